Background: an optimization exercise with open tools, aiming at small area and a short achievable clock period. Do not read the settings as production practice. At most, simulation tests tie the RTL to the original design; equivalence was not proved. Runs are listed by start time; runs that overlapped did not see each other's results, and the first one shown may already differ from the original design. The series may have gaps, and a smaller design here may also do less where the tests do not look. The RTL of runs 3 to 14 was laid out without a check of its function. Power figures rest on the tool's default switching activity, not on a simulated workload.

[flow/run.sh]
#!/bin/bash
# synth_recipe.tcl (not shown) runs the flow's synth.tcl, then flattens the netlist and writes it again
# the make line also repeats each setting of config.mk as NAME=value (left out here)
make -C /OpenROAD-flow-scripts/flow DESIGN_CONFIG=/design/flow/config.mk WORK_HOME=/design/flow/orfs CLKGATE_MAP_FILE= SYNTH_SCRIPT=/design/flow/synth_recipe.tcl finish
[flow/config.mk]
export PLATFORM = sky130hd
export DESIGN_NAME = final_top
export DESIGN_NICKNAME = final_top
export VERILOG_FILES = /design/flow/design.v
export SDC_FILE = /design/flow/constraint.sdc
export NUM_CORES = 4
export LEC_CHECK = 0
export CAP_MARGIN = 20
export CORE_MARGIN = 2
export CORE_UTILIZATION = 40
export SLEW_MARGIN = 20
[flow/design.v]
module instruction_decoder (
    input [31:0] instruction,
    output reg [3:0] opcode,
    output reg [3:0] reg1,
    output reg [3:0] reg2,
    output reg [3:0] destReg,
    output reg [15:0] immediate
);
    always @(*) begin
        opcode = instruction[31:28];
        reg1 = instruction[27:24];
        reg2 = instruction[23:20];
        destReg = instruction[19:16];
        immediate = instruction[15:0];
    end
endmodule
module reg_file (
    input clk,
    input rst,  
    input [3:0] read_reg1,
    input [3:0] read_reg2,
    input [3:0] write_reg,
    input [15:0] write_data,
    input write_enable,
    output reg [15:0] read_data1,
    output reg [15:0] read_data2
);
    reg [255:0] registers;
    wire [15:0] regs_w [0:15];
    integer i;
    genvar g;
    generate
        for (g = 0; g < 16; g = g + 1) begin : rd
            assign regs_w[g] = registers[g*16 +: 16];
        end
    endgenerate
    always @(posedge clk or posedge rst) begin
        if (rst) begin
            registers <= 256'b0;
        end else begin
            for (i = 0; i < 16; i = i + 1) begin
                if (write_enable && write_reg == i)
                    registers[i*16 +: 16] <= write_data;
            end
        end
    end
    always @(*) begin
        read_data1 = (write_enable && write_reg == read_reg1) ? write_data : regs_w[read_reg1];
        read_data2 = (write_enable && write_reg == read_reg2) ? write_data : regs_w[read_reg2];
    end
endmodule
module alu (
    input [15:0] operand1,
    input [15:0] operand2,
    input carry_in,
    input [3:0] opcode,
    output reg [15:0] result,
    output reg zero,
    output reg carry_out
);
    always @(*) begin
        case (opcode)
            4'b0011: {carry_out, result} = operand1 + operand2 + carry_in;
            4'b0100: {carry_out, result} = operand1 - (operand2 + carry_in);
            4'b0101, 4'b1101: {carry_out, result} = {1'b0, operand1 & operand2};
            4'b0110, 4'b1110: {carry_out, result} = {1'b0, operand1 | operand2};
            4'b0111, 4'b1111: {carry_out, result} = {1'b0, operand1 ^ operand2};
            4'b1000: {carry_out, result} = {1'b0, operand1 << operand2};
            4'b1001: {carry_out, result} = {1'b0, operand1 >> operand2};
            4'b1010: {carry_out, result} = {1'b0, $signed(operand1) >>> operand2};
            4'b1011: {carry_out, result} = {1'b0, operand1 + operand2};  
            4'b1100: {carry_out, result} = {1'b0, operand1 - operand2};  
            default: {carry_out, result} = 17'b0;
        endcase
        zero = ({carry_out, result} == 17'b0) ? 1'b1 : 1'b0;
    end
endmodule
module final_top (
    input clk,
    input rst,  
    input [31:0] instruction,
    input [15:0] data_in,  
    output [15:0] data_out,  
    output [15:0] addr,  
    output we,  
    output [15:0] out_reg,  
    output zero,
    output carry
);
    wire [3:0] opcode, reg1, reg2, destReg;
    wire [15:0] alu_result, alu_operand1, alu_operand2, immediate, write_data, reg_data1, reg_data2;
    wire write_enable_rf, zero_d2, carry_d2;
    reg [31:0] instruction_d1;
    reg [15:0] alu_operand1_d2, alu_operand2_d2, addr_d2, data_out_d2, write_data_d3, alu_result_d3;
    reg [3:0] opcode_d2, destReg_d2, destReg_d3;
    reg we_d2, zero_d3, carry_d3, write_enable_rf_d3;
    instruction_decoder id (
        .instruction (instruction_d1),
        .opcode (opcode),
        .reg1 (reg1),
        .reg2 (reg2),
        .destReg (destReg),
        .immediate (immediate)
    );
    reg_file rf (
        .clk(clk),
        .rst(rst),
        .read_reg1(reg1),
        .read_reg2(reg2),
        .write_reg(destReg_d3),
        .write_data(write_data),
        .write_enable(write_enable_rf),
        .read_data1(reg_data1),
        .read_data2(reg_data2)
    );
    alu alu_unit (
        .operand1(alu_operand1),
        .operand2(alu_operand2),
        .carry_in(carry_d3),
        .opcode(opcode_d2),
        .result(alu_result),
        .zero(zero_d2),
        .carry_out(carry_d2)
    );
    always @(posedge clk or posedge rst) begin
        if (rst) begin
            instruction_d1 <= 32'b0;
        end else begin
            instruction_d1 <= instruction;
        end
    end
    always @(posedge clk or posedge rst) begin
        if (rst) begin
            opcode_d2 <= 4'b0;
            alu_operand1_d2 <= 16'b0;
            alu_operand2_d2 <= 16'b0;
            addr_d2 <= 16'b0;
            data_out_d2 <= 16'b0;
            we_d2 <= 1'b0;
            destReg_d2 <= 4'b0;
        end else begin
            opcode_d2 <= opcode;
            alu_operand1_d2 <= reg_data1;
            alu_operand2_d2 <= (opcode == 4'b1011 || opcode == 4'b1100 || opcode == 4'b1101 || opcode == 4'b1110 || opcode == 4'b1111) ? immediate : reg_data2;
            addr_d2 <= immediate;
            data_out_d2 <= (opcode == 4'b0001) ? reg_data1 : 16'b0;
            destReg_d2 <= destReg;
            we_d2 <= (opcode == 4'b0001);
        end
    end
    always @(posedge clk or posedge rst) begin
        if (rst) begin
            write_enable_rf_d3 <= 1'b0;
            write_data_d3 <= 16'b0;
            alu_result_d3 <= 16'b0;
            zero_d3 <= 1'b0;
            carry_d3 <= 1'b0;
            destReg_d3 <= 4'b0;
        end else begin
            carry_d3 <= carry_d2;  
            write_enable_rf_d3 <= !(opcode_d2 == 4'b0000 || opcode_d2 == 4'b0001);
            write_data_d3 <= (opcode_d2 == 4'b0010) ? data_in : alu_result;
            alu_result_d3 <= alu_result;
            zero_d3 <= zero_d2;
            destReg_d3 <= destReg_d2;
        end
    end
    assign alu_operand1 = alu_operand1_d2;
    assign alu_operand2 = alu_operand2_d2;
    assign write_enable_rf = write_enable_rf_d3;
    assign write_data = write_data_d3;
    assign out_reg = alu_result_d3;
    assign addr = addr_d2;
    assign data_out = data_out_d2;
    assign we = we_d2;
    assign zero = zero_d3;
    assign carry = carry_d3;
endmodule
[flow/constraint.sdc]
create_clock -name core_clock -period 4.5 [get_ports {clk}]
set_input_delay 0.9000 -clock core_clock [delete_from_list [all_inputs] [get_ports {clk}]]
set_output_delay 0.9000 -clock core_clock [all_outputs]
set_load 0.01 [all_outputs]
==> out/results.ini, run 1 <==
[cts]
cts_setup_buffers = 0
clk_pin_slew_ns = 0.06
cts_made_buffers = 46
clockBufferDepth = 3
cts.sinks = 400
cts_hold_buf = 0
htreeDepth = 2
root_buffer = clkbuf_16
cts_tree = yes
clock_latency_ns = 0.61

[placement]
preCtsSetupSlack_ns = 0.145
dpl_cell_area_um2 = 25600
gp_congestion = 1.05
portBuffers = 100
place_hpwl_um = 66700
dp.cells = 3001

[floorplan]
fp-row-count = 87
core_um2 = 56500
die-area_um2 = 59200
start_util = 0.405
die_h_um = 243
io_pins = 101
die_x_um = 243

[finish]
filler_cell_count = 5100
syn2layout_area_growth_pct = 19.3
layout_commonest_cell = dfrtp_1
final_cells = 3089
layout_common_cells = 399 x dfrtp_1, 276 x mux2_2, 140 x buf_4
fin_nets = 2427
design_area_um2 = 27300
drive_gt1_frac = 0.246

[synthesis]
synth_seq_area_share = 0.437
syn_inst = 2141
synth_edf_count = 0
avgSynthCellArea_um2 = 10.7
yosysWarnings = 4
syn-num-nets = 2274
ys.flop_type = dfrtp_1
synthesis.area_um2 = 22900
synth.distinct_cells = 80
async_flop_share = 1.00
ys_ff_latch = 400

[routing]
firstDrtPassIters = 10
drtIter0Drc = 2488
wirelength_um = 97500
drc_errors = 0
via_per_inst = 6.64
routedWlPerCell_um = 31.6
vias = 20500
ant_nets = 0

[pwr]
p_leak_nw = 11.8
power.total_mw = 18.6
power_density_nw_per_um2 = 680
peakVddDrop_v = 0.000451

[grt]
grt_max_degree = 79
globalRouteOverflowTotal = 0
grtUsageTotal = 0.325
grt_pass1_wl_um = 141000
grt_pass1_vias = 20600
antenna_found_initial = 5

[worst_setup_path]
crit_family = simple AND/OR/NAND/NOR gates
crit_required_ns = 4.99
crit_chain = nor4bb_1, nor2_1, xnor2_1, ha_1, nor2b_1, o31a_1, o31a_1, o41ai_1, buf_4, xnor2_1, a221o_1, or4_1, nor4_1, nor4b_2
start_kind = flop
critPathMaxStageDelay_ns = 0.53
end_kind = flop
worstPathArrival_ns = 4.77
critPathKind = reg2reg
cp.buffers_inverters = 1
critPathMaxFanout = 4
crit_slowest_cell = or4_1

[timing]
max_freq_mhz = 234
fin_crit_sh = 0.950
hold_viol = 0
rsz0062_at_grt = false
layout_setup_ws_ns = 0.225
relSlewSlack = 0.206
tightest_slew_ns = 1.18
setup_violations = 0
finClkSkew_ns = 0.0352
whs_ns = 0.347
slew_viol_final = 0
layout_min_cycle_time_ns = 4.28

[run_status]
status = timing/DRC/antenna clean

[run]
maxCapViolations = 0

[min_path]
min_path_type = reg2reg

-- repair_timing --
| item | in CTS | in global routing |
|---|---|---|
| gates resized for setup | 0 | 1 |
| endpoints found under the setup margin | 0 | 1 |
| hold endpoints to repair | 0 | 0 |
-- area by class of cell --
cell class | count | area [um^2] | share of cell area
multi-input combinational | 1536 | 12200 | 0.448
sequential | 400 | 10000 | 0.366
timing repair buffer | 247 | 2190 | 0.0802
clock buffer | 60 | 1330 | 0.0485
tap | 756 | 946 | 0.0346
clock inverter | 24 | 348 | 0.0127
inverter | 63 | 240 | 0.00879
antenna | 3 | 7.51 | 0.000275
-- Yosys cell counts, drive strengths merged (14+ instances only) --
cell type / count / area share
mux4: 18 / 0.018
buf: 19 / 0.0040
a221oi: 53 / 0.020
o22ai: 34 / 0.0096
clkbuf: 123 / 0.020
dfrtp: 400 / 0.44
a22oi: 138 / 0.045
xnor2: 27 / 0.010
nand2: 97 / 0.016
a211oi: 14 / 0.0046
a21oi: 89 / 0.019
and2: 19 / 0.0052
xor2: 16 / 0.0061
o21ai: 81 / 0.018
nand4: 49 / 0.014
inv: 61 / 0.010
nand2b: 29 / 0.0079
a21o: 23 / 0.0075
nor2: 105 / 0.017
mux2i: 32 / 0.014
ha: 78 / 0.043
nand3: 52 / 0.011
mux2: 276 / 0.14
nor3: 46 / 0.010
a22o: 59 / 0.023
o21a: 20 / 0.0066
-- kinds of logic after synthesis --
logic type      after synthesis  synth area share
compound gates              603             0.187
xor+xnor                     43            0.0165
fa+ha+maj                    83            0.0470
buf+inv                     205            0.0346
flops                       400             0.437
mux                         326             0.167
simple gates                481             0.110
-- routing by layer --
| layer | track usage | wire (um) |
|---|---|---|
| met1 | 0.393 | 35800 |
| met2 | 0.517 | 44900 |
| met3 | 0.0760 | 9370 |
| met4 | 0.216 | 7410 |
| met5 | 0 | 0 |
-- path summary, 6_finish.rpt --
kind / startpoint / endpoint / slack (ns) / cells past startpoint
min: instruction_d1[19] / destReg_d2[3] / 0.35 / 0
min reg2reg: instruction_d1[19] / destReg_d2[3] / 0.35 / 0
max: opcode_d2[1] / zero_d3 / 0.22 / 14
min in group asynchronous: rst / rf.registers[155] / 0.62 / 2
max reg2reg: opcode_d2[1] / zero_d3 / 0.22 / 14
max in group asynchronous: rst / alu_result_d3[10] / 2.91 / 4
-- state kept, by name, indices dropped and copies added (netlist names), 16 cells and up --
name / cells
write_data_d3: 16
data_out_d2: 16
instruction_d1: 32
alu_operand2_d2: 16
alu_result_d3: 16
addr_d2: 16
rf.registers: 256
alu_operand1_d2: 16
-- where the power goes --
part / leakage [nW] / internal (mW) / switching (mW)
Clock: 0.814 / 2.45 / 1.64
Sequential: 5.08 / 4.97 / 1.69
Combinational: 5.87 / 3.45 / 4.39
Total: 11.8 / 10.9 / 7.72
-- stage by stage --
step	util	setup TNS (ns)
CTS	0.483	0
global placement	0.453	0
detailed placement	0.453	0
finish	0.484	0
floorplan	-	-714.31
global route	0.483	0
==> inputs of run 2 (changes only) <==
==> flow/design.v (replaced) <==
module instruction_decoder (
    input [31:0] instruction,
    output [3:0] opcode,
    output [3:0] reg1,
    output [3:0] reg2,
    output [3:0] destReg,
    output [15:0] immediate
);
    assign opcode = instruction[31:28];
    assign reg1 = instruction[27:24];
    assign reg2 = instruction[23:20];
    assign destReg = instruction[19:16];
    assign immediate = instruction[15:0];
endmodule
module reg_file (
    input clk,
    input rst,  
    input [3:0] read_reg1,
    input [3:0] read_reg2,
    input [3:0] write_reg,
    input [15:0] write_data,
    input write_enable,
    output [15:0] read_data1,
    output [15:0] read_data2
);
    reg [15:0] regs [0:15];
    genvar g;
    generate
        for (g = 0; g < 16; g = g + 1) begin : r
            always @(posedge clk or posedge rst) begin
                if (rst)
                    regs[g] <= 16'b0;
                else if (write_enable && write_reg == g)
                    regs[g] <= write_data;
            end
        end
    endgenerate
    assign read_data1 = regs[read_reg1];
    assign read_data2 = regs[read_reg2];
endmodule
module alu (
    input [15:0] operand1,
    input [15:0] operand2,
    input carry_in,
    input [3:0] opcode,
    output reg [15:0] result,
    output reg carry_out
);
    wire is_addc = (opcode == 4'b0011);
    wire is_subc = (opcode == 4'b0100);
    wire cin = (is_addc & carry_in) | (is_subc & ~carry_in) | (opcode == 4'b1100);
    wire [16:0] sum = {1'b0, operand1} + {1'b0, operand2} + {16'b0, cin};
    wire big = |operand2[15:4];
    wire fill = (opcode == 4'b1010) & operand1[15];
    wire [31:0] shr_full = {{16{fill}}, operand1} >> operand2[3:0];
    wire [15:0] shr = big ? {16{fill}} : shr_full[15:0];
    wire [15:0] shl = big ? 16'b0 : (operand1 << operand2[3:0]);
    always @(*) begin
        carry_out = (is_addc & sum[16]) | (is_subc & ~sum[16]);
        case (opcode)
            4'b0011, 4'b0100, 4'b1011, 4'b1100: result = sum[15:0];
            4'b0101, 4'b1101: result = operand1 & operand2;
            4'b0110, 4'b1110: result = operand1 | operand2;
            4'b0111, 4'b1111: result = operand1 ^ operand2;
            4'b1000: result = shl;
            4'b1001, 4'b1010: result = shr;
            default: result = 16'b0;
        endcase
    end
endmodule
module final_top (
    input clk,
    input rst,  
    input [31:0] instruction,
    input [15:0] data_in,  
    output [15:0] data_out,  
    output [15:0] addr,  
    output we,  
    output [15:0] out_reg,  
    output zero,
    output carry
);
    wire [3:0] opcode, reg1, reg2, destReg;
    wire [15:0] immediate, reg_data1, reg_data2, alu_result;
    wire carry_d2;
    reg [3:0] opcode_d1;
    reg [15:0] imm_d1;
    reg [11:0] regs_d1;
    reg [3:0] opcode_d2, destReg_d2;
    reg [15:0] op1_d2, op2_d2, addr_d2;
    reg [15:0] result_d3;
    reg carry_d3;
    reg live_d3;  
    instruction_decoder id (
        .instruction ({opcode_d1, regs_d1, imm_d1}),
        .opcode (opcode),
        .reg1 (reg1),
        .reg2 (reg2),
        .destReg (destReg),
        .immediate (immediate)
    );
    wire is_load_d2 = (opcode_d2 == 4'b0010);
    wire rf_we = (opcode_d2 != 4'b0000) && (opcode_d2 != 4'b0001);
    reg_file rf (
        .clk(clk),
        .rst(rst),
        .read_reg1(reg1),
        .read_reg2(reg2),
        .write_reg(destReg_d2),
        .write_data(is_load_d2 ? data_in : alu_result),
        .write_enable(rf_we),
        .read_data1(reg_data1),
        .read_data2(reg_data2)
    );
    alu alu_unit (
        .operand1(op1_d2),
        .operand2(op2_d2),
        .carry_in(carry_d3),
        .opcode(opcode_d2),
        .result(alu_result),
        .carry_out(carry_d2)
    );
    wire use_imm = (opcode == 4'b1011) || (opcode == 4'b1100) || (opcode == 4'b1101) ||
                   (opcode == 4'b1110) || (opcode == 4'b1111);
    wire invert_b = (opcode == 4'b0100) || (opcode == 4'b1100);
    wire [15:0] b = use_imm ? immediate : reg_data2;
    always @(posedge clk or posedge rst) begin
        if (rst) begin
            opcode_d1 <= 4'b0;
            imm_d1 <= 16'b0;
            opcode_d2 <= 4'b0;
            addr_d2 <= 16'b0;
            result_d3 <= 16'b0;
            carry_d3 <= 1'b0;
            live_d3 <= 1'b0;
        end else begin
            opcode_d1 <= instruction[31:28];
            imm_d1 <= instruction[15:0];
            opcode_d2 <= opcode;
            addr_d2 <= immediate;
            result_d3 <= alu_result;
            carry_d3 <= carry_d2;
            live_d3 <= 1'b1;
        end
    end
    always @(posedge clk) begin
        regs_d1 <= instruction[27:16];
        destReg_d2 <= destReg;
        op1_d2 <= reg_data1;
        op2_d2 <= invert_b ? ~b : b;
    end
    assign addr = addr_d2;
    assign we = (opcode_d2 == 4'b0001);
    assign data_out = we ? op1_d2 : 16'b0;
    assign out_reg = result_d3;
    assign carry = carry_d3;
    assign zero = live_d3 & ~(carry_d3 | (|result_d3));
endmodule
==> run 2 against run 1 <==
Still clean. Register-to-register slack better by 0.39 ns. Wire length is 19% lower. Clock-buffer cell count is 2 lower. Critical path depth is 10 lower. Synthesized area is 16% lower.
==> out/results.ini, run 2 <==
[pwr]
pwr-share-seq = 0.421  ; was 0.358
peakVddDrop_v = 0.000288  ; was 0.000451 V
p_clk_frac = 0.300  ; was 0.220
switching_share = 0.357  ; was 0.415
p_leak_nw = 9.62  ; was 11.8 nW
p_sw_mw = 4.45  ; was 7.72 mW
intPower_mw = 8.03  ; was 10.9 mW
power_density_nw_per_um2 = 551  ; was 680 nW/um^2
combPwrFrac = 0.279  ; was 0.422

[routing]
wirelength_um = 79400  ; was 97500 um
ant_nets = 0  ; unchanged
vias = 17600  ; was 20500
via_per_inst = 6.59  ; was 6.64
drtIter0Drc = 2216  ; was 2488
dr_wl_met2_um = 34900  ; was 44900 um
wl_met3_um = 8660  ; was 9370 um
wl_met1_um = 30800  ; was 35800 um
routed.top_layer = met4  ; unchanged
drc_errors = 0  ; unchanged
firstDrtPassIters = 7  ; was 10
routedWlPerCell_um = 29.8  ; was 31.6 um

[cts]
clockBufferDepth = 3  ; unchanged
cts_made_buffers = 42  ; was 46
root_buffer = clkbuf_16  ; unchanged
cts_setup_buffers = 0  ; unchanged
cts_tree = yes  ; unchanged
htreeDepth = 2  ; unchanged
clock_latency_ns = 0.59  ; was 0.61 ns
cts_hold_buf = 0  ; unchanged
cts.sinks = 362  ; was 400
clk_pin_slew_ns = 0.07  ; was 0.06 ns
cts-resized-gates = 0  ; unchanged

[finish]
layout_common_cells = 314 x dfrtp_1, 222 x nand2_1, 173 x o21ai_0  ; was 399 x dfrtp_1, 276 x mux2_2, 140 x buf_4
largest_register_ffs = 256  ; unchanged
drive_gt1_frac = 0.158  ; was 0.246
fin_nets = 2100  ; was 2427
syn2layout_area_growth_pct = 18.4  ; was 19.3%
final_cells = 2667  ; was 3089
layout_commonest_cell = dfrtp_1  ; unchanged
largest_register = rf.regs  ; was rf.registers

[worst_setup_path]
end_kind = output port  ; was flop
crit_required_ns = 3.60  ; was 4.99 ns
start_kind = flop  ; unchanged
worstPathArrival_ns = 3.17  ; was 4.77 ns
crit_slowest_cell = or3_1  ; was or4_1
critPathMaxFanout = 22  ; was 4
crit_family = simple AND/OR/NAND/NOR gates  ; unchanged
critPathMaxStageDelay_ns = 0.70  ; was 0.53 ns
rr_worst_depth = 10  ; was 14
critPathKind = reg2out  ; was reg2reg
cp.buffers_inverters = 2  ; was 1
crit_chain = buf_4, or3_1, nor3_1, clkdlybuf4s50_1  ; was nor4bb_1, nor2_1, xnor2_1, ha_1, nor2b_1, o31a_1, o31a_1, o41ai_1, buf_4, xnor2_1, a221o_1, or4_1, nor4_1, nor4b_2
crit_cells = 4  ; was 14

[synthesis]
synth_edf_count = 0  ; unchanged
synth_top_area_share = 0.410  ; was 0.437
syn-num-nets = 2017  ; was 2274
ys_ff_latch = 362  ; was 400
synth.most_common_cell = dfrtp_1  ; unchanged
synth.distinct_cells = 80  ; unchanged
synth.area.top_cells = dfrtp_1 41%, a22oi_1 6.7%, mux2_2 5.4%  ; was dfrtp_1 44%, mux2_2 14%, a22oi_1 4.5%
synthesis.area_um2 = 19100  ; was 22900 um^2
synth_seq_area_share = 0.461  ; was 0.437
avgSynthCellArea_um2 = 9.91  ; was 10.7 um^2
ys.flop_type = dfrtp_1  ; unchanged
async_flop_share = 0.867  ; was 1.00
yosysWarnings = 4  ; unchanged
syn_inst = 1932  ; was 2141
synthTopCellsByCount = 314 x dfrtp_1, 222 x nand2_1, 173 x o21ai_0  ; was 400 x dfrtp_1, 276 x mux2_2, 138 x a22oi_1
synth_top_area_cell = dfrtp_1  ; unchanged

[timing]
fin_crit_sh = 0.904  ; was 0.950
relSlewSlack = 0.0810  ; was 0.206
max_freq_mhz = 246  ; was 234 MHz
slew_viol_final = 0  ; unchanged
tightest_slew_ns = 1.38  ; was 1.18 ns
setup_violations = 0  ; unchanged
whs_ns = 0.334  ; was 0.347 ns
layout_min_cycle_time_ns = 4.07  ; was 4.28 ns
rsz0062_at_grt = false  ; unchanged
hold_viol = 0  ; unchanged
layout_setup_ws_ns = 0.433  ; was 0.225 ns
finClkSkew_ns = 0.0243  ; was 0.0352 ns

[placement]
gp_congestion = 0.969  ; was 1.05
portBuffers = 100  ; unchanged
dp.cells = 2586  ; was 3001
preCtsSetupSlack_ns = 0.766  ; was 0.145 ns
place_hpwl_um = 52500  ; was 66700 um

[floorplan]
io_pins = 101  ; unchanged
die-area_um2 = 49600  ; was 59200 um^2
core_um2 = 47400  ; was 56500 um^2
start_util = 0.404  ; was 0.405
fp-row-count = 80  ; was 87
die_h_um = 223  ; was 243 um
die_x_um = 223  ; was 243 um

[min_path]
min_path_type = reg2reg  ; unchanged
hold_depth = 0  ; unchanged

[grt]
grtUsageTotal = 0.316  ; was 0.325
grt_max_degree = 69  ; was 79
grt_pass1_wl_um = 115000  ; was 141000 um
globalRouteOverflowTotal = 0  ; unchanged
grt_pass1_vias = 17100  ; was 20600
antenna_found_initial = 2  ; was 5

[run_status]
status = timing/DRC/antenna clean  ; unchanged

[run]
maxCapViolations = 0  ; unchanged

[run 2: metal layers]
layer,global-route usage,vias up
met5,0,-
met4,0.180,0
met3,0.0787,337
met2,0.482,1279
met1,0.411,8534
li1,-,7420
[run 2: cell families after synthesis]
logic type	share of synthesized area
buf+inv	0.0395
simple gates	0.139
other cells	0.000196
mux	0.114
compound gates	0.214
flops	0.461
xor+xnor	0.00869
fa+ha+maj	0.0237
[run 2: worst paths after layout]
check	start	endpoint	slack, ns
setup / recovery	opcode_d2[1]	data_out[12]	0.43
hold / removal	regs_d1[0]	destReg_d2[0]	0.33
setup reg to reg	opcode_d2[0]	rf.regs[2][15]	0.61
hold reg to reg	regs_d1[0]	destReg_d2[0]	0.33
max in group asynchronous	rst	opcode_d1[3]	2.72
min in group asynchronous	rst	result_d3[15]	0.86
[run 2: final cells by class]
cell class	count	area, um^2
fillers	4455	24800
multi-input cells	1393	9750
flip-flops and latches	362	8820
repair buffers	179	1660
clock buffers	58	1210
well taps	615	769
clock inverters	20	309
inverters	37	143
diodes	3	7.51
[run 2: stage by stage]
stage          setup TNS [ns]  power [mW]  utilization  cell area, um^2
2_1_floorplan         -183.02        7.27            -            19100
3_3_place_gp                0        8.58        0.445            21100
3_5_place_dp                0        8.67        0.445            21100
4_1_cts                     0        12.4        0.478            22700
5_1_grt                     0        13.1        0.478            22700
6_report                    0        12.5        0.478            22700
[run 2: power by group through the flow]
stage | combinational (mW) | sequential (mW) | clock, mW
finish | 3.49 | 5.26 | 3.74
global route | 3.78 | 5.35 | 3.93
CTS | 3.43 | 5.20 | 3.79
detailed placement | 3.42 | 5.24 | 0
global placement | 3.36 | 5.22 | 0
floorplan | 2.37 | 4.90 | 0
==> inputs of run 3 (changes only) <==
--- a/flow/design.v
+++ b/flow/design.v
@@ -44,28 +44,61 @@
     input carry_in,
     input [3:0] opcode,
-    output reg [15:0] result,
-    output reg carry_out
+    output [15:0] result,
+    output carry_out
 );
     wire is_addc = (opcode == 4'b0011);
     wire is_subc = (opcode == 4'b0100);
+    wire is_arith = is_addc | is_subc | (opcode == 4'b1011) | (opcode == 4'b1100);
+    wire is_shl = (opcode == 4'b1000);
+    wire is_shr = (opcode == 4'b1001) | (opcode == 4'b1010);
+    wire is_and = (opcode[2:0] == 3'b101);
+    wire is_or = (opcode[2:0] == 3'b110);
+    wire is_xor = (opcode[2:0] == 3'b111);
     wire cin = (is_addc & carry_in) | (is_subc & ~carry_in) | (opcode == 4'b1100);
-    wire [16:0] sum = {1'b0, operand1} + {1'b0, operand2} + {16'b0, cin};
+    wire [15:0] p = operand1 ^ operand2;
+    wire [15:0] g = operand1 & operand2;
+    wire [16:0] gk [0:5];
+    wire [16:0] pk [0:5];
+    assign gk[0] = {g, cin};
+    assign pk[0] = {p, 1'b0};
+    genvar i, l;
+    generate
+        for (l = 0; l < 5; l = l + 1) begin : lvl
+            for (i = 0; i < 17; i = i + 1) begin : b
+                if (i >= (1 << l)) begin : pg
+                    assign gk[l+1][i] = gk[l][i] | (pk[l][i] & gk[l][i - (1 << l)]);
+                    assign pk[l+1][i] = pk[l][i] & pk[l][i - (1 << l)];
+                end else begin : pass
+                    assign gk[l+1][i] = gk[l][i];
+                    assign pk[l+1][i] = pk[l][i];
+                end
+            end
+        end
+    endgenerate
+    wire [15:0] sum = p ^ gk[5][15:0];
+    wire c16 = gk[5][16];
+    assign carry_out = (is_addc & c16) | (is_subc & ~c16);
+    function [15:0] rev;
+        input [15:0] x;
+        integer k;
+        begin
+            for (k = 0; k < 16; k = k + 1)
+                rev[k] = x[15 - k];
+        end
+    endfunction
+    wire fill = (opcode == 4'b1010) & operand1[15];
+    wire [15:0] s0 = is_shl ? rev(operand1) : operand1;
+    wire [15:0] s1 = operand2[0] ? {fill, s0[15:1]} : s0;
+    wire [15:0] s2 = operand2[1] ? {{2{fill}}, s1[15:2]} : s1;
+    wire [15:0] s3 = operand2[2] ? {{4{fill}}, s2[15:4]} : s2;
+    wire [15:0] s4 = operand2[3] ? {{8{fill}}, s3[15:8]} : s3;
     wire big = |operand2[15:4];
-    wire fill = (opcode == 4'b1010) & operand1[15];
-    wire [31:0] shr_full = {{16{fill}}, operand1} >> operand2[3:0];
-    wire [15:0] shr = big ? {16{fill}} : shr_full[15:0];
-    wire [15:0] shl = big ? 16'b0 : (operand1 << operand2[3:0]);
-    always @(*) begin
-        carry_out = (is_addc & sum[16]) | (is_subc & ~sum[16]);
-        case (opcode)
-            4'b0011, 4'b0100, 4'b1011, 4'b1100: result = sum[15:0];
-            4'b0101, 4'b1101: result = operand1 & operand2;
-            4'b0110, 4'b1110: result = operand1 | operand2;
-            4'b0111, 4'b1111: result = operand1 ^ operand2;
-            4'b1000: result = shl;
-            4'b1001, 4'b1010: result = shr;
-            default: result = 16'b0;
-        endcase
-    end
+    wire [15:0] sh = big ? {16{fill}} : s4;
+    assign result = ({16{is_arith}} & sum) |
+                    ({16{is_and}} & g) |
+                    ({16{is_or}} & (p | g)) |
+                    ({16{is_xor}} & p) |
+                    ({16{is_shr}} & sh) |
+                    ({16{is_shl}} & rev(sh));
 endmodule
 module final_top (
--- a/flow/config.mk
+++ b/flow/config.mk
@@ -9,3 +9,4 @@
 export CORE_MARGIN = 2
 export CORE_UTILIZATION = 40
+export SETUP_SLACK_MARGIN = 2.0
 export SLEW_MARGIN = 20
==> run 3 against run 2 <==
Synthesized area is 1.8% lower. Global-route usage is 2.0 points higher. Worst hold slack worse by 0.0059 ns. Synthesized cell count is 4.0% lower. Via count is 1.8% higher. Clock power is 9.1% lower. Worst setup slack better by 0.68 ns. Clock skew is 0.00089 ns higher. Largest cell class unchanged.
==> out/results.ini, run 3 <==
[synthesis]
yosys.area_share.simple = 0.129  ; was 0.139
avgSynthCellArea_um2 = 10.1  ; was 9.91 um^2
async_flop_share = 0.867  ; unchanged
synth.area.top_cells = dfrtp_1 42%, mux2_2 9.7%, a22oi_1 7.0%  ; was dfrtp_1 41%, a22oi_1 6.7%, mux2_2 5.4%
ys.flop_type = dfrtp_1  ; unchanged
synthesis.area_um2 = 18800  ; was 19100 um^2
synthAdderAreaFrac = 0.0224  ; was 0.0237
synth.distinct_cells = 90  ; was 80
ys_ff_latch = 362  ; unchanged
synth_top_area_cell = dfrtp_1  ; unchanged
syn_inst = 1855  ; was 1932
synth_top_family_by_area = compound AO/OA/AOI/OAI gates  ; unchanged
muxShareOfSynthArea = 0.121  ; was 0.114
synthTopCellsByCount = 314 x dfrtp_1, 190 x nand2_1, 174 x a22oi_1  ; was 314 x dfrtp_1, 222 x nand2_1, 173 x o21ai_0
synth.most_common_cell = dfrtp_1  ; unchanged
synth_seq_area_share = 0.469  ; was 0.461
synth_top_area_share = 0.418  ; was 0.410
syn-num-nets = 1938  ; was 2017
yosysWarnings = 4  ; unchanged
synth-compound-area-share = 0.210  ; was 0.214
synth_edf_count = 0  ; unchanged
synth-xor-area-share = 0.0126  ; was 0.00869

[floorplan]
die-area_um2 = 48700  ; was 49600 um^2
io_pins = 101  ; unchanged
core_um2 = 46500  ; was 47400 um^2
die_h_um = 221  ; was 223 um
die_x_um = 221  ; was 223 um
start_util = 0.405  ; was 0.404
fp-row-count = 79  ; was 80

[pwr]
p_leak_nw = 10.5  ; was 9.62 nW
power.total_mw = 14.1  ; was 12.5 mW
peakVddDrop_v = 0.000321  ; was 0.000288 V
power_density_nw_per_um2 = 570  ; was 551 nW/um^2

[cts]
cts_made_buffers = 42  ; unchanged
root_buffer = clkbuf_16  ; unchanged
clock_latency_ns = 0.59  ; about the same
cts.sinks = 362  ; unchanged
cts_tree = yes  ; unchanged
clk_pin_slew_ns = 0.06  ; was 0.07 ns
htreeDepth = 2  ; unchanged
clockBufferDepth = 3  ; unchanged

[placement]
portBuffers = 100  ; unchanged
dpl_cell_area_um2 = 21200  ; was 21100 um^2
place_hpwl_um = 51400  ; was 52500 um
gp_congestion = 0.997  ; was 0.969

[worst_setup_path]
critPathKind = reg2reg  ; was reg2out
crit_required_ns = 4.95  ; was 3.60 ns
start_kind = flop  ; unchanged
worstPathArrival_ns = 3.84  ; was 3.17 ns
critPathMaxFanout = 8  ; was 22
end_kind = flop  ; was output port

[grt]
grt_pass1_vias = 17200  ; was 17100
grt_pass1_wl_um = 118000  ; was 115000 um
grtUsageTotal = 0.336  ; was 0.316
grt_max_degree = 93  ; was 69
globalRouteOverflowTotal = 0  ; unchanged
antenna_found_initial = 2  ; unchanged

[run]
maxCapViolations = 0  ; unchanged

[finish]
syn2layout_area_growth_pct = 31.6  ; was 18.4%
largest_register_ffs = 256  ; unchanged
layout_commonest_cell = dfrtp_1  ; unchanged
drive_gt1_frac = 0.334  ; was 0.158
largest_register = rf.regs  ; unchanged
fin_nets = 2155  ; was 2100
layout_common_cells = 309 x dfrtp_1, 184 x nand2_1, 171 x a22oi_1  ; was 314 x dfrtp_1, 222 x nand2_1, 173 x o21ai_0
design_area_um2 = 24700  ; was 22700 um^2

[routing]
drc_errors = 0  ; unchanged
routedWlPerCell_um = 30.9  ; was 29.8 um
ant_nets = 0  ; unchanged
wirelength_um = 83600  ; was 79400 um
drtIter0Drc = 2393  ; was 2216
via_per_inst = 6.60  ; was 6.59
vias = 17900  ; was 17600
firstDrtPassIters = 7  ; unchanged

[timing]
hold_viol = 0  ; unchanged
layout_min_cycle_time_ns = 3.38  ; was 4.07 ns
fin_crit_sh = 0.752  ; was 0.904
tightest_slew_ns = 1.16  ; was 1.38 ns
rsz0062_at_grt = true  ; was false
max_freq_mhz = 296  ; was 246 MHz
slew_viol_final = 0  ; unchanged
setup_violations = 0  ; unchanged
relSlewSlack = 0.227  ; was 0.0810
finClkSkew_ns = 0.0252  ; was 0.0243 ns

[min_path]
min_path_type = reg2reg  ; unchanged

[run_status]
status = timing/DRC/antenna clean  ; unchanged

-- run 3: changes by cell type after synthesis, sizes merged, moves of 8 or more --
cell / change
mux4: -14
mux2i: -19
mux2: +58
o211ai: -8
o21ai: -26
and3: +13
nor3: -29
nand2: -32
o22ai: -16
nand3: -12
-- run 3: worst paths after layout --
path | start | to | slack, ns | depth (start not counted)
setup reg to reg | opcode_d2[2] | rf.regs[0][11] | 1.12 | 13
setup / recovery | opcode_d2[2] | rf.regs[0][11] | 1.12 | 13
max in group asynchronous | rst | rf.regs[12][10] | 2.88 | 3
hold / removal | regs_d1[0] | destReg_d2[0] | 0.33 | 0
min in group asynchronous | rst | result_d3[5] | 0.74 | 2
hold reg to reg | regs_d1[0] | destReg_d2[0] | 0.33 | 0
-- run 3: kinds of logic (layout without fill, tap and decap cells) --
logic type	after synthesis	in the layout
compound gates	581	582
fa+ha+maj	33	33
simple gates	495	496
mux	191	192
buf+inv	165	410
other cells	1	2
xor+xnor	27	27
flops	362	362
-- run 3: area by class of cell --
cell class	count	area, um^2
sequential	362	8860
timing repair buffer	298	2880
antenna	1	2.50
tap	607	759
inverter	37	143
fill	4150	21700
clock inverter	16	188
multi-input combinational	1331	10700
clock buffer	59	1150
-- run 3: worst max-delay path, stage by stage (launching register included) --
cell	delay, ns
dfrtp_2	0.44
buf_6	0.13
and3b_2	0.28
mux2i_4	0.09
fa_2	0.38
nor2b_2	0.15
o311a_1	0.19
o21a_1	0.19
a31oi_4	0.16
xnor2_2	0.17
a22oi_2	0.30
a41oi_4	0.27
buf_6	0.22
mux2_2	0.26
-- run 3: what timing repair did --
item | CTS | global route
setup buffers | 55 | 23
setup endpoints to repair | 311 | 301
endpoints found under the hold margin | 0 | 0
cloned | 8 | 5
hold buffers | 0 | 0
pin swaps | 64 | 42
resized for setup | 281 | 213
-- run 3: metrics by stage --
stage,setup TNS [ns],hold slack (ns),util,worst slack (ns),instances
floorplan,-183.02,0.310,-,-0.583,1855
global placement,0,0.320,0.455,0.612,2544
detailed placement,0,0.315,0.455,0.608,2544
CTS,0,0.334,0.511,1.16,2682
global route,0,0.337,0.532,1.05,2710
finish,0,0.328,0.532,1.12,2711
-- run 3: power breakdown --
part | total (mW) | switching [mW] | internal, mW | leakage [nW]
Sequential | 5.48 | 1.12 | 4.36 | 4.32
Combinational | 5.21 | 2.78 | 2.43 | 5.50
Clock | 3.40 | 1.47 | 1.93 | 0.641
Total | 14.1 | 5.37 | 8.72 | 10.5
-- run 3: layer usage --
metal  track usage  vias up  part of all wire
li1              -     7432                 -
met5             0        -           0.00018
met3        0.0856      391              0.11
met4         0.200        2             0.070
met2         0.522     1291              0.44
met1         0.423     8772              0.37
==> inputs of run 4 (changes only) <==
--- a/flow/design.v
+++ b/flow/design.v
@@ -36,6 +36,6 @@
         end
     endgenerate
-    assign read_data1 = regs[read_reg1];
-    assign read_data2 = regs[read_reg2];
+    assign read_data1 = (write_enable && write_reg == read_reg1) ? write_data : regs[read_reg1];
+    assign read_data2 = (write_enable && write_reg == read_reg2) ? write_data : regs[read_reg2];
 endmodule
 module alu (
@@ -122,7 +122,8 @@
     reg [3:0] opcode_d2, destReg_d2;
     reg [15:0] op1_d2, op2_d2, addr_d2;
-    reg [15:0] result_d3;
-    reg carry_d3;
+    reg [15:0] wdata_d3;
+    reg load_d3, rf_we_d3, carry_d3;
     reg live_d3;  
+    reg [3:0] destReg_d3;
     instruction_decoder id (
         .instruction ({opcode_d1, regs_d1, imm_d1}),
@@ -133,6 +134,4 @@
         .immediate (immediate)
     );
-    wire is_load_d2 = (opcode_d2 == 4'b0010);
-    wire rf_we = (opcode_d2 != 4'b0000) && (opcode_d2 != 4'b0001);
     reg_file rf (
         .clk(clk),
@@ -140,7 +139,7 @@
         .read_reg1(reg1),
         .read_reg2(reg2),
-        .write_reg(destReg_d2),
-        .write_data(is_load_d2 ? data_in : alu_result),
-        .write_enable(rf_we),
+        .write_reg(destReg_d3),
+        .write_data(wdata_d3),
+        .write_enable(rf_we_d3),
         .read_data1(reg_data1),
         .read_data2(reg_data2)
@@ -158,4 +157,5 @@
     wire invert_b = (opcode == 4'b0100) || (opcode == 4'b1100);
     wire [15:0] b = use_imm ? immediate : reg_data2;
+    wire is_load_d2 = (opcode_d2 == 4'b0010);
     always @(posedge clk or posedge rst) begin
         if (rst) begin
@@ -164,5 +164,7 @@
             opcode_d2 <= 4'b0;
             addr_d2 <= 16'b0;
-            result_d3 <= 16'b0;
+            wdata_d3 <= 16'b0;
+            load_d3 <= 1'b0;
+            rf_we_d3 <= 1'b0;
             carry_d3 <= 1'b0;
             live_d3 <= 1'b0;
@@ -172,5 +174,7 @@
             opcode_d2 <= opcode;
             addr_d2 <= immediate;
-            result_d3 <= alu_result;
+            wdata_d3 <= is_load_d2 ? data_in : alu_result;
+            load_d3 <= is_load_d2;
+            rf_we_d3 <= (opcode_d2 != 4'b0000) && (opcode_d2 != 4'b0001);
             carry_d3 <= carry_d2;
             live_d3 <= 1'b1;
@@ -180,4 +184,5 @@
         regs_d1 <= instruction[27:16];
         destReg_d2 <= destReg;
+        destReg_d3 <= destReg_d2;
         op1_d2 <= reg_data1;
         op2_d2 <= invert_b ? ~b : b;
@@ -186,6 +191,6 @@
     assign we = (opcode_d2 == 4'b0001);
     assign data_out = we ? op1_d2 : 16'b0;
-    assign out_reg = result_d3;
+    assign out_reg = load_d3 ? 16'b0 : wdata_d3;
     assign carry = carry_d3;
-    assign zero = live_d3 & ~(carry_d3 | (|result_d3));
+    assign zero = live_d3 & ~(carry_d3 | (|out_reg));
 endmodule
==> run 4 against run 3 <==
Still clean on timing, DRC and antenna. Wire length decreased by 0.43%. Combinational power decreased by 8.8%. Flip-flop and latch count up 6. Clock-buffer cell count fell by 2. Cell count is 0.89% lower. Core utilization shrank 1.8 points. Die area up 4.4%. Worst hold slack worse by 0.0012 ns. First-iteration DRC count down 4.8%. Non-clock buffer count decreased by 4. Sequential share of layout area rose by 0.26 points. Critical path type is now reg2out. Largest cell class unchanged.
==> out/results.ini, run 4 <==
[timing]
tightest_slew_ns = 1.02  ; was 1.16 ns
setup_violations = 0  ; unchanged
relSlewSlack = 0.321  ; was 0.227
slew_viol_final = 0  ; unchanged
hold_viol = 0  ; unchanged
rsz0062_at_grt = true  ; unchanged
max_freq_mhz = 301  ; was 296 MHz
whs_ns = 0.327  ; was 0.328 ns
layout_min_cycle_time_ns = 3.32  ; was 3.38 ns
finClkSkew_ns = 0.0345  ; was 0.0252 ns
setup_tns_ns = 0  ; unchanged
fin_crit_sh = 0.738  ; was 0.752

[synthesis]
syn_inst = 1850  ; was 1855
synth_seq_area_share = 0.456  ; was 0.469
synthesis.area_um2 = 19600  ; was 18800 um^2
syn-num-nets = 1933  ; was 1938
synth_top_area_cell = dfrtp_1  ; unchanged
synth_edf_count = 0  ; unchanged
avgSynthCellArea_um2 = 10.6  ; was 10.1 um^2
yosysWarnings = 4  ; unchanged
synth.most_common_cell = dfrtp_1  ; unchanged
synth.distinct_cells = 76  ; was 90
async_flop_share = 0.859  ; was 0.867
ys.flop_type = dfrtp_1  ; unchanged
ys_ff_latch = 368  ; was 362
synth_top_area_share = 0.403  ; was 0.418
synthTopCellsByCount = 316 x dfrtp_1, 259 x mux2_2, 203 x a22oi_1  ; was 314 x dfrtp_1, 190 x nand2_1, 174 x a22oi_1
synth.area.top_cells = dfrtp_1 40%, mux2_2 15%, a22oi_1 7.8%  ; was dfrtp_1 42%, mux2_2 9.7%, a22oi_1 7.0%

[finish]
fin_util = 0.515  ; was 0.532
syn2layout_area_growth_pct = 27.5  ; was 31.6%
layout_commonest_cell = dfrtp_1  ; unchanged
layout_common_cells = 296 x dfrtp_1, 259 x mux2_2, 201 x a22oi_1  ; was 309 x dfrtp_1, 184 x nand2_1, 171 x a22oi_1
largest_register = rf.regs  ; unchanged
final_cells = 2687  ; was 2711
drive_gt1_frac = 0.379  ; was 0.334
fin_nets = 2115  ; was 2155
largest_register_ffs = 256  ; unchanged
design_area_um2 = 25000  ; was 24700 um^2

[routing]
vias = 17900  ; about the same
firstDrtPassIters = 6  ; was 7
routedWlPerCell_um = 31.0  ; was 30.9 um
via_per_inst = 6.67  ; was 6.60
drtIter0Drc = 2278  ; was 2393
wirelength_um = 83300  ; was 83600 um
ant_nets = 0  ; unchanged
drc_errors = 0  ; unchanged

[placement]
gp_congestion = 0.967  ; was 0.997
portBuffers = 100  ; unchanged
dp.cells = 2490  ; was 2544
place_hpwl_um = 51800  ; was 51400 um
dpl_cell_area_um2 = 21700  ; was 21200 um^2

[grt]
globalRouteOverflowTotal = 0  ; unchanged
grt_pass1_wl_um = 120000  ; was 118000 um
antenna_found_initial = 1  ; was 2
grtUsageTotal = 0.324  ; was 0.336
grt_max_degree = 93  ; unchanged
grt_pass1_vias = 17700  ; was 17200

[floorplan]
die_x_um = 226  ; was 221 um
die-area_um2 = 50900  ; was 48700 um^2
die_h_um = 226  ; was 221 um
fp-row-count = 81  ; was 79
io_pins = 101  ; unchanged
start_util = 0.403  ; was 0.405
core_um2 = 48600  ; was 46500 um^2

[pwr]
power_density_nw_per_um2 = 574  ; was 570 nW/um^2
peakVddDrop_v = 0.000290  ; was 0.000321 V
p_leak_nw = 10.7  ; was 10.5 nW

[min_path]
hold_depth = 0  ; unchanged
min_path_type = reg2reg  ; unchanged

[worst_setup_path]
critPathMaxFanout = 4  ; was 8
crit_chain = buf_6, nor2b_4, nor4_2, nand2_1, or4_1, and3b_2, buf_6  ; was buf_6, and3b_2, mux2i_4, fa_2, nor2b_2, o311a_1, o21a_1, a31oi_4, xnor2_2, a22oi_2, a41oi_4, buf_6, mux2_2
critPathMaxStageDelay_ns = 0.48  ; was 0.44 ns
rr_worst_depth = 12  ; was 13
crit_top_cell = buf_6  ; unchanged
crit_required_ns = 3.60  ; was 4.95 ns
worstPathArrival_ns = 2.42  ; was 3.84 ns
start_kind = flop  ; unchanged
end_kind = output port  ; was flop
critPathKind = reg2out  ; was reg2reg
crit_slowest_cell = or4_1  ; was dfrtp_2

[cts]
clk_pin_slew_ns = 0.07  ; was 0.06 ns
clock_latency_ns = 0.59  ; about the same
cts_tree = yes  ; unchanged
root_buffer = clkbuf_16  ; unchanged
clockBufferDepth = 3  ; unchanged
cts.sinks = 368  ; was 362
cts_made_buffers = 41  ; was 42
htreeDepth = 2  ; unchanged

[run_status]
status = timing/DRC/antenna clean  ; unchanged

[run]
maxCapViolations = 0  ; unchanged

==> run 4: cell types whose count changed in the layout (fill, tap and decap cells not counted), sizes merged, moves of 16 or more <==
cell           before  now
mux2              165  259
nand2             190  101
o21ai             159   79
a22oi             174  204
nor3               29   50
mux2i              17   36
nand3              42   24
and3               21    5
clkdlybuf4s50      81   65
==> run 4: cell families after synthesis <==
logic type	synth area share
AO/OA/AOI/OAI	0.183
XOR/XNOR	0.00535
adder cells (fa/ha/maj)	0.0214
buffers and inverters	0.0389
flip-flops	0.456
multiplexers	0.183
other	0.000191
AND/OR/NAND/NOR	0.112
==> run 4: critical path: cells and delay by family, from the launching register on <==
| family | cells | cell delay, ns |
|---|---|---|
| buffers and inverters | 2 | 0.24 |
| flip-flops | 1 | 0.38 |
| AND/OR/NAND/NOR | 5 | 1.22 |
==> run 4: per-stage QoR <==
stage          power (mW)  worst slack (ns)
2_1_floorplan        8.25            -0.611
3_3_place_gp         9.80              1.06
3_5_place_dp         9.90              1.05
4_1_cts              14.0              1.15
5_1_grt              15.0              1.12
6_report             14.4              1.18
==> run 4: worst paths after layout <==
path	startpoint	endpoint	slack, ns
max in group asynchronous	rst	wdata_d3[8]	2.66
worst min register to register	regs_d1[2]	destReg_d2[2]	0.33
worst min-delay path	regs_d1[2]	destReg_d2[2]	0.33
worst max register to register	opcode_d2[3]	wdata_d3[9]	1.62
worst max-delay path	load_d3	zero	1.18
min in group asynchronous	rst	rf.regs[1][2]	0.83
==> run 4: metal layers <==
metal | up-vias | global-route usage | wire, um
met4 | 0 | 0.216 | 6650
met1 | 8877 | 0.390 | 30800
met3 | 437 | 0.0817 | 8620
met2 | 1246 | 0.516 | 37200
li1 | 7356 | - | -
met5 | - | 0 | 0
==> run 4: layout make-up <==
cell class                      count  area, um^2
Fill cell                        4291       23600
Multi-Input combinational cell   1290       10900
Sequential cell                   368        9030
Timing Repair Buffer              294        2680
Clock buffer                       57        1280
Tap cell                          622         778
Clock inverter                     17         179
Inverter                           37         155
Antenna cell                        2        5.00
==> run 4: repair_timing <==
action,4_1_cts,5_1_grt
endpoints found under the setup margin,82,85
pin swaps,45,47
cloned,3,2
resized for setup,301,115
buffers inserted,91,25
hold buffers,0,0
==> run 4: power by group <==
part           total (mW)  switching [mW]  internal, mW
Combinational        4.75            2.47          2.28
Sequential           6.02            1.41          4.60
Clock                3.62            1.44          2.17
Total                14.4            5.33          9.05
==> inputs of run 5 (changes only) <==
--- a/flow/design.v
+++ b/flow/design.v
@@ -58,12 +58,12 @@
     wire [15:0] p = operand1 ^ operand2;
     wire [15:0] g = operand1 & operand2;
-    wire [16:0] gk [0:5];
-    wire [16:0] pk [0:5];
-    assign gk[0] = {g, cin};
-    assign pk[0] = {p, 1'b0};
+    wire [15:0] gk [0:4];
+    wire [15:0] pk [0:4];
+    assign gk[0] = g;
+    assign pk[0] = p;
     genvar i, l;
     generate
-        for (l = 0; l < 5; l = l + 1) begin : lvl
-            for (i = 0; i < 17; i = i + 1) begin : b
+        for (l = 0; l < 4; l = l + 1) begin : lvl
+            for (i = 0; i < 16; i = i + 1) begin : b
                 if (i >= (1 << l)) begin : pg
                     assign gk[l+1][i] = gk[l][i] | (pk[l][i] & gk[l][i - (1 << l)]);
@@ -76,6 +76,7 @@
         end
     endgenerate
-    wire [15:0] sum = p ^ gk[5][15:0];
-    wire c16 = gk[5][16];
+    wire [15:0] c = gk[4] | (pk[4] & {16{cin}});
+    wire [15:0] sum = p ^ {c[14:0], cin};
+    wire c16 = c[15];
     assign carry_out = (is_addc & c16) | (is_subc & ~c16);
     function [15:0] rev;
@@ -124,5 +125,5 @@
     reg [15:0] wdata_d3;
     reg load_d3, rf_we_d3, carry_d3;
-    reg live_d3;  
+    reg nzen_d3;  
     reg [3:0] destReg_d3;
     instruction_decoder id (
@@ -168,5 +169,5 @@
             rf_we_d3 <= 1'b0;
             carry_d3 <= 1'b0;
-            live_d3 <= 1'b0;
+            nzen_d3 <= 1'b0;
         end else begin
             opcode_d1 <= instruction[31:28];
@@ -174,9 +175,9 @@
             opcode_d2 <= opcode;
             addr_d2 <= immediate;
-            wdata_d3 <= is_load_d2 ? data_in : alu_result;
+            wdata_d3 <= alu_result | (data_in & {16{is_load_d2}});  
             load_d3 <= is_load_d2;
             rf_we_d3 <= (opcode_d2 != 4'b0000) && (opcode_d2 != 4'b0001);
             carry_d3 <= carry_d2;
-            live_d3 <= 1'b1;
+            nzen_d3 <= ~is_load_d2;
         end
     end
@@ -193,4 +194,4 @@
     assign out_reg = load_d3 ? 16'b0 : wdata_d3;
     assign carry = carry_d3;
-    assign zero = live_d3 & ~(carry_d3 | (|out_reg));
+    assign zero = load_d3 | (nzen_d3 & ~(carry_d3 | (|wdata_d3)));
 endmodule
--- a/flow/config.mk
+++ b/flow/config.mk
@@ -9,4 +9,4 @@
 export CORE_MARGIN = 2
 export CORE_UTILIZATION = 40
-export SETUP_SLACK_MARGIN = 2.0
+export SETUP_SLACK_MARGIN = 1.5
 export SLEW_MARGIN = 20
==> run 5 against run 4 <==
Largest cell class unchanged. Worst setup slack gained 0.28 ns. Synthesized area shrank 1.6%. Global-route usage shrank 2.2 points. Synthesized cell count shrank 4.2%.
==> out/results.ini, run 5 <==
[run_status]
status = timing/DRC/antenna clean  ; unchanged

[grt]
grt_pass1_vias = 16400  ; was 17700
grt_max_degree = 141  ; was 93
grt_pass1_wl_um = 112000  ; was 120000 um
globalRouteOverflowTotal = 0  ; unchanged
antenna_found_initial = 1  ; unchanged
grtUsageTotal = 0.302  ; was 0.324

[timing]
finClkSkew_ns = 0.0157  ; was 0.0345 ns
whs_ns = 0.327  ; about the same
fin_crit_sh = 0.676  ; was 0.738
layout_min_cycle_time_ns = 3.04  ; was 3.32 ns
setup_violations = 0  ; unchanged
max_freq_mhz = 329  ; was 301 MHz
rsz0062_at_grt = true  ; unchanged
slew_viol_final = 0  ; unchanged
relSlewSlack = 0.177  ; was 0.321
hold_viol = 0  ; unchanged
tightest_slew_ns = 1.23  ; was 1.02 ns

[pwr]
p_leak_nw = 9.77  ; was 10.7 nW
power.total_mw = 14.2  ; was 14.4 mW
power_density_nw_per_um2 = 612  ; was 574 nW/um^2
peakVddDrop_v = 0.000382  ; was 0.000290 V

[routing]
via_per_inst = 6.66  ; was 6.67
routedWlPerCell_um = 30.6  ; was 31.0 um
drc_errors = 0  ; unchanged
drtIter0Drc = 2497  ; was 2278
vias = 16700  ; was 17900
wirelength_um = 76700  ; was 83300 um
ant_nets = 0  ; unchanged
firstDrtPassIters = 8  ; was 6

[cts]
root_buffer = clkbuf_16  ; unchanged
htreeDepth = 2  ; unchanged
cts_made_buffers = 42  ; was 41
clock_latency_ns = 0.58  ; was 0.59 ns
clk_pin_slew_ns = 0.06  ; was 0.07 ns
cts_tree = yes  ; unchanged
clockBufferDepth = 3  ; unchanged
cts.sinks = 368  ; unchanged

[worst_setup_path]
worstPathArrival_ns = 3.49  ; was 2.42 ns
start_kind = flop  ; unchanged
crit_slowest_cell = and4b_1  ; was or4_1
crit_required_ns = 4.95  ; was 3.60 ns
critPathKind = reg2reg  ; was reg2out
critPathMaxFanout = 18  ; was 4
cp.buffers_inverters = 1  ; was 2
crit_top_cell = a21oi_1  ; was buf_6
critPathMaxStageDelay_ns = 0.75  ; was 0.48 ns
end_kind = flop  ; was output port
crit_chain = and4b_1, buf_4, a21oi_1, nand4_1, o22ai_1, o21ai_1, mux2i_1, a21oi_1  ; was buf_6, nor2b_4, nor4_2, nand2_1, or4_1, and3b_2, buf_6
crit_family = simple AND/OR/NAND/NOR gates  ; unchanged

[synthesis]
synth_top_family_by_area = multiplexers  ; unchanged
synth.area.top_cells = dfrtp_1 41%, mux2_2 15%, a22oi_1 7.0%  ; was dfrtp_1 40%, mux2_2 15%, a22oi_1 7.8%
ys.flop_type = dfrtp_1  ; unchanged
yosysWarnings = 4  ; unchanged
syn-num-nets = 1856  ; was 1933
synth_edf_count = 0  ; unchanged
synthAdderAreaFrac = 0.0224  ; was 0.0214
ys_ff_latch = 368  ; unchanged
synthTopCellsByCount = 316 x dfrtp_1, 258 x mux2_2, 181 x a22oi_1  ; was 316 x dfrtp_1, 259 x mux2_2, 203 x a22oi_1
async_flop_share = 0.859  ; unchanged
syn_inst = 1772  ; was 1850
synth_top_area_cell = dfrtp_1  ; unchanged
muxShareOfSynthArea = 0.195  ; was 0.183
synth_top_area_share = 0.409  ; was 0.403
synthesis.area_um2 = 19300  ; was 19600 um^2
avgSynthCellArea_um2 = 10.9  ; was 10.6 um^2
synth.most_common_cell = dfrtp_1  ; unchanged
synth.distinct_cells = 71  ; was 76
synth-compound-area-share = 0.174  ; was 0.183
synth-xor-area-share = 0.00816  ; was 0.00535
yosys.area_share.simple = 0.0968  ; was 0.112
synth_seq_area_share = 0.463  ; was 0.456

[finish]
drive_gt1_frac = 0.286  ; was 0.379
largest_register = rf.regs  ; unchanged
final_cells = 2506  ; was 2687
syn2layout_area_growth_pct = 20.2  ; was 27.5%
fin_nets = 1941  ; was 2115
design_area_um2 = 23200  ; was 25000 um^2
layout_common_cells = 300 x dfrtp_1, 258 x mux2_2, 181 x a22oi_1  ; was 296 x dfrtp_1, 259 x mux2_2, 201 x a22oi_1
register_area_um2 = 8990  ; was 9030 um^2
multiInputGateArea_um2 = 9990  ; was 10900 um^2
filler_cell_count = 4304  ; was 4291
largest_register_ffs = 256  ; unchanged
fin_util = 0.486  ; was 0.515
layout_commonest_cell = dfrtp_1  ; unchanged

[placement]
portBuffers = 100  ; unchanged
dpl_cell_area_um2 = 21200  ; was 21700 um^2
gp_congestion = 0.986  ; was 0.967
dp.cells = 2399  ; was 2490
place_hpwl_um = 48500  ; was 51800 um

[min_path]
min_path_type = reg2reg  ; unchanged

[run]
maxCapViolations = 0  ; unchanged

[floorplan]
die-area_um2 = 50100  ; was 50900 um^2
io_pins = 101  ; unchanged
core_um2 = 47700  ; was 48600 um^2
start_util = 0.405  ; was 0.403
die_h_um = 224  ; was 226 um
fp-row-count = 80  ; was 81
die_x_um = 224  ; was 226 um

run 5: cell count changes in the layout (fill, tap and decap cells not counted), sizes merged, moves of 11 or more:
| cell | change |
|---|---|
| o211a | -11 |
| clkdlybuf4s50 | +17 |
| a22o | +11 |
| nor2 | -31 |
| nand3 | +15 |
| nor3 | -19 |
| buf | -131 |
| a22oi | -23 |
| mux2i | +18 |
| o22ai | +24 |
run 5: worst paths after layout:
path,from,to,slack [ns],cells past startpoint
min,regs_d1[2],destReg_d2[2],0.33,0
min in group asynchronous,rst,rf.regs[13][13],0.87,3
max,regs_d1[5],op2_d2[10],1.46,8
max in group asynchronous,rst,wdata_d3[13],2.74,3
min reg2reg,regs_d1[2],destReg_d2[2],0.33,0
max reg2reg,regs_d1[5],op2_d2[10],1.46,8
run 5: final cells by class:
cell class,count,area share
inverter,37,0.00625
antenna,1,0.000108
clock buffer,54,0.0512
sequential,368,0.387
tap,615,0.0332
timing repair buffer,194,0.0771
multi-input combinational,1214,0.430
clock inverter,23,0.0144
run 5: power by group:
group,switching [mW],internal [mW]
Clock,1.46,2.33
Combinational,2.14,2.07
Sequential,1.58,4.62
Total,5.18,9.02
run 5: stage by stage:
step | setup TNS (ns) | setup slack (ns)
finish | 0 | 1.46
global route | 0 | 1.42
CTS | 0 | 1.40
detailed placement | 0 | 1.07
global placement | 0 | 1.23
floorplan | -193.03 | -0.611
run 5: cell families after synthesis:
group / Yosys count
compound gates: 486
simple gates: 351
xor+xnor: 18
buf+inv: 190
fa+ha+maj: 34
flops: 368
mux: 325
run 5: layer usage:
layer / GRT usage / up-vias / wire (um)
met3: 0.0782 / 321 / 8410
met1: 0.387 / 8319 / 29400
met4: 0.160 / 0 / 4450
li1: - / 6884 / -
met2: 0.471 / 1159 / 34500
met5: 0 / - / 0
run 5: timing repair:
item | CTS | global route
pin swaps | 3 | 9
endpoints found under the setup margin | 67 | 36
endpoints found under the hold margin | 0 | 0
resized for setup | 72 | 39
cloned | 1 | 1
buffers inserted | 15 | 12
hold buffers | 0 | 0
==> inputs of run 6 (changes only) <==
--- a/flow/config.mk
+++ b/flow/config.mk
@@ -9,4 +9,4 @@
 export CORE_MARGIN = 2
 export CORE_UTILIZATION = 40
-export SETUP_SLACK_MARGIN = 1.5
+export SETUP_SLACK_MARGIN = 2.0
 export SLEW_MARGIN = 20
==> run 6 against run 5 <==
Total power grew 2.2%. Critical path depth shrank 4. Via count grew 3.3%. Clock-buffer cell count grew 3. Fmax is 0.17% lower. Synthesized area is the same. Core utilization up 2.8 points. Non-clock buffer count increased by 95.
==> out/results.ini, run 6 <==
[timing]
layout_setup_ws_ns = 1.45  ; was 1.46 ns
hold_viol = 0  ; unchanged
whs_ns = 0.319  ; was 0.327 ns
max_freq_mhz = 328  ; was 329 MHz
setup_violations = 0  ; unchanged
slew_viol_final = 0  ; unchanged
finClkSkew_ns = 0.0270  ; was 0.0157 ns
fin_crit_sh = 0.677  ; was 0.676
relSlewSlack = 0.351  ; was 0.177
tightest_slew_ns = 0.971  ; was 1.23 ns
layout_min_cycle_time_ns = 3.05  ; was 3.04 ns
rsz0062_at_grt = true  ; unchanged
setup_tns_ns = 0  ; unchanged

[synthesis]
synth_edf_count = 0  ; unchanged
synthesis.area_um2 = 19300  ; unchanged
synth_top_area_cell = dfrtp_1  ; unchanged
ys.flop_type = dfrtp_1  ; unchanged
syn-num-nets = 1856  ; unchanged
synth_seq_area_share = 0.463  ; unchanged
async_flop_share = 0.859  ; unchanged
synth.most_common_cell = dfrtp_1  ; unchanged
syn_inst = 1772  ; unchanged
synthTopCellsByCount = 316 x dfrtp_1, 258 x mux2_2, 181 x a22oi_1  ; unchanged
synth.area.top_cells = dfrtp_1 41%, mux2_2 15%, a22oi_1 7.0%  ; unchanged
synth_top_area_share = 0.409  ; unchanged
ys_ff_latch = 368  ; unchanged
yosysWarnings = 4  ; unchanged
synth.distinct_cells = 71  ; unchanged
avgSynthCellArea_um2 = 10.9  ; unchanged

[pwr]
intPower_mw = 9.08  ; was 9.02 mW
p_clk_frac = 0.246  ; was 0.267
switching_share = 0.374  ; was 0.365
power_density_nw_per_um2 = 591  ; was 612 nW/um^2
peakVddDrop_v = 0.000301  ; was 0.000382 V
pwr-share-seq = 0.427  ; was 0.436
combPwrFrac = 0.327  ; was 0.297
p_leak_nw = 10.4  ; was 9.77 nW
p_sw_mw = 5.44  ; was 5.18 mW

[finish]
diodes = 0  ; was 1
filler_cell_count = 4163  ; was 4304
layout_commonest_cell = dfrtp_1  ; unchanged
syn2layout_area_growth_pct = 27.1  ; was 20.2%
fin_nets = 2039  ; was 1941
largest_register_ffs = 256  ; unchanged
layout_common_cells = 301 x dfrtp_1, 257 x mux2_2, 181 x a22oi_1  ; was 300 x dfrtp_1, 258 x mux2_2, 181 x a22oi_1
drive_gt1_frac = 0.374  ; was 0.286
register_area_um2 = 9030  ; was 8990 um^2
largest_register = rf.regs  ; unchanged
multiInputGateArea_um2 = 10500  ; was 9990 um^2

[cts]
clock_latency_ns = 0.59  ; was 0.58 ns
cts.sinks = 368  ; unchanged
clk_pin_slew_ns = 0.06  ; about the same
cts_tree = yes  ; unchanged
root_buffer = clkbuf_16  ; unchanged
cts_made_buffers = 42  ; unchanged
htreeDepth = 2  ; unchanged
clockBufferDepth = 3  ; unchanged

[placement]
place_hpwl_um = 48100  ; was 48500 um
portBuffers = 100  ; unchanged
gp_congestion = 0.962  ; was 0.986
preCtsSetupSlack_ns = 1.05  ; was 1.07 ns

[worst_setup_path]
rr_worst_depth = 10  ; was 8
crit_required_ns = 3.60  ; was 4.95 ns
worstPathArrival_ns = 2.15  ; was 3.49 ns
start_kind = flop  ; unchanged
critPathKind = reg2out  ; was reg2reg
critPathMaxFanout = 20  ; was 18
end_kind = output port  ; was flop

[floorplan]
fp-row-count = 80  ; unchanged
start_util = 0.405  ; unchanged
die-area_um2 = 50100  ; unchanged
die_x_um = 224  ; unchanged
io_pins = 101  ; unchanged
core_um2 = 47700  ; unchanged
die_h_um = 224  ; unchanged

[routing]
firstDrtPassIters = 9  ; was 8
via_per_inst = 6.62  ; was 6.66
drc_errors = 0  ; unchanged
vias = 17200  ; was 16700
ant_nets = 0  ; unchanged
drtIter0Drc = 2204  ; was 2497
routedWlPerCell_um = 30.2  ; was 30.6 um
wirelength_um = 78600  ; was 76700 um

[grt]
grt_pass1_wl_um = 113000  ; was 112000 um
grt_pass1_vias = 16900  ; was 16400
globalRouteOverflowTotal = 0  ; unchanged
grt_max_degree = 61  ; was 141
grtUsageTotal = 0.308  ; was 0.302
antenna_found_initial = 3  ; was 1

[min_path]
min_path_type = reg2reg  ; unchanged
hold_depth = 0  ; unchanged

[run_status]
status = timing/DRC/antenna clean  ; unchanged

[run]
maxCapViolations = 0  ; unchanged

[run 6: cell types whose count changed in the layout (fill, tap and decap cells not counted), sizes merged, moves of 2 or more]
cell	delta
buf	+123
clkdlybuf4s50	-17
dlygate4sd2	-9
bufinv	-4
clkbuf	+4
clkinvlp	+4
clkdlybuf4s15	-3
or3	+3
dlygate4sd1	-2
[run 6: cells by family (layout without fill, tap and decap cells)]
logic type | after synthesis | after routing | share of synthesized area
flip-flops | 368 | 368 | 0.463
multiplexers | 325 | 325 | 0.195
AND/OR/NAND/NOR | 351 | 354 | 0.0968
AO/OA/AOI/OAI | 486 | 486 | 0.174
buffers and inverters | 190 | 404 | 0.0402
XOR/XNOR | 18 | 18 | 0.00816
adder cells (fa/ha/maj) | 34 | 34 | 0.0224
[run 6: layer usage]
layer / part of all wire / vias up / GRT usage
met1: 0.38 / 8541 / 0.389
li1: - / 7100 / -
met3: 0.10 / 401 / 0.0732
met4: 0.070 / 2 / 0.186
met2: 0.44 / 1183 / 0.480
met5: 0.00015 / - / 0
[run 6: power by group through the flow]
| stage | sequential (mW) | combinational, mW | clock [mW] |
|---|---|---|---|
| 2_1_floorplan | 5.38 | 3.03 | 0 |
| 3_3_place_gp | 6.14 | 3.84 | 0 |
| 3_5_place_dp | 6.17 | 3.90 | 0 |
| 4_1_cts | 6.09 | 4.46 | 3.61 |
| 5_1_grt | 6.28 | 5.07 | 3.76 |
| 6_report | 6.20 | 4.74 | 3.58 |
[run 6: path summary, 6_finish.rpt]
kind | start | slack, ns | end
worst max-delay path | wdata_d3[2] | 1.45 | zero
worst min-delay path | regs_d1[3] | 0.32 | destReg_d2[3]
worst max register to register | opcode_d2[1] | 1.60 | wdata_d3[9]
worst min register to register | regs_d1[3] | 0.32 | destReg_d2[3]
max in group asynchronous | rst | 2.79 | rf.regs[14][2]
min in group asynchronous | rst | 0.77 | rf.regs[13][5]
[run 6: cell type report]
| type | count | area share |
|---|---|---|
| multi-input combinational | 1217 | 0.427 |
| sequential | 368 | 0.368 |
| timing repair buffer | 289 | 0.108 |
| clock buffer | 57 | 0.0488 |
| tap | 615 | 0.0313 |
| clock inverter | 21 | 0.0101 |
| inverter | 37 | 0.00703 |
[run 6: critical path, cell delays in order, from the launching register on]
cell and delay, ns:
dfrtp_1 0.36, buf_4 0.20, or4_4 0.63, o41ai_4 0.21, buf_2 0.17
[run 6: repair_timing]
item	4_1_cts	5_1_grt
setup endpoints to repair	73	64
hold buffers	0	0
endpoints found under the hold margin	0	0
gates cloned	5	0
pin swaps	51	35
buffers inserted	70	40
resized for setup	281	85
[run 6: per-stage QoR]
step	cells	power (mW)	util	area [um^2]
6_report	2604	14.5	0.514	24500
4_1_cts	2564	14.2	0.502	24000
5_1_grt	2604	15.1	0.514	24500
3_5_place_dp	2411	10.1	0.449	21400
3_3_place_gp	2411	9.97	0.449	21400
2_1_floorplan	1772	8.41	-	19500
==> inputs of run 7 (changes only) <==
--- a/flow/design.v
+++ b/flow/design.v
@@ -16,11 +16,11 @@
     input clk,
     input rst,  
-    input [3:0] read_reg1,
-    input [3:0] read_reg2,
+    input [15:0] read_sel1,
+    input [15:0] read_sel2,
     input [3:0] write_reg,
     input [15:0] write_data,
     input write_enable,
-    output [15:0] read_data1,
-    output [15:0] read_data2
+    output reg [15:0] read_data1,
+    output reg [15:0] read_data2
 );
     reg [15:0] regs [0:15];
@@ -36,6 +36,13 @@
         end
     endgenerate
-    assign read_data1 = (write_enable && write_reg == read_reg1) ? write_data : regs[read_reg1];
-    assign read_data2 = (write_enable && write_reg == read_reg2) ? write_data : regs[read_reg2];
+    integer i;
+    always @(*) begin
+        read_data1 = 16'b0;
+        read_data2 = 16'b0;
+        for (i = 0; i < 16; i = i + 1) begin
+            read_data1 = read_data1 | (regs[i] & {16{read_sel1[i]}});
+            read_data2 = read_data2 | (regs[i] & {16{read_sel2[i]}});
+        end
+    end
 endmodule
 module alu (
@@ -118,7 +125,8 @@
     wire [15:0] immediate, reg_data1, reg_data2, alu_result;
     wire carry_d2;
-    reg [3:0] opcode_d1;
+    reg [3:0] opcode_d1, destReg_d1;
     reg [15:0] imm_d1;
-    reg [11:0] regs_d1;
+    reg [15:0] sel1_d1, sel2_d1;
+    reg fwd1_d1, fwd2_d1, use_imm_d1, inv_d1;
     reg [3:0] opcode_d2, destReg_d2;
     reg [15:0] op1_d2, op2_d2, addr_d2;
@@ -128,5 +136,5 @@
     reg [3:0] destReg_d3;
     instruction_decoder id (
-        .instruction ({opcode_d1, regs_d1, imm_d1}),
+        .instruction (instruction),
         .opcode (opcode),
         .reg1 (reg1),
@@ -135,9 +143,22 @@
         .immediate (immediate)
     );
+    wire rf_we_d2 = (opcode_d2 != 4'b0000) && (opcode_d2 != 4'b0001);
+    wire use_imm = (opcode == 4'b1011) || (opcode == 4'b1100) || (opcode == 4'b1101) ||
+                   (opcode == 4'b1110) || (opcode == 4'b1111);
+    wire fwd1 = rf_we_d2 && (reg1 == destReg_d2);
+    wire fwd2 = rf_we_d2 && (reg2 == destReg_d2);
+    wire [15:0] sel1, sel2;
+    genvar k;
+    generate
+        for (k = 0; k < 16; k = k + 1) begin : dec
+            assign sel1[k] = (reg1 == k) && !fwd1;
+            assign sel2[k] = (reg2 == k) && !fwd2;
+        end
+    endgenerate
     reg_file rf (
         .clk(clk),
         .rst(rst),
-        .read_reg1(reg1),
-        .read_reg2(reg2),
+        .read_sel1(sel1_d1),
+        .read_sel2(sel2_d1),
         .write_reg(destReg_d3),
         .write_data(wdata_d3),
@@ -154,8 +175,4 @@
         .carry_out(carry_d2)
     );
-    wire use_imm = (opcode == 4'b1011) || (opcode == 4'b1100) || (opcode == 4'b1101) ||
-                   (opcode == 4'b1110) || (opcode == 4'b1111);
-    wire invert_b = (opcode == 4'b0100) || (opcode == 4'b1100);
-    wire [15:0] b = use_imm ? immediate : reg_data2;
     wire is_load_d2 = (opcode_d2 == 4'b0010);
     always @(posedge clk or posedge rst) begin
@@ -171,11 +188,11 @@
             nzen_d3 <= 1'b0;
         end else begin
-            opcode_d1 <= instruction[31:28];
-            imm_d1 <= instruction[15:0];
-            opcode_d2 <= opcode;
-            addr_d2 <= immediate;
+            opcode_d1 <= opcode;
+            imm_d1 <= immediate;
+            opcode_d2 <= opcode_d1;
+            addr_d2 <= imm_d1;
             wdata_d3 <= alu_result | (data_in & {16{is_load_d2}});  
             load_d3 <= is_load_d2;
-            rf_we_d3 <= (opcode_d2 != 4'b0000) && (opcode_d2 != 4'b0001);
+            rf_we_d3 <= rf_we_d2;
             carry_d3 <= carry_d2;
             nzen_d3 <= ~is_load_d2;
@@ -183,9 +200,15 @@
     end
     always @(posedge clk) begin
-        regs_d1 <= instruction[27:16];
-        destReg_d2 <= destReg;
+        destReg_d1 <= destReg;
+        sel1_d1 <= sel1;
+        sel2_d1 <= use_imm ? 16'b0 : sel2;
+        fwd1_d1 <= fwd1;
+        fwd2_d1 <= fwd2 && !use_imm;
+        use_imm_d1 <= use_imm;
+        inv_d1 <= (opcode == 4'b0100) || (opcode == 4'b1100);
+        destReg_d2 <= destReg_d1;
         destReg_d3 <= destReg_d2;
-        op1_d2 <= reg_data1;
-        op2_d2 <= invert_b ? ~b : b;
+        op1_d2 <= reg_data1 | (wdata_d3 & {16{fwd1_d1}});
+        op2_d2 <= (reg_data2 | (wdata_d3 & {16{fwd2_d1}}) | (imm_d1 & {16{use_imm_d1}})) ^ {16{inv_d1}};
     end
     assign addr = addr_d2;
--- a/flow/config.mk
+++ b/flow/config.mk
@@ -9,4 +9,4 @@
 export CORE_MARGIN = 2
 export CORE_UTILIZATION = 40
-export SETUP_SLACK_MARGIN = 2.0
+export SETUP_SLACK_MARGIN = 1.5
 export SLEW_MARGIN = 20
==> run 7 against run 6 <==
Register-to-register slack got worse by 0.06 ns. Design area fell by 4.8%. Via count fell by 7.0%. Total power fell by 1.3%. Fmax fell by 0.34%. First-iteration DRC count rose by 2.2%. Core utilization fell by 2.5 points. Clock-buffer cell count rose by 5. Flip-flop and latch count rose by 28. Still clean. Synthesized cell count fell by 4.1%.
==> out/results.ini, run 7 <==
[synthesis]
async_flop_share = 0.798  ; was 0.859
synthTopCellsByCount = 316 x dfrtp_1, 265 x mux2_2, 185 x a22oi_1  ; was 316 x dfrtp_1, 258 x mux2_2, 181 x a22oi_1
ys.flop_type = dfrtp_1  ; unchanged
synth.most_common_cell = dfrtp_1  ; unchanged
ys_ff_latch = 396  ; was 368
synth.area.top_cells = dfrtp_1 41%, mux2_2 15%, dfxtp_1 8.3%  ; was dfrtp_1 41%, mux2_2 15%, a22oi_1 7.0%
syn-num-nets = 1783  ; was 1856
synth.distinct_cells = 65  ; was 71
synth_top_area_share = 0.408  ; was 0.409
synth_edf_count = 0  ; unchanged
syn_inst = 1700  ; was 1772
avgSynthCellArea_um2 = 11.4  ; was 10.9 um^2
synth_seq_area_share = 0.491  ; was 0.463
synth_top_area_cell = dfrtp_1  ; unchanged
synthesis.area_um2 = 19400  ; was 19300 um^2
yosysWarnings = 4  ; unchanged

[routing]
dr_wl_met2_um = 33700  ; was 35000 um
drc_errors = 0  ; unchanged
vias = 16000  ; was 17200
wl_met1_um = 28800  ; was 30000 um
routedWlPerCell_um = 30.7  ; was 30.2 um
drtIter0Drc = 2252  ; was 2204
wirelength_um = 75400  ; was 78600 um
via_per_inst = 6.52  ; was 6.62
routed.top_layer = met4  ; was met5
ant_nets = 0  ; unchanged
firstDrtPassIters = 6  ; was 9
wl_met3_um = 8400  ; was 8150 um

[pwr]
power_density_nw_per_um2 = 613  ; was 591 nW/um^2
p_leak_nw = 10.1  ; was 10.4 nW
power.total_mw = 14.3  ; was 14.5 mW
combPwrFrac = 0.295  ; was 0.327
p_clk_frac = 0.266  ; was 0.246
switching_share = 0.353  ; was 0.374
peakVddDrop_v = 0.000257  ; was 0.000301 V
intPower_mw = 9.27  ; was 9.08 mW
p_sw_mw = 5.05  ; was 5.44 mW
pwr-share-seq = 0.439  ; was 0.427

[timing]
max_freq_mhz = 327  ; was 328 MHz
rsz0062_at_grt = true  ; unchanged
finClkSkew_ns = 0.0280  ; was 0.0270 ns
hold_viol = 0  ; unchanged
relSlewSlack = 0.149  ; was 0.351
setup_violations = 0  ; unchanged
fin_crit_sh = 0.680  ; was 0.677
slew_viol_final = 0  ; unchanged
layout_setup_ws_ns = 1.44  ; was 1.45 ns
layout_min_cycle_time_ns = 3.06  ; was 3.05 ns
tightest_slew_ns = 1.27  ; was 0.971 ns

[placement]
dp.cells = 2333  ; was 2411
gp_congestion = 0.926  ; was 0.962
dpl_cell_area_um2 = 21200  ; was 21400 um^2
preCtsSetupSlack_ns = 1.07  ; was 1.05 ns
place_hpwl_um = 44300  ; was 48100 um
portBuffers = 100  ; unchanged

[grt]
antenna_found_initial = 3  ; unchanged
globalRouteOverflowTotal = 0  ; unchanged
grt_pass1_wl_um = 108000  ; was 113000 um
grtUsageTotal = 0.298  ; was 0.308
grt_pass1_vias = 15900  ; was 16900
grt_max_degree = 106  ; was 61

[run]
maxCapViolations = 0  ; unchanged

[finish]
syn2layout_area_growth_pct = 20.6  ; was 27.1%
largest_register = rf.regs  ; unchanged
diodes = 0  ; unchanged
final_cells = 2457  ; was 2604
design_area_um2 = 23400  ; was 24500 um^2
layout_common_cells = 306 x dfrtp_1, 265 x mux2_2, 185 x a22oi_1  ; was 301 x dfrtp_1, 257 x mux2_2, 181 x a22oi_1
drive_gt1_frac = 0.300  ; was 0.374
fin_nets = 1889  ; was 2039
layout_commonest_cell = dfrtp_1  ; unchanged
largest_register_ffs = 256  ; unchanged
filler_cell_count = 4320  ; was 4163

[floorplan]
core_um2 = 47700  ; unchanged
fp-row-count = 80  ; unchanged
die_x_um = 224  ; about the same
die-area_um2 = 50200  ; was 50100 um^2
io_pins = 101  ; unchanged
die_h_um = 224  ; about the same
start_util = 0.406  ; was 0.405

[cts]
cts_tree = yes  ; unchanged
clockBufferDepth = 3  ; unchanged
clk_pin_slew_ns = 0.07  ; was 0.06 ns
root_buffer = clkbuf_16  ; unchanged
cts.sinks = 396  ; was 368
htreeDepth = 2  ; unchanged
clock_latency_ns = 0.59  ; about the same
cts_made_buffers = 44  ; was 42

[worst_setup_path]
start_kind = flop  ; unchanged
critPathMaxFanout = 11  ; was 20
critPathKind = reg2out  ; unchanged
crit_required_ns = 3.60  ; about the same
r2r_slack_ns = 1.54  ; was 1.60 ns
end_kind = output port  ; unchanged
worstPathArrival_ns = 2.16  ; was 2.15 ns

[run_status]
status = timing/DRC/antenna clean  ; unchanged

[min_path]
min_path_type = reg2reg  ; unchanged

[run 7: critical path, cell delays in order, from the launching register on]
cell and delay (ns):
dfrtp_2 0.52, nor4b_4 0.28, nand3_2 0.17, o41ai_4 0.39, buf_2 0.21
[run 7: timing repair]
item | in CTS | in global routing
buffers inserted | 33 | 1
hold buffers | 0 | 0
resized for setup | 91 | 37
pin swaps | 5 | 2
endpoints found under the setup margin | 40 | 37
gates cloned | 8 | 0
[run 7: layout make-up]
class / count / area (um^2) / area share
tap: 615 / 769 / 0.0329
sequential: 396 / 9540 / 0.408
timing repair buffer: 213 / 2030 / 0.0869
clock inverter: 20 / 239 / 0.0102
multi-input combinational: 1102 / 9300 / 0.398
inverter: 49 / 191 / 0.00819
clock buffer: 62 / 1300 / 0.0556
[run 7: worst paths after layout]
kind	start	cells past startpoint	to
min in group asynchronous	rst	2	addr_d2[13]
max in group asynchronous	rst	3	addr_d2[7]
worst max register to register	opcode_d2[1]	8	wdata_d3[11]
worst min register to register	destReg_d1[2]	0	destReg_d2[2]
worst min-delay path	destReg_d1[2]	0	destReg_d2[2]
worst max-delay path	wdata_d3[8]	4	zero
[run 7: cell families (layout without fill, tap and decap cells)]
logic type / count (synthesis) / after routing / share of synthesized area
compound gates: 404 / 404 / 0.159
flops: 396 / 396 / 0.491
simple gates: 329 / 329 / 0.0859
mux: 301 / 301 / 0.187
buf+inv: 202 / 344 / 0.0401
xor+xnor: 35 / 35 / 0.0158
fa+ha+maj: 33 / 33 / 0.0217
[run 7: stage by stage]
step	utilization	hold slack [ns]	setup TNS [ns]
floorplan	-	0.310	-193.03
global placement	0.444	0.310	0
detailed placement	0.444	0.312	0
CTS	0.489	0.326	0
global route	0.489	0.334	0
finish	0.489	0.325	0
[run 7: power groups by stage]
stage / logic [mW] / registers (mW) / clock network [mW]
floorplan: 2.90 / 5.61 / 0
global placement: 3.76 / 6.20 / 0
detailed placement: 3.81 / 6.24 / 0
CTS: 4.15 / 6.19 / 3.86
global route: 4.55 / 6.40 / 4.01
finish: 4.23 / 6.29 / 3.81
[run 7: layer usage]
layer / global-route usage / vias up
li1: - / 6616
met1: 0.387 / 7986
met2: 0.459 / 1112
met3: 0.0732 / 310
met4: 0.162 / 0
met5: 0 / -
==> inputs of run 8 (changes only) <==
--- a/flow/config.mk
+++ b/flow/config.mk
@@ -9,4 +9,4 @@
 export CORE_MARGIN = 2
 export CORE_UTILIZATION = 40
-export SETUP_SLACK_MARGIN = 1.5
+export SETUP_SLACK_MARGIN = 2.0
 export SLEW_MARGIN = 20
==> run 8 against run 7 <==
Total power up 1.1%. Worst setup slack worse by 0.065 ns. Sequential share of layout area down 1.1 points. Clock power down 5.5%. Sequential power about the same. Die area unchanged. Fmax down 2.1%. First-iteration DRC count down 0.93%. Global-route usage down 0.12 points. Largest power group unchanged.
==> out/results.ini, run 8 <==
[run_status]
status = timing/DRC/antenna clean  ; unchanged

[placement]
portBuffers = 100  ; unchanged
gp_congestion = 0.965  ; was 0.926
place_hpwl_um = 44800  ; was 44300 um
dp.cells = 2331  ; was 2333
preCtsSetupSlack_ns = 1.01  ; was 1.07 ns
dpl_cell_area_um2 = 21200  ; about the same

[synthesis]
yosysWarnings = 4  ; unchanged
async_flop_share = 0.798  ; unchanged
syn_inst = 1700  ; unchanged
synthTopCellsByCount = 316 x dfrtp_1, 265 x mux2_2, 185 x a22oi_1  ; unchanged
synthesis.area_um2 = 19400  ; unchanged
synth_seq_area_share = 0.491  ; unchanged
ys_ff_latch = 396  ; unchanged
avgSynthCellArea_um2 = 11.4  ; unchanged
synth_edf_count = 0  ; unchanged
synth.most_common_cell = dfrtp_1  ; unchanged
synth.distinct_cells = 65  ; unchanged
synth.area.top_cells = dfrtp_1 41%, mux2_2 15%, dfxtp_1 8.3%  ; unchanged
synth_top_area_share = 0.408  ; unchanged
ys.flop_type = dfrtp_1  ; unchanged
syn-num-nets = 1783  ; unchanged
synth_top_area_cell = dfrtp_1  ; unchanged

[worst_setup_path]
critPathMaxStageDelay_ns = 0.45  ; was 0.52 ns
r2r_start = opcode_d2[1]  ; unchanged
crit_cells = 5  ; was 4
rr_worst_depth = 8  ; unchanged
crit_family = compound AO/OA/AOI/OAI gates  ; was flip-flops
critPathKind = reg2out  ; unchanged
crit_slowest_cell = o41ai_4  ; was dfrtp_2
critPathMaxFanout = 20  ; was 11
worstPathArrival_ns = 2.22  ; was 2.16 ns
r2r_slack_ns = 1.54  ; about the same
end_kind = output port  ; unchanged
worstSetupEndpoint = zero  ; unchanged
critPathLaunch = wdata_d3[6]  ; was wdata_d3[8]
cp.buffers_inverters = 2  ; was 1
crit_required_ns = 3.60  ; about the same
start_kind = flop  ; unchanged
rr_endpoint = wdata_d3[11]  ; unchanged
crit_chain = buf_6, nor4b_4, nand3_2, o41ai_4, buf_2  ; was nor4b_4, nand3_2, o41ai_4, buf_2

[grt]
grt_pass1_vias = 16100  ; was 15900
grt_max_degree = 84  ; was 106
grtUsageTotal = 0.297  ; was 0.298
antenna_found_initial = 0  ; was 3
globalRouteOverflowTotal = 0  ; unchanged
grt_pass1_wl_um = 109000  ; was 108000 um

[timing]
layout_min_cycle_time_ns = 3.12  ; was 3.06 ns
hold_viol = 0  ; unchanged
layout_setup_ws_ns = 1.38  ; was 1.44 ns
fin_crit_sh = 0.694  ; was 0.680
tightest_slew_ns = 1.36  ; was 1.27 ns
finClkSkew_ns = 0.0276  ; was 0.0280 ns
max_freq_mhz = 320  ; was 327 MHz
slew_viol_final = 0  ; unchanged
relSlewSlack = 0.0902  ; was 0.149
setup_violations = 0  ; unchanged
rsz0062_at_grt = true  ; unchanged

[finish]
fin_nets = 1904  ; was 1889
diodes = 0  ; unchanged
fin_util = 0.504  ; was 0.489
layout_commonest_cell = dfrtp_1  ; unchanged
final_cells = 2471  ; was 2457
drive_gt1_frac = 0.355  ; was 0.300
layout_common_cells = 306 x dfrtp_1, 262 x mux2_2, 185 x a22oi_1  ; was 306 x dfrtp_1, 265 x mux2_2, 185 x a22oi_1
largest_register_ffs = 256  ; unchanged
filler_cell_count = 4209  ; was 4320
syn2layout_area_growth_pct = 24.1  ; was 20.6%
largest_register = rf.regs  ; unchanged
design_area_um2 = 24000  ; was 23400 um^2

[cts]
cts_tree = yes  ; unchanged
root_buffer = clkbuf_16  ; unchanged
cts_made_buffers = 43  ; was 44
cts.sinks = 396  ; unchanged
htreeDepth = 2  ; unchanged
clock_latency_ns = 0.59  ; about the same
clockBufferDepth = 3  ; unchanged
cts_hold_buf = 0  ; unchanged
clk_pin_slew_ns = 0.06  ; was 0.07 ns

[routing]
drtIter0Drc = 2231  ; was 2252
wl_met3_um = 7910  ; was 8400 um
wl_met1_um = 28700  ; was 28800 um
firstDrtPassIters = 9  ; was 6
vias = 16000  ; about the same
routedWlPerCell_um = 30.2  ; was 30.7 um
wirelength_um = 74600  ; was 75400 um
via_per_inst = 6.48  ; was 6.52
ant_nets = 0  ; unchanged
drc_errors = 0  ; unchanged
routed.top_layer = met4  ; unchanged
dr_wl_met2_um = 33600  ; was 33700 um

[floorplan]
start_util = 0.406  ; unchanged
core_um2 = 47700  ; unchanged
fp-row-count = 80  ; unchanged
die_x_um = 224  ; unchanged
die-area_um2 = 50200  ; unchanged
io_pins = 101  ; unchanged
die_h_um = 224  ; unchanged

[min_path]
min_path_type = reg2reg  ; unchanged

[run]
maxCapViolations = 0  ; unchanged

[pwr]
power.total_mw = 14.5  ; was 14.3 mW
peakVddDrop_v = 0.000282  ; was 0.000257 V
power_density_nw_per_um2 = 603  ; was 613 nW/um^2
p_leak_nw = 10.3  ; was 10.1 nW

## run 8: worst min-delay path by stage
stage / startpoint / to / cells after the start
after global placement: destReg_d1[0] / destReg_d2[0] / 0
after global routing: destReg_d1[1] / destReg_d2[1] / 0
final: destReg_d1[3] / destReg_d2[3] / 0
after floorplan: destReg_d1[0] / destReg_d2[0] / 0
after detailed placement: destReg_d1[3] / destReg_d2[3] / 0
after CTS: destReg_d1[3] / destReg_d2[3] / 0
## run 8: per-layer routing
| layer | vias up | global-route usage |
|---|---|---|
| li1 | 6647 | - |
| met1 | 7990 | 0.380 |
| met2 | 1064 | 0.461 |
| met3 | 312 | 0.0771 |
| met4 | 0 | 0.158 |
| met5 | - | 0 |
## run 8: power breakdown
part	internal (mW)	leakage (nW)	switching [mW]
clock	2.07	0.718	1.53
combinational	2.33	4.80	2.28
sequential	4.86	4.74	1.42
## run 8: stage by stage
stage | hold slack, ns | setup TNS [ns]
2_1_floorplan | 0.310 | -193.03
3_3_place_gp | 0.311 | 0
3_5_place_dp | 0.314 | 0
4_1_cts | 0.328 | 0
5_1_grt | 0.343 | 0
6_report | 0.326 | 0
## run 8: cells by family (layout without fill, tap and decap cells)
logic type | Yosys count | in the layout | share of synthesized area
mux | 301 | 301 | 0.187
fa+ha+maj | 33 | 33 | 0.0217
compound gates | 404 | 404 | 0.159
flops | 396 | 396 | 0.491
simple gates | 329 | 329 | 0.0859
buf+inv | 202 | 358 | 0.0401
xor+xnor | 35 | 35 | 0.0158
## run 8: timing repair
item	in CTS	in global routing
endpoints found under the setup margin	52	50
pin swaps	36	17
resized for setup	300	76
buffers inserted	44	11
gates cloned	5	0
## run 8: layout make-up
| class | instances | area, um^2 | share of cell area |
|---|---|---|---|
| Clock buffer | 58 | 1230 | 0.0514 |
| Clock inverter | 22 | 218 | 0.00905 |
| Timing Repair Buffer | 229 | 2270 | 0.0944 |
| Multi-Input combinational cell | 1102 | 9800 | 0.408 |
| Sequential cell | 396 | 9560 | 0.397 |
| Tap cell | 615 | 769 | 0.0320 |
| Inverter | 49 | 191 | 0.00796 |
==> inputs of run 9 (changes only) <==
--- a/flow/design.v
+++ b/flow/design.v
@@ -25,12 +25,11 @@
 );
     reg [15:0] regs [0:15];
+    wire [15:0] wd = rst ? 16'b0 : write_data;
     genvar g;
     generate
         for (g = 0; g < 16; g = g + 1) begin : r
-            always @(posedge clk or posedge rst) begin
-                if (rst)
-                    regs[g] <= 16'b0;
-                else if (write_enable && write_reg == g)
-                    regs[g] <= write_data;
+            always @(posedge clk) begin
+                if (rst || (write_enable && write_reg == g))
+                    regs[g] <= wd;
             end
         end
@@ -51,6 +50,8 @@
     input carry_in,
     input [3:0] opcode,
-    output [15:0] result,
-    output carry_out
+    output [15:0] x,
+    output [15:0] cm,
+    output carry_out,
+    output zero
 );
     wire is_addc = (opcode == 4'b0011);
@@ -65,4 +66,5 @@
     wire [15:0] p = operand1 ^ operand2;
     wire [15:0] g = operand1 & operand2;
+    wire [15:0] k = operand1 | operand2;
     wire [15:0] gk [0:4];
     wire [15:0] pk [0:4];
@@ -84,13 +86,12 @@
     endgenerate
     wire [15:0] c = gk[4] | (pk[4] & {16{cin}});
-    wire [15:0] sum = p ^ {c[14:0], cin};
     wire c16 = c[15];
     assign carry_out = (is_addc & c16) | (is_subc & ~c16);
     function [15:0] rev;
-        input [15:0] x;
-        integer k;
+        input [15:0] v;
+        integer j;
         begin
-            for (k = 0; k < 16; k = k + 1)
-                rev[k] = x[15 - k];
+            for (j = 0; j < 16; j = j + 1)
+                rev[j] = v[15 - j];
         end
     endfunction
@@ -103,10 +104,14 @@
     wire big = |operand2[15:4];
     wire [15:0] sh = big ? {16{fill}} : s4;
-    assign result = ({16{is_arith}} & sum) |
-                    ({16{is_and}} & g) |
-                    ({16{is_or}} & (p | g)) |
-                    ({16{is_xor}} & p) |
-                    ({16{is_shr}} & sh) |
-                    ({16{is_shl}} & rev(sh));
+    wire [15:0] r_na = ({16{is_and}} & g) |
+                       ({16{is_or}} & k) |
+                       ({16{is_xor}} & p) |
+                       ({16{is_shr}} & sh) |
+                       ({16{is_shl}} & rev(sh));
+    assign x = r_na | ({16{is_arith}} & p);
+    assign cm = {16{is_arith}} & {c[14:0], cin};
+    wire sum_zero = &(p ~^ {k[14:0], cin});
+    wire arith_zero = sum_zero & ~(is_addc & k[15]) & ~(is_subc & ~k[15]);
+    assign zero = is_arith ? arith_zero : ~(|r_na);
 endmodule
 module final_top (
@@ -123,6 +128,6 @@
 );
     wire [3:0] opcode, reg1, reg2, destReg;
-    wire [15:0] immediate, reg_data1, reg_data2, alu_result;
-    wire carry_d2;
+    wire [15:0] immediate, reg_data1, reg_data2, alu_x, alu_cm;
+    wire carry_d2, zero_d2;
     reg [3:0] opcode_d1, destReg_d1;
     reg [15:0] imm_d1;
@@ -131,8 +136,8 @@
     reg [3:0] opcode_d2, destReg_d2;
     reg [15:0] op1_d2, op2_d2, addr_d2;
-    reg [15:0] wdata_d3;
-    reg load_d3, rf_we_d3, carry_d3;
-    reg nzen_d3;  
+    reg [15:0] x_d3, cm_d3;
+    reg load_d3, rf_we_d3, carry_d3, zero_d3;
     reg [3:0] destReg_d3;
+    wire [15:0] wdata_d3 = x_d3 ^ cm_d3;
     instruction_decoder id (
         .instruction (instruction),
@@ -172,6 +177,8 @@
         .carry_in(carry_d3),
         .opcode(opcode_d2),
-        .result(alu_result),
-        .carry_out(carry_d2)
+        .x(alu_x),
+        .cm(alu_cm),
+        .carry_out(carry_d2),
+        .zero(zero_d2)
     );
     wire is_load_d2 = (opcode_d2 == 4'b0010);
@@ -182,9 +189,10 @@
             opcode_d2 <= 4'b0;
             addr_d2 <= 16'b0;
-            wdata_d3 <= 16'b0;
+            x_d3 <= 16'b0;
+            cm_d3 <= 16'b0;
             load_d3 <= 1'b0;
             rf_we_d3 <= 1'b0;
             carry_d3 <= 1'b0;
-            nzen_d3 <= 1'b0;
+            zero_d3 <= 1'b0;
         end else begin
             opcode_d1 <= opcode;
@@ -192,9 +200,10 @@
             opcode_d2 <= opcode_d1;
             addr_d2 <= imm_d1;
-            wdata_d3 <= alu_result | (data_in & {16{is_load_d2}});  
+            x_d3 <= alu_x | (data_in & {16{is_load_d2}});  
+            cm_d3 <= alu_cm;
             load_d3 <= is_load_d2;
             rf_we_d3 <= rf_we_d2;
             carry_d3 <= carry_d2;
-            nzen_d3 <= ~is_load_d2;
+            zero_d3 <= zero_d2;
         end
     end
@@ -217,4 +226,4 @@
     assign out_reg = load_d3 ? 16'b0 : wdata_d3;
     assign carry = carry_d3;
-    assign zero = load_d3 | (nzen_d3 & ~(carry_d3 | (|wdata_d3)));
-endmodule
+    assign zero = zero_d3;
+endmodule
==> run 9 against run 8 <==
Clock power grew 3%. Sequential share of layout area rose by 8.7 points. Critical path depth up 4. Non-clock buffer count down 10. Total power is 21% lower. Wire length fell by 3.6%. Clock skew down 0.0040 ns. Critical endpoint is now zero_d3. Largest cell class is now flip-flops and latches. Largest power group unchanged.
==> out/results.ini, run 9 <==
[grt]
grtUsageTotal = 0.298  ; was 0.297
grt_pass1_wl_um = 102000  ; was 109000 um
globalRouteOverflowTotal = 0  ; unchanged
antenna_found_initial = 2  ; was 0
grt_max_degree = 58  ; was 84
grt_pass1_vias = 14600  ; was 16100

[timing]
whs_ns = 0.326  ; about the same
layout_min_cycle_time_ns = 3.22  ; was 3.12 ns
setup_violations = 0  ; unchanged
finClkSkew_ns = 0.0236  ; was 0.0276 ns
relSlewSlack = 0.0890  ; was 0.0902
rsz0062_at_grt = true  ; unchanged
max_freq_mhz = 311  ; was 320 MHz
tightest_slew_ns = 1.36  ; about the same
fin_crit_sh = 0.715  ; was 0.694
hold_viol = 0  ; unchanged
setup_tns_ns = 0  ; unchanged
slew_viol_final = 0  ; unchanged

[cts]
clockBufferDepth = 3  ; unchanged
clock_latency_ns = 0.59  ; about the same
cts_hold_buf = 0  ; unchanged
root_buffer = clkbuf_16  ; unchanged
cts_tree = yes  ; unchanged
clk_pin_slew_ns = 0.06  ; about the same
htreeDepth = 2  ; unchanged
cts.sinks = 412  ; was 396
cts_made_buffers = 44  ; was 43

[pwr]
power_density_nw_per_um2 = 494  ; was 603 nW/um^2
p_leak_nw = 8.70  ; was 10.3 nW
power.total_mw = 11.4  ; was 14.5 mW
peakVddDrop_v = 0.000285  ; was 0.000282 V

[worst_setup_path]
crit_slowest_cell = mux4_2  ; was o41ai_4
critPathMaxStageDelay_ns = 0.59  ; was 0.45 ns
rr_worst_depth = 9  ; was 8
r2r_start = opcode_d2[1]  ; unchanged
critPathMaxFanout = 4  ; was 20
r2r_slack_ns = 1.28  ; was 1.54 ns
end_kind = flop  ; was output port
crit_required_ns = 4.98  ; was 3.60 ns
worstPathArrival_ns = 3.70  ; was 2.22 ns
start_kind = flop  ; unchanged
crit_chain = buf_4, nor4b_4, mux4_2, mux4_2, buf_4, o22ai_4, nand2b_1, a211o_1, o31ai_2  ; was buf_6, nor4b_4, nand3_2, o41ai_4, buf_2
critPathKind = reg2reg  ; was reg2out
rr_endpoint = zero_d3  ; was wdata_d3[11]

[placement]
place_hpwl_um = 45200  ; was 44800 um
gp_congestion = 0.984  ; was 0.965
portBuffers = 100  ; unchanged

[routing]
routed.top_layer = met5  ; was met4
vias = 14900  ; was 16000
wl_met3_um = 8950  ; was 7910 um
wl_met1_um = 27100  ; was 28700 um
wirelength_um = 71900  ; was 74600 um
drtIter0Drc = 2577  ; was 2231
via_per_inst = 6.59  ; was 6.48
routedWlPerCell_um = 31.7  ; was 30.2 um
ant_nets = 0  ; unchanged
firstDrtPassIters = 7  ; was 9
drc_errors = 0  ; unchanged
dr_wl_met2_um = 32700  ; was 33600 um

[finish]
fin_nets = 1712  ; was 1904
largest_register_ffs = 256  ; unchanged
drive_gt1_frac = 0.232  ; was 0.355
filler_cell_count = 3962  ; was 4209
syn2layout_area_growth_pct = 25.5  ; was 24.1%
largest_register = rf.regs  ; unchanged
layout_commonest_cell = edfxtp_1  ; was dfrtp_1
layout_common_cells = 256 x edfxtp_1, 154 x a22oi_1, 102 x nor2_1  ; was 306 x dfrtp_1, 262 x mux2_2, 185 x a22oi_1

[floorplan]
core_um2 = 45500  ; was 47700 um^2
start_util = 0.406  ; about the same
die-area_um2 = 47900  ; was 50200 um^2
die_x_um = 219  ; was 224 um
fp-row-count = 78  ; was 80
io_pins = 101  ; unchanged
die_h_um = 219  ; was 224 um

[synthesis]
avgSynthCellArea_um2 = 12.5  ; was 11.4 um^2
synth_edf_count = 256  ; was 0
synth.most_common_cell = edfxtp_1  ; was dfrtp_1
synthesis.area_um2 = 18500  ; was 19400 um^2
synth.distinct_cells = 67  ; was 65
ys_ff_latch = 412  ; was 396
yosysWarnings = 4  ; unchanged
syn_inst = 1475  ; was 1700
async_flop_share = 0.184  ; was 0.798
synth.area.top_cells = edfxtp_1 42%, dfrtp_1 10%, dfxtp_1 8.7%  ; was dfrtp_1 41%, mux2_2 15%, dfxtp_1 8.3%
synth_top_area_cell = edfxtp_1  ; was dfrtp_1
synth_top_area_share = 0.416  ; was 0.408
synthTopCellsByCount = 256 x edfxtp_1, 155 x a22oi_1, 114 x nor2_1  ; was 316 x dfrtp_1, 265 x mux2_2, 185 x a22oi_1
syn-num-nets = 1558  ; was 1783
synth_seq_area_share = 0.606  ; was 0.491
ys.flop_type = edfxtp_1  ; was dfrtp_1

[min_path]
whs_endpoint = destReg_d2[3]  ; unchanged
min_path_type = reg2reg  ; unchanged
hold_path_startpoint = destReg_d1[3]  ; unchanged
hold_depth = 0  ; unchanged

[run_status]
status = timing/DRC/antenna clean  ; unchanged

[run]
maxCapViolations = 0  ; unchanged

run 9: changes by cell type in the layout (fill, tap and decap cells not counted), sizes merged, moves of 15 or more:
cell	change
nor2b	-28
mux2	-264
dfrtp	-240
nand3	-16
nor2	+28
xor2	+21
nand4	+22
a22o	+25
a22oi	-30
xnor2	+15
edfxtp	+256
run 9: through the flow:
step	worst slack, ns	std cells	instance area, um^2	util
after floorplan	1.46	1475	18600	-
after global placement	1.10	2111	20300	0.446
after detailed placement	1.05	2113	20300	0.447
after CTS	1.37	2249	22600	0.498
after global routing	1.20	2266	23200	0.509
final	1.28	2267	23200	0.509
run 9: final cells by class:
type / instances / area (um^2) / share of cell area
multi-input cells: 911 / 7490 / 0.323
repair buffers: 219 / 2060 / 0.0891
clock buffers: 63 / 1260 / 0.0543
clock inverters: 19 / 218 / 0.00940
well taps: 600 / 751 / 0.0324
flip-flops and latches: 412 / 11200 / 0.484
inverters: 41 / 166 / 0.00718
diodes: 2 / 5.00 / 0.000216
run 9: power by group:
group | switching [mW] | internal [mW] | leakage [nW]
Clock | 1.57 | 2.15 | 0.727
Sequential | 0.553 | 4.63 | 4.25
Combinational | 1.45 | 1.09 | 3.73
Total | 3.57 | 7.87 | 8.70
run 9: cell families (layout without fill, tap and decap cells):
family,Yosys count,in the layout,share of synthesized area
adder cells (fa/ha/maj),33,33,0.0228
other,0,2,0
buffers and inverters,152,342,0.0317
multiplexers,48,48,0.0397
XOR/XNOR,71,71,0.0337
AND/OR/NAND/NOR,346,346,0.0945
flip-flops,412,412,0.606
AO/OA/AOI/OAI,413,413,0.172
run 9: per-layer routing:
layer  up-vias  global-route usage
li1       6133                   -
met1      7348               0.399
met2      1208               0.469
met3       241              0.0729
met4         2               0.111
met5         -                   0
run 9: what timing repair did:
action / in CTS / in global routing
endpoints found under the setup margin: 61 / 54
pin swaps: 33 / 26
hold endpoints to repair: 0 / 0
gates resized for setup: 211 / 111
gates cloned: 2 / 0
setup buffers: 52 / 15
run 9: worst max path at each step:
stage               endpoint  cells after the start  slack, ns    startpoint
floorplan            zero_d3                     10       1.46  opcode_d2[0]
global placement     zero_d3                      8       1.10  opcode_d2[3]
detailed placement   zero_d3                      8       1.05  opcode_d2[3]
CTS                  zero_d3                      9       1.37  opcode_d2[2]
global route         zero_d3                      9       1.20  opcode_d2[1]
finish               zero_d3                      9       1.28  opcode_d2[1]
run 9: critical path: cells and delay by family (launching register included):
kind,cells,cell delay [ns]
AO/OA/AOI/OAI,3,0.74
buffers and inverters,2,0.34
flip-flops,1,0.41
multiplexers,2,1.15
AND/OR/NAND/NOR,2,0.49
==> inputs of run 10 (changes only) <==
--- a/flow/design.v
+++ b/flow/design.v
@@ -25,11 +25,12 @@
 );
     reg [15:0] regs [0:15];
-    wire [15:0] wd = rst ? 16'b0 : write_data;
     genvar g;
     generate
         for (g = 0; g < 16; g = g + 1) begin : r
-            always @(posedge clk) begin
-                if (rst || (write_enable && write_reg == g))
-                    regs[g] <= wd;
+            always @(posedge clk or posedge rst) begin
+                if (rst)
+                    regs[g] <= 16'b0;
+                else if (write_enable && write_reg == g)
+                    regs[g] <= write_data;
             end
         end
==> run 10 against run 9 <==
Combinational power up 72%. Sequential share of layout area down 7.0 points. Cell count up 23%. Critical path type unchanged. Clock-buffer cell count up 12. Sequential power up 13%. Register-to-register slack better by 0.18 ns. Highest routed layer is now met4. Global-route usage up 1.6 points. Worst setup slack better by 0.18 ns. Core utilization down 0.69 points. Still clean on timing, DRC and antenna.
==> out/results.ini, run 10 <==
[run_status]
status = timing/DRC/antenna clean  ; unchanged

[timing]
relSlewSlack = 0.0879  ; was 0.0890
layout_min_cycle_time_ns = 3.04  ; was 3.22 ns
max_freq_mhz = 329  ; was 311 MHz
fin_crit_sh = 0.676  ; was 0.715
hold_viol = 0  ; unchanged
rsz0062_at_grt = true  ; unchanged
setup_violations = 0  ; unchanged
slew_viol_final = 0  ; unchanged
setup_tns_ns = 0  ; unchanged
tightest_slew_ns = 1.37  ; was 1.36 ns
finClkSkew_ns = 0.0252  ; was 0.0236 ns

[placement]
place_hpwl_um = 48500  ; was 45200 um
portBuffers = 100  ; unchanged
gp_congestion = 0.950  ; was 0.984

[floorplan]
die_x_um = 224  ; was 219 um
start_util = 0.405  ; was 0.406
die-area_um2 = 50100  ; was 47900 um^2
die_h_um = 224  ; was 219 um
fp-row-count = 80  ; was 78
io_pins = 101  ; unchanged
core_um2 = 47700  ; was 45500 um^2

[routing]
drc_errors = 0  ; unchanged
ant_nets = 0  ; unchanged
drtIter0Drc = 2255  ; was 2577
firstDrtPassIters = 8  ; was 7
wirelength_um = 79500  ; was 71900 um
routedWlPerCell_um = 28.4  ; was 31.7 um
vias = 17600  ; was 14900
via_per_inst = 6.30  ; was 6.59

[synthesis]
ys.flop_type = dfrtp_1  ; was edfxtp_1
synthesis.area_um2 = 19300  ; was 18500 um^2
synthTopCellsByCount = 332 x dfrtp_1, 263 x nor2_1, 250 x a22oi_1  ; was 256 x edfxtp_1, 155 x a22oi_1, 114 x nor2_1
synth_top_area_cell = dfrtp_1  ; was edfxtp_1
muxShareOfSynthArea = 0.0333  ; was 0.0397
synth_edf_count = 0  ; was 256
yosysWarnings = 4  ; unchanged
avgSynthCellArea_um2 = 9.54  ; was 12.5 um^2
synth-compound-area-share = 0.227  ; was 0.172
synth_top_area_share = 0.430  ; was 0.416
synth.most_common_cell = dfrtp_1  ; was edfxtp_1
synth.distinct_cells = 69  ; was 67
synth_top_family_by_area = compound AO/OA/AOI/OAI gates  ; unchanged
yosys.area_share.simple = 0.138  ; was 0.0945
synth_seq_area_share = 0.513  ; was 0.606
syn_inst = 2026  ; was 1475
synthAdderAreaFrac = 0.0217  ; was 0.0228
synth-xor-area-share = 0.0249  ; was 0.0337
async_flop_share = 0.806  ; was 0.184
ys_ff_latch = 412  ; unchanged
syn-num-nets = 2109  ; was 1558
synth.area.top_cells = dfrtp_1 43%, a22oi_1 9.7%, dfxtp_1 8.3%  ; was edfxtp_1 42%, dfrtp_1 10%, dfxtp_1 8.7%

[cts]
cts_made_buffers = 47  ; was 44
clockBufferDepth = 3  ; unchanged
clock_latency_ns = 0.60  ; was 0.59 ns
htreeDepth = 2  ; unchanged
cts.sinks = 412  ; unchanged
cts_tree = yes  ; unchanged
clk_pin_slew_ns = 0.06  ; about the same
cts_hold_buf = 0  ; unchanged
root_buffer = clkbuf_16  ; unchanged

[worst_setup_path]
crit_required_ns = 5.02  ; was 4.98 ns
start_kind = flop  ; unchanged
critPathMaxFanout = 6  ; was 4
critPathKind = reg2reg  ; unchanged
end_kind = flop  ; unchanged
worstPathArrival_ns = 3.56  ; was 3.70 ns

[finish]
layout_commonest_cell = dfrtp_1  ; was edfxtp_1
multiInputGateArea_um2 = 9220  ; was 7490 um^2
drive_gt1_frac = 0.173  ; was 0.232
syn2layout_area_growth_pct = 24.1  ; was 25.5%
register_area_um2 = 9940  ; was 11200 um^2
fin_nets = 2222  ; was 1712
filler_cell_count = 4438  ; was 3962
layout_common_cells = 325 x dfrtp_1, 248 x a22oi_1, 237 x nor2_1  ; was 256 x edfxtp_1, 154 x a22oi_1, 102 x nor2_1
largest_register = rf.regs  ; unchanged
largest_register_ffs = 256  ; unchanged

[pwr]
peakVddDrop_v = 0.000289  ; was 0.000285 V
power.total_mw = 14.2  ; was 11.4 mW
power_density_nw_per_um2 = 591  ; was 494 nW/um^2
p_leak_nw = 9.85  ; was 8.70 nW

[grt]
grt_max_degree = 101  ; was 58
globalRouteOverflowTotal = 0  ; unchanged
grtUsageTotal = 0.314  ; was 0.298
grt_pass1_vias = 17200  ; was 14600
grt_pass1_wl_um = 115000  ; was 102000 um
antenna_found_initial = 0  ; was 2

[run]
maxCapViolations = 0  ; unchanged

[min_path]
min_path_type = reg2reg  ; unchanged

==> run 10: changes by cell type in the layout (fill, tap and decap cells not counted), moves of 15 or more <==
cell | before | now
a22oi_1 | 154 | 248
xor2_1 | 27 | 11
nor2_1 | 102 | 237
a22o_1 | 61 | 15
o21ai_0 | 13 | 145
edfxtp_1 | 256 | 0
and3_1 | 1 | 18
a21oi_1 | 26 | 176
and3_4 | 16 | 1
a221oi_1 | 53 | 6
nand2_1 | 52 | 142
dfrtp_1 | 68 | 325
==> run 10: final cells by class <==
class                      count  area share
sequential                   412       0.414
tap                          615      0.0321
multi-input combinational   1401       0.384
timing repair buffer         234      0.0945
clock buffer                  75      0.0608
antenna                        1    0.000104
clock inverter                13     0.00673
inverter                      43     0.00730
==> run 10: kinds of logic (layout without fill, tap and decap cells) <==
logic type | after synthesis | after routing
XOR/XNOR | 55 | 55
buffers and inverters | 213 | 365
AO/OA/AOI/OAI | 681 | 681
adder cells (fa/ha/maj) | 33 | 33
flip-flops | 412 | 412
multiplexers | 39 | 39
AND/OR/NAND/NOR | 593 | 593
other | 0 | 1
==> run 10: where the power goes <==
part           total (mW)  internal (mW)  leakage (nW)  switching (mW)
Sequential           5.84           4.72          4.69            1.12
Combinational        4.38           1.88          4.37            2.50
Clock                3.95           2.35         0.791            1.60
==> run 10: layer usage <==
layer | GRT usage | share of wire
met5 | 0 | 0
met4 | 0.178 | 0.066
met3 | 0.0942 | 0.12
met2 | 0.478 | 0.44
met1 | 0.399 | 0.38
==> run 10: worst paths after layout <==
kind / slack (ns) / from / cells after the start / end
worst max-delay path: 1.46 / opcode_d2[0] / 7 / zero_d3
worst min-delay path: 0.32 / destReg_d1[2] / 0 / destReg_d2[2]
worst max register to register: 1.46 / opcode_d2[0] / 7 / zero_d3
worst min register to register: 0.32 / destReg_d1[2] / 0 / destReg_d2[2]
max in group asynchronous: 2.71 / rst / 3 / rf.regs[9][10]
min in group asynchronous: 0.68 / rst / 2 / rf.regs[7][8]
==> run 10: repair_timing <==
action	in CTS	in global routing
resized for setup	227	51
pin swaps	27	18
buffers inserted	43	15
setup endpoints to repair	61	55
gates cloned	2	1
==> run 10: worst max-delay path, cell delays in order, from the launching register on <==
cell	delay, ns
dfrtp_2	0.45
or4b_4	0.61
mux4_2	0.33
mux4_2	0.49
o22a_1	0.25
a221o_1	0.36
nor4_2	0.29
a31o_1	0.18
==> run 10: through the flow <==
step / std cells / setup WS [ns] / area [um^2] / util / hold WS (ns)
floorplan: 2026 / -0.835 / 19500 / - / 0.310
global placement: 2644 / 1.17 / 21300 / 0.445 / 0.312
detailed placement: 2644 / 1.14 / 21300 / 0.445 / 0.312
CTS: 2777 / 1.48 / 23700 / 0.495 / 0.323
global route: 2793 / 1.40 / 24000 / 0.502 / 0.326
finish: 2794 / 1.46 / 24000 / 0.502 / 0.322
==> inputs of run 11 (changes only) <==
--- a/flow/design.v
+++ b/flow/design.v
@@ -25,12 +25,11 @@
 );
     reg [15:0] regs [0:15];
+    wire [15:0] wd = rst ? 16'b0 : write_data;
     genvar g;
     generate
         for (g = 0; g < 16; g = g + 1) begin : r
-            always @(posedge clk or posedge rst) begin
-                if (rst)
-                    regs[g] <= 16'b0;
-                else if (write_enable && write_reg == g)
-                    regs[g] <= write_data;
+            always @(posedge clk) begin
+                if (rst || (write_enable && write_reg == g))
+                    regs[g] <= wd;
             end
         end
@@ -49,6 +48,16 @@
     input [15:0] operand1,
     input [15:0] operand2,
+    input big,
     input carry_in,
-    input [3:0] opcode,
+    input is_arith,  
+    input is_addc,
+    input is_subc,
+    input is_subi,
+    input is_and,
+    input is_or,
+    input is_xor,
+    input is_shr,  
+    input is_sra,
+    input is_shl,
     output [15:0] x,
     output [15:0] cm,
@@ -56,13 +65,5 @@
     output zero
 );
-    wire is_addc = (opcode == 4'b0011);
-    wire is_subc = (opcode == 4'b0100);
-    wire is_arith = is_addc | is_subc | (opcode == 4'b1011) | (opcode == 4'b1100);
-    wire is_shl = (opcode == 4'b1000);
-    wire is_shr = (opcode == 4'b1001) | (opcode == 4'b1010);
-    wire is_and = (opcode[2:0] == 3'b101);
-    wire is_or = (opcode[2:0] == 3'b110);
-    wire is_xor = (opcode[2:0] == 3'b111);
-    wire cin = (is_addc & carry_in) | (is_subc & ~carry_in) | (opcode == 4'b1100);
+    wire cin = (is_addc & carry_in) | (is_subc & ~carry_in) | is_subi;
     wire [15:0] p = operand1 ^ operand2;
     wire [15:0] g = operand1 & operand2;
@@ -97,5 +98,5 @@
         end
     endfunction
-    wire fill = (opcode == 4'b1010) & operand1[15];
+    wire fill = is_sra & operand1[15];
     wire [15:0] s0 = is_shl ? rev(operand1) : operand1;
     wire [15:0] s1 = operand2[0] ? {fill, s0[15:1]} : s0;
@@ -103,11 +104,13 @@
     wire [15:0] s3 = operand2[2] ? {{4{fill}}, s2[15:4]} : s2;
     wire [15:0] s4 = operand2[3] ? {{8{fill}}, s3[15:8]} : s3;
-    wire big = |operand2[15:4];
-    wire [15:0] sh = big ? {16{fill}} : s4;
+    wire shr_small = is_shr & ~big;
+    wire shl_small = is_shl & ~big;
+    wire shr_fill = is_shr & big & fill;
     wire [15:0] r_na = ({16{is_and}} & g) |
                        ({16{is_or}} & k) |
                        ({16{is_xor}} & p) |
-                       ({16{is_shr}} & sh) |
-                       ({16{is_shl}} & rev(sh));
+                       ({16{shr_small}} & s4) |
+                       ({16{shl_small}} & rev(s4)) |
+                       {16{shr_fill}};
     assign x = r_na | ({16{is_arith}} & p);
     assign cm = {16{is_arith}} & {c[14:0], cin};
@@ -135,6 +138,9 @@
     reg [15:0] sel1_d1, sel2_d1;
     reg fwd1_d1, fwd2_d1, use_imm_d1, inv_d1;
-    reg [3:0] opcode_d2, destReg_d2;
     reg [15:0] op1_d2, op2_d2, addr_d2;
+    reg big_d2;  
+    reg arith_d2, addc_d2, subc_d2, subi_d2, and_d2, or_d2, xor_d2;
+    reg shr_d2, sra_d2, shl_d2, load_d2, store_d2, rf_we_d2;
+    reg [3:0] destReg_d2;
     reg [15:0] x_d3, cm_d3;
     reg load_d3, rf_we_d3, carry_d3, zero_d3;
@@ -149,5 +155,4 @@
         .immediate (immediate)
     );
-    wire rf_we_d2 = (opcode_d2 != 4'b0000) && (opcode_d2 != 4'b0001);
     wire use_imm = (opcode == 4'b1011) || (opcode == 4'b1100) || (opcode == 4'b1101) ||
                    (opcode == 4'b1110) || (opcode == 4'b1111);
@@ -173,9 +178,21 @@
         .read_data2(reg_data2)
     );
+    wire [15:0] a_d1 = reg_data1 | (wdata_d3 & {16{fwd1_d1}});
+    wire [15:0] b_d1 = reg_data2 | (wdata_d3 & {16{fwd2_d1}}) | (imm_d1 & {16{use_imm_d1}});
     alu alu_unit (
         .operand1(op1_d2),
         .operand2(op2_d2),
+        .big(big_d2),
         .carry_in(carry_d3),
-        .opcode(opcode_d2),
+        .is_arith(arith_d2),
+        .is_addc(addc_d2),
+        .is_subc(subc_d2),
+        .is_subi(subi_d2),
+        .is_and(and_d2),
+        .is_or(or_d2),
+        .is_xor(xor_d2),
+        .is_shr(shr_d2),
+        .is_sra(sra_d2),
+        .is_shl(shl_d2),
         .x(alu_x),
         .cm(alu_cm),
@@ -183,11 +200,22 @@
         .zero(zero_d2)
     );
-    wire is_load_d2 = (opcode_d2 == 4'b0010);
     always @(posedge clk or posedge rst) begin
         if (rst) begin
             opcode_d1 <= 4'b0;
             imm_d1 <= 16'b0;
-            opcode_d2 <= 4'b0;
             addr_d2 <= 16'b0;
+            arith_d2 <= 1'b0;
+            addc_d2 <= 1'b0;
+            subc_d2 <= 1'b0;
+            subi_d2 <= 1'b0;
+            and_d2 <= 1'b0;
+            or_d2 <= 1'b0;
+            xor_d2 <= 1'b0;
+            shr_d2 <= 1'b0;
+            sra_d2 <= 1'b0;
+            shl_d2 <= 1'b0;
+            load_d2 <= 1'b0;
+            store_d2 <= 1'b0;
+            rf_we_d2 <= 1'b0;
             x_d3 <= 16'b0;
             cm_d3 <= 16'b0;
@@ -199,9 +227,22 @@
             opcode_d1 <= opcode;
             imm_d1 <= immediate;
-            opcode_d2 <= opcode_d1;
             addr_d2 <= imm_d1;
-            x_d3 <= alu_x | (data_in & {16{is_load_d2}});  
+            arith_d2 <= (opcode_d1 == 4'b0011) || (opcode_d1 == 4'b0100) ||
+                        (opcode_d1 == 4'b1011) || (opcode_d1 == 4'b1100);
+            addc_d2 <= (opcode_d1 == 4'b0011);
+            subc_d2 <= (opcode_d1 == 4'b0100);
+            subi_d2 <= (opcode_d1 == 4'b1100);
+            and_d2 <= (opcode_d1 == 4'b0101) || (opcode_d1 == 4'b1101);
+            or_d2 <= (opcode_d1 == 4'b0110) || (opcode_d1 == 4'b1110);
+            xor_d2 <= (opcode_d1 == 4'b0111) || (opcode_d1 == 4'b1111);
+            shr_d2 <= (opcode_d1 == 4'b1001) || (opcode_d1 == 4'b1010);
+            sra_d2 <= (opcode_d1 == 4'b1010);
+            shl_d2 <= (opcode_d1 == 4'b1000);
+            load_d2 <= (opcode_d1 == 4'b0010);
+            store_d2 <= (opcode_d1 == 4'b0001);
+            rf_we_d2 <= (opcode_d1 != 4'b0000) && (opcode_d1 != 4'b0001);
+            x_d3 <= alu_x | (data_in & {16{load_d2}});  
             cm_d3 <= alu_cm;
-            load_d3 <= is_load_d2;
+            load_d3 <= load_d2;
             rf_we_d3 <= rf_we_d2;
             carry_d3 <= carry_d2;
@@ -219,10 +260,11 @@
         destReg_d2 <= destReg_d1;
         destReg_d3 <= destReg_d2;
-        op1_d2 <= reg_data1 | (wdata_d3 & {16{fwd1_d1}});
-        op2_d2 <= (reg_data2 | (wdata_d3 & {16{fwd2_d1}}) | (imm_d1 & {16{use_imm_d1}})) ^ {16{inv_d1}};
+        op1_d2 <= a_d1;
+        op2_d2 <= b_d1 ^ {16{inv_d1}};
+        big_d2 <= |b_d1[15:4];
     end
     assign addr = addr_d2;
-    assign we = (opcode_d2 == 4'b0001);
-    assign data_out = we ? op1_d2 : 16'b0;
+    assign we = store_d2;
+    assign data_out = op1_d2 & {16{store_d2}};
     assign out_reg = load_d3 ? 16'b0 : wdata_d3;
     assign carry = carry_d3;
==> run 11 against run 10 <==
Critical path depth rose by 4. Sequential power down 9.4%. Design area fell by 4.2%. Critical path type unchanged. Largest cell class unchanged. Largest power group unchanged.
==> out/results.ini, run 11 <==
[run_status]
status = timing/DRC/antenna clean  ; unchanged

[worst_setup_path]
critPathMaxFanout = 11  ; was 6
critPathKind = reg2reg  ; unchanged
r2r_slack_ns = 1.73  ; was 1.46 ns
r2r_start = op2_d2[0]  ; was opcode_d2[0]
crit_required_ns = 4.95  ; was 5.02 ns
end_kind = flop  ; unchanged
start_kind = flop  ; unchanged
rr_endpoint = carry_d3  ; was zero_d3
rr_worst_depth = 11  ; was 7
worstPathArrival_ns = 3.22  ; was 3.56 ns

[timing]
setup_tns_ns = 0  ; unchanged
slew_viol_final = 0  ; unchanged
whs_ns = 0.328  ; was 0.322 ns
finClkSkew_ns = 0.0266  ; was 0.0252 ns
hold_viol = 0  ; unchanged
layout_min_cycle_time_ns = 2.77  ; was 3.04 ns
fin_crit_sh = 0.616  ; was 0.676
rsz0062_at_grt = true  ; unchanged
setup_violations = 0  ; unchanged
relSlewSlack = 0.133  ; was 0.0879
max_freq_mhz = 361  ; was 329 MHz
tightest_slew_ns = 1.30  ; was 1.37 ns
layout_setup_ws_ns = 1.73  ; was 1.46 ns

[cts]
cts_made_buffers = 44  ; was 47
cts_tree = yes  ; unchanged
root_buffer = clkbuf_16  ; unchanged
clockBufferDepth = 3  ; unchanged
cts.sinks = 422  ; was 412
clk_pin_slew_ns = 0.06  ; about the same
htreeDepth = 2  ; unchanged
cts_hold_buf = 0  ; unchanged
clock_latency_ns = 0.58  ; was 0.60 ns

[placement]
preCtsSetupSlack_ns = 1.24  ; was 1.14 ns
dp.cells = 2154  ; was 2644
portBuffers = 100  ; unchanged
place_hpwl_um = 45600  ; was 48500 um
gp_congestion = 0.986  ; was 0.950
dpl_cell_area_um2 = 20600  ; was 21300 um^2

[finish]
largest_register = rf.regs  ; unchanged
design_area_um2 = 23000  ; was 24000 um^2
final_cells = 2273  ; was 2794
diodes = 0  ; was 1
largest_register_ffs = 256  ; unchanged
fin_util = 0.494  ; was 0.502
syn2layout_area_growth_pct = 21.8  ; was 24.1%
layout_common_cells = 256 x edfxtp_1, 165 x a22oi_1, 92 x nor2_1  ; was 325 x dfrtp_1, 248 x a22oi_1, 237 x nor2_1
drive_gt1_frac = 0.178  ; was 0.173
fin_nets = 1713  ; was 2222
layout_commonest_cell = edfxtp_1  ; was dfrtp_1

[min_path]
min_path_type = reg2reg  ; unchanged
hold_path_startpoint = destReg_d1[0]  ; was destReg_d1[2]
hold_depth = 0  ; unchanged
whs_endpoint = destReg_d2[0]  ; was destReg_d2[2]

[synthesis]
synth.area.top_cells = edfxtp_1 41%, dfrtp_1 11%, dfxtp_1 8.6%  ; was dfrtp_1 43%, a22oi_1 9.7%, dfxtp_1 8.3%
syn-num-nets = 1602  ; was 2109
synth_seq_area_share = 0.606  ; was 0.513
async_flop_share = 0.201  ; was 0.806
synth_edf_count = 256  ; was 0
synth_top_area_cell = edfxtp_1  ; was dfrtp_1
synth.distinct_cells = 64  ; was 69
synth_top_area_share = 0.407  ; was 0.430
syn_inst = 1519  ; was 2026
synthesis.area_um2 = 18900  ; was 19300 um^2
avgSynthCellArea_um2 = 12.4  ; was 9.54 um^2
ys_ff_latch = 422  ; was 412
synth.most_common_cell = edfxtp_1  ; was dfrtp_1
synthTopCellsByCount = 256 x edfxtp_1, 165 x a22oi_1, 110 x nor2_1  ; was 332 x dfrtp_1, 263 x nor2_1, 250 x a22oi_1
ys.flop_type = edfxtp_1  ; was dfrtp_1
yosysWarnings = 4  ; unchanged

[routing]
ant_nets = 0  ; unchanged
firstDrtPassIters = 9  ; was 8
vias = 15100  ; was 17600
drtIter0Drc = 2648  ; was 2255
wirelength_um = 73400  ; was 79500 um
drc_errors = 0  ; unchanged
via_per_inst = 6.62  ; was 6.30
routedWlPerCell_um = 32.3  ; was 28.4 um

[floorplan]
core_um2 = 46600  ; was 47700 um^2
die_h_um = 221  ; was 224 um
io_pins = 101  ; unchanged
start_util = 0.405  ; about the same
fp-row-count = 79  ; was 80
die_x_um = 221  ; was 224 um
die-area_um2 = 48900  ; was 50100 um^2

[pwr]
p_clk_frac = 0.327  ; was 0.279
peakVddDrop_v = 0.000285  ; was 0.000289 V
power_density_nw_per_um2 = 514  ; was 591 nW/um^2
p_leak_nw = 8.61  ; was 9.85 nW
pwr-share-seq = 0.448  ; was 0.412
p_sw_mw = 3.63  ; was 5.22 mW
combPwrFrac = 0.225  ; was 0.309
power.total_mw = 11.8  ; was 14.2 mW
switching_share = 0.308  ; was 0.368
intPower_mw = 8.17  ; was 8.96 mW

[grt]
grtUsageTotal = 0.293  ; was 0.314
grt_pass1_vias = 14700  ; was 17200
globalRouteOverflowTotal = 0  ; unchanged
grt_pass1_wl_um = 104000  ; was 115000 um
grt_max_degree = 42  ; was 101
antenna_found_initial = 2  ; was 0

[run]
maxCapViolations = 0  ; unchanged

-- run 11: worst max-delay path, stage by stage (launching register included) --
cell     delay, ns
dfxtp_4       0.38
buf_6         0.15
buf_12        0.15
ha_4          0.17
o21a_1        0.17
nor2_2        0.09
a21oi_2       0.05
a31o_2        0.25
a221o_1       0.39
a211o_1       0.31
a31oi_1       0.17
mux2_2        0.35
-- run 11: area by class of cell --
| cell class | count | area, um^2 |
|---|---|---|
| clock buffer | 58 | 1260 |
| clock inverter | 24 | 282 |
| fill | 4031 | 23600 |
| inverter | 42 | 164 |
| multi-input combinational | 942 | 7290 |
| sequential | 422 | 11500 |
| tap | 607 | 759 |
| timing repair buffer | 178 | 1730 |
-- run 11: logic make-up (layout without fill, tap and decap cells) --
| family | Yosys count | count (layout) | share of synthesized area |
|---|---|---|---|
| muxes | 43 | 43 | 0.0405 |
| DFF | 422 | 422 | 0.606 |
| and+or+nand+nor | 379 | 379 | 0.0992 |
| AOI/OAI and AO/OA | 418 | 418 | 0.168 |
| xor gates and xnor gates | 69 | 69 | 0.0320 |
| adders and majority gates | 33 | 33 | 0.0223 |
| buffers and inverters | 155 | 302 | 0.0318 |
-- run 11: timing repair --
action,in CTS,in global routing
resized for setup,187,35
endpoints found under the setup margin,57,29
pin swaps,20,17
buffers inserted,29,8
-- run 11: layer usage --
metal	wire [um]	track usage
met1	27400	0.381
met2	32800	0.460
met3	8350	0.0641
met4	4840	0.155
met5	13	0
-- run 11: power by group through the flow --
stage | logic (mW) | registers [mW] | clock network, mW
2_1_floorplan | 1.48 | 5.06 | 0
3_3_place_gp | 2.30 | 5.31 | 0
3_5_place_dp | 2.29 | 5.32 | 0
4_1_cts | 2.52 | 5.25 | 3.90
5_1_grt | 2.78 | 5.33 | 4.06
6_report | 2.65 | 5.29 | 3.86
-- run 11: worst max-delay path by stage --
stage / startpoint / to / slack (ns)
after floorplan: op2_d2[0] / carry_d3 / 1.70
after global placement: op2_d2[0] / zero_d3 / 1.28
after detailed placement: op2_d2[0] / zero_d3 / 1.24
after CTS: op2_d2[0] / zero_d3 / 1.69
after global routing: op2_d2[0] / carry_d3 / 1.65
final: op2_d2[0] / carry_d3 / 1.73
==> inputs of run 12 (changes only) <==
--- a/flow/design.v
+++ b/flow/design.v
@@ -25,11 +25,12 @@
 );
     reg [15:0] regs [0:15];
-    wire [15:0] wd = rst ? 16'b0 : write_data;
     genvar g;
     generate
         for (g = 0; g < 16; g = g + 1) begin : r
-            always @(posedge clk) begin
-                if (rst || (write_enable && write_reg == g))
-                    regs[g] <= wd;
+            always @(posedge clk or posedge rst) begin
+                if (rst)
+                    regs[g] <= 16'b0;
+                else if (write_enable && write_reg == g)
+                    regs[g] <= write_data;
             end
         end
==> run 12 against run 11 <==
Critical path type unchanged. Design area up 7.7%. Wire length grew 13%. Total power rose by 28%.
==> out/results.ini, run 12 <==
[floorplan]
core_um2 = 49800  ; was 46600 um^2
fp-row-count = 82  ; was 79
die_x_um = 228  ; was 221 um
die-area_um2 = 51900  ; was 48900 um^2
die_h_um = 228  ; was 221 um
start_util = 0.403  ; was 0.405
io_pins = 101  ; unchanged

[timing]
relSlewSlack = 0.111  ; was 0.133
slew_viol_final = 0  ; unchanged
max_freq_mhz = 371  ; was 361 MHz
setup_tns_ns = 0  ; unchanged
hold_viol = 0  ; unchanged
tightest_slew_ns = 1.33  ; was 1.30 ns
finClkSkew_ns = 0.0591  ; was 0.0266 ns
rsz0062_at_grt = true  ; unchanged
fin_crit_sh = 0.599  ; was 0.616
layout_min_cycle_time_ns = 2.70  ; was 2.77 ns
layout_setup_ws_ns = 1.80  ; was 1.73 ns
setup_violations = 0  ; unchanged

[pwr]
peakVddDrop_v = 0.000306  ; was 0.000285 V
intPower_mw = 9.46  ; was 8.17 mW
pwr-share-seq = 0.399  ; was 0.448
p_clk_frac = 0.263  ; was 0.327
p_leak_nw = 10.4  ; was 8.61 nW
power_density_nw_per_um2 = 612  ; was 514 nW/um^2
p_sw_mw = 5.69  ; was 3.63 mW
switching_share = 0.376  ; was 0.308
combPwrFrac = 0.338  ; was 0.225

[worst_setup_path]
cp.buffers_inverters = 1  ; was 2
critPathMaxFanout = 7  ; was 11
start_kind = flop  ; unchanged
critPathKind = reg2reg  ; unchanged
critPathMaxStageDelay_ns = 0.57  ; was 0.39 ns
crit_family = multiplexers  ; was compound AO/OA/AOI/OAI gates
crit_slowest_cell = or4b_4  ; was a221o_1
worstPathArrival_ns = 3.19  ; was 3.22 ns
end_kind = flop  ; unchanged
crit_required_ns = 4.99  ; was 4.95 ns
crit_chain = clkbuf_16, mux4_2, mux2i_2, nand2_1, o21ai_2, o2111ai_2, or4b_4, o31ai_4  ; was buf_6, buf_12, ha_4, o21a_1, nor2_2, a21oi_2, a31o_2, a221o_1, a211o_1, a31oi_1, mux2_2

[grt]
grtUsageTotal = 0.310  ; was 0.293
globalRouteOverflowTotal = 0  ; unchanged
antenna_found_initial = 3  ; was 2
grt_pass1_vias = 17700  ; was 14700
grt_max_degree = 183  ; was 42
grt_pass1_wl_um = 120000  ; was 104000 um

[finish]
fin_util = 0.498  ; was 0.494
final_cells = 2928  ; was 2273
largest_register = rf.regs  ; unchanged
layout_commonest_cell = dfrtp_1  ; was edfxtp_1
syn2layout_area_growth_pct = 23.6  ; was 21.8%
largest_register_ffs = 256  ; unchanged
layout_common_cells = 335 x dfrtp_1, 247 x nor2_1, 228 x a22oi_1  ; was 256 x edfxtp_1, 165 x a22oi_1, 92 x nor2_1
fin_nets = 2300  ; was 1713
drive_gt1_frac = 0.179  ; was 0.178

[cts]
cts_hold_buf = 0  ; unchanged
clock_latency_ns = 0.62  ; was 0.58 ns
clockBufferDepth = 3  ; unchanged
cts.sinks = 422  ; unchanged
cts_tree = yes  ; unchanged
cts_made_buffers = 46  ; was 44
clk_pin_slew_ns = 0.07  ; was 0.06 ns
root_buffer = clkbuf_16  ; unchanged
htreeDepth = 2  ; unchanged

[synthesis]
yosysWarnings = 4  ; unchanged
avgSynthCellArea_um2 = 9.56  ; was 12.4 um^2
syn_inst = 2095  ; was 1519
synth.area.top_cells = dfrtp_1 43%, a22oi_1 8.5%, dfxtp_1 8.1%  ; was edfxtp_1 41%, dfrtp_1 11%, dfxtp_1 8.6%
synthesis.area_um2 = 20000  ; was 18900 um^2
synth_top_area_cell = dfrtp_1  ; was edfxtp_1
synth_seq_area_share = 0.507  ; was 0.606
synthTopCellsByCount = 341 x dfrtp_1, 268 x nor2_1, 228 x a22oi_1  ; was 256 x edfxtp_1, 165 x a22oi_1, 110 x nor2_1
syn-num-nets = 2178  ; was 1602
async_flop_share = 0.808  ; was 0.201
ys.flop_type = dfrtp_1  ; was edfxtp_1
ys_ff_latch = 422  ; unchanged
synth_edf_count = 0  ; was 256
synth.distinct_cells = 78  ; was 64
synth.most_common_cell = dfrtp_1  ; was edfxtp_1
synth_top_area_share = 0.426  ; was 0.407

[routing]
vias = 18500  ; was 15100
drc_errors = 0  ; unchanged
via_per_inst = 6.33  ; was 6.62
firstDrtPassIters = 6  ; was 9
routedWlPerCell_um = 28.2  ; was 32.3 um
drtIter0Drc = 2879  ; was 2648
ant_nets = 0  ; unchanged
wirelength_um = 82600  ; was 73400 um

[placement]
gp_congestion = 0.952  ; was 0.986
dp.cells = 2747  ; was 2154
preCtsSetupSlack_ns = 1.10  ; was 1.24 ns
portBuffers = 100  ; unchanged
place_hpwl_um = 49600  ; was 45600 um

[run_status]
status = timing/DRC/antenna clean  ; unchanged

[min_path]
min_path_type = reg2reg  ; unchanged

[run]
maxCapViolations = 0  ; unchanged

run 12: changes by cell type after synthesis, sizes merged, moves of 64 or more:
cell,before,now
a21oi,39,192
a22oi,165,229
clkbuf,101,165
dfrtp,85,341
edfxtp,256,0
nand2,70,157
nor2,110,268
o21ai,27,152
run 12: through the flow:
step                cell area [um^2]  hold WS (ns)  power [mW]
global route                   24800         0.333        15.8
global placement               21800         0.315        10.1
CTS                            24100         0.332        14.6
floorplan                      20100         0.310        8.39
finish                         24800         0.328        15.1
detailed placement             21800         0.316        10.2
run 12: timing repair:
item | 4_1_cts | 5_1_grt
resized for setup | 158 | 81
buffers inserted | 50 | 41
pin swaps | 11 | 25
setup endpoints to repair | 61 | 31
cloned | 0 | 2
run 12: cells by family after synthesis:
family	after synthesis	share of synthesized area
compound gates	694	0.225
xor+xnor	56	0.0245
fa+ha+maj	33	0.0210
buf+inv	221	0.0436
flops	422	0.507
mux	40	0.0374
simple gates	629	0.141
run 12: layout make-up:
cell class | instances | area (um^2)
Tap cell | 672 | 841
Multi-Input combinational cell | 1452 | 9470
Antenna cell | 1 | 2.50
Timing Repair Buffer | 254 | 2410
Clock buffer | 63 | 1340
Clock inverter | 23 | 270
Sequential cell | 422 | 10200
Inverter | 41 | 176
Fill cell | 4522 | 25000
run 12: layer usage:
metal  part of all wire  wire (um)  vias up  global-route usage
li1                   -          -     7853                   -
met1               0.38      31300     8951               0.408
met2               0.45      36900     1375               0.481
met3               0.12       9620      354              0.0693
met4              0.058       4820        2               0.158
met5            0.00016         13        -                   0
run 12: worst reg2reg max path, stage by stage, from the launching register on:
cell and delay (ns):
dfxtp_4 0.45, clkbuf_16 0.18, mux4_2 0.50, mux2i_2 0.20, nand2_1 0.10, o21ai_2 0.22
o2111ai_2 0.18, or4b_4 0.57, o31ai_4 0.22
run 12: power groups by stage:
| stage | clock, mW | sequential (mW) | combinational, mW |
|---|---|---|---|
| after floorplan | 0 | 5.54 | 2.84 |
| after global placement | 0 | 6.07 | 4.03 |
| after detailed placement | 0 | 6.09 | 4.07 |
| after CTS | 4.03 | 5.99 | 4.57 |
| after global routing | 4.18 | 6.14 | 5.49 |
| final | 3.98 | 6.05 | 5.12 |
run 12: path summary, 6_finish.rpt:
check	start	end	slack, ns	cells past startpoint
max	op2_d2[0]	zero_d3	1.80	8
min	destReg_d1[1]	destReg_d2[1]	0.33	0
max reg2reg	op2_d2[0]	zero_d3	1.80	8
min reg2reg	destReg_d1[1]	destReg_d2[1]	0.33	0
max in group asynchronous	rst	store_d2	2.72	4
min in group asynchronous	rst	imm_d1[11]	0.81	3
==> inputs of run 13 (changes only) <==
--- a/flow/design.v
+++ b/flow/design.v
@@ -25,12 +25,11 @@
 );
     reg [15:0] regs [0:15];
+    wire [15:0] wd = rst ? 16'b0 : write_data;
     genvar g;
     generate
         for (g = 0; g < 16; g = g + 1) begin : r
-            always @(posedge clk or posedge rst) begin
-                if (rst)
-                    regs[g] <= 16'b0;
-                else if (write_enable && write_reg == g)
-                    regs[g] <= write_data;
+            always @(posedge clk) begin
+                if (rst || (write_enable && write_reg == g))
+                    regs[g] <= wd;
             end
         end
--- a/flow/config.mk
+++ b/flow/config.mk
@@ -9,4 +9,5 @@
 export CORE_MARGIN = 2
 export CORE_UTILIZATION = 40
+export CTS_BUF_LIST = sky130_fd_sc_hd__clkbuf_4 sky130_fd_sc_hd__clkbuf_8
 export SETUP_SLACK_MARGIN = 2.0
 export SLEW_MARGIN = 20
==> run 13 against run 12 <==
Combinational power is 47% lower. Flip-flop and latch count stayed put. Register-to-register slack worse by 0.06 ns. Synthesized cell count is 27% lower. Global-route usage is 1.5 points lower. Sequential share of layout area is 8.7 points higher. Clock-buffer cell count is 35 higher. Worst setup slack worse by 0.057 ns. Cell count is 21% lower.
==> out/results.ini, run 13 <==
[run_status]
status = timing/DRC/antenna clean  ; unchanged

[worst_setup_path]
r2r_slack_ns = 1.75  ; was 1.80 ns
crit_slowest_cell = mux4_2  ; was or4b_4
critPathLaunch = op2_d2[0]  ; unchanged
rr_endpoint = zero_d3  ; unchanged
worstSetupEndpoint = zero_d3  ; unchanged
start_kind = flop  ; unchanged
critPathKind = reg2reg  ; unchanged
critPathMaxStageDelay_ns = 0.50  ; was 0.57 ns
crit_required_ns = 5.05  ; was 4.99 ns
r2r_start = op2_d2[0]  ; unchanged
crit_chain = buf_6, buf_12, buf_4, mux4_2, mux2i_1, o21ai_0, a221o_1, nor3_1, nand4_1, o31ai_2  ; was clkbuf_16, mux4_2, mux2i_2, nand2_1, o21ai_2, o2111ai_2, or4b_4, o31ai_4
worstPathArrival_ns = 3.30  ; was 3.19 ns
end_kind = flop  ; unchanged
critPathMaxFanout = 6  ; was 7
rr_worst_depth = 10  ; was 8

[grt]
antenna_found_initial = 0  ; was 3
grt_pass1_vias = 14900  ; was 17700
grt_pass1_wl_um = 104000  ; was 120000 um
globalRouteOverflowTotal = 0  ; unchanged
grtUsageTotal = 0.295  ; was 0.310
grt_max_degree = 42  ; was 183

[floorplan]
start_util = 0.405  ; was 0.403
io_pins = 101  ; unchanged
fp-row-count = 79  ; was 82
core_um2 = 46600  ; was 49800 um^2
die-area_um2 = 48900  ; was 51900 um^2
die_x_um = 221  ; was 228 um
die_h_um = 221  ; was 228 um

[pwr]
p_leak_nw = 8.62  ; was 10.4 nW
p_clk_frac = 0.318  ; was 0.263
pwr-share-seq = 0.452  ; was 0.399
intPower_mw = 8.03  ; was 9.46 mW
peakVddDrop_v = 0.000336  ; was 0.000306 V
combPwrFrac = 0.230  ; was 0.338
switching_share = 0.313  ; was 0.376
p_sw_mw = 3.66  ; was 5.69 mW
power_density_nw_per_um2 = 510  ; was 612 nW/um^2

[synthesis]
yosysWarnings = 4  ; unchanged
synth.most_common_cell = edfxtp_1  ; was dfrtp_1
synth_top_area_cell = edfxtp_1  ; was dfrtp_1
synth_top_area_share = 0.407  ; was 0.426
synth.distinct_cells = 64  ; was 78
synth_edf_count = 256  ; was 0
syn_inst = 1519  ; was 2095
synth.area.top_cells = edfxtp_1 41%, dfrtp_1 11%, dfxtp_1 8.6%  ; was dfrtp_1 43%, a22oi_1 8.5%, dfxtp_1 8.1%
avgSynthCellArea_um2 = 12.4  ; was 9.56 um^2
synthTopCellsByCount = 256 x edfxtp_1, 165 x a22oi_1, 110 x nor2_1  ; was 341 x dfrtp_1, 268 x nor2_1, 228 x a22oi_1
synthesis.area_um2 = 18900  ; was 20000 um^2
synth_seq_area_share = 0.606  ; was 0.507
ys_ff_latch = 422  ; unchanged
syn-num-nets = 1602  ; was 2178
async_flop_share = 0.201  ; was 0.808
ys.flop_type = edfxtp_1  ; was dfrtp_1

[timing]
tightest_slew_ns = 1.31  ; was 1.33 ns
max_freq_mhz = 363  ; was 371 MHz
hold_viol = 0  ; unchanged
slew_viol_final = 0  ; unchanged
setup_tns_ns = 0  ; unchanged
layout_min_cycle_time_ns = 2.75  ; was 2.70 ns
finClkSkew_ns = 0.0430  ; was 0.0591 ns
setup_violations = 0  ; unchanged
fin_crit_sh = 0.612  ; was 0.599
rsz0062_at_grt = true  ; unchanged
relSlewSlack = 0.123  ; was 0.111

[finish]
layout_commonest_cell = edfxtp_1  ; was dfrtp_1
fin_nets = 1740  ; was 2300
largest_register = rf.regs  ; unchanged
largest_register_ffs = 256  ; unchanged
fin_util = 0.493  ; was 0.498
drive_gt1_frac = 0.215  ; was 0.179
layout_common_cells = 256 x edfxtp_1, 165 x a22oi_1, 91 x nor2_1  ; was 335 x dfrtp_1, 247 x nor2_1, 228 x a22oi_1
diodes = 0  ; was 1
syn2layout_area_growth_pct = 21.6  ; was 23.6%

[placement]
portBuffers = 100  ; unchanged
place_hpwl_um = 45600  ; was 49600 um
gp_congestion = 0.986  ; was 0.952

[cts]
clockBufferDepth = 3  ; unchanged
cts_hold_buf = 0  ; unchanged
cts.sinks = 422  ; unchanged
clock_latency_ns = 0.64  ; was 0.62 ns
htreeDepth = 3  ; was 2
cts_made_buffers = 69  ; was 46
clk_pin_slew_ns = 0.06  ; was 0.07 ns
cts_tree = yes  ; unchanged
root_buffer = clkbuf_8  ; was clkbuf_16

[routing]
via_per_inst = 6.55  ; was 6.33
routedWlPerCell_um = 31.9  ; was 28.2 um
ant_nets = 0  ; unchanged
drtIter0Drc = 2672  ; was 2879
firstDrtPassIters = 9  ; was 6
drc_errors = 0  ; unchanged
vias = 15200  ; was 18500
wirelength_um = 74000  ; was 82600 um

[run]
maxCapViolations = 0  ; unchanged

[min_path]
min_path_type = reg2reg  ; unchanged

run 13: changes by cell type in the layout (fill, tap and decap cells not counted), moves of 93 or more:
cell | previous run | this run
dfrtp_1 | 335 | 81
nand2_1 | 157 | 64
a21oi_1 | 189 | 37
nor2_1 | 247 | 91
edfxtp_1 | 0 | 256
o21ai_0 | 146 | 18
run 13: metrics by stage:
stage	hold WS [ns]	instances	area [um^2]	total power, mW	setup slack, ns
6_report	0.328	2320	22900	11.7	1.75
2_1_floorplan	0.310	1519	19000	6.54	1.70
3_5_place_dp	0.319	2154	20600	7.61	1.24
4_1_cts	0.333	2313	22800	11.6	1.70
5_1_grt	0.340	2320	22900	12.1	1.68
3_3_place_gp	0.314	2154	20600	7.61	1.28
run 13: kinds of logic after synthesis:
logic type      Yosys count  synth area share
flops                   422             0.606
xor+xnor                 69            0.0320
simple gates            379            0.0992
fa+ha+maj                33            0.0223
compound gates          418             0.168
buf+inv                 155            0.0318
mux                      43            0.0405
run 13: area by class of cell:
cell class	count	area, um^2
clock buffers	98	1220
well taps	607	759
inverters	42	164
fillers	4086	23600
multi-input cells	942	7330
clock inverters	29	323
repair buffers	180	1670
flip-flops and latches	422	11500
run 13: worst min path at each step:
stage	startpoint	to	cells after the start
global route	destReg_d1[2]	destReg_d2[2]	0
detailed placement	destReg_d1[2]	destReg_d2[2]	0
floorplan	destReg_d1[0]	destReg_d2[0]	0
finish	destReg_d1[0]	destReg_d2[0]	0
global placement	destReg_d1[0]	destReg_d2[0]	0
CTS	destReg_d1[3]	destReg_d2[3]	0
run 13: power groups by stage:
| stage | clock network (mW) | logic [mW] | registers, mW |
|---|---|---|---|
| 3_5_place_dp | 0 | 2.29 | 5.32 |
| 2_1_floorplan | 0 | 1.48 | 5.06 |
| 3_3_place_gp | 0 | 2.30 | 5.31 |
| 5_1_grt | 3.95 | 2.82 | 5.32 |
| 6_report | 3.72 | 2.69 | 5.29 |
| 4_1_cts | 3.77 | 2.57 | 5.25 |
run 13: worst max-delay path: cells and delay by family (launching register included):
kind | cells | cell delay, ns
muxes | 2 | 0.80
buffers and inverters | 3 | 0.38
and+or+nand+nor | 2 | 0.35
DFF | 1 | 0.41
AOI/OAI and AO/OA | 3 | 0.74
run 13: timing repair:
action / CTS / global route
gates resized for setup: 237 / 36
endpoints found under the setup margin: 57 / 33
setup buffers: 32 / 7
pin swaps: 26 / 17
endpoints found under the hold margin: 0 / 0
run 13: per-layer routing:
metal	vias to the layer above	global-route usage	part of all wire
met4	0	0.157	0.059
li1	6214	-	-
met5	-	0	0
met3	289	0.0694	0.12
met1	7369	0.382	0.37
met2	1313	0.461	0.45
==> inputs of run 14 (changes only) <==
--- a/flow/config.mk
+++ b/flow/config.mk
@@ -8,6 +8,7 @@
 export CAP_MARGIN = 20
 export CORE_MARGIN = 2
-export CORE_UTILIZATION = 40
-export CTS_BUF_LIST = sky130_fd_sc_hd__clkbuf_4 sky130_fd_sc_hd__clkbuf_8
+export CORE_UTILIZATION = 60
+export CTS_CLUSTER_DIAMETER = 90
+export CTS_CLUSTER_SIZE = 24
 export SETUP_SLACK_MARGIN = 2.0
 export SLEW_MARGIN = 20
==> run 14 against run 13 <==
Still clean. First-iteration DRC count up 20%. Clock-buffer cell count shrank 62. Sequential share of layout area rose by 2.8 points. Synthesized area stayed put. Global-route usage increased by 12 points. Core utilization grew 21 points. Worst setup slack got worse by 0.072 ns. Wire length is 6.9% lower. Non-clock buffer count down 8. Cell count fell by 13%. Sequential power about the same. Clock skew is 0.0037 ns lower. Critical path type unchanged. Critical endpoint unchanged.
==> out/results.ini, run 14 <==
[worst_setup_path]
cp.buffers_inverters = 1  ; was 3
critPathMaxFanout = 14  ; was 6
worstSetupEndpoint = zero_d3  ; unchanged
rr_worst_depth = 9  ; was 10
start_kind = flop  ; unchanged
r2r_start = op2_d2[0]  ; unchanged
crit_cells = 9  ; was 10
worstPathArrival_ns = 3.31  ; was 3.30 ns
critPathKind = reg2reg  ; unchanged
critPathLaunch = op2_d2[0]  ; unchanged
crit_family = multiplexers  ; unchanged
crit_required_ns = 4.99  ; was 5.05 ns
crit_slowest_cell = mux4_1  ; was mux4_2
crit_top_cell = and3_1
rr_endpoint = zero_d3  ; unchanged
critPathMaxStageDelay_ns = 0.63  ; was 0.50 ns
end_kind = flop  ; unchanged
r2r_slack_ns = 1.67  ; was 1.75 ns
crit_chain = buf_4, mux4_1, mux2i_4, o221ai_1, a21oi_1, and3_1, and3_1, nand4_1, o31ai_2  ; was buf_6, buf_12, buf_4, mux4_2, mux2i_1, o21ai_0, a221o_1, nor3_1, nand4_1, o31ai_2

[synthesis]
synth_top_family_by_area = compound AO/OA/AOI/OAI gates  ; unchanged
synth-xor-area-share = 0.0320  ; unchanged
muxShareOfSynthArea = 0.0405  ; unchanged
ys_ff_latch = 422  ; unchanged
async_flop_share = 0.201  ; unchanged
synth.area.top_cells = edfxtp_1 41%, dfrtp_1 11%, dfxtp_1 8.6%  ; unchanged
syn_inst = 1519  ; unchanged
synth_top_area_cell = edfxtp_1  ; unchanged
yosysWarnings = 4  ; unchanged
synth_edf_count = 256  ; unchanged
synth_seq_area_share = 0.606  ; unchanged
synthesis.area_um2 = 18900  ; unchanged
avgSynthCellArea_um2 = 12.4  ; unchanged
synth.most_common_cell = edfxtp_1  ; unchanged
synth-compound-area-share = 0.168  ; unchanged
synthTopCellsByCount = 256 x edfxtp_1, 165 x a22oi_1, 110 x nor2_1  ; unchanged
synth_top_area_share = 0.407  ; unchanged
yosys.area_share.simple = 0.0992  ; unchanged
syn-num-nets = 1602  ; unchanged
synthAdderAreaFrac = 0.0223  ; unchanged
synth.distinct_cells = 64  ; unchanged
ys.flop_type = edfxtp_1  ; unchanged

[finish]
largest_register = rf.regs  ; unchanged
layout_common_cells = 256 x edfxtp_1, 165 x a22oi_1, 96 x nor2_1  ; was 256 x edfxtp_1, 165 x a22oi_1, 91 x nor2_1
diodes = 0  ; unchanged
syn2layout_area_growth_pct = 15.2  ; was 21.6%
drive_gt1_frac = 0.153  ; was 0.215
fin_nets = 1685  ; was 1740
largest_register_ffs = 256  ; unchanged
layout_commonest_cell = edfxtp_1  ; unchanged
fin_util = 0.707  ; was 0.493

[floorplan]
die_x_um = 181  ; was 221 um
die_h_um = 181  ; was 221 um
io_pins = 101  ; unchanged
fp-row-count = 64  ; was 79
core_um2 = 30700  ; was 46600 um^2
die-area_um2 = 32900  ; was 48900 um^2
start_util = 0.614  ; was 0.405

[routing]
firstDrtPassIters = 12  ; was 9
ant_nets = 0  ; unchanged
routedWlPerCell_um = 34.2  ; was 31.9 um
via_per_inst = 7.66  ; was 6.55
drc_errors = 0  ; unchanged
vias = 15400  ; was 15200
drtIter0Drc = 3194  ; was 2672
wirelength_um = 68900  ; was 74000 um

[placement]
place_hpwl_um = 44100  ; was 45600 um
portBuffers = 100  ; unchanged
gp_congestion = 0.968  ; was 0.986

[timing]
tightest_slew_ns = 1.33  ; was 1.31 ns
rsz0062_at_grt = true  ; unchanged
finClkSkew_ns = 0.0394  ; was 0.0430 ns
max_freq_mhz = 354  ; was 363 MHz
relSlewSlack = 0.112  ; was 0.123
fin_crit_sh = 0.628  ; was 0.612
layout_min_cycle_time_ns = 2.83  ; was 2.75 ns
setup_violations = 0  ; unchanged
slew_viol_final = 0  ; unchanged
setup_tns_ns = 0  ; unchanged
hold_viol = 0  ; unchanged

[cts]
root_buffer = clkbuf_16  ; was clkbuf_8
cts_tree = yes  ; unchanged
htreeDepth = 1  ; was 3
clockBufferDepth = 3  ; unchanged
clock_latency_ns = 0.57  ; was 0.64 ns
cts_made_buffers = 22  ; was 69
cts.sinks = 422  ; unchanged
cts_hold_buf = 0  ; unchanged
clk_pin_slew_ns = 0.10  ; was 0.06 ns

[run_status]
status = timing/DRC/antenna clean  ; unchanged

[grt]
antenna_found_initial = 1  ; was 0
grt_max_degree = 64  ; was 42
grt_pass1_wl_um = 98600  ; was 104000 um
grt_pass1_vias = 14900  ; unchanged
globalRouteOverflowTotal = 0  ; unchanged
grtUsageTotal = 0.415  ; was 0.295

[pwr]
p_leak_nw = 8.14  ; was 8.62 nW
peakVddDrop_v = 0.000441  ; was 0.000336 V
power_density_nw_per_um2 = 468  ; was 510 nW/um^2

[run]
maxCapViolations = 0  ; unchanged

[min_path]
min_path_type = reg2reg  ; unchanged

run 14: metal layers:
metal / global-route usage / part of all wire / wire length, um / vias to the layer above
met3: 0.141 / 0.17 / 11800 / 387
met1: 0.562 / 0.35 / 23900 / 7306
met2: 0.603 / 0.42 / 28700 / 1662
met5: 0 / 0.00019 / 13 / -
met4: 0.205 / 0.065 / 4500 / 2
li1: - / - / - / 6077
run 14: kinds of logic (layout without fill, tap and decap cells):
logic type / count (synthesis) / in the layout
multiplexers: 43 / 43
buffers and inverters: 155 / 254
XOR/XNOR: 69 / 69
adder cells (fa/ha/maj): 33 / 33
AND/OR/NAND/NOR: 379 / 379
flip-flops: 422 / 422
AO/OA/AOI/OAI: 418 / 418
run 14: how the worst min path moves through the flow:
| stage | start | end | cells after the start |
|---|---|---|---|
| 2_1_floorplan | destReg_d1[0] | destReg_d2[0] | 0 |
| 3_3_place_gp | destReg_d1[1] | destReg_d2[1] | 0 |
| 3_5_place_dp | destReg_d1[2] | destReg_d2[2] | 0 |
| 4_1_cts | destReg_d1[2] | destReg_d2[2] | 0 |
| 5_1_grt | destReg_d1[1] | destReg_d2[1] | 0 |
| 6_report | destReg_d1[2] | destReg_d2[2] | 0 |
run 14: stage by stage:
step	area (um^2)	instances	setup slack, ns	power, mW	hold slack (ns)
6_report	21700	2014	1.67	10.2	0.332
5_1_grt	21700	2014	1.54	10.4	0.338
4_1_cts	21500	2006	1.72	9.90	0.333
3_5_place_dp	20400	1941	1.00	7.59	0.312
3_3_place_gp	20300	1941	1.05	7.57	0.311
2_1_floorplan	19000	1519	1.70	6.54	0.310
run 14: layout make-up:
class / instances / area [um^2]
sequential: 422 / 11500
fill: 2142 / 9010
multi-input combinational: 942 / 7320
timing repair buffer: 172 / 1580
clock buffer: 36 / 603
tap: 396 / 495
inverter: 42 / 178
clock inverter: 4 / 57.6
run 14: power by group:
| part | switching [mW] | internal [mW] |
|---|---|---|
| sequential | 0.551 | 4.76 |
| clock | 1.25 | 0.951 |
| combinational | 1.59 | 1.07 |
| total | 3.39 | 6.79 |
run 14: repair_timing:
action                                  in CTS  in global routing
gates cloned                                 1                  0
resized for setup                          141                 61
pin swaps                                   14                  8
endpoints found under the setup margin     401                135
buffers inserted                            24                  7
==> inputs of run 15 (changes only) <==
--- a/flow/design.v
+++ b/flow/design.v
@@ -60,4 +60,5 @@
     input is_sra,
     input is_shl,
+    input is_none,  
     output [15:0] x,
     output [15:0] cm,
@@ -117,5 +118,11 @@
     wire sum_zero = &(p ~^ {k[14:0], cin});
     wire arith_zero = sum_zero & ~(is_addc & k[15]) & ~(is_subc & ~k[15]);
-    assign zero = is_arith ? arith_zero : ~(|r_na);
+    wire shift_zero = big ? ~fill : ~(|s4);  
+    assign zero = (is_arith & arith_zero) |
+                  (is_and & ~(|g)) |
+                  (is_or & ~(|k)) |
+                  (is_xor & ~(|p)) |
+                  ((is_shr | is_shl) & shift_zero) |
+                  is_none;
 endmodule
 module final_top (
@@ -141,10 +148,10 @@
     reg big_d2;  
     reg arith_d2, addc_d2, subc_d2, subi_d2, and_d2, or_d2, xor_d2;
-    reg shr_d2, sra_d2, shl_d2, load_d2, store_d2, rf_we_d2;
+    reg shr_d2, sra_d2, shl_d2, some_d2, load_d2, store_d2, rf_we_d2;  
     reg [3:0] destReg_d2;
     reg [15:0] x_d3, cm_d3;
     reg load_d3, rf_we_d3, carry_d3, zero_d3;
     reg [3:0] destReg_d3;
-    wire [15:0] wdata_d3 = x_d3 ^ cm_d3;
+    wire [15:0] wdata_d3 = x_d3 ^ (cm_d3 & {16{~load_d3}});
     instruction_decoder id (
         .instruction (instruction),
@@ -195,4 +202,5 @@
         .is_sra(sra_d2),
         .is_shl(shl_d2),
+        .is_none(~some_d2),
         .x(alu_x),
         .cm(alu_cm),
@@ -215,4 +223,5 @@
             sra_d2 <= 1'b0;
             shl_d2 <= 1'b0;
+            some_d2 <= 1'b0;
             load_d2 <= 1'b0;
             store_d2 <= 1'b0;
@@ -239,9 +248,10 @@
             sra_d2 <= (opcode_d1 == 4'b1010);
             shl_d2 <= (opcode_d1 == 4'b1000);
+            some_d2 <= (opcode_d1 != 4'b0000) && (opcode_d1 != 4'b0001) && (opcode_d1 != 4'b0010);
             load_d2 <= (opcode_d1 == 4'b0010);
             store_d2 <= (opcode_d1 == 4'b0001);
             rf_we_d2 <= (opcode_d1 != 4'b0000) && (opcode_d1 != 4'b0001);
             x_d3 <= alu_x | (data_in & {16{load_d2}});  
-            cm_d3 <= alu_cm;
+            cm_d3 <= alu_cm | (data_in & {16{load_d2}});
             load_d3 <= load_d2;
             rf_we_d3 <= rf_we_d2;
@@ -267,5 +277,5 @@
     assign we = store_d2;
     assign data_out = op1_d2 & {16{store_d2}};
-    assign out_reg = load_d3 ? 16'b0 : wdata_d3;
+    assign out_reg = x_d3 ^ cm_d3;
     assign carry = carry_d3;
     assign zero = zero_d3;
--- a/flow/config.mk
+++ b/flow/config.mk
@@ -8,7 +8,5 @@
 export CAP_MARGIN = 20
 export CORE_MARGIN = 2
-export CORE_UTILIZATION = 60
-export CTS_CLUSTER_DIAMETER = 90
-export CTS_CLUSTER_SIZE = 24
+export CORE_UTILIZATION = 40
 export SETUP_SLACK_MARGIN = 2.0
 export SLEW_MARGIN = 20
==> run 15 against run 14 <==
Still clean. Largest power group unchanged. Critical path type unchanged. Fmax grew 12%. Flip-flop and latch count grew 1. Clock skew shrank 0.0091 ns.
==> out/results.ini, run 15 <==
[run_status]
status = timing/DRC/antenna clean  ; unchanged

[synthesis]
ys_ff_latch = 423  ; was 422
synthesis.area_um2 = 18900  ; about the same
synth_edf_count = 256  ; unchanged
synth.most_common_cell = edfxtp_1  ; unchanged
avgSynthCellArea_um2 = 12.6  ; was 12.4 um^2
synthTopCellsByCount = 256 x edfxtp_1, 217 x a22oi_1, 98 x clkbuf_1  ; was 256 x edfxtp_1, 165 x a22oi_1, 110 x nor2_1
synth_top_area_cell = edfxtp_1  ; unchanged
synth_top_area_share = 0.407  ; about the same
synth.distinct_cells = 75  ; was 64
ys.flop_type = edfxtp_1  ; unchanged
async_flop_share = 0.203  ; was 0.201
syn_inst = 1503  ; was 1519
synth.area.top_cells = edfxtp_1 41%, dfrtp_1 11%, a22oi_1 8.6%  ; was edfxtp_1 41%, dfrtp_1 11%, dfxtp_1 8.6%
yosysWarnings = 4  ; unchanged
syn-num-nets = 1586  ; was 1602
synth_seq_area_share = 0.607  ; was 0.606

[routing]
drtIter0Drc = 2922  ; was 3194
firstDrtPassIters = 7  ; was 12
routedWlPerCell_um = 31.9  ; was 34.2 um
via_per_inst = 6.66  ; was 7.66
wirelength_um = 71500  ; was 68900 um
ant_nets = 0  ; unchanged
drc_errors = 0  ; unchanged
vias = 14900  ; was 15400

[cts]
clock_latency_ns = 0.59  ; was 0.57 ns
cts_hold_buf = 0  ; unchanged
root_buffer = clkbuf_16  ; unchanged
cts_made_buffers = 45  ; was 22
cts_tree = yes  ; unchanged
htreeDepth = 2  ; was 1
clockBufferDepth = 3  ; unchanged
clk_pin_slew_ns = 0.06  ; was 0.10 ns
cts.sinks = 423  ; was 422

[worst_setup_path]
critPathKind = reg2reg  ; unchanged
rr_worst_depth = 7  ; was 9
critPathMaxFanout = 12  ; was 14
start_kind = flop  ; unchanged
crit_chain = buf_4, a22oi_1, nand4_1, nor3_2, nand2_1, nor3_1, nand3_1  ; was buf_4, mux4_1, mux2i_4, o221ai_1, a21oi_1, and3_1, and3_1, nand4_1, o31ai_2
crit_required_ns = 4.93  ; was 4.99 ns
crit_slowest_cell = dfxtp_1  ; was mux4_1
critPathMaxStageDelay_ns = 0.69  ; was 0.63 ns
end_kind = flop  ; unchanged
worstPathArrival_ns = 2.96  ; was 3.31 ns

[pwr]
p_clk_frac = 0.328  ; was 0.216
p_sw_mw = 3.58  ; was 3.39 mW
combPwrFrac = 0.211  ; was 0.261
power_density_nw_per_um2 = 513  ; was 468 nW/um^2
p_leak_nw = 8.54  ; was 8.14 nW
pwr-share-seq = 0.461  ; was 0.522
peakVddDrop_v = 0.000322  ; was 0.000441 V
intPower_mw = 7.97  ; was 6.79 mW
switching_share = 0.310  ; was 0.333

[finish]
diodes = 0  ; unchanged
filler_cell_count = 4034  ; was 2142
layout_common_cells = 256 x edfxtp_1, 217 x a22oi_1, 78 x dfrtp_1  ; was 256 x edfxtp_1, 165 x a22oi_1, 96 x nor2_1
largest_register_ffs = 256  ; unchanged
syn2layout_area_growth_pct = 19.2  ; was 15.2%
drive_gt1_frac = 0.146  ; was 0.153
register_area_um2 = 11500  ; about the same
multiInputGateArea_um2 = 7020  ; was 7320 um^2
design_area_um2 = 22500  ; was 21700 um^2
layout_commonest_cell = edfxtp_1  ; unchanged
fin_nets = 1680  ; was 1685
largest_register = rf.regs  ; unchanged

[placement]
portBuffers = 100  ; unchanged
place_hpwl_um = 44300  ; was 44100 um
dpl_cell_area_um2 = 20500  ; was 20400 um^2
gp_congestion = 0.957  ; was 0.968

[run]
maxCapViolations = 0  ; unchanged

[grt]
antenna_found_initial = 2  ; was 1
globalRouteOverflowTotal = 0  ; unchanged
grt_pass1_vias = 14500  ; was 14900
grt_max_degree = 47  ; was 64
grtUsageTotal = 0.283  ; was 0.415
grt_pass1_wl_um = 101000  ; was 98600 um

[floorplan]
start_util = 0.406  ; was 0.614
fp-row-count = 79  ; was 64
die_h_um = 221  ; was 181 um
core_um2 = 46600  ; was 30700 um^2
die_x_um = 221  ; was 181 um
die-area_um2 = 49000  ; was 32900 um^2
io_pins = 101  ; unchanged

[timing]
max_freq_mhz = 395  ; was 354 MHz
finClkSkew_ns = 0.0303  ; was 0.0394 ns
layout_min_cycle_time_ns = 2.53  ; was 2.83 ns
setup_violations = 0  ; unchanged
slew_viol_final = 0  ; unchanged
setup_tns_ns = 0  ; unchanged
relSlewSlack = 0.111  ; was 0.112
fin_crit_sh = 0.562  ; was 0.628
tightest_slew_ns = 1.33  ; about the same
hold_viol = 0  ; unchanged
rsz0062_at_grt = true  ; unchanged

[min_path]
min_path_type = reg2reg  ; unchanged
hold_depth = 0  ; unchanged

run 15: cell types whose count changed after synthesis, sizes merged, moves of 9 or more:
cell	change
a211o	+21
nand2b	+11
nor4	+9
o221ai	+17
a22o	-30
nand2	+13
nor2	-50
o2111ai	+9
a22oi	+52
xor2	+10
a221oi	-35
run 15: path summary, 6_finish.rpt:
kind | startpoint | to | slack [ns]
min in group asynchronous | rst | imm_d1[8] | 0.90
max in group asynchronous | rst | store_d2 | 2.31
hold / removal | destReg_d1[2] | destReg_d2[2] | 0.33
hold reg to reg | destReg_d1[2] | destReg_d2[2] | 0.33
setup / recovery | use_imm_d1 | big_d2 | 1.97
setup reg to reg | use_imm_d1 | big_d2 | 1.97
run 15: what timing repair did:
action | CTS | global route
setup endpoints to repair | 304 | 102
setup buffers | 4 | 18
pin swaps | 2 | 6
resized for setup | 99 | 38
cloned | 0 | 1
run 15: routing by layer:
| metal | vias up | GRT usage | part of all wire |
|---|---|---|---|
| li1 | 6079 | - | - |
| met1 | 7299 | 0.390 | 0.39 |
| met2 | 1317 | 0.405 | 0.42 |
| met3 | 232 | 0.0932 | 0.14 |
| met4 | 0 | 0.129 | 0.047 |
| met5 | - | 0 | 0 |
run 15: logic make-up after synthesis:
kind of cell             Yosys count  share of synthesized area
AO/OA/AOI/OAI                    423                      0.169
XOR/XNOR                          72                     0.0334
adder cells (fa/ha/maj)           33                     0.0223
buffers and inverters            151                     0.0318
flip-flops                       423                      0.607
multiplexers                      32                     0.0336
AND/OR/NAND/NOR                  369                      0.102
run 15: final cells by class:
cell class / count / share of cell area
Sequential cell: 423 / 0.512
Clock inverter: 28 / 0.0122
Tap cell: 607 / 0.0337
Timing Repair Buffer: 157 / 0.0666
Inverter: 41 / 0.00773
Multi-Input combinational cell: 929 / 0.312
Clock buffer: 56 / 0.0555
run 15: power by group through the flow:
stage | Combinational, mW | Sequential (mW) | Clock [mW]
after detailed placement | 2.20 | 5.35 | 0
after CTS | 2.23 | 5.29 | 3.83
after global routing | 2.56 | 5.36 | 3.99
final | 2.43 | 5.33 | 3.79
after floorplan | 1.44 | 5.07 | 0
after global placement | 2.21 | 5.35 | 0
run 15: per-stage QoR:
stage	hold slack [ns]	setup slack [ns]	power, mW	instances	utilization
global route	0.330	1.88	11.9	2241	0.484
floorplan	0.310	2.03	6.51	1503	-
detailed placement	0.312	1.00	7.55	2134	0.440
finish	0.325	1.97	11.6	2241	0.484
CTS	0.327	1.82	11.4	2222	0.477
global placement	0.314	1.11	7.56	2134	0.440
run 15: critical path, delay by kind of cell, from the launching register on:
family	cells	cell delay (ns)
buffers and inverters	1	0.37
and+or+nand+nor	5	1.15
DFF	1	0.69
AOI/OAI and AO/OA	1	0.17
==> inputs of run 16 (changes only) <==
--- a/flow/config.mk
+++ b/flow/config.mk
@@ -9,4 +9,4 @@
 export CORE_MARGIN = 2
 export CORE_UTILIZATION = 40
-export SETUP_SLACK_MARGIN = 2.0
+export SETUP_SLACK_MARGIN = 2.3
 export SLEW_MARGIN = 20
==> run 16 against run 15 <==
Cell count up 2.5%. Total power up 3.7%. Non-clock buffer count up 59. Core utilization up 1.6 points. Design area up 3.3%. First-iteration DRC count up 11%. Flip-flop and latch count unchanged. Die area unchanged. Critical path depth up 1. Global-route usage up 0.44 points. Clock power down 1%. Clock skew down 0.012 ns. Largest power group unchanged. Highest routed layer unchanged.
==> out/results.ini, run 16 <==
[routing]
vias = 15500  ; was 14900
firstDrtPassIters = 9  ; was 7
wirelength_um = 72900  ; was 71500 um
drc_errors = 0  ; unchanged
ant_nets = 0  ; unchanged
via_per_inst = 6.72  ; was 6.66
routedWlPerCell_um = 31.7  ; was 31.9 um
drtIter0Drc = 3232  ; was 2922

[cts]
cts_tree = yes  ; unchanged
cts.sinks = 423  ; unchanged
cts_made_buffers = 44  ; was 45
htreeDepth = 2  ; unchanged
cts_hold_buf = 0  ; unchanged
root_buffer = clkbuf_16  ; unchanged
clock_latency_ns = 0.58  ; was 0.59 ns
clockBufferDepth = 3  ; unchanged
clk_pin_slew_ns = 0.07  ; was 0.06 ns

[synthesis]
synth.distinct_cells = 75  ; unchanged
async_flop_share = 0.203  ; unchanged
ys.flop_type = edfxtp_1  ; unchanged
syn-num-nets = 1586  ; unchanged
synth.area.top_cells = edfxtp_1 41%, dfrtp_1 11%, a22oi_1 8.6%  ; unchanged
synth_top_area_share = 0.407  ; unchanged
synth.most_common_cell = edfxtp_1  ; unchanged
synthesis.area_um2 = 18900  ; unchanged
synth_top_area_cell = edfxtp_1  ; unchanged
avgSynthCellArea_um2 = 12.6  ; unchanged
syn_inst = 1503  ; unchanged
synth_edf_count = 256  ; unchanged
synthTopCellsByCount = 256 x edfxtp_1, 217 x a22oi_1, 98 x clkbuf_1  ; unchanged
ys_ff_latch = 423  ; unchanged
yosysWarnings = 4  ; unchanged
synth_seq_area_share = 0.607  ; unchanged

[floorplan]
die-area_um2 = 49000  ; unchanged
die_x_um = 221  ; unchanged
die_h_um = 221  ; unchanged
fp-row-count = 79  ; unchanged
start_util = 0.406  ; unchanged
core_um2 = 46600  ; unchanged
io_pins = 101  ; unchanged

[timing]
fin_crit_sh = 0.533  ; was 0.562
setup_tns_ns = 0  ; unchanged
finClkSkew_ns = 0.0178  ; was 0.0303 ns
hold_viol = 0  ; unchanged
slew_viol_final = 0  ; unchanged
max_freq_mhz = 417  ; was 395 MHz
relSlewSlack = 0.137  ; was 0.111
layout_setup_ws_ns = 2.10  ; was 1.97 ns
setup_violations = 0  ; unchanged
rsz0062_at_grt = true  ; unchanged
whs_ns = 0.325  ; about the same
tightest_slew_ns = 1.29  ; was 1.33 ns
layout_min_cycle_time_ns = 2.40  ; was 2.53 ns

[worst_setup_path]
crit_required_ns = 5.01  ; was 4.93 ns
crit_slowest_cell = mux4_2  ; was dfxtp_1
critPathLaunch = op2_d2[0]  ; was use_imm_d1
r2r_start = op2_d2[0]  ; was use_imm_d1
end_kind = flop  ; unchanged
crit_chain = buf_4, mux4_2, mux2_4, mux2i_4, o21a_2, nand2_1, nor4bb_1, a41o_1  ; was buf_4, a22oi_1, nand4_1, nor3_2, nand2_1, nor3_1, nand3_1
critPathKind = reg2reg  ; unchanged
critPathMaxStageDelay_ns = 0.51  ; was 0.69 ns
start_kind = flop  ; unchanged
worstPathArrival_ns = 2.90  ; was 2.96 ns
critPathMaxFanout = 8  ; was 12

[grt]
grt_max_degree = 53  ; was 47
grt_pass1_wl_um = 103000  ; was 101000 um
globalRouteOverflowTotal = 0  ; unchanged
grtUsageTotal = 0.288  ; was 0.283
antenna_found_initial = 1  ; was 2
grt_pass1_vias = 14900  ; was 14500

[finish]
fin_util = 0.499  ; was 0.484
design_area_um2 = 23300  ; was 22500 um^2
layout_commonest_cell = edfxtp_1  ; unchanged
largest_register = rf.regs  ; unchanged
layout_common_cells = 256 x edfxtp_1, 217 x a22oi_1, 97 x buf_4  ; was 256 x edfxtp_1, 217 x a22oi_1, 78 x dfrtp_1
syn2layout_area_growth_pct = 23.2  ; was 19.2%
fin_nets = 1739  ; was 1680
largest_register_ffs = 256  ; unchanged
drive_gt1_frac = 0.238  ; was 0.146
diodes = 0  ; unchanged

[placement]
gp_congestion = 0.987  ; was 0.957
portBuffers = 100  ; unchanged
preCtsSetupSlack_ns = 1.03  ; was 1.00 ns
place_hpwl_um = 44100  ; was 44300 um
dpl_cell_area_um2 = 20500  ; about the same

[min_path]
hold_path_startpoint = destReg_d1[0]  ; was destReg_d1[2]
min_path_type = reg2reg  ; unchanged

[pwr]
peakVddDrop_v = 0.000350  ; was 0.000322 V
p_leak_nw = 8.88  ; was 8.54 nW
power_density_nw_per_um2 = 515  ; was 513 nW/um^2

[run]
maxCapViolations = 0  ; unchanged

[run_status]
status = timing/DRC/antenna clean  ; unchanged

[run 16: final timing paths]
check / endpoint / slack [ns] / cells after the start
max: zero_d3 / 2.10 / 8
min: destReg_d2[0] / 0.33 / 0
max reg2reg: zero_d3 / 2.10 / 8
min reg2reg: destReg_d2[0] / 0.33 / 0
max in group asynchronous: load_d3 / 2.85 / 4
min in group asynchronous: addr_d2[15] / 0.52 / 2
[run 16: report_power, final]
group | total, mW | switching, mW | internal [mW]
registers | 5.29 | 0.501 | 4.79
clock network | 3.74 | 1.58 | 2.16
logic | 2.95 | 1.69 | 1.26
[run 16: timing repair]
| action | in CTS | in global routing |
|---|---|---|
| cloned | 1 | 1 |
| buffers inserted | 39 | 43 |
| endpoints found under the setup margin | 578 | 144 |
| pin swaps | 21 | 42 |
| gates resized for setup | 265 | 92 |
[run 16: logic make-up after synthesis]
group | after synthesis | share of synthesized area
AOI/OAI and AO/OA | 423 | 0.169
xor gates and xnor gates | 72 | 0.0334
adders and majority gates | 33 | 0.0223
buffers and inverters | 151 | 0.0318
DFF | 423 | 0.607
muxes | 32 | 0.0336
and+or+nand+nor | 369 | 0.102
[run 16: stage by stage]
step	cells	power (mW)
after floorplan	1503	6.58
after global placement	2133	7.58
after detailed placement	2133	7.59
final	2298	12.0
after CTS	2254	11.5
after global routing	2298	12.3
[run 16: layer usage]
layer	routed length (um)	share of wire	up-vias	global-route usage
met5	0	0	-	0
met4	3980	0.055	0	0.130
met3	10600	0.15	300	0.0815
met2	30400	0.42	1455	0.415
met1	28000	0.38	7509	0.402
li1	-	-	6190	-
[run 16: critical path: cells and delay by family (launching register included)]
family / cells / cell delay, ns
compound gates: 2 / 0.44
mux: 3 / 0.98
simple gates: 2 / 0.37
buf+inv: 1 / 0.13
flops: 1 / 0.42
[run 16: cell type report]
class                      instances  area (um^2)
clock buffer                      50         1200
clock inverter                    31          288
fill                            3999        23300
inverter                          41          191
multi-input combinational        929         7470
sequential                       423        11500
tap                              607          759
timing repair buffer             216         1800
timing repair inverter             1         8.76
==> inputs of run 17 (changes only) <==
--- a/flow/config.mk
+++ b/flow/config.mk
@@ -8,5 +8,7 @@
 export CAP_MARGIN = 20
 export CORE_MARGIN = 2
-export CORE_UTILIZATION = 40
+export CORE_UTILIZATION = 60
+export CTS_CLUSTER_DIAMETER = 90
+export CTS_CLUSTER_SIZE = 24
 export SETUP_SLACK_MARGIN = 2.3
 export SLEW_MARGIN = 20
==> run 17 against run 16 <==
Still clean on timing, DRC and antenna. Sequential power about the same. Worst setup slack lost 0.12 ns. Clock power fell by 41%. Largest power group unchanged.
==> out/results.ini, run 17 <==
[run_status]
status = timing/DRC/antenna clean  ; unchanged

[grt]
grtUsageTotal = 0.407  ; was 0.288
grt_pass1_wl_um = 96600  ; was 103000 um
antenna_found_initial = 2  ; was 1
globalRouteOverflowTotal = 0  ; unchanged
grt_pass1_vias = 14500  ; was 14900
grt_max_degree = 49  ; was 53

[worst_setup_path]
critPathMaxStageDelay_ns = 0.54  ; was 0.51 ns
r2r_slack_ns = 1.98  ; was 2.10 ns
start_kind = flop  ; unchanged
critPathKind = reg2reg  ; unchanged
crit_slowest_cell = mux4_2  ; unchanged
crit_required_ns = 4.96  ; was 5.01 ns
end_kind = flop  ; unchanged
crit_chain = buf_12, mux4_2, mux2_4, mux2i_4, a221o_1, nand2_1, nor4bb_2, a41o_1  ; was buf_4, mux4_2, mux2_4, mux2i_4, o21a_2, nand2_1, nor4bb_1, a41o_1
worstPathArrival_ns = 2.97  ; was 2.90 ns
critPathMaxFanout = 6  ; was 8

[finish]
drive_gt1_frac = 0.176  ; was 0.238
fin_util = 0.708  ; was 0.499
multiInputGateArea_um2 = 7310  ; was 7470 um^2
layout_commonest_cell = edfxtp_1  ; unchanged
filler_cell_count = 2162  ; was 3999
syn2layout_area_growth_pct = 15.2  ; was 23.2%
largest_register = rf.regs  ; unchanged
register_area_um2 = 11500  ; about the same
layout_common_cells = 256 x edfxtp_1, 217 x a22oi_1, 82 x dfrtp_1  ; was 256 x edfxtp_1, 217 x a22oi_1, 97 x buf_4
largest_register_ffs = 256  ; unchanged
fin_nets = 1678  ; was 1739

[cts]
cts_tree = yes  ; unchanged
clk_pin_slew_ns = 0.10  ; was 0.07 ns
clockBufferDepth = 3  ; unchanged
cts_hold_buf = 0  ; unchanged
root_buffer = clkbuf_16  ; unchanged
htreeDepth = 1  ; was 2
cts_made_buffers = 22  ; was 44
cts.sinks = 423  ; unchanged
clock_latency_ns = 0.57  ; was 0.58 ns

[timing]
finClkSkew_ns = 0.0473  ; was 0.0178 ns
hold_viol = 0  ; unchanged
layout_min_cycle_time_ns = 2.52  ; was 2.40 ns
max_freq_mhz = 398  ; was 417 MHz
slew_viol_final = 0  ; unchanged
setup_violations = 0  ; unchanged
fin_crit_sh = 0.559  ; was 0.533
rsz0062_at_grt = true  ; unchanged
relSlewSlack = 0.0835  ; was 0.137
tightest_slew_ns = 1.37  ; was 1.29 ns
setup_tns_ns = 0  ; unchanged

[synthesis]
syn_inst = 1503  ; unchanged
synth_top_area_share = 0.407  ; unchanged
syn-num-nets = 1586  ; unchanged
synthTopCellsByCount = 256 x edfxtp_1, 217 x a22oi_1, 98 x clkbuf_1  ; unchanged
async_flop_share = 0.203  ; unchanged
synth_edf_count = 256  ; unchanged
synth_top_area_cell = edfxtp_1  ; unchanged
synth.most_common_cell = edfxtp_1  ; unchanged
synth.area.top_cells = edfxtp_1 41%, dfrtp_1 11%, a22oi_1 8.6%  ; unchanged
ys.flop_type = edfxtp_1  ; unchanged
synth.distinct_cells = 75  ; unchanged
synth_seq_area_share = 0.607  ; unchanged
synthesis.area_um2 = 18900  ; unchanged
ys_ff_latch = 423  ; unchanged
yosysWarnings = 4  ; unchanged
avgSynthCellArea_um2 = 12.6  ; unchanged

[floorplan]
die_h_um = 181  ; was 221 um
core_um2 = 30700  ; was 46600 um^2
io_pins = 101  ; unchanged
die_x_um = 181  ; was 221 um
fp-row-count = 64  ; was 79
start_util = 0.614  ; was 0.406
die-area_um2 = 32900  ; was 49000 um^2

[routing]
drc_errors = 0  ; unchanged
ant_nets = 0  ; unchanged
firstDrtPassIters = 9  ; unchanged
wirelength_um = 68700  ; was 72900 um
routedWlPerCell_um = 34.2  ; was 31.7 um
vias = 15300  ; was 15500
via_per_inst = 7.59  ; was 6.72
drtIter0Drc = 3858  ; was 3232

[pwr]
p_leak_nw = 8.26  ; was 8.88 nW
peakVddDrop_v = 0.000291  ; was 0.000350 V
power_density_nw_per_um2 = 468  ; was 515 nW/um^2

[placement]
gp_congestion = 0.989  ; was 0.987
portBuffers = 100  ; unchanged
place_hpwl_um = 42200  ; was 44100 um

[min_path]
min_path_type = reg2reg  ; unchanged

[run]
maxCapViolations = 0  ; unchanged

run 17: cell counts after synthesis:
No cell type changed its count.
run 17: what timing repair did:
item	in CTS	in global routing
endpoints found under the setup margin	569	228
gates cloned	0	2
resized for setup	261	36
buffers inserted	31	23
pin swaps	17	20
run 17: power breakdown:
part / total [mW] / switching (mW) / internal [mW] / leakage, nW
sequential: 5.31 / 0.538 / 4.78 / 4.40
combinational: 2.68 / 1.57 / 1.12 / 3.54
clock: 2.19 / 1.23 / 0.959 / 0.319
run 17: logic make-up after synthesis:
group,count (synthesis),share of synthesized area
simple gates,369,0.102
flops,423,0.607
compound gates,423,0.169
fa+ha+maj,33,0.0223
buf+inv,151,0.0318
xor+xnor,72,0.0334
mux,32,0.0336
run 17: area by class of cell:
type	count	share of cell area
Sequential cell	423	0.531
Timing Repair Buffer	177	0.0710
Antenna cell	3	0.000345
Timing Repair inverter	1	0.000403
Tap cell	396	0.0228
Inverter	41	0.00857
Clock inverter	5	0.00247
Multi-Input combinational cell	929	0.336
Clock buffer	35	0.0280
run 17: worst max-delay path: cells and delay by family, from the launching register on:
kind	cells	cell delay [ns]
mux	3	1.00
compound gates	2	0.46
flops	1	0.42
simple gates	2	0.41
buf+inv	1	0.13
run 17: path summary, 6_finish.rpt:
path / start / endpoint / cells past startpoint
max: op2_d2[0] / zero_d3 / 8
min: destReg_d1[3] / destReg_d2[3] / 0
max reg2reg: op2_d2[0] / zero_d3 / 8
min reg2reg: destReg_d1[3] / destReg_d2[3] / 0
max in group asynchronous: rst / load_d3 / 4
min in group asynchronous: rst / imm_d1[0] / 2
run 17: per-stage QoR:
| step | instance area, um^2 | std cells | power [mW] | hold slack, ns | setup slack, ns |
|---|---|---|---|---|---|
| final | 21800 | 2010 | 10.2 | 0.335 | 1.98 |
| after global routing | 21800 | 2007 | 10.5 | 0.352 | 1.88 |
| after CTS | 21400 | 1981 | 9.86 | 0.337 | 2.10 |
| after detailed placement | 20200 | 1910 | 7.55 | 0.314 | 1.09 |
| after global placement | 20200 | 1910 | 7.53 | 0.312 | 1.22 |
| after floorplan | 19000 | 1503 | 6.58 | 0.310 | 2.16 |
run 17: per-layer routing:
metal  global-route usage  vias to the layer above  share of wire
met1                0.555                     7273           0.35
li1                     -                     6047              -
met2                0.577                     1585           0.41
met4                0.193                        0          0.063
met3                0.158                      347           0.17
met5              0.00444                        -              0
==> inputs of run 18 (changes only) <==
--- a/flow/design.v
+++ b/flow/design.v
@@ -25,11 +25,12 @@
 );
     reg [15:0] regs [0:15];
-    wire [15:0] wd = rst ? 16'b0 : write_data;
     genvar g;
     generate
         for (g = 0; g < 16; g = g + 1) begin : r
-            always @(posedge clk) begin
-                if (rst || (write_enable && write_reg == g))
-                    regs[g] <= wd;
+            always @(posedge clk or posedge rst) begin
+                if (rst)
+                    regs[g] <= 16'b0;
+                else if (write_enable && write_reg == g)
+                    regs[g] <= write_data;
             end
         end
@@ -118,5 +119,11 @@
     wire sum_zero = &(p ~^ {k[14:0], cin});
     wire arith_zero = sum_zero & ~(is_addc & k[15]) & ~(is_subc & ~k[15]);
-    wire shift_zero = big ? ~fill : ~(|s4);  
+    wire [15:0] keep;
+    generate
+        for (i = 0; i < 16; i = i + 1) begin : kp
+            assign keep[i] = (operand2[3:0] <= i);
+        end
+    endgenerate
+    wire shift_zero = big ? ~fill : ~(|(s0 & keep));
     assign zero = (is_arith & arith_zero) |
                   (is_and & ~(|g)) |
==> run 18 against run 17 <==
Register-to-register slack better by 0.14 ns. First-iteration DRC count is 14% lower. Wire length is 17% higher. Worst hold slack worse by 0.0021 ns. Sequential share of layout area is 10 points lower. Synthesized area is 6.9% higher. Flip-flop and latch count stayed put. Combinational power is 95% higher. Critical path type unchanged. Critical endpoint unchanged.
==> out/results.ini, run 18 <==
[synthesis]
async_flop_share = 0.809  ; was 0.203
synthesis.area_um2 = 20200  ; was 18900 um^2
synth_seq_area_share = 0.504  ; was 0.607
yosysWarnings = 4  ; unchanged
synth_top_area_share = 0.424  ; was 0.407
ys.flop_type = dfrtp_1  ; was edfxtp_1
synth.most_common_cell = dfrtp_1  ; was edfxtp_1
synth_edf_count = 0  ; was 256
syn-num-nets = 2239  ; was 1586
synthTopCellsByCount = 342 x dfrtp_1, 266 x nor2_1, 239 x a22oi_1  ; was 256 x edfxtp_1, 217 x a22oi_1, 98 x clkbuf_1
ys_ff_latch = 423  ; unchanged
synth_top_area_cell = dfrtp_1  ; was edfxtp_1
avgSynthCellArea_um2 = 9.36  ; was 12.6 um^2
synth.distinct_cells = 64  ; was 75
synth.area.top_cells = dfrtp_1 42%, a22oi_1 8.9%, dfxtp_1 8.0%  ; was edfxtp_1 41%, dfrtp_1 11%, a22oi_1 8.6%
syn_inst = 2156  ; was 1503

[floorplan]
die_h_um = 187  ; was 181 um
start_util = 0.605  ; was 0.614
die-area_um2 = 35100  ; was 32900 um^2
die_x_um = 187  ; was 181 um
core_um2 = 33400  ; was 30700 um^2
fp-row-count = 67  ; was 64
io_pins = 101  ; unchanged

[pwr]
pwr-share-seq = 0.444  ; was 0.522
p_clk_frac = 0.167  ; was 0.215
power_density_nw_per_um2 = 560  ; was 468 nW/um^2
p_sw_mw = 5.45  ; was 3.33 mW
intPower_mw = 8.03  ; was 6.85 mW
peakVddDrop_v = 0.000445  ; was 0.000291 V
power.total_mw = 13.5  ; was 10.2 mW
p_leak_nw = 9.94  ; was 8.26 nW
combPwrFrac = 0.388  ; was 0.263
switching_share = 0.404  ; was 0.327

[timing]
layout_setup_ws_ns = 2.13  ; was 1.98 ns
finClkSkew_ns = 0.0435  ; was 0.0473 ns
layout_min_cycle_time_ns = 2.37  ; was 2.52 ns
max_freq_mhz = 421  ; was 398 MHz
rsz0062_at_grt = true  ; unchanged
fin_crit_sh = 0.528  ; was 0.559
setup_violations = 0  ; unchanged
hold_viol = 0  ; unchanged
setup_tns_ns = 0  ; unchanged
tightest_slew_ns = 1.25  ; was 1.37 ns
relSlewSlack = 0.165  ; was 0.0835
slew_viol_final = 0  ; unchanged

[routing]
wl_met1_um = 27700  ; was 24200 um
via_per_inst = 7.07  ; was 7.59
vias = 19300  ; was 15300
dr_wl_met2_um = 34400  ; was 28300 um
routed.top_layer = met5  ; was met4
ant_nets = 0  ; unchanged
drtIter0Drc = 3333  ; was 3858
routedWlPerCell_um = 29.4  ; was 34.2 um
firstDrtPassIters = 8  ; was 9
drc_errors = 0  ; unchanged
wirelength_um = 80500  ; was 68700 um
wl_met3_um = 11100  ; was 11900 um

[grt]
grt_pass1_vias = 18600  ; was 14500
grtUsageTotal = 0.448  ; was 0.407
grt_max_degree = 114  ; was 49
grt_pass1_wl_um = 117000  ; was 96600 um
antenna_found_initial = 3  ; was 2
globalRouteOverflowTotal = 0  ; unchanged

[run_status]
status = timing/DRC/antenna clean  ; unchanged

[cts]
cts_tree = yes  ; unchanged
clk_pin_slew_ns = 0.11  ; was 0.10 ns
cts.sinks = 423  ; unchanged
root_buffer = clkbuf_16  ; unchanged
cts_hold_buf = 0  ; unchanged
cts_made_buffers = 22  ; unchanged
clock_latency_ns = 0.59  ; was 0.57 ns
clockBufferDepth = 3  ; unchanged
htreeDepth = 1  ; unchanged

[min_path]
hold_path_startpoint = destReg_d1[0]  ; was destReg_d1[3]
min_path_type = reg2reg  ; unchanged

[worst_setup_path]
critPathLaunch = op1_d2[10]  ; was op2_d2[0]
crit_top_cell = nand4_1
crit_required_ns = 4.96  ; about the same
cp.buffers_inverters = 1  ; unchanged
worstPathArrival_ns = 2.84  ; was 2.97 ns
critPathKind = reg2reg  ; unchanged
end_kind = flop  ; unchanged
crit_chain = inv_1, ha_1, xor2_1, nand4_1, nor3_4, nand4_1, o311ai_1  ; was buf_12, mux4_2, mux2_4, mux2i_4, a221o_1, nand2_1, nor4bb_2, a41o_1
critPathMaxStageDelay_ns = 0.54  ; about the same
critPathMaxFanout = 8  ; was 6
r2r_start = op1_d2[10]  ; was op2_d2[0]
crit_family = simple AND/OR/NAND/NOR gates  ; was multiplexers
crit_slowest_cell = dfxtp_2  ; was mux4_2
start_kind = flop  ; unchanged

[placement]
place_hpwl_um = 49400  ; was 42200 um
preCtsSetupSlack_ns = 1.29  ; was 1.09 ns
dpl_cell_area_um2 = 21600  ; was 20200 um^2
portBuffers = 100  ; unchanged
gp_congestion = 0.958  ; was 0.989

[finish]
largest_register = rf.regs  ; unchanged
design_area_um2 = 24100  ; was 21800 um^2
layout_common_cells = 329 x dfrtp_1, 250 x nor2_1, 238 x a22oi_1  ; was 256 x edfxtp_1, 217 x a22oi_1, 82 x dfrtp_1
fin_nets = 2353  ; was 1678
filler_cell_count = 2535  ; was 2162
syn2layout_area_growth_pct = 19.2  ; was 15.2%
drive_gt1_frac = 0.184  ; was 0.176
largest_register_ffs = 256  ; unchanged
layout_commonest_cell = dfrtp_1  ; was edfxtp_1

[run]
maxCapViolations = 0  ; unchanged

## run 18: power groups by stage
stage               sequential [mW]  combinational [mW]  clock (mW)
floorplan                      5.57                2.81           0
global placement               6.01                3.97           0
detailed placement             6.04                4.02           0
CTS                            5.94                4.53        2.26
global route                   6.05                5.55        2.41
finish                         5.99                5.23        2.26
## run 18: what timing repair did
action	in CTS	in global routing
setup endpoints to repair	97	79
pin swaps	26	29
cloned	1	2
gates resized for setup	290	108
buffers inserted	61	46
## run 18: logic make-up after synthesis
kind of cell | count (synthesis) | synth area share
adders and majority gates | 34 | 0.0213
xor gates and xnor gates | 69 | 0.0318
and+or+nand+nor | 647 | 0.143
AOI/OAI and AO/OA | 714 | 0.228
buffers and inverters | 231 | 0.0446
muxes | 38 | 0.0260
DFF | 423 | 0.504
## run 18: final cells by class
class                           count  area, um^2  share of cell area
Sequential cell                   423       10300               0.428
Multi-Input combinational cell   1502        9820               0.408
Timing Repair Buffer              273        2490               0.103
Clock buffer                       36         613              0.0255
Tap cell                          448         561              0.0233
Inverter                           48         219             0.00910
Clock inverter                      4        63.8             0.00265
Antenna cell                        1        2.50            0.000104
## run 18: layer usage
metal  global-route usage  vias up
met1                0.559     9096
li1                     -     8020
met3                0.137      551
met2                0.679     1658
met4                0.297        2
met5                    0        -
## run 18: final timing paths
check	to	cells past startpoint	slack, ns
worst max-delay path	zero_d3	7	2.13
worst min-delay path	destReg_d2[0]	0	0.33
worst max register to register	zero_d3	7	2.13
worst min register to register	destReg_d2[0]	0	0.33
max in group asynchronous	rf.regs[6][6]	3	2.85
min in group asynchronous	cm_d3[13]	2	0.70
## run 18: stage by stage
step	hold WS (ns)	util	cells
finish	0.332	0.721	2735
detailed placement	0.314	0.648	2584
global placement	0.310	0.648	2584
CTS	0.334	0.693	2686
global route	0.337	0.721	2734
floorplan	0.310	-	2156
==> inputs of run 19 (changes only) <==
--- a/flow/design.v
+++ b/flow/design.v
@@ -25,12 +25,11 @@
 );
     reg [15:0] regs [0:15];
+    wire [15:0] wd = rst ? 16'b0 : write_data;
     genvar g;
     generate
         for (g = 0; g < 16; g = g + 1) begin : r
-            always @(posedge clk or posedge rst) begin
-                if (rst)
-                    regs[g] <= 16'b0;
-                else if (write_enable && write_reg == g)
-                    regs[g] <= write_data;
+            always @(posedge clk) begin
+                if (rst || (write_enable && write_reg == g))
+                    regs[g] <= wd;
             end
         end
==> run 19 against run 18 <==
Critical path type is now reg2out. Worst hold slack gained 0.0017 ns. Die area shrank 5.5%. Still clean on timing, DRC and antenna. Sequential power fell by 12%. Worst setup slack better by 0.018 ns.
==> out/results.ini, run 19 <==
[synthesis]
ys.flop_type = edfxtp_1  ; was dfrtp_1
synth.most_common_cell = edfxtp_1  ; was dfrtp_1
synthAdderAreaFrac = 0.0221  ; was 0.0213
synth.distinct_cells = 70  ; was 64
async_flop_share = 0.203  ; was 0.809
synth_top_area_cell = edfxtp_1  ; was dfrtp_1
yosys.area_share.simple = 0.0996  ; was 0.143
synth_edf_count = 256  ; was 0
synth.area.top_cells = edfxtp_1 40%, dfrtp_1 11%, a22oi_1 9.1%  ; was dfrtp_1 42%, a22oi_1 8.9%, dfxtp_1 8.0%
synth_seq_area_share = 0.602  ; was 0.504
syn-num-nets = 1652  ; was 2239
synth_top_family_by_area = compound AO/OA/AOI/OAI gates  ; unchanged
ys_ff_latch = 423  ; unchanged
syn_inst = 1569  ; was 2156
synthTopCellsByCount = 256 x edfxtp_1, 231 x a22oi_1, 102 x clkbuf_1  ; was 342 x dfrtp_1, 266 x nor2_1, 239 x a22oi_1
avgSynthCellArea_um2 = 12.1  ; was 9.36 um^2
synth-compound-area-share = 0.180  ; was 0.228
synthesis.area_um2 = 19000  ; was 20200 um^2
synth_top_area_share = 0.404  ; was 0.424
yosysWarnings = 4  ; unchanged
synth-xor-area-share = 0.0331  ; was 0.0318
muxShareOfSynthArea = 0.0292  ; was 0.0260

[routing]
wirelength_um = 73200  ; was 80500 um
firstDrtPassIters = 10  ; was 8
drtIter0Drc = 3170  ; was 3333
routedWlPerCell_um = 34.6  ; was 29.4 um
via_per_inst = 7.50  ; was 7.07
ant_nets = 0  ; unchanged
drc_errors = 0  ; unchanged
vias = 15900  ; was 19300

[run_status]
status = timing/DRC/antenna clean  ; unchanged

[timing]
layout_min_cycle_time_ns = 2.36  ; was 2.37 ns
slew_viol_final = 0  ; unchanged
layout_setup_ws_ns = 2.14  ; was 2.13 ns
relSlewSlack = 0.137  ; was 0.165
max_freq_mhz = 424  ; was 421 MHz
fin_crit_sh = 0.524  ; was 0.528
whs_ns = 0.334  ; was 0.332 ns
setup_tns_ns = 0  ; unchanged
rsz0062_at_grt = true  ; unchanged
tightest_slew_ns = 1.29  ; was 1.25 ns
finClkSkew_ns = 0.0143  ; was 0.0435 ns
setup_violations = 0  ; unchanged
hold_viol = 0  ; unchanged

[finish]
filler_cell_count = 2090  ; was 2535
design_area_um2 = 22700  ; was 24100 um^2
final_cells = 2114  ; was 2735
layout_commonest_cell = edfxtp_1  ; was dfrtp_1
largest_register_ffs = 256  ; unchanged
fin_util = 0.723  ; was 0.721
diodes = 0  ; was 1
layout_common_cells = 256 x edfxtp_1, 230 x a22oi_1, 95 x buf_4  ; was 329 x dfrtp_1, 250 x nor2_1, 238 x a22oi_1
drive_gt1_frac = 0.218  ; was 0.184
largest_register = rf.regs  ; unchanged
fin_nets = 1779  ; was 2353
syn2layout_area_growth_pct = 19.1  ; was 19.2%

[pwr]
peakVddDrop_v = 0.000433  ; was 0.000445 V
power.total_mw = 10.7  ; was 13.5 mW
power_density_nw_per_um2 = 470  ; was 560 nW/um^2
p_leak_nw = 8.56  ; was 9.94 nW

[worst_setup_path]
end_kind = output port  ; was flop
worstPathArrival_ns = 1.46  ; was 2.84 ns
rr_endpoint = x_d3[10]  ; was zero_d3
r2r_start = shl_d2  ; was op1_d2[10]
critPathKind = reg2out  ; was reg2reg
start_kind = flop  ; unchanged
r2r_slack_ns = 2.21  ; was 2.13 ns
critPathMaxFanout = 2  ; was 8
rr_worst_depth = 6  ; was 7
crit_required_ns = 3.60  ; was 4.96 ns

[min_path]
whs_endpoint = destReg_d2[3]  ; was destReg_d2[0]
min_path_type = reg2reg  ; unchanged
hold_path_startpoint = destReg_d1[3]  ; was destReg_d1[0]
hold_depth = 0  ; unchanged

[grt]
grt_pass1_wl_um = 104000  ; was 117000 um
globalRouteOverflowTotal = 0  ; unchanged
grt_pass1_vias = 15500  ; was 18600
grt_max_degree = 52  ; was 114
grtUsageTotal = 0.437  ; was 0.448
antenna_found_initial = 4  ; was 3

[floorplan]
die_x_um = 182  ; was 187 um
start_util = 0.607  ; was 0.605
fp-row-count = 65  ; was 67
die-area_um2 = 33200  ; was 35100 um^2
io_pins = 101  ; unchanged
die_h_um = 182  ; was 187 um
core_um2 = 31400  ; was 33400 um^2

[placement]
gp_congestion = 1.03  ; was 0.958
dpl_cell_area_um2 = 20500  ; was 21600 um^2
portBuffers = 100  ; unchanged
place_hpwl_um = 45900  ; was 49400 um
preCtsSetupSlack_ns = 1.56  ; was 1.29 ns
dp.cells = 1994  ; was 2584

[cts]
clock_latency_ns = 0.56  ; was 0.59 ns
htreeDepth = 1  ; unchanged
cts_hold_buf = 0  ; unchanged
cts.sinks = 423  ; unchanged
cts_made_buffers = 22  ; unchanged
root_buffer = clkbuf_16  ; unchanged
cts_tree = yes  ; unchanged
clk_pin_slew_ns = 0.09  ; was 0.11 ns
clockBufferDepth = 3  ; unchanged

[run]
maxCapViolations = 0  ; unchanged

[run 19: how the worst max path moves through the flow]
stage / start / end / slack (ns) / depth (start not counted)
4_1_cts: cm_d3[11] / out_reg[11] / 2.16 / 2
3_3_place_gp: rst / rf.regs[8][10] / 1.64 / 3
5_1_grt: x_d3[13] / out_reg[13] / 2.14 / 2
2_1_floorplan: op2_d2[1] / carry_d3 / 2.16 / 11
3_5_place_dp: rst / rf.regs[8][6] / 1.56 / 3
6_report: x_d3[13] / out_reg[13] / 2.14 / 2
[run 19: layer usage]
| metal | global-route usage | vias to the layer above | wire, um |
|---|---|---|---|
| met2 | 0.666 | 1676 | 31900 |
| met5 | 0 | - | 52 |
| li1 | - | 6325 | - |
| met3 | 0.157 | 489 | 11300 |
| met4 | 0.268 | 6 | 6070 |
| met1 | 0.536 | 7364 | 23900 |
[run 19: cell type report]
class,instances,area (um^2),share of cell area
Sequential cell,423,11600,0.510
Timing Repair Buffer,219,1980,0.0872
Clock inverter,3,41.3,0.00182
Tap cell,402,503,0.0222
Clock buffer,37,638,0.0281
Multi-Input combinational cell,983,7750,0.342
Inverter,47,211,0.00932
[run 19: critical path, cell delays in order (launching register included)]
cell,delay [ns]
dfrtp_1,0.44
xor2_2,0.28
buf_2,0.18
[run 19: repair_timing]
| item | in CTS | in global routing |
|---|---|---|
| pin swaps | 39 | 35 |
| setup endpoints to repair | 462 | 131 |
| cloned | 2 | 0 |
| setup buffers | 44 | 34 |
| resized for setup | 314 | 86 |
[run 19: where the power goes]
group	total [mW]	internal [mW]	switching, mW
registers	5.29	4.78	0.518
clock network	2.24	0.994	1.25
logic	3.14	1.31	1.83
total	10.7	7.08	3.59
[run 19: cells by family after synthesis]
logic type               after synthesis
XOR/XNOR                              72
AO/OA/AOI/OAI                        467
buffers and inverters                163
adder cells (fa/ha/maj)               33
flip-flops                           423
multiplexers                          39
AND/OR/NAND/NOR                      372
==> inputs of run 20 (changes only) <==
--- a/flow/config.mk
+++ b/flow/config.mk
@@ -11,4 +11,4 @@
 export CTS_CLUSTER_DIAMETER = 90
 export CTS_CLUSTER_SIZE = 24
-export SETUP_SLACK_MARGIN = 2.3
+export SETUP_SLACK_MARGIN = 2.1
 export SLEW_MARGIN = 20
==> run 20 against run 19 <==
Wire length shrank 5.3%. Global-route usage down 2.1 points. Clock power fell by 3%. Via count is 3.7% lower. Sequential power about the same. Combinational power is 17% lower. Core utilization decreased by 2.5 points. First-iteration DRC count is 9.8% lower. Register-to-register slack worse by 0.11 ns. Critical endpoint is now data_out[0]. Fmax decreased by 6.4%. Worst hold slack improved by 0.0033 ns.
==> out/results.ini, run 20 <==
[floorplan]
io_pins = 101  ; unchanged
die_h_um = 182  ; unchanged
die-area_um2 = 33200  ; unchanged
start_util = 0.607  ; unchanged
die_x_um = 182  ; unchanged
fp-row-count = 65  ; unchanged
core_um2 = 31400  ; unchanged

[finish]
final_cells = 2068  ; was 2114
layout_common_cells = 256 x edfxtp_1, 230 x a22oi_1, 85 x nand2_1  ; was 256 x edfxtp_1, 230 x a22oi_1, 95 x buf_4
fin_util = 0.698  ; was 0.723
syn2layout_area_growth_pct = 15.0  ; was 19.1%
drive_gt1_frac = 0.148  ; was 0.218
diodes = 0  ; unchanged
largest_register_ffs = 256  ; unchanged
fin_nets = 1733  ; was 1779
design_area_um2 = 21900  ; was 22700 um^2
largest_register = rf.regs  ; unchanged
layout_commonest_cell = edfxtp_1  ; unchanged

[timing]
relSlewSlack = 0.127  ; was 0.137
max_freq_mhz = 397  ; was 424 MHz
whs_ns = 0.337  ; was 0.334 ns
rsz0062_at_grt = true  ; unchanged
setup_tns_ns = 0  ; unchanged
fin_crit_sh = 0.559  ; was 0.524
layout_setup_ws_ns = 1.98  ; was 2.14 ns
slew_viol_final = 0  ; unchanged
setup_violations = 0  ; unchanged
tightest_slew_ns = 1.31  ; was 1.29 ns
hold_viol = 0  ; unchanged
layout_min_cycle_time_ns = 2.52  ; was 2.36 ns
finClkSkew_ns = 0.0477  ; was 0.0143 ns

[placement]
portBuffers = 100  ; unchanged
preCtsSetupSlack_ns = 1.42  ; was 1.56 ns
gp_congestion = 0.996  ; was 1.03
dp.cells = 1993  ; was 1994
place_hpwl_um = 45200  ; was 45900 um
dpl_cell_area_um2 = 20500  ; about the same

[worst_setup_path]
critPathKind = reg2out  ; unchanged
critPathMaxFanout = 6  ; was 2
rr_worst_depth = 8  ; was 6
crit_required_ns = 3.60  ; about the same
start_kind = flop  ; unchanged
worstPathArrival_ns = 1.62  ; was 1.46 ns
cp.buffers_inverters = 4  ; was 1
crit_chain = buf_6, buf_12, buf_6, and2_4, buf_6  ; was xor2_2, buf_2
crit_family = buffers and inverters  ; was flip-flops
crit_slowest_cell = dfrtp_2  ; was dfrtp_1
crit_top_cell = buf_6
crit_cells = 5  ; was 2
critPathMaxStageDelay_ns = 0.43  ; was 0.44 ns
end_kind = output port  ; unchanged

[pwr]
power.total_mw = 10.1  ; was 10.7 mW
power_density_nw_per_um2 = 460  ; was 470 nW/um^2
peakVddDrop_v = 0.000430  ; was 0.000433 V
p_leak_nw = 8.22  ; was 8.56 nW

[synthesis]
synth_edf_count = 256  ; unchanged
ys.flop_type = edfxtp_1  ; unchanged
yosysWarnings = 4  ; unchanged
synthTopCellsByCount = 256 x edfxtp_1, 231 x a22oi_1, 102 x clkbuf_1  ; unchanged
ys_ff_latch = 423  ; unchanged
synthesis.area_um2 = 19000  ; unchanged
synth_top_area_cell = edfxtp_1  ; unchanged
synth.distinct_cells = 70  ; unchanged
synth_top_area_share = 0.404  ; unchanged
syn-num-nets = 1652  ; unchanged
synth.area.top_cells = edfxtp_1 40%, dfrtp_1 11%, a22oi_1 9.1%  ; unchanged
avgSynthCellArea_um2 = 12.1  ; unchanged
syn_inst = 1569  ; unchanged
synth_seq_area_share = 0.602  ; unchanged
async_flop_share = 0.203  ; unchanged
synth.most_common_cell = edfxtp_1  ; unchanged

[cts]
htreeDepth = 1  ; unchanged
cts.sinks = 423  ; unchanged
clock_latency_ns = 0.59  ; was 0.56 ns
clockBufferDepth = 3  ; unchanged
cts_made_buffers = 22  ; unchanged
clk_pin_slew_ns = 0.09  ; about the same
root_buffer = clkbuf_16  ; unchanged
cts_tree = yes  ; unchanged
cts_hold_buf = 0  ; unchanged

[grt]
grt_max_degree = 43  ; was 52
grtUsageTotal = 0.416  ; was 0.437
grt_pass1_vias = 15000  ; was 15500
globalRouteOverflowTotal = 0  ; unchanged
antenna_found_initial = 2  ; was 4
grt_pass1_wl_um = 99300  ; was 104000 um

[routing]
via_per_inst = 7.38  ; was 7.50
routedWlPerCell_um = 33.5  ; was 34.6 um
ant_nets = 0  ; unchanged
vias = 15300  ; was 15900
firstDrtPassIters = 10  ; unchanged
wirelength_um = 69300  ; was 73200 um
drtIter0Drc = 2859  ; was 3170
drc_errors = 0  ; unchanged

[run_status]
status = timing/DRC/antenna clean  ; unchanged

[min_path]
min_path_type = reg2reg  ; unchanged
hold_depth = 0  ; unchanged

[run]
maxCapViolations = 0  ; unchanged

[run 20: cell counts after synthesis]
Identical to the previous run, type by type.
[run 20: cells by family after synthesis]
kind of cell             after synthesis  share of synthesized area
XOR/XNOR                              72                     0.0331
AO/OA/AOI/OAI                        467                      0.180
flip-flops                           423                      0.602
adder cells (fa/ha/maj)               33                     0.0221
multiplexers                          39                     0.0292
AND/OR/NAND/NOR                      372                     0.0996
buffers and inverters                163                     0.0342
[run 20: what timing repair did]
action / 4_1_cts / 5_1_grt
setup buffers: 23 / 10
pin swaps: 2 / 6
setup endpoints to repair: 187 / 42
gates cloned: 1 / 0
gates resized for setup: 164 / 58
[run 20: worst paths after layout]
kind | startpoint | endpoint | slack (ns)
worst max-delay path | store_d2 | data_out[0] | 1.98
worst min-delay path | destReg_d1[2] | destReg_d2[2] | 0.34
worst max register to register | op1_d2[9] | cm_d3[14] | 2.10
worst min register to register | destReg_d1[2] | destReg_d2[2] | 0.34
max in group asynchronous | rst | x_d3[4] | 2.51
min in group asynchronous | rst | addr_d2[1] | 0.99
[run 20: layer usage]
layer	track usage	share of wire	routed length, um	vias up
li1	-	-	-	6230
met1	0.519	0.33	23100	7307
met2	0.644	0.45	31100	1354
met3	0.113	0.13	9220	381
met4	0.274	0.085	5860	0
met5	0	0	0	-
[run 20: where the power goes]
part,switching (mW),internal (mW)
combinational,1.59,1.01
sequential,0.508,4.77
clock,1.24,0.950
total,3.33,6.74
[run 20: cell type report]
type                            count  area [um^2]
Clock buffer                       35          599
Clock inverter                      5         72.6
Fill cell                        2291         9490
Inverter                           47          198
Multi-Input combinational cell    983         7340
Sequential cell                   423        11500
Tap cell                          402          503
Timing Repair Buffer              173         1650
==> inputs of run 21 (changes only) <==
--- a/flow/config.mk
+++ b/flow/config.mk
@@ -11,4 +11,4 @@
 export CTS_CLUSTER_DIAMETER = 90
 export CTS_CLUSTER_SIZE = 24
-export SETUP_SLACK_MARGIN = 2.1
+export SETUP_SLACK_MARGIN = 2.5
 export SLEW_MARGIN = 20
==> run 21 against run 20 <==
Still clean on timing, DRC and antenna. Total power is 7.7% higher. Synthesized area is the same. First-iteration DRC count grew 19%. Flip-flop and latch count unchanged. Clock-buffer cell count increased by 2. Design area rose by 6.6%. Clock power grew 3%. Sequential share of layout area decreased by 3.1 points. Worst hold slack got worse by 0.0038 ns. Critical endpoint is now zero_d3. Highest routed layer unchanged.
==> out/results.ini, run 21 <==
[worst_setup_path]
critPathMaxStageDelay_ns = 0.50  ; was 0.43 ns
end_kind = flop  ; was output port
r2r_start = op2_d2[0]  ; was op1_d2[9]
rr_worst_depth = 8  ; unchanged
crit_chain = buf_4, buf_4, nand2_1, o21ai_0, o21ai_0, a2111oi_1, nand3_1, o31ai_1  ; was buf_6, buf_12, buf_6, and2_4, buf_6
critPathKind = reg2reg  ; was reg2out
critPathMaxFanout = 6  ; unchanged
crit_slowest_cell = a2111oi_1  ; was dfrtp_2
start_kind = flop  ; unchanged
crit_required_ns = 4.95  ; was 3.60 ns
rr_endpoint = zero_d3  ; was cm_d3[14]
r2r_slack_ns = 1.99  ; was 2.10 ns
critPathLaunch = op2_d2[0]  ; was store_d2
worstPathArrival_ns = 2.96  ; was 1.62 ns
worstSetupEndpoint = zero_d3  ; was data_out[0]

[cts]
cts.sinks = 423  ; unchanged
htreeDepth = 1  ; unchanged
root_buffer = clkbuf_16  ; unchanged
cts_hold_buf = 0  ; unchanged
clockBufferDepth = 3  ; unchanged
clock_latency_ns = 0.59  ; about the same
cts_tree = yes  ; unchanged
clk_pin_slew_ns = 0.09  ; about the same
cts_made_buffers = 22  ; unchanged

[routing]
firstDrtPassIters = 9  ; was 10
vias = 16300  ; was 15300
ant_nets = 0  ; unchanged
via_per_inst = 7.60  ; was 7.38
drc_errors = 0  ; unchanged
wirelength_um = 76300  ; was 69300 um
drtIter0Drc = 3396  ; was 2859
routedWlPerCell_um = 35.6  ; was 33.5 um

[finish]
diodes = 0  ; unchanged
layout_common_cells = 256 x edfxtp_1, 230 x a22oi_1, 106 x buf_4  ; was 256 x edfxtp_1, 230 x a22oi_1, 85 x nand2_1
fin_nets = 1807  ; was 1733
largest_register_ffs = 256  ; unchanged
fin_util = 0.744  ; was 0.698
design_area_um2 = 23400  ; was 21900 um^2
drive_gt1_frac = 0.266  ; was 0.148
layout_commonest_cell = edfxtp_1  ; unchanged
syn2layout_area_growth_pct = 22.6  ; was 15.0%
largest_register = rf.regs  ; unchanged

[synthesis]
synth_edf_count = 256  ; unchanged
ys.flop_type = edfxtp_1  ; unchanged
avgSynthCellArea_um2 = 12.1  ; unchanged
synth.distinct_cells = 70  ; unchanged
synth_top_area_cell = edfxtp_1  ; unchanged
async_flop_share = 0.203  ; unchanged
syn_inst = 1569  ; unchanged
yosysWarnings = 4  ; unchanged
synth_top_area_share = 0.404  ; unchanged
synthesis.area_um2 = 19000  ; unchanged
synth_seq_area_share = 0.602  ; unchanged
syn-num-nets = 1652  ; unchanged
synth.most_common_cell = edfxtp_1  ; unchanged
synthTopCellsByCount = 256 x edfxtp_1, 231 x a22oi_1, 102 x clkbuf_1  ; unchanged
synth.area.top_cells = edfxtp_1 40%, dfrtp_1 11%, a22oi_1 9.1%  ; unchanged
ys_ff_latch = 423  ; unchanged

[timing]
tightest_slew_ns = 1.32  ; was 1.31 ns
slew_viol_final = 0  ; unchanged
hold_viol = 0  ; unchanged
layout_min_cycle_time_ns = 2.51  ; was 2.52 ns
layout_setup_ws_ns = 1.99  ; was 1.98 ns
finClkSkew_ns = 0.0451  ; was 0.0477 ns
whs_ns = 0.334  ; was 0.337 ns
max_freq_mhz = 398  ; was 397 MHz
setup_violations = 0  ; unchanged
fin_crit_sh = 0.558  ; was 0.559
rsz0062_at_grt = true  ; unchanged
relSlewSlack = 0.119  ; was 0.127
setup_tns_ns = 0  ; unchanged

[floorplan]
io_pins = 101  ; unchanged
die-area_um2 = 33200  ; unchanged
start_util = 0.607  ; unchanged
die_h_um = 182  ; unchanged
die_x_um = 182  ; unchanged
core_um2 = 31400  ; unchanged
fp-row-count = 65  ; unchanged

[placement]
portBuffers = 100  ; unchanged
preCtsSetupSlack_ns = 1.58  ; was 1.42 ns
place_hpwl_um = 46400  ; was 45200 um
gp_congestion = 1.02  ; was 0.996
dpl_cell_area_um2 = 20500  ; about the same

[run_status]
status = timing/DRC/antenna clean  ; unchanged

[pwr]
peakVddDrop_v = 0.000475  ; was 0.000430 V
power_density_nw_per_um2 = 464  ; was 460 nW/um^2
p_leak_nw = 8.85  ; was 8.22 nW

[min_path]
min_path_type = reg2reg  ; unchanged

[grt]
grt_pass1_wl_um = 108000  ; was 99300 um
grtUsageTotal = 0.454  ; was 0.416
grt_pass1_vias = 15800  ; was 15000
globalRouteOverflowTotal = 0  ; unchanged
antenna_found_initial = 1  ; was 2
grt_max_degree = 37  ; was 43

[run]
maxCapViolations = 0  ; unchanged

-- run 21: cell counts after synthesis --
Identical to the previous run, type by type.
-- run 21: repair_timing --
action	4_1_cts	5_1_grt
pin swaps	68	43
gates cloned	5	1
setup endpoints to repair	618	303
setup buffers	91	25
gates resized for setup	445	83
-- run 21: logic make-up after synthesis --
group           synth area share
compound gates             0.180
xor+xnor                  0.0331
fa+ha+maj                 0.0221
buf+inv                   0.0342
flops                      0.602
mux                       0.0292
simple gates              0.0996
-- run 21: worst min-delay path by stage --
stage | depth (start not counted) | slack (ns) | startpoint | endpoint
floorplan | 0 | 0.31 | destReg_d1[0] | destReg_d2[0]
global placement | 0 | 0.31 | destReg_d1[3] | destReg_d2[3]
detailed placement | 0 | 0.31 | destReg_d1[3] | destReg_d2[3]
CTS | 0 | 0.34 | destReg_d1[0] | destReg_d2[0]
global route | 0 | 0.35 | destReg_d1[1] | destReg_d2[1]
finish | 0 | 0.33 | destReg_d1[0] | destReg_d2[0]
-- run 21: worst max-delay path: cells and delay by family (launching register included) --
| kind | cells | cell delay [ns] |
|---|---|---|
| AOI/OAI and AO/OA | 4 | 1.28 |
| DFF | 1 | 0.44 |
| buffers and inverters | 2 | 0.42 |
| and+or+nand+nor | 2 | 0.26 |
-- run 21: area by class of cell --
type / count / area [um^2]
tap: 402 / 503
clock inverter: 3 / 62.6
inverter: 47 / 239
clock buffer: 37 / 629
timing repair buffer: 246 / 2290
multi-input combinational: 983 / 8060
sequential: 423 / 11600
fill: 2030 / 8040
timing repair inverter: 1 / 8.76
-- run 21: through the flow --
stage                     total power [mW]  std cells
after floorplan                       6.56       1569
after global placement                7.65       1978
after detailed placement              7.66       1980
after CTS                             10.4       2116
after global routing                  11.1       2142
final                                 10.8       2142
-- run 21: layer usage --
layer,vias up,share of wire,track usage
met4,0,0.095,0.311
li1,6382,-,-
met5,-,0,0
met1,7600,0.32,0.560
met2,1777,0.43,0.682
met3,529,0.15,0.152
-- run 21: where the power goes --
group	switching, mW	internal [mW]	total, mW
sequential	0.550	4.77	5.32
combinational	1.91	1.36	3.27
clock	1.26	0.993	2.25

re-timing with driven ports:
How much do the figures lean on ideal ports? The routed layouts below were timed once more, with nothing changed but the port constraints. Step 1, drivers: a clkbuf_16 drives clk and a buf_2 each remaining input, both assumed. Step 2 also shifts input and output timing later by t, the mid clock arrival at the registers, as if the neighbouring blocks saw the same clock. Three values: ideal, step 1, step 2; two values: the first two.
run | t (ns) | setup slack, ns | latest minus earliest clock arrival (ns)
run 1 | 0.649 | 0.225 / 0.225 / 0.225 | 0.036 / 0.035
run 2 | 0.637 | 0.433 / 0.377 / 0.611 | 0.024 / 0.025
run 3 | 0.640 | 1.117 / 1.117 / 1.117 | 0.026 / 0.026
run 4 | 0.623 | 1.177 / 1.123 / 1.618 | 0.037 / 0.037
run 5 | 0.625 | 1.458 / 1.436 / 1.458 | 0.018 / 0.018
run 6 | 0.631 | 1.452 / 1.397 / 1.603 | 0.027 / 0.027
run 7 | 0.639 | 1.442 / 1.384 / 1.539 | 0.032 / 0.031
run 8 | 0.637 | 1.377 / 1.317 / 1.539 | 0.029 / 0.028
run 9 | 0.631 | 1.283 / 1.283 / 1.283 | 0.025 / 0.025
run 10 | 0.651 | 1.460 / 1.460 / 1.460 | 0.028 / 0.028
run 11 | 0.627 | 1.728 / 1.728 / 1.572 | 0.027 / 0.027
run 12 | 0.647 | 1.803 / 1.803 / 1.803 | 0.059 / 0.060
run 13 | 0.671 | 1.745 / 1.745 / 1.569 | 0.053 / 0.052
run 14 | 0.605 | 1.674 / 1.674 / 1.652 | 0.040 / 0.041
run 15 | 0.633 | 1.970 / 1.970 / 1.532 | 0.031 / 0.031
run 16 | 0.623 | 2.102 / 2.098 / 1.868 | 0.018 / 0.018
run 17 | 0.607 | 1.985 / 1.985 / 1.880 | 0.052 / 0.051
run 18 | 0.620 | 2.126 / 2.109 / 1.869 | 0.044 / 0.044
run 19 | 0.606 | 2.144 / 2.090 / 1.808 | 0.015 / 0.014
run 20 | 0.614 | 1.983 / 1.932 / 1.595 | 0.048 / 0.048
run 21 | 0.623 | 1.990 / 1.990 / 1.990 | 0.045 / 0.045
After both steps every run listed still meets setup and hold. The setup slack of run 15, which loses most, moves by 0.000 ns with the drivers and by -0.438 ns with both steps.
